This is an optimization exercise on Yosys and OpenROAD, whose aim is small area, a short achievable clock period and few clock cycles per item, not a production implementation.
RTL that was checked went through simulation tests only; none was proved equivalent to the original.
The runs stand in the order in which they began. Some may have run side by side, so a run need not build on the results above it, and the first need not be the original design.
Not every run is shown, and edits may drop behaviour that the tests do not exercise.
For runs 1, 2, 5, 6, 9, 10, 12 to 14 and 17 to 24, only the layout was checked, not whether the RTL still works.
No driver is modelled on the clock port, so clock power and skew are understated where the tree is cut down; a real chip needs a root buffer or a tree.
Power is estimated from default activity; no workload was simulated.

==> flow/design.v <==
`timescale 1ns / 1ps
module adder(input wire [7:0] A,
             input wire [6:1] T,
             output wire [8:0] S
            );
    wire [8:0] p = A + A[7:1];
    wire [2:0] r = {T[4], (T[2] & ~T[4]) | T[6],
                    (T[1] & ~T[2]) | (T[3] & ~T[4]) | (T[5] & ~T[6])};
    wire [2:0] lo = p[2:0] + r;
    wire c3 = (T[6] & (p[2:0] >= 3'd2)) | (T[5] & (p[2:0] >= 3'd3)) |
              (T[4] & (p[2:0] >= 3'd4)) | (T[3] & (p[2:0] >= 3'd5)) |
              (T[2] & (p[2:0] >= 3'd6)) | (T[1] & (p[2:0] == 3'd7));
    assign S = {p[8:3] + c3, lo};
endmodule
`timescale 1ns / 1ps
`timescale 1ns / 1ps
module cbrt(input [7:0] a,
            output [6:1] t
            );
    assign t[1] = |a;                                               
    assign t[2] = |a[7:3];                                          
    assign t[3] = |a[7:5] | (a[4] & a[3] & (a[2] | (a[1] & a[0])));  
    assign t[4] = a[7] | a[6];                                      
    assign t[5] = a[7] | (&a[6:2] & (a[1] | a[0]));                 
    assign t[6] = a[7] & a[6] & (a[5] | (a[4] & a[3]));             
endmodule
`timescale 1ns / 1ps
module functions(input clk,
                 input rst,
                 input [7:0] a,
                 input [7:0] b,
                 input start,
                 output reg [9:0] out,
                 output wire busy
                );
    wire [6:1] t;
    cbrt root(.a(b), .t(t));
    wire [8:0] hi;
    adder sum(.A(a), .T(t), .S(hi));
    assign busy = 1'b0;
    always @(posedge clk)
        if (rst)
            out <= 10'd0;
        else if (start)
            out <= {hi, a[0]};
endmodule
==> flow/flow/run.sh <==
#!/bin/bash
# The standard layout (standard.sh), with three changes:
#  - synthesis maps the logic with its own delay-driven ABC script
#    (flow/abc.script) and leaves adders to ABC instead of ORFS's
#    full/half-adder cells;
#  - the port buffers are the smallest buffer instead of the resizer's
#    default pick (a slow delay buffer).
set -euo pipefail
here=$(pwd)
cat flow/abc_wrap.tcl synth_recipe.tcl > own_synth.tcl
export MY_ABC_SCRIPT=$here/flow/abc.script
export MY_ABC_D=1500
bash standard.sh SYNTH_SCRIPT=$here/own_synth.tcl ADDER_MAP_FILE= \
  BUFFER_PORTS_ARGS="-buffer_cell sky130_fd_sc_hd__buf_1" finish > orfs_flow.log 2>&1
==> flow/flow/abc.script <==
strash
dch
map -D 1500
topo
stime -c
buffer -c
upsize -c -D 1500
dnsize -c -D 1500
==> flow/flow/abc_wrap.tcl <==
# Runs Yosys's abc with this flow's own ABC script (flow/abc.script) and
# delay target in place of ORFS's; everything else in the synthesis is
# the standard script, which this file is put in front of.
proc abc {args} {
  set i [lsearch -exact $args -script]
  if {$i >= 0} { set args [lreplace $args $i [expr {$i + 1}] -script $::env(MY_ABC_SCRIPT)] }
  set i [lsearch -exact $args -D]
  if {$i >= 0} { set args [lreplace $args $i [expr {$i + 1}]] }
  lappend args -D $::env(MY_ABC_D)
  puts "abc (own script): $args"
  yosys abc {*}$args
}
==> flow/standard.sh <==
#!/bin/bash
# synth_recipe.tcl (not shown) runs the flow's synth.tcl, then flattens the netlist and writes it again
# the make line also repeats each setting of config.mk as NAME=value (left out here)
make -C /OpenROAD-flow-scripts/flow DESIGN_CONFIG=/design/flow/config.mk WORK_HOME=/design/flow/orfs CLKGATE_MAP_FILE= SYNTH_SCRIPT=/design/flow/synth_recipe.tcl "${@:-finish}"
==> flow/config.mk <==
export PLATFORM = sky130hd
export DESIGN_NAME = functions
export DESIGN_NICKNAME = functions
export VERILOG_FILES = /design/flow/design.v
export SDC_FILE = /design/flow/constraint.sdc
export NUM_CORES = 4
export LEC_CHECK = 0
export CAP_MARGIN = 20
export CORE_AREA = 4 4 56 56
export DIE_AREA = 0 0 60 60
export SLEW_MARGIN = 20
==> flow/constraint.sdc <==
create_clock -name core_clock -period 5.5 [get_ports {clk}]
set_input_delay 1.1000 -clock core_clock [delete_from_list [all_inputs] [get_ports {clk}]]
set_output_delay 1.1000 -clock core_clock [all_outputs]
set_load 0.01 [all_outputs]
==> results of run 1 <==
-- where the power goes --
part	switching, mW	internal (mW)
registers	0.00345	0.0798
logic	0.0531	0.0296
clock network	0.0273	0.0402
total	0.0838	0.150
-- per-layer routing --
layer | vias up | track usage | part of all wire
met5 | - | 0 | 0
met3 | 0 | 0.0281 | 0.056
met1 | 424 | 0.165 | 0.48
met4 | 0 | 0.0316 | 0
li1 | 536 | - | -
met2 | 27 | 0.194 | 0.46
-- final cells by class --
cell class / instances / area [um2] / area share
Multi-Input combinational cell: 113 / 576 / 0.559
Sequential cell: 10 / 200 / 0.194
Timing Repair Buffer: 28 / 105 / 0.102
Inverter: 20 / 75.1 / 0.0729
Tap cell: 30 / 37.5 / 0.0365
Clock buffer: 4 / 36.3 / 0.0352
-- critical path: cells and delay by family --
family | cells | cell delay [ns]
AOI/OAI and AO/OA | 4 | 0.67
and+or+nand+nor | 5 | 0.72
buffers and inverters | 3 | 0.26
-- cell families after synthesis --
family / Yosys count / share of synthesized area
compound gates: 43 / 0.286
other cells: 1 / 0.00433
simple gates: 60 / 0.283
buf+inv: 23 / 0.104
xor+xnor: 9 / 0.0910
flops: 10 / 0.231
-- metrics by stage --
| step | total power [mW] | instances | cell area [um2] |
|---|---|---|---|
| 3_3_place_gp | 0.166 | 201 | 993 |
| 6_report | 0.233 | 205 | 1030 |
| 4_1_cts | 0.236 | 205 | 1030 |
| 2_1_floorplan | 0.145 | 146 | 866 |
| 3_5_place_dp | 0.168 | 201 | 993 |
| 5_1_grt | 0.254 | 205 | 1030 |
-- final timing paths --
kind	from	cells after the start	slack (ns)	end
max reg2reg	out[0]	2	4.83	out[0]
min reg2reg	out[6]	2	0.53	out[6]
max	b[3]	12	2.87	out[8]
min	out[6]	2	0.53	out[6]
-- cells in the final DEF, fill, tap and decap left out --
cell	count
nor2_1	30
buf_1	28
inv_1	20
o21ai_0	20
nand2_1	20
dfxtp_1	10
a21oi_1	9
xor2_1	7
nand3_1	5
a31oi_1	4
o21ai_1	3
clkbuf_4	3
nor3_1	2
xnor2_1	2
nand4_1	1
o211ai_1	1
a22oi_1	1
o21ai_2	1
o31ai_1	1
o21a_1	1
a31o_1	1
o2111ai_2	1
nand3_2	1
nor2_2	1
conb_1	1
clkbuf_8	1
==> impl_metrics.env, run 1 <==
export IMPL_cts_tree="built"
export IMPL_yosysSeqAreaShare=0.231
export IMPL_area_growth_pct=18.9
export IMPL_cp_slowest_stage_delay_ns=0.32
export IMPL_initial_utilization=0.343
export IMPL_ir_worst_vdd_v=0.000184
export IMPL_nFillCells=289
export IMPL_end_kind="flip-flop"
export IMPL_synth_most_common_cell="nor2_1"
export IMPL_final_util=0.408
export IMPL_viasPerCell=4.81
export IMPL_path_max_fanout=4
export IMPL_dp_slack_ns=2.60
export IMPL_synth_commonest_cells="nor2_1 (30), inv_1 (20), nand2_1 (20), o21ai_0 (20), dfxtp_1 (10)"
export IMPL_status="finished clean"
export IMPL_die_h_um=60
export IMPL_hold_violations=0
export IMPL_synth_top_cell_by_area="dfxtp_1"
export IMPL_finalWirelength_um=2040
export IMPL_largest_register="out"
export IMPL_ys_async_sr_fraction=0
export IMPL_drv_slew=0
export IMPL_synth_ff_type="dfxtp_1"
export IMPL_cp_slowest_cell="o21ai_0"
export IMPL_grt_pass1_wl_um=3510
export IMPL_synth_distinct_cells=25
export IMPL_relSlewSlack=0.536
export IMPL_grt_use_total=0.122
export IMPL_largest_register_ffs=10
export IMPL_yosys_area_top_type_share=0.231
export IMPL_ios=30
export IMPL_antenna_found_initial=0
export IMPL_fin_skew_ns=0
export IMPL_first_pass_iters=4
export IMPL_drc=0
export IMPL_core_um2=2520
export IMPL_num_antenna_cells=0
export IMPL_fin_hold_ws_ns=0.527
export IMPL_place_gp_congestion=0.873
export IMPL_synth_seq_cells=10
export IMPL_reg_top3="out (10)"
export IMPL_post_route_period_util=0.479
export IMPL_max_cap_violations=0
export IMPL_rsz0062_at_grt="false"
export IMPL_rows=18
export IMPL_cpMostUsedCell="inv_1"
export IMPL_io_buffers=28
export IMPL_cts_root_buf="clkbuf_4"
export IMPL_cts_buffer_depth=2
export IMPL_netlist_area_um2=866
export IMPL_worst_pin_slew_ns=0.696
export IMPL_drt_initial_drc_count=40
export IMPL_period_needed_ns=2.63
export IMPL_die_x_um=60
export IMPL_grt_pass1_vias=913
export IMPL_ant_nets=0
export IMPL_crit_required_ns=5.63
export IMPL_syn_nets=165
export IMPL_die_area_um2=3600
export IMPL_p_leak_nw=0.460
export IMPL_grt_max_degree=21
export IMPL_cts_resized=0
export IMPL_cp_cell_sequence="buf_1 > inv_1 > nor2_1 > nand4_1 > o21ai_0 > nand3_1 > o2111ai_2 > nand3_2 > nor2_2 > inv_1 > o21ai_1 > a31oi_1"
export IMPL_ys_top_cells_by_area="dfxtp_1 (23%), nor2_1 (13%), o21ai_0 (12%), inv_1 (8.7%), nand2_1 (8.7%)"
export IMPL_setup_ws_ns=2.87
export IMPL_powerDensity_nw_per_um2=227
export IMPL_finalSetupViolations=0
export IMPL_wl_per_cell_um=9.97
export IMPL_syn_inst=146
export IMPL_arrival_ns=2.76
export IMPL_insertion_delay_ns=0.27
export IMPL_numCtsBuffers=3
export IMPL_dr_total_vias=987
export IMPL_synth_edf_count=0
export IMPL_cts_htree_levels=1
export IMPL_cts_sinks=10
export IMPL_synth_area_per_cell_um2=5.93
export IMPL_hold_buffers=0
export IMPL_cts_setup_buffers=0
export IMPL_fin_setup_tns_ns=0
export IMPL_clk_pin_slew_ns=0.07
export IMPL_critPathLaunchType="input port"
export IMPL_fin_nets=195
export IMPL_grt_overflow=0
export IMPL_yosysWarnings=1
export IMPL_maxClockFrequency_ghz=0.380
export IMPL_hold_path_class="reg -> reg"
export IMPL_drive_gt1_frac=0.0457
export IMPL_worstSetupPathType="in -> reg"
export IMPL_hpwl_um=1690
==> run 2, diff against run 1 <==
==> flow/design.v (replaced) <==
`timescale 1ns / 1ps
module adder #(parameter J = 5)
             (input wire [7:0] A,
              input wire [6:1] T,
              output wire [J+1:0] S
             );
    wire [2:0] r = {T[4], (T[2] & ~T[4]) | T[6],
                    (T[1] & ~T[2]) | (T[3] & ~T[4]) | (T[5] & ~T[6])};
    assign S = A[J-1:0] + A[J:1] + r;
endmodule
`timescale 1ns / 1ps
`timescale 1ns / 1ps
module cbrt(input [7:0] a,
            output [6:1] t
            );
    assign t[1] = |a;                                               
    assign t[2] = |a[7:3];                                          
    assign t[3] = |a[7:5] | (a[4] & a[3] & (a[2] | (a[1] & a[0])));  
    assign t[4] = a[7] | a[6];                                      
    assign t[5] = a[7] | (&a[6:2] & (a[1] | a[0]));                 
    assign t[6] = a[7] & a[6] & (a[5] | (a[4] & a[3]));             
endmodule
`timescale 1ns / 1ps
module functions(input clk,
                 input rst,
                 input [7:0] a,
                 input [7:0] b,
                 input start,
                 output wire [9:0] out,
                 output wire busy
                );
    localparam J = 3;
    wire [6:1] t;
    cbrt root(.a(b), .t(t));
    wire [J+1:0] lo;
    adder #(.J(J)) sum(.A(a), .T(t), .S(lo));
    reg       a0_q;
    reg [J-1:0] lo_q;
    reg [1:0] c_q;
    reg [7:J] ahi_q;
    always @(posedge clk)
        if (rst) begin
            a0_q  <= 1'b0;
            lo_q  <= 0;
            c_q   <= 2'd0;
            ahi_q <= 0;
        end else if (start) begin
            a0_q  <= a[0];
            lo_q  <= lo[J-1:0];
            c_q   <= lo[J+1:J];
            ahi_q <= a[7:J];
        end
    wire [8-J:0] hi = ahi_q + ahi_q[7:J+1] + c_q;
    assign out  = {hi, lo_q, a0_q};
    assign busy = 1'b0;
endmodule
--- a/flow/flow/run.sh
+++ b/flow/flow/run.sh
@@ -10,5 +10,5 @@
 cat flow/abc_wrap.tcl synth_recipe.tcl > own_synth.tcl
 export MY_ABC_SCRIPT=$here/flow/abc.script
-export MY_ABC_D=1500
+export MY_ABC_D=1000
 bash standard.sh SYNTH_SCRIPT=$here/own_synth.tcl ADDER_MAP_FILE= \
   BUFFER_PORTS_ARGS="-buffer_cell sky130_fd_sc_hd__buf_1" finish > orfs_flow.log 2>&1
==> flow/flow/abc.script (replaced) <==
strash
dch
map -D 1000
topo
stime -c
buffer -c
upsize -c -D 1000
dnsize -c -D 1000
==> run 2 against run 1 <==
- still clean on timing, DRC and antenna
- sequential power increased by 8.9%
- via count down 8.1%
- area after synthesis shrank 3.3%
- cell count is 10% lower
- largest cell class unchanged
- largest power group unchanged
==> impl_metrics.env, run 2 <==
export IMPL_status="finished clean"
export IMPL_powerDensity_nw_per_um2=223
export IMPL_hold_buffers=0
export IMPL_ios=30
export IMPL_fin_nets=174
export IMPL_dr_total_vias=907
export IMPL_place_gp_congestion=0.693
export IMPL_crit_required_ns=4.40
export IMPL_crit_reg2reg_launch="c_q[0]"
export IMPL_cts_setup_buffers=0
export IMPL_critPathLaunchType="flip-flop"
export IMPL_die_x_um=60
export IMPL_wl_per_cell_um=10.2
export IMPL_drive_gt1_frac=0.0909
export IMPL_cp_slowest_cell="dfxtp_1"
export IMPL_reg_top3="ahi_q (5), lo_q (3), c_q (2)"
export IMPL_ant_nets=0
export IMPL_final_common_cell="buf_1"
export IMPL_largest_register="ahi_q"
export IMPL_synth_top_cell_by_area="dfxtp_1"
export IMPL_synth_commonest_cells="nand2_1 (23), a21oi_1 (16), nor2_1 (12)"
export IMPL_cts_buffer_depth=2
export IMPL_period_needed_ns=2.89
export IMPL_hold_violations=0
export IMPL_hold_path_class="reg -> reg"
export IMPL_cts_sinks=11
export IMPL_synth_edf_count=0
export IMPL_cts_root_buf="clkbuf_4"
export IMPL_yosysWarnings=1
export IMPL_drv_slew=0
export IMPL_cts_resized=0
export IMPL_cp_cell_sequence="inv_2 > nor2_1 > nor2_1 > a21oi_1 > nor3_1 > o21bai_2 > nor2_1 > nand2_1 > nand2_1 > buf_1"
export IMPL_ys_async_sr_fraction=0
export IMPL_power_mw=0.219
export IMPL_initial_utilization=0.332
export IMPL_synth_ff_type="dfxtp_1"
export IMPL_cts_htree_levels=1
export IMPL_clk_pin_slew_ns=0.07
export IMPL_nFillCells=295
export IMPL_maxClockFrequency_ghz=0.346
export IMPL_finalWirelength_um=1870
export IMPL_die_h_um=60
export IMPL_syn_inst=126
export IMPL_core_um2=2520
export IMPL_path_max_fanout=4
export IMPL_num_antenna_cells=0
export IMPL_io_buffers=28
export IMPL_largest_register_ffs=5
export IMPL_synth_seq_cells=11
export IMPL_cpMostUsedCell="nor2_1"
export IMPL_syn_nets=145
export IMPL_insertion_delay_ns=0.27
export IMPL_grt_pass1_wl_um=3080
export IMPL_ys_top_cells_by_area="dfxtp_1 (26%), nand2_1 (10%), a21oi_1 (9.6%), o21ai_0 (6.6%), nor2_1 (5.4%)"
export IMPL_final_util=0.389
export IMPL_worst_hold_path_num_cells=2
export IMPL_numCtsBuffers=3
export IMPL_viasPerCell=4.93
export IMPL_r2r_end="c_q[0]"
export IMPL_p_leak_nw=0.396
export IMPL_final_cell_mix="buf_1 (28), nand2_1 (23), a21oi_1 (16), nor2_1 (12)"
export IMPL_drc=0
export IMPL_cts_tree="built"
export IMPL_arrival_ns=1.79
export IMPL_synth_distinct_cells=29
export IMPL_grt_pass1_vias=804
export IMPL_finalSetupViolations=0
export IMPL_netlist_area_um2=837
export IMPL_r2r_slack_ns=4.77
export IMPL_antenna_found_initial=0
export IMPL_yosysSeqAreaShare=0.263
export IMPL_worstSetupPathType="reg -> out"
export IMPL_end_kind="primary output"
export IMPL_hpwl_um=1550
export IMPL_fin_hold_ws_ns=0.486
export IMPL_fin_setup_tns_ns=0
export IMPL_grt_use_total=0.113
export IMPL_yosys_area_top_type_share=0.263
export IMPL_area_growth_pct=17.3
export IMPL_path_buf_inv=2
export IMPL_hold_start="c_q[1]"
export IMPL_first_pass_iters=4
export IMPL_rows=18
export IMPL_post_route_period_util=0.525
export IMPL_fin_skew_ns=0
export IMPL_max_cap_violations=0
export IMPL_grt_max_degree=13
export IMPL_cp_slowest_stage_delay_ns=0.34
export IMPL_die_area_um2=3600
export IMPL_whs_endpoint="c_q[1]"
export IMPL_grt_overflow=0
export IMPL_r2r_cells=2
export IMPL_ir_worst_vdd_v=0.000102
export IMPL_rsz0062_at_grt="false"
export IMPL_synth_most_common_cell="nand2_1"
export IMPL_drt_initial_drc_count=16
export IMPL_synth_area_per_cell_um2=6.64
export IMPL_crit_family="simple AND/OR/NAND/NOR gates"
[run 2: cell count changes in the layout (fill, tap and decap cells not counted), sizes merged, moves of 2 or more]
cell and delta:
a21oi +7, nor2 -18, nand4 +2, inv -7, xor2 -4, nor3 +2
xnor2 +2, a31oi -3, o21ai -10, nand3 +3, nand2 +3
[run 2: cell type report]
type,instances,area [um2],share of cell area
repair buffers,28,105,0.107
well taps,30,37.5,0.0382
clock buffers,4,26.3,0.0268
multi-input cells,98,544,0.554
inverters,13,48.8,0.0497
flip-flops and latches,11,220,0.224
[run 2: per-layer routing]
metal	GRT usage	part of all wire
met1	0.114	0.39
met2	0.216	0.54
met3	0.00864	0.048
met4	0.0759	0.022
met5	0	0
[run 2: tightest hold or removal path, delay by kind of cell, from the launching register on]
kind / cells / cell delay [ns]
and+or+nand+nor: 1 / 0.07
AOI/OAI and AO/OA: 1 / 0.06
DFF: 1 / 0.32
[run 2: report_power, final]
part	leakage (nW)	internal, mW	switching [mW]
clock network	0.0150	0.0281	0.0272
logic	0.290	0.0280	0.0449
registers	0.0913	0.0861	0.00459
total	0.396	0.142	0.0767
[run 2: cells by family after synthesis]
kind of cell / after synthesis / share of synthesized area
and+or+nand+nor: 53 / 0.311
AOI/OAI and AO/OA: 37 / 0.262
buffers and inverters: 17 / 0.0867
DFF: 11 / 0.263
xor gates and xnor gates: 7 / 0.0732
other: 1 / 0.00448
[run 2: worst max path at each step]
stage / from / to / slack (ns) / cells after the start
floorplan: ahi_q[4] / out[8] / 3.14 / 9
global placement: ahi_q[4] / out[8] / 2.98 / 10
detailed placement: ahi_q[4] / out[8] / 2.91 / 10
CTS: ahi_q[4] / out[8] / 2.61 / 10
global route: ahi_q[4] / out[8] / 2.42 / 10
finish: ahi_q[4] / out[8] / 2.61 / 10
[run 2: through the flow]
step | std cells | setup slack (ns) | area, um2
after detailed placement | 180 | 2.91 | 956
after floorplan | 126 | 3.14 | 837
final | 184 | 2.61 | 982
after global placement | 180 | 2.98 | 956
after global routing | 184 | 2.42 | 982
after CTS | 184 | 2.61 | 982
==> run 3, diff against run 2 <==
--- a/flow/design.v
+++ b/flow/design.v
@@ -30,5 +30,5 @@
                  output wire busy
                 );
-    localparam J = 3;
+    localparam J = 5;
     wire [6:1] t;
     cbrt root(.a(b), .t(t));
--- a/flow/flow/run.sh
+++ b/flow/flow/run.sh
@@ -12,3 +12,5 @@
 export MY_ABC_D=1000
 bash standard.sh SYNTH_SCRIPT=$here/own_synth.tcl ADDER_MAP_FILE= \
-  BUFFER_PORTS_ARGS="-buffer_cell sky130_fd_sc_hd__buf_1" finish > orfs_flow.log 2>&1
+  BUFFER_PORTS_ARGS="-buffer_cell sky130_fd_sc_hd__buf_1" \
+  CTS_ARGS="-sink_clustering_enable -sink_clustering_size 30 -sink_clustering_max_diameter 200 -buf_list sky130_fd_sc_hd__clkbuf_4 -root_buf sky130_fd_sc_hd__clkbuf_4 -repair_clock_nets" \
+  finish > orfs_flow.log 2>&1
==> run 3 against run 2 <==
- still clean
- clock skew unchanged
- cell count increased by 7.1%
- cell area increased by 4.1%
- synthesized cell count increased by 9.5%
- maximum frequency increased by 13%
- sequential cell count unchanged
- sequential share of layout area decreased by 0.88 points
- worst hold slack improved by 0.0013 ns
- area after synthesis increased by 3.7%
- register-to-register slack improved by 0.04 ns
- non-clock buffer count unchanged
- largest power group unchanged
==> impl_metrics.env, run 3 <==
export IMPL_status="finished clean"
export IMPL_nFillCells=282
export IMPL_synth_most_common_cell="nand2_1"
export IMPL_switching_power_mw=0.0805
export IMPL_grt_overflow=0
export IMPL_ant_nets=0
export IMPL_initial_utilization=0.344
export IMPL_drive_gt1_frac=0.0778
export IMPL_drt_met1_wl_um=979
export IMPL_ys_top_cells_by_area="dfxtp_1 (25%), nand2_1 (14%), nor2_1 (7.3%), o21ai_0 (6.9%), inv_1 (6.1%)"
export IMPL_p_int_mw=0.148
export IMPL_ys_async_sr_fraction=0
export IMPL_worstSetupPathType="reg -> out"
export IMPL_clk_pin_slew_ns=0.07
export IMPL_hold_path_class="reg -> reg"
export IMPL_arrival_ns=1.47
export IMPL_pwr_share_clk=0.261
export IMPL_p_leak_nw=0.437
export IMPL_wl_met3_um=115
export IMPL_reg_top3="lo_q (5), ahi_q (3), c_q (2)"
export IMPL_grt_max_degree=15
export IMPL_cp_cell_sequence="inv_1 > nor2_1 > nor2_1 > xor2_1 > nor2_1 > xnor2_1 > buf_1"
export IMPL_final_util=0.405
export IMPL_cts_setup_buffers=0
export IMPL_syn_inst=138
export IMPL_wl_met2_um=916
export IMPL_cp_slowest_stage_delay_ns=0.33
export IMPL_critPathLaunchType="flip-flop"
export IMPL_viasPerCell=4.95
export IMPL_cts_root_buf="clkbuf_4"
export IMPL_period_needed_ns=2.57
export IMPL_top_layer_used="met4"
export IMPL_max_cap_violations=0
export IMPL_fin_setup_tns_ns=0
export IMPL_numCtsBuffers=3
export IMPL_yosysWarnings=1
export IMPL_drc=0
export IMPL_die_h_um=60
export IMPL_cts_resized=0
export IMPL_core_um2=2520
export IMPL_hold_buffers=0
export IMPL_die_area_um2=3600
export IMPL_largest_register_ffs=5
export IMPL_antenna_found_initial=0
export IMPL_path_buf_inv=2
export IMPL_largest_register="lo_q"
export IMPL_ios=30
export IMPL_yosysSeqAreaShare=0.254
export IMPL_post_route_period_util=0.467
export IMPL_io_buffers=28
export IMPL_grt_use_total=0.121
export IMPL_netlist_area_um2=868
export IMPL_area_growth_pct=17.7
export IMPL_drt_initial_drc_count=58
export IMPL_synth_seq_cells=11
export IMPL_synth_top_cell_by_area="dfxtp_1"
export IMPL_cts_tree="built"
export IMPL_grt_pass1_vias=847
export IMPL_cp_slowest_cell="dfxtp_1"
export IMPL_cts_buffer_depth=2
export IMPL_worst_pin_slew_ns=0.502
export IMPL_cts_htree_levels=1
export IMPL_finalWirelength_um=2030
export IMPL_crit_required_ns=4.40
export IMPL_ir_worst_vdd_v=0.000107
export IMPL_first_pass_iters=5
export IMPL_cpMostUsedCell="nor2_1"
export IMPL_dr_total_vias=975
export IMPL_syn_nets=157
export IMPL_wl_per_cell_um=10.3
export IMPL_finalSetupViolations=0
export IMPL_synth_distinct_cells=30
export IMPL_yosys_area_top_type_share=0.254
export IMPL_insertion_delay_ns=0.26
export IMPL_drv_slew=0
export IMPL_die_x_um=60
export IMPL_hpwl_um=1730
export IMPL_power_share_switching=0.353
export IMPL_maxClockFrequency_ghz=0.390
export IMPL_grt_pass1_wl_um=3350
export IMPL_final_cell_mix="nand2_1 (32), buf_1 (28), nor2_1 (17), inv_1 (14), o21ai_0 (12)"
export IMPL_end_kind="primary output"
export IMPL_rows=18
export IMPL_fin_nets=187
export IMPL_path_max_fanout=4
export IMPL_place_gp_congestion=0.802
export IMPL_final_common_cell="nand2_1"
export IMPL_comb_power_share=0.343
export IMPL_hold_violations=0
export IMPL_cts_sinks=11
export IMPL_synth_area_per_cell_um2=6.29
export IMPL_synth_ff_type="dfxtp_1"
export IMPL_seqPwrFrac=0.396
export IMPL_crit_family="XOR/XNOR gates"
export IMPL_fin_skew_ns=0
export IMPL_synth_commonest_cells="nand2_1 (32), nor2_1 (17), inv_1 (14)"
export IMPL_synth_edf_count=0
export IMPL_num_antenna_cells=0
export IMPL_rsz0062_at_grt="false"
export IMPL_relSlewSlack=0.665
export IMPL_powerDensity_nw_per_um2=223
==> run 3: per-layer routing <==
layer  up-vias  track usage
met3         4       0.0259
met5         -            0
met2        30        0.190
met1       421        0.159
li1        520            -
met4         0       0.0506
==> run 3: cells by family (layout without fill, tap and decap cells) <==
group,Yosys count,count (layout),synth area share
xor+xnor,6,6,0.0605
compound gates,35,35,0.249
other cells,1,1,0.00432
buf+inv,18,47,0.0864
simple gates,67,67,0.346
flops,11,11,0.254
==> run 3: area by class of cell <==
| type | count | area, um2 | share of cell area |
|---|---|---|---|
| repair buffers | 28 | 105 | 0.103 |
| inverters | 15 | 56.3 | 0.0551 |
| clock buffers | 4 | 30.0 | 0.0294 |
| well taps | 30 | 37.5 | 0.0367 |
| multi-input cells | 109 | 573 | 0.561 |
| flip-flops and latches | 11 | 220 | 0.215 |
==> run 3: through the flow <==
step | area (um2) | hold WS, ns | instances | power, mW | worst slack (ns)
detailed placement | 992 | 0.475 | 193 | 0.171 | 2.95
floorplan | 868 | 0.452 | 138 | 0.148 | 3.31
CTS | 1020 | 0.486 | 197 | 0.230 | 2.91
finish | 1020 | 0.487 | 197 | 0.228 | 2.93
global route | 1020 | 0.508 | 197 | 0.246 | 2.80
global placement | 992 | 0.489 | 193 | 0.169 | 3.01
==> run 3: power groups by stage <==
stage	sequential (mW)	clock, mW	combinational (mW)
2_1_floorplan	0.0931	0	0.0549
3_3_place_gp	0.0922	0	0.0766
3_5_place_dp	0.0922	0	0.0786
4_1_cts	0.0904	0.0610	0.0790
5_1_grt	0.0914	0.0653	0.0895
6_report	0.0903	0.0596	0.0784
==> run 3: tightest hold or removal path, cell delays in order (launching register included) <==
cell and delay (ns):
dfxtp_1 0.33, nand2_1 0.06, a21oi_1 0.05
==> run 3: worst paths after layout <==
check           start  endpoint  slack [ns]  cells after the start
max          ahi_q[6]    out[8]        2.93                      7
max reg2reg    c_q[0]    c_q[0]        4.81                      2
min            c_q[1]    c_q[1]        0.49                      2
min reg2reg    c_q[1]    c_q[1]        0.49                      2
Testbench counts for the RTL of run 3, summed over its fixed seeds: cycles 800, items 800.
==> run 4, diff against run 3 <==
==> flow/flow/run.sh (replaced) <==
#!/bin/bash
# The standard layout (standard.sh), with two changes:
#  - synthesis maps the logic with its own delay-driven ABC script
#    (flow/abc.script) and leaves adders to ABC instead of ORFS's
#    full/half-adder cells;
#  - the port buffers are the smallest buffer instead of the resizer's
#    default pick (a slow delay buffer).
set -euo pipefail
here=$(pwd)
cat flow/abc_wrap.tcl synth_recipe.tcl > own_synth.tcl
export MY_ABC_SCRIPT=$here/flow/abc.script
export MY_ABC_D=1000
bash standard.sh SYNTH_SCRIPT=$here/own_synth.tcl ADDER_MAP_FILE= \
  BUFFER_PORTS_ARGS="-buffer_cell sky130_fd_sc_hd__buf_1" finish > orfs_flow.log 2>&1
--- a/flow/config.mk
+++ b/flow/config.mk
@@ -7,5 +7,5 @@
 export LEC_CHECK = 0
 export CAP_MARGIN = 20
-export CORE_AREA = 4 4 56 56
-export DIE_AREA = 0 0 60 60
+export CORE_AREA = 4 4 66 66
+export DIE_AREA = 0 0 70 70
 export SLEW_MARGIN = 20
==> run 4 against run 3 <==
- critical path type unchanged
- cell area rose by 3.7%
- sequential cell count did not move
- synthesized cell count did not move
- worst hold slack barely moved
- critical endpoint unchanged
- global-route usage fell by 4.2 points
- setup slack improved by 0.056 ns
- area after synthesis did not move
- count of clock-buffer cells in the layout did not move
==> impl_metrics.env, run 4 <==
export IMPL_status="finished clean"
export IMPL_syn_nets=157
export IMPL_die_h_um=70
export IMPL_final_cell_mix="nand2_1 (32), buf_1 (28), nor2_1 (17), inv_1 (14), o21ai_0 (12)"
export IMPL_synth_area_per_cell_um2=6.29
export IMPL_pwr_share_clk=0.317
export IMPL_cp_cell_sequence="inv_1 > nor2_1 > nor2_1 > xor2_1 > nor2_1 > xnor2_1 > buf_1"
export IMPL_cp_slowest_cell="dfxtp_1"
export IMPL_viasPerCell=4.26
export IMPL_finalWirelength_um=1940
export IMPL_power_share_switching=0.326
export IMPL_hold_path_class="reg -> reg"
export IMPL_synth_edf_count=0
export IMPL_drv_slew=0
export IMPL_cp_slowest_stage_delay_ns=0.32
export IMPL_cpMostUsedCell="nor2_1"
export IMPL_maxClockFrequency_ghz=0.398
export IMPL_synth_top_family_by_area="simple AND/OR/NAND/NOR gates"
export IMPL_die_area_um2=4900
export IMPL_ys_async_sr_fraction=0
export IMPL_synth_xor_area_frac=0.0605
export IMPL_seqPwrFrac=0.369
export IMPL_largest_register="lo_q"
export IMPL_syn_inst=138
export IMPL_register_area_um2=220
export IMPL_switching_power_mw=0.0801
export IMPL_synth_mux_area_frac=0
export IMPL_numCtsBuffers=3
export IMPL_worstSetupPathType="reg -> out"
export IMPL_p_leak_nw=0.441
export IMPL_hold_violations=0
export IMPL_nFillCells=441
export IMPL_fin_nets=187
export IMPL_drt_met1_wl_um=998
export IMPL_grt_overflow=0
export IMPL_cts_setup_buffers=0
export IMPL_fin_skew_ns=0
export IMPL_synthSimpleGateAreaFrac=0.346
export IMPL_synth_distinct_cells=30
export IMPL_final_common_cell="nand2_1"
export IMPL_initial_utilization=0.235
export IMPL_ios=30
export IMPL_cts_htree_levels=1
export IMPL_hpwl_um=1660
export IMPL_arrival_ns=1.41
export IMPL_dr_total_vias=915
export IMPL_grt_pass1_vias=792
export IMPL_yosysSeqAreaShare=0.254
export IMPL_ir_worst_vdd_v=0.0000632
export IMPL_netlist_area_um2=868
export IMPL_rows=22
export IMPL_yosys_area_top_type_share=0.254
export IMPL_insertion_delay_ns=0.23
export IMPL_top_layer_used="met4"
export IMPL_period_needed_ns=2.51
export IMPL_place_gp_congestion=0.749
export IMPL_num_antenna_cells=0
export IMPL_cts_resized=0
export IMPL_end_kind="primary output"
export IMPL_rsz0062_at_grt="false"
export IMPL_comb_power_share=0.315
export IMPL_synth_seq_cells=11
export IMPL_grt_pass1_wl_um=3220
export IMPL_drive_gt1_frac=0.0719
export IMPL_fin_setup_tns_ns=0
export IMPL_cts_tree="built"
export IMPL_synth_top_cell_by_area="dfxtp_1"
export IMPL_finalSetupViolations=0
export IMPL_critPathLaunchType="flip-flop"
export IMPL_p_int_mw=0.166
export IMPL_yosysWarnings=1
export IMPL_grt_use_total=0.0791
export IMPL_cts_sinks=11
export IMPL_synth_most_common_cell="nand2_1"
export IMPL_drt_initial_drc_count=56
export IMPL_max_cap_violations=0
export IMPL_core_um2=3690
export IMPL_placed_area_um2=1010
export IMPL_wl_met2_um=830
export IMPL_design_area_um2=1060
export IMPL_first_pass_iters=4
export IMPL_clk_pin_slew_ns=0.05
export IMPL_synth_compound_area_frac=0.249
export IMPL_hold_buffers=0
export IMPL_ys_top_cells_by_area="dfxtp_1 (25%), nand2_1 (14%), nor2_1 (7.3%), o21ai_0 (6.9%), inv_1 (6.1%)"
export IMPL_ant_nets=0
export IMPL_wl_met3_um=70
export IMPL_synth_commonest_cells="nand2_1 (32), nor2_1 (17), inv_1 (14)"
export IMPL_grt_max_degree=15
export IMPL_cts_root_buf="clkbuf_8"
export IMPL_path_max_fanout=4
export IMPL_synthAdderAreaFrac=0
export IMPL_io_buffers=28
export IMPL_antenna_found_initial=0
export IMPL_die_x_um=70
export IMPL_post_route_period_util=0.456
export IMPL_drc=0
export IMPL_reg_top3="lo_q (5), ahi_q (3), c_q (2)"
export IMPL_cts_buffer_depth=2
export IMPL_crit_required_ns=4.40
export IMPL_wl_per_cell_um=9.00
export IMPL_multi_input_area_um2=573
export IMPL_synth_ff_type="dfxtp_1"
export IMPL_area_growth_pct=22.0
export IMPL_powerDensity_nw_per_um2=232
export IMPL_largest_register_ffs=5
[run 4: layout make-up]
type | count | area share
inverter | 15 | 0.0531
sequential | 11 | 0.208
timing repair buffer | 28 | 0.0992
multi-input combinational | 109 | 0.541
clock buffer | 4 | 0.0425
tap | 48 | 0.0567
[run 4: power groups by stage]
stage	sequential, mW	clock (mW)	combinational, mW
3_5_place_dp	0.0923	0	0.0779
4_1_cts	0.0907	0.0807	0.0782
6_report	0.0906	0.0779	0.0773
5_1_grt	0.0915	0.0856	0.0896
2_1_floorplan	0.0931	0	0.0549
3_3_place_gp	0.0922	0	0.0780
[run 4: critical path, delay by kind of cell, from the launching register on]
kind                   cells  cell delay [ns]
buffers and inverters      2             0.27
flip-flops                 1             0.32
XOR/XNOR                   2             0.34
AND/OR/NAND/NOR            3             0.25
[run 4: metrics by stage]
| step | instances | power [mW] | utilization | setup WS (ns) | hold WS [ns] |
|---|---|---|---|---|---|
| after floorplan | 138 | 0.148 | - | 3.31 | 0.452 |
| after global placement | 211 | 0.170 | 0.275 | 2.96 | 0.493 |
| after detailed placement | 211 | 0.170 | 0.275 | 2.94 | 0.483 |
| after CTS | 215 | 0.250 | 0.287 | 2.96 | 0.490 |
| after global routing | 215 | 0.267 | 0.287 | 2.83 | 0.503 |
| final | 215 | 0.246 | 0.287 | 2.99 | 0.487 |
[run 4: cells by family after synthesis]
| group | count (synthesis) |
|---|---|
| buf+inv | 18 |
| flops | 11 |
| compound gates | 35 |
| simple gates | 67 |
| other cells | 1 |
| xor+xnor | 6 |
[run 4: metal layers]
metal,GRT usage,up-vias
met3,0.0129,4
met2,0.121,19
li1,-,516
met4,0.0447,0
met5,0,-
met1,0.105,376
[run 4: worst paths after layout]
| kind | start | end | slack, ns | depth (start not counted) |
|---|---|---|---|---|
| hold reg to reg | c_q[1] | c_q[1] | 0.49 | 2 |
| hold / removal | c_q[1] | c_q[1] | 0.49 | 2 |
| setup / recovery | ahi_q[6] | out[8] | 2.99 | 7 |
| setup reg to reg | c_q[0] | c_q[0] | 4.82 | 2 |
==> run 5, diff against run 4 <==
--- a/flow/design.v
+++ b/flow/design.v
@@ -31,25 +31,38 @@
                 );
     localparam J = 5;
+    localparam W = 9 - J;
     wire [6:1] t;
     cbrt root(.a(b), .t(t));
     wire [J+1:0] lo;
     adder #(.J(J)) sum(.A(a), .T(t), .S(lo));
-    reg       a0_q;
+    wire [W-1:0] v = a[7:J] + a[7:J+1];
+    reg         a0_q;
     reg [J-1:0] lo_q;
-    reg [1:0] c_q;
-    reg [7:J] ahi_q;
+    reg [1:0]   c_q;
+    reg [W-1:0] v_q;
     always @(posedge clk)
         if (rst) begin
-            a0_q  <= 1'b0;
-            lo_q  <= 0;
-            c_q   <= 2'd0;
-            ahi_q <= 0;
+            a0_q <= 1'b0;
+            lo_q <= 0;
+            c_q  <= 2'd0;
+            v_q  <= 0;
         end else if (start) begin
-            a0_q  <= a[0];
-            lo_q  <= lo[J-1:0];
-            c_q   <= lo[J+1:J];
-            ahi_q <= a[7:J];
+            a0_q <= a[0];
+            lo_q <= lo[J-1:0];
+            c_q  <= lo[J+1:J];
+            v_q  <= v;
         end
-    wire [8-J:0] hi = ahi_q + ahi_q[7:J+1] + c_q;
+    reg [W-1:0] hi;
+    reg ones0, ones1;
+    integer i;
+    always @(*) begin
+        ones0 = 1'b1;
+        ones1 = 1'b1;
+        for (i = 0; i < W; i = i + 1) begin
+            hi[i] = v_q[i] ^ ((c_q[0] & ones0) | (c_q[1] & ones1 & (i > 0)));
+            ones0 = ones0 & v_q[i];
+            if (i > 0) ones1 = ones1 & v_q[i];
+        end
+    end
     assign out  = {hi, lo_q, a0_q};
     assign busy = 1'b0;
==> run 5 against run 4 <==
- sequential share of layout area down 0.27 points
- non-clock buffer count is the same
- wire length up 9.3%
- first-iteration DRC count fell by 45%
- area after synthesis rose by 14%
- largest power group unchanged
==> impl_metrics.env, run 5 <==
export IMPL_numCtsBuffers=3
export IMPL_die_x_um=70
export IMPL_seqPwrFrac=0.353
export IMPL_crit_reg2reg_launch="lo_q[4]"
export IMPL_fin_cells=214
export IMPL_critPathLaunchType="input port"
export IMPL_ios=30
export IMPL_drc=0
export IMPL_die_h_um=70
export IMPL_grt_max_degree=20
export IMPL_cts_resized=0
export IMPL_synth_top_cell_by_area="dfxtp_1"
export IMPL_multi_input_area_um2=651
export IMPL_drv_slew=0
export IMPL_synth_seq_cells=12
export IMPL_ys_async_sr_fraction=0
export IMPL_cts_setup_buffers=0
export IMPL_dr_total_vias=964
export IMPL_r2r_end="lo_q[4]"
export IMPL_die_area_um2=4900
export IMPL_worst_hold_path_num_cells=2
export IMPL_fin_setup_tns_ns=0
export IMPL_path_buf_inv=1
export IMPL_fin_nets=186
export IMPL_crit_required_ns=5.59
export IMPL_period_needed_ns=2.45
export IMPL_ys_top_cells_by_area="dfxtp_1 (24%), nand2_1 (9.9%), xor2_1 (7.1%), inv_1 (5.3%), o21ai_0 (5.1%)"
export IMPL_hold_buffers=0
export IMPL_r2r_cells=3
export IMPL_area_growth_pct=18.5
export IMPL_largest_register="lo_q"
export IMPL_crit_start="a[0]"
export IMPL_ir_worst_vdd_v=0.0000760
export IMPL_power_share_switching=0.321
export IMPL_netlist_area_um2=988
export IMPL_rows=22
export IMPL_whs_endpoint="c_q[1]"
export IMPL_post_route_period_util=0.446
export IMPL_hold_path_class="reg -> reg"
export IMPL_hpwl_um=1770
export IMPL_maxClockFrequency_ghz=0.408
export IMPL_worst_pin_slew_ns=0.670
export IMPL_fin_skew_ns=0
export IMPL_synth_ff_type="dfxtp_1"
export IMPL_max_cap_violations=0
export IMPL_yosysSeqAreaShare=0.243
export IMPL_yosysWarnings=1
export IMPL_finalSetupViolations=0
export IMPL_antenna_found_initial=0
export IMPL_register_area_um2=240
export IMPL_final_common_cell="buf_1"
export IMPL_r2r_slack_ns=4.77
export IMPL_p_leak_nw=0.477
export IMPL_synth_commonest_cells="nand2_1 (26), inv_1 (14), dfxtp_1 (12)"
export IMPL_powerDensity_nw_per_um2=238
export IMPL_first_pass_iters=4
export IMPL_grt_overflow=0
export IMPL_final_cell_mix="buf_1 (28), nand2_1 (26), inv_1 (14), dfxtp_1 (12), o21ai_0 (10)"
export IMPL_finalWirelength_um=2120
export IMPL_drt_initial_drc_count=31
export IMPL_dp_slack_ns=2.83
export IMPL_drive_gt1_frac=0.139
export IMPL_wl_per_cell_um=9.89
export IMPL_pwr_share_clk=0.334
export IMPL_status="finished clean"
export IMPL_setup_ws_ns=3.05
export IMPL_grt_pass1_vias=892
export IMPL_largest_register_ffs=5
export IMPL_ant_nets=0
export IMPL_hold_violations=0
export IMPL_synth_distinct_cells=37
export IMPL_grt_use_total=0.0925
export IMPL_cts_buffer_depth=2
export IMPL_place_gp_congestion=0.771
export IMPL_insertion_delay_ns=0.23
export IMPL_p_int_mw=0.189
export IMPL_end_kind="flip-flop"
export IMPL_dp_cells=210
export IMPL_worstSetupPathType="in -> reg"
export IMPL_viasPerCell=4.50
export IMPL_clk_pin_slew_ns=0.05
export IMPL_hold_start="c_q[1]"
export IMPL_core_um2=3690
export IMPL_arrival_ns=2.55
export IMPL_reg_top3="lo_q (5), v_q (4), c_q (2)"
export IMPL_cts_tree="built"
export IMPL_yosys_area_top_type_share=0.243
export IMPL_cp_slowest_cell="or2_2"
export IMPL_switching_power_mw=0.0895
export IMPL_num_antenna_cells=0
export IMPL_syn_nets=157
export IMPL_grt_pass1_wl_um=3770
export IMPL_comb_power_share=0.313
export IMPL_cp_slowest_stage_delay_ns=0.32
export IMPL_cts_sinks=12
export IMPL_io_buffers=28
export IMPL_cts_htree_levels=1
export IMPL_synth_area_per_cell_um2=7.16
export IMPL_cp_cell_sequence="buf_1 > o21ai_2 > nand3b_1 > o22ai_1 > or2_2 > a21oi_2 > nand4_1 > o211ai_1 > a31oi_1"
export IMPL_synth_edf_count=0
export IMPL_rsz0062_at_grt="false"
export IMPL_syn_inst=138
export IMPL_cts_root_buf="clkbuf_8"
export IMPL_crit_family="compound AO/OA/AOI/OAI gates"
export IMPL_synth_most_common_cell="nand2_1"
export IMPL_path_max_fanout=4
export IMPL_relSlewSlack=0.554
export IMPL_initial_utilization=0.268
export IMPL_nFillCells=433
==> run 5: cell type report <==
class | count | share of cell area
Tap cell | 48 | 0.0513
Timing Repair Buffer | 28 | 0.0897
Multi-Input combinational cell | 106 | 0.556
Clock buffer | 4 | 0.0470
Sequential cell | 12 | 0.205
Inverter | 16 | 0.0513
==> run 5: cell families (layout without fill, tap and decap cells) <==
family                 Yosys count  in the layout  synth area share
AO/OA/AOI/OAI                   38             38             0.280
flip-flops                      12             12             0.243
other                            1              1           0.00379
AND/OR/NAND/NOR                 57             57             0.278
buffers and inverters           20             48            0.0987
XOR/XNOR                        10             10            0.0962
==> run 5: worst max-delay path by stage <==
stage | endpoint | slack [ns] | cells after the start
final | c_q[0] | 3.05 | 9
after floorplan | c_q[0] | 3.19 | 8
after detailed placement | c_q[0] | 2.83 | 10
after CTS | c_q[0] | 3.08 | 10
after global placement | c_q[0] | 2.88 | 9
after global routing | c_q[0] | 2.86 | 10
==> run 5: layer usage <==
layer,share of wire,track usage,vias up,routed length [um]
met4,0.013,0.0447,0,27
li1,-,-,527,-
met3,0.068,0.0115,2,144
met1,0.49,0.124,404,1050
met2,0.42,0.146,31,899
met5,0,0,-,0
==> run 5: power groups by stage <==
stage / Sequential, mW / Combinational [mW] / Clock [mW]
detailed placement: 0.100 / 0.0875 / 0
finish: 0.0983 / 0.0871 / 0.0931
global placement: 0.0999 / 0.0873 / 0
floorplan: 0.101 / 0.0643 / 0
CTS: 0.0983 / 0.0877 / 0.0960
global route: 0.0993 / 0.0991 / 0.100
==> run 5: metrics by stage <==
step | area (um2) | hold WS (ns) | util | power [mW]
2_1_floorplan | 988 | 0.438 | - | 0.165
3_5_place_dp | 1120 | 0.457 | 0.303 | 0.188
5_1_grt | 1170 | 0.511 | 0.318 | 0.299
3_3_place_gp | 1120 | 0.454 | 0.303 | 0.187
6_report | 1170 | 0.468 | 0.318 | 0.278
4_1_cts | 1170 | 0.465 | 0.318 | 0.282
==> run 5: worst register-to-register path, stage by stage, from the launching register on <==
cell and delay (ns):
dfxtp_1 0.32, o21ai_0 0.07, a31o_1 0.21, nor2_1 0.07
==> run 6, diff against run 5 <==
--- a/flow/design.v
+++ b/flow/design.v
@@ -30,5 +30,5 @@
                  output wire busy
                 );
-    localparam J = 5;
+    localparam J = 4;
     localparam W = 9 - J;
     wire [6:1] t;
==> run 6 against run 5 <==
- still clean
- worst hold slack better by 0.052 ns
- maximum frequency fell by 2.6%
- die area unchanged
- critical path type is now reg -> out
==> impl_metrics.env, run 6 <==
export IMPL_die_area_um2=4900
export IMPL_ant_nets=0
export IMPL_period_needed_ns=2.52
export IMPL_post_route_period_util=0.458
export IMPL_fin_nets=187
export IMPL_status="finished clean"
export IMPL_die_x_um=70
export IMPL_dr_total_vias=927
export IMPL_drv_slew=0
export IMPL_antenna_found_initial=0
export IMPL_cts_sinks=12
export IMPL_crit_required_ns=4.40
export IMPL_rows=22
export IMPL_drive_gt1_frac=0.114
export IMPL_num_antenna_cells=0
export IMPL_viasPerCell=4.31
export IMPL_nFillCells=438
export IMPL_cts_tree="built"
export IMPL_clk_pin_slew_ns=0.05
export IMPL_fin_setup_tns_ns=0
export IMPL_hold_violations=0
export IMPL_wl_per_cell_um=9.50
export IMPL_yosysWarnings=1
export IMPL_maxClockFrequency_ghz=0.397
export IMPL_grt_pass1_wl_um=3570
export IMPL_ios=30
export IMPL_netlist_area_um2=978
export IMPL_rsz0062_at_grt="false"
export IMPL_synth_seq_cells=12
export IMPL_hold_path_class="reg -> reg"
export IMPL_finalSetupViolations=0
export IMPL_path_max_fanout=3
export IMPL_area_growth_pct=18.5
export IMPL_grt_overflow=0
export IMPL_final_cell_mix="buf_1 (28), nand2_1 (26), inv_1 (15), a21oi_1 (14)"
export IMPL_synth_edf_count=0
export IMPL_syn_inst=140
export IMPL_critPathLaunchType="flip-flop"
export IMPL_ys_async_sr_fraction=0
export IMPL_relSlewSlack=0.521
export IMPL_insertion_delay_ns=0.24
export IMPL_cts_root_buf="clkbuf_8"
export IMPL_largest_register_ffs=5
export IMPL_setup_ws_ns=2.98
export IMPL_yosysSeqAreaShare=0.246
export IMPL_grt_max_degree=22
export IMPL_drt_initial_drc_count=20
export IMPL_synth_commonest_cells="nand2_1 (26), inv_1 (15), a21oi_1 (14)"
export IMPL_reg_top3="v_q (5), lo_q (4), c_q (2)"
export IMPL_synth_distinct_cells=32
export IMPL_final_common_cell="buf_1"
export IMPL_numCtsBuffers=3
export IMPL_ir_worst_vdd_v=0.0000702
export IMPL_grt_use_total=0.0872
export IMPL_synth_top_cell_by_area="dfxtp_1"
export IMPL_io_buffers=28
export IMPL_worstSetupPathType="reg -> out"
export IMPL_cts_setup_buffers=0
export IMPL_syn_nets=159
export IMPL_arrival_ns=1.42
export IMPL_finalWirelength_um=2040
export IMPL_yosys_area_top_type_share=0.246
export IMPL_cts_resized=0
export IMPL_hold_buffers=0
export IMPL_p_leak_nw=0.529
export IMPL_cts_buffer_depth=2
export IMPL_worst_pin_slew_ns=0.718
export IMPL_fin_skew_ns=0
export IMPL_place_gp_congestion=0.749
export IMPL_largest_register="v_q"
export IMPL_die_h_um=70
export IMPL_core_um2=3690
export IMPL_ys_top_cells_by_area="dfxtp_1 (25%), nand2_1 (10%), a21oi_1 (7.2%), xor2_1 (6.3%), o21ai_0 (6.1%)"
export IMPL_max_cap_violations=0
export IMPL_first_pass_iters=4
export IMPL_hpwl_um=1730
export IMPL_cts_htree_levels=1
export IMPL_dp_slack_ns=3.09
export IMPL_synth_area_per_cell_um2=6.99
export IMPL_synth_most_common_cell="nand2_1"
export IMPL_powerDensity_nw_per_um2=238
export IMPL_drc=0
export IMPL_initial_utilization=0.265
export IMPL_grt_pass1_vias=823
export IMPL_synth_ff_type="dfxtp_1"
export IMPL_end_kind="primary output"
run 6: metrics by stage:
step	area, um2	utilization	total power, mW	hold slack, ns	std cells
2_1_floorplan	978	-	0.161	0.490	140
3_3_place_gp	1100	0.300	0.183	0.508	211
3_5_place_dp	1100	0.300	0.183	0.509	211
4_1_cts	1160	0.314	0.280	0.526	215
5_1_grt	1160	0.314	0.296	0.559	215
6_report	1160	0.314	0.276	0.520	215
run 6: critical path: stages, from the launching register on:
cell and delay [ns]:
dfxtp_1 0.36, a21oi_1 0.11, nor2_1 0.19, and3_1 0.22, xor2_1 0.14, buf_1 0.16
run 6: path summary, 6_finish.rpt:
check | end | slack [ns] | depth (start not counted) | startpoint
min reg2reg | c_q[1] | 0.52 | 2 | c_q[1]
max reg2reg | v_q[2] | 4.78 | 2 | v_q[2]
max | out[9] | 2.98 | 5 | v_q[0]
min | c_q[1] | 0.52 | 2 | c_q[1]
run 6: power breakdown:
group	internal, mW	total, mW	leakage, nW	switching, mW
logic	0.0316	0.0816	0.401	0.0500
registers	0.0946	0.0991	0.0996	0.00447
clock network	0.0632	0.0950	0.0288	0.0318
total	0.189	0.276	0.529	0.0863
run 6: layer usage:
layer / up-vias / wire length (um) / share of wire / track usage
met5: - / 0 / 0 / 0
met4: 0 / 25 / 0.012 / 0.0511
met3: 2 / 50 / 0.024 / 0.0115
met2: 12 / 931 / 0.46 / 0.129
met1: 395 / 1040 / 0.51 / 0.119
li1: 518 / - / - / -
run 6: cell type report:
| cell class | instances | area, um2 | share of cell area |
|---|---|---|---|
| clock buffer | 4 | 55.1 | 0.0475 |
| inverter | 16 | 60.1 | 0.0518 |
| multi-input combinational | 107 | 639 | 0.551 |
| sequential | 12 | 240 | 0.207 |
| tap | 48 | 60.1 | 0.0518 |
| timing repair buffer | 28 | 105 | 0.0906 |
run 6: kinds of logic (layout without fill, tap and decap cells):
family                    after synthesis  count (layout)  synth area share
buffers and inverters                  21              48             0.101
xor gates and xnor gates               11              11             0.106
and+or+nand+nor                        56              56             0.311
AOI/OAI and AO/OA                      39              39             0.233
DFF                                    12              12             0.246
other                                   1               1           0.00383
==> run 7, diff against run 6 <==
--- a/flow/design.v
+++ b/flow/design.v
@@ -30,39 +30,26 @@
                  output wire busy
                 );
-    localparam J = 4;
-    localparam W = 9 - J;
+    localparam J = 5;
     wire [6:1] t;
     cbrt root(.a(b), .t(t));
     wire [J+1:0] lo;
     adder #(.J(J)) sum(.A(a), .T(t), .S(lo));
-    wire [W-1:0] v = a[7:J] + a[7:J+1];
-    reg         a0_q;
+    reg       a0_q;
     reg [J-1:0] lo_q;
-    reg [1:0]   c_q;
-    reg [W-1:0] v_q;
+    reg [1:0] c_q;
+    reg [7:J] ahi_q;
     always @(posedge clk)
         if (rst) begin
-            a0_q <= 1'b0;
-            lo_q <= 0;
-            c_q  <= 2'd0;
-            v_q  <= 0;
+            a0_q  <= 1'b0;
+            lo_q  <= 0;
+            c_q   <= 2'd0;
+            ahi_q <= 0;
         end else if (start) begin
-            a0_q <= a[0];
-            lo_q <= lo[J-1:0];
-            c_q  <= lo[J+1:J];
-            v_q  <= v;
+            a0_q  <= a[0];
+            lo_q  <= lo[J-1:0];
+            c_q   <= lo[J+1:J];
+            ahi_q <= a[7:J];
         end
-    reg [W-1:0] hi;
-    reg ones0, ones1;
-    integer i;
-    always @(*) begin
-        ones0 = 1'b1;
-        ones1 = 1'b1;
-        for (i = 0; i < W; i = i + 1) begin
-            hi[i] = v_q[i] ^ ((c_q[0] & ones0) | (c_q[1] & ones1 & (i > 0)));
-            ones0 = ones0 & v_q[i];
-            if (i > 0) ones1 = ones1 & v_q[i];
-        end
-    end
+    wire [8-J:0] hi = ahi_q + ahi_q[7:J+1] + c_q;
     assign out  = {hi, lo_q, a0_q};
     assign busy = 1'b0;
==> flow/flow/run.sh (replaced) <==
#!/bin/bash
# The standard layout (standard.sh), with three changes:
#  - synthesis maps the logic with its own delay-driven ABC script
#    (flow/abc.script) and leaves adders to ABC instead of ORFS's
#    full/half-adder cells;
#  - the port buffers are the smallest buffer instead of the resizer's
#    default pick (a slow delay buffer);
#  - the clock tree is one buffer (flow/post_cts.tcl).
set -euo pipefail
here=$(pwd)
cat flow/abc_wrap.tcl synth_recipe.tcl > own_synth.tcl
export MY_ABC_SCRIPT=$here/flow/abc.script
export MY_ABC_D=1000
bash standard.sh SYNTH_SCRIPT=$here/own_synth.tcl ADDER_MAP_FILE= \
  BUFFER_PORTS_ARGS="-buffer_cell sky130_fd_sc_hd__buf_1" \
  CTS_ARGS="-sink_clustering_enable -repair_clock_nets -buf_list sky130_fd_sc_hd__clkbuf_4 -root_buf sky130_fd_sc_hd__clkbuf_4" \
  POST_CTS_TCL=$here/flow/post_cts.tcl \
  finish > orfs_flow.log 2>&1
==> flow/flow/post_cts.tcl (new file) <==
# After CTS: the clock tree TritonCTS builds for this small design is a root
# buffer feeding two leaf buffers. Drive every clock sink from the root
# buffer instead and remove the leaf buffers, so the clock port feeds one
# buffer and that buffer feeds all the flip-flops.
set block [ord::get_db_block]
set clk_port_net [$block findNet clk]
set root ""
foreach it [$clk_port_net getITerms] {
  if {[$it isInputSignal] || [[$it getMTerm] getIoType] eq "INPUT"} {
    set root [$it getInst]
  }
}
if {$root eq ""} { error "post_cts: no buffer on the clock port" }
set root_out ""
foreach it [$root getITerms] {
  if {[[$it getMTerm] getIoType] eq "OUTPUT"} { set root_out [$it getNet] }
}
puts "post_cts: root buffer [$root getName] drives [$root_out getName]"
set leaves {}
foreach it [$root_out getITerms] {
  set inst [$it getInst]
  if {$inst eq $root} { continue }
  if {[string match "*clkbuf*" [[$inst getMaster] getName]]} { lappend leaves $inst }
}
foreach leaf $leaves {
  set out ""
  foreach it [$leaf getITerms] {
    if {[[$it getMTerm] getIoType] eq "OUTPUT"} { set out [$it getNet] }
  }
  set sinks {}
  foreach it [$out getITerms] {
    if {[$it getInst] ne $leaf} { lappend sinks $it }
  }
  foreach it $sinks {
    $it disconnect
    $it connect $root_out
  }
  puts "post_cts: removed [$leaf getName], [llength $sinks] sinks moved to [$root_out getName]"
  odb::dbInst_destroy $leaf
  odb::dbNet_destroy $out
}
==> run 7 against run 6 <==
- largest power group unchanged
- worst hold slack lost 0.015 ns
- wire length shrank 5.7%
- non-clock buffer count is the same
- still clean on timing, DRC and antenna
==> impl_metrics.env, run 7 <==
export IMPL_arrival_ns=1.38
export IMPL_path_max_fanout=4
export IMPL_hpwl_um=1660
export IMPL_drt_initial_drc_count=97
export IMPL_final_common_cell="nand2_1"
export IMPL_synth_most_common_cell="nand2_1"
export IMPL_cpMostUsedCell="nor2_1"
export IMPL_finalSetupViolations=0
export IMPL_end_kind="primary output"
export IMPL_synth_top_cell_by_area="dfxtp_1"
export IMPL_synth_edf_count=0
export IMPL_rsz0062_at_grt="false"
export IMPL_drive_gt1_frac=0.0667
export IMPL_synth_ff_type="dfxtp_1"
export IMPL_max_cap_violations=0
export IMPL_die_h_um=70
export IMPL_final_cell_mix="nand2_1 (32), buf_1 (28), nor2_1 (17), inv_1 (14), o21ai_0 (12)"
export IMPL_critPathLaunchType="flip-flop"
export IMPL_ys_async_sr_fraction=0
export IMPL_antenna_found_initial=0
export IMPL_drv_slew=0
export IMPL_fin_setup_tns_ns=0
export IMPL_period_needed_ns=2.48
export IMPL_nFillCells=439
export IMPL_insertion_delay_ns=0.17
export IMPL_synth_area_per_cell_um2=6.29
export IMPL_p_leak_nw=0.427
export IMPL_grt_pass1_vias=774
export IMPL_cts_sinks=11
export IMPL_finalWirelength_um=1930
export IMPL_first_pass_iters=5
export IMPL_syn_nets=157
export IMPL_io_buffers=28
export IMPL_viasPerCell=4.35
export IMPL_largest_register="lo_q"
export IMPL_dr_total_vias=927
export IMPL_rows=22
export IMPL_die_area_um2=4900
export IMPL_yosysWarnings=1
export IMPL_fin_nets=185
export IMPL_grt_use_total=0.0815
export IMPL_grt_max_degree=15
export IMPL_die_x_um=70
export IMPL_dp_cells=211
export IMPL_worstSetupPathType="reg -> out"
export IMPL_ant_nets=0
export IMPL_fin_cells=213
export IMPL_yosys_area_top_type_share=0.254
export IMPL_ios=30
export IMPL_reg_top3="lo_q (5), ahi_q (3), c_q (2)"
export IMPL_ys_top_cells_by_area="dfxtp_1 (25%), nand2_1 (14%), nor2_1 (7.3%), o21ai_0 (6.9%), inv_1 (6.1%)"
export IMPL_cp_cell_sequence="inv_1 > nor2_1 > nor2_1 > xor2_1 > nor2_1 > xnor2_1 > buf_1"
export IMPL_dp_slack_ns=2.94
export IMPL_grt_overflow=0
export IMPL_ir_worst_vdd_v=0.0000646
export IMPL_netlist_area_um2=868
export IMPL_powerDensity_nw_per_um2=199
export IMPL_grt_pass1_wl_um=3170
export IMPL_maxClockFrequency_ghz=0.404
export IMPL_place_gp_congestion=0.749
export IMPL_hold_path_class="reg -> reg"
export IMPL_area_growth_pct=18.6
export IMPL_post_route_period_util=0.450
export IMPL_setup_ws_ns=3.02
export IMPL_crit_required_ns=4.40
export IMPL_hold_violations=0
export IMPL_num_antenna_cells=0
export IMPL_wl_per_cell_um=9.04
export IMPL_synth_distinct_cells=30
export IMPL_clk_pin_slew_ns=0.12
export IMPL_core_um2=3690
export IMPL_cp_slowest_stage_delay_ns=0.35
export IMPL_status="finished clean"
export IMPL_cp_slowest_cell="dfxtp_1"
export IMPL_fin_skew_ns=0
export IMPL_synth_seq_cells=11
export IMPL_synth_commonest_cells="nand2_1 (32), nor2_1 (17), inv_1 (14)"
export IMPL_drc=0
export IMPL_largest_register_ffs=5
export IMPL_initial_utilization=0.235
export IMPL_yosysSeqAreaShare=0.254
export IMPL_syn_inst=138
run 7: changes by cell type in the layout (fill, tap and decap cells not counted), sizes merged, moves of 3 or more:
cell   previous run  this run
nor2             11        18
nand2            29        32
a21oi            14        11
xor2              8         4
run 7: metal layers:
layer,track usage,up-vias,part of all wire
met5,0,-,0
met4,0.0191,0,0.011
met3,0.00863,2,0.058
met2,0.132,27,0.45
met1,0.115,386,0.48
li1,-,512,-
run 7: layout make-up:
type	count	area (um2)	share of cell area
well taps	48	60.1	0.0583
multi-input cells	109	573	0.556
inverters	15	56.3	0.0547
clock buffers	2	15.0	0.0146
flip-flops and latches	11	220	0.214
repair buffers	28	105	0.102
run 7: path summary, 6_finish.rpt:
kind	startpoint	to	slack, ns	depth (start not counted)
max reg2reg	c_q[0]	c_q[0]	4.81	2
min reg2reg	c_q[1]	c_q[1]	0.50	2
min	c_q[1]	c_q[1]	0.50	2
max	ahi_q[6]	out[8]	3.02	7
run 7: logic make-up (layout without fill, tap and decap cells):
| logic type | count (synthesis) | after routing | share of synthesized area |
|---|---|---|---|
| AND/OR/NAND/NOR | 67 | 67 | 0.346 |
| AO/OA/AOI/OAI | 35 | 35 | 0.249 |
| flip-flops | 11 | 11 | 0.254 |
| other | 1 | 1 | 0.00432 |
| buffers and inverters | 18 | 45 | 0.0864 |
| XOR/XNOR | 6 | 6 | 0.0605 |
run 7: power by group:
group	leakage (nW)	switching [mW]	internal [mW]	total [mW]
Sequential	0.0912	0.00379	0.0864	0.0902
Clock	0.00920	0.0211	0.0164	0.0375
Combinational	0.327	0.0489	0.0284	0.0773
run 7: critical path: cells and delay by family, from the launching register on:
family / cells / cell delay [ns]
flops: 1 / 0.35
xor+xnor: 2 / 0.34
buf+inv: 2 / 0.27
simple gates: 3 / 0.25
run 7: per-stage QoR:
| stage | power, mW | utilization | area [um2] | hold WS [ns] |
|---|---|---|---|---|
| after floorplan | 0.148 | - | 868 | 0.452 |
| after global placement | 0.170 | 0.275 | 1010 | 0.493 |
| after detailed placement | 0.170 | 0.275 | 1010 | 0.483 |
| after global routing | 0.222 | 0.279 | 1030 | 0.531 |
| final | 0.205 | 0.279 | 1030 | 0.505 |
Testbench counts for the RTL of run 7, summed over its fixed seeds: cycles 800, items 800.
==> run 8, diff against run 7 <==
--- a/flow/flow/run.sh
+++ b/flow/flow/run.sh
@@ -14,5 +14,5 @@
 bash standard.sh SYNTH_SCRIPT=$here/own_synth.tcl ADDER_MAP_FILE= \
   BUFFER_PORTS_ARGS="-buffer_cell sky130_fd_sc_hd__buf_1" \
-  CTS_ARGS="-sink_clustering_enable -repair_clock_nets -buf_list sky130_fd_sc_hd__clkbuf_4 -root_buf sky130_fd_sc_hd__clkbuf_4" \
+  CTS_ARGS="-sink_clustering_enable -repair_clock_nets -dont_use_dummy_load -buf_list sky130_fd_sc_hd__clkbuf_4 -root_buf sky130_fd_sc_hd__clkbuf_4" \
   POST_CTS_TCL=$here/flow/post_cts.tcl \
   finish > orfs_flow.log 2>&1
==> run 8 against run 7 <==
- area after synthesis did not move
- sequential cell count did not move
- global-route usage did not move
- non-clock buffer count unchanged
- critical path depth stayed put
- largest power group unchanged
==> impl_metrics.env, run 8 <==
export IMPL_drt_initial_drc_count=101
export IMPL_rsz0062_at_grt="false"
export IMPL_die_area_um2=4900
export IMPL_ys_top_cells_by_area="dfxtp_1 (25%), nand2_1 (14%), nor2_1 (7.3%), o21ai_0 (6.9%), inv_1 (6.1%)"
export IMPL_synth_top_family_by_area="simple AND/OR/NAND/NOR gates"
export IMPL_powerDensity_nw_per_um2=192
export IMPL_largest_register="lo_q"
export IMPL_wl_per_cell_um=9.10
export IMPL_largest_register_ffs=5
export IMPL_grt_use_met1=0.115
export IMPL_drv_slew=0
export IMPL_max_cap_violations=0
export IMPL_status="finished clean"
export IMPL_nFillCells=438
export IMPL_design_area_um2=1020
export IMPL_path_buf_inv=2
export IMPL_grt_pass1_vias=774
export IMPL_maxClockFrequency_ghz=0.405
export IMPL_syn_nets=157
export IMPL_reg_top3="lo_q (5), ahi_q (3), c_q (2)"
export IMPL_drive_gt1_frac=0.0610
export IMPL_finalWirelength_um=1930
export IMPL_insertion_delay_ns=0.17
export IMPL_crit_family="flip-flops"
export IMPL_place_gp_congestion=0.749
export IMPL_grt_pass1_wl_um=3170
export IMPL_critPathLaunchType="flip-flop"
export IMPL_yosysSeqAreaShare=0.254
export IMPL_synth_xor_area_frac=0.0605
export IMPL_arrival_ns=1.37
export IMPL_fin_nets=185
export IMPL_synth_ff_type="dfxtp_1"
export IMPL_core_um2=3690
export IMPL_netlist_area_um2=868
export IMPL_drc=0
export IMPL_fin_setup_tns_ns=0
export IMPL_dr_total_vias=924
export IMPL_yosysWarnings=1
export IMPL_synth_seq_cells=11
export IMPL_synth_compound_area_frac=0.249
export IMPL_register_area_um2=220
export IMPL_yosys_area_top_type_share=0.254
export IMPL_num_antenna_cells=0
export IMPL_die_h_um=70
export IMPL_ys_async_sr_fraction=0
export IMPL_hpwl_um=1660
export IMPL_ir_worst_vdd_v=0.0000625
export IMPL_synth_mux_area_frac=0
export IMPL_cp_cell_sequence="inv_1 > nor2_1 > nor2_1 > xor2_1 > nor2_1 > xnor2_1 > buf_1"
export IMPL_synth_top_cell_by_area="dfxtp_1"
export IMPL_antenna_found_initial=0
export IMPL_crit_required_ns=4.40
export IMPL_p_leak_nw=0.423
export IMPL_hold_path_class="reg -> reg"
export IMPL_post_route_period_util=0.449
export IMPL_synthAdderAreaFrac=0
export IMPL_synth_edf_count=0
export IMPL_placed_area_um2=1010
export IMPL_final_cell_mix="nand2_1 (32), buf_1 (28), nor2_1 (17), inv_1 (14), o21ai_0 (12)"
export IMPL_cp_slowest_cell="dfxtp_1"
export IMPL_end_kind="primary output"
export IMPL_synth_area_per_cell_um2=6.29
export IMPL_synth_commonest_cells="nand2_1 (32), nor2_1 (17), inv_1 (14)"
export IMPL_cts_sinks=11
export IMPL_die_x_um=70
export IMPL_cp_slowest_stage_delay_ns=0.35
export IMPL_worstSetupPathType="reg -> out"
export IMPL_path_max_fanout=4
export IMPL_ant_nets=0
export IMPL_first_pass_iters=6
export IMPL_period_needed_ns=2.47
export IMPL_cpMostUsedCell="nor2_1"
export IMPL_viasPerCell=4.36
export IMPL_grt_busiest_layer="met2"
export IMPL_met2_usage=0.132
export IMPL_multi_input_area_um2=573
export IMPL_synth_distinct_cells=30
export IMPL_syn_inst=138
export IMPL_initial_utilization=0.235
export IMPL_synth_most_common_cell="nand2_1"
export IMPL_finalSetupViolations=0
export IMPL_ios=30
export IMPL_synthSimpleGateAreaFrac=0.346
export IMPL_final_common_cell="nand2_1"
export IMPL_clk_pin_slew_ns=0.11
export IMPL_rows=22
export IMPL_grt_use_total=0.0815
export IMPL_area_growth_pct=17.7
export IMPL_fin_skew_ns=0
export IMPL_grt_max_degree=15
export IMPL_hold_violations=0
export IMPL_grt_overflow=0
export IMPL_met3_usage=0.00863
export IMPL_io_buffers=28
## run 8: power by group
| part | internal [mW] | total [mW] | switching (mW) |
|---|---|---|---|
| Combinational | 0.0284 | 0.0774 | 0.0490 |
| Clock | 0.00875 | 0.0286 | 0.0198 |
| Sequential | 0.0864 | 0.0902 | 0.00377 |
| Total | 0.124 | 0.196 | 0.0726 |
## run 8: cells by family after synthesis
logic type	Yosys count
AOI/OAI and AO/OA	35
xor gates and xnor gates	6
buffers and inverters	18
DFF	11
other	1
and+or+nand+nor	67
## run 8: final cells by class
type	instances	share of cell area
well taps	48	0.0588
inverters	15	0.0551
multi-input cells	109	0.561
flip-flops and latches	11	0.215
clock buffers	1	0.00734
repair buffers	28	0.103
## run 8: final timing paths
check | from | endpoint | slack, ns | depth (start not counted)
setup / recovery | ahi_q[6] | out[8] | 3.03 | 7
hold / removal | c_q[1] | c_q[1] | 0.50 | 2
setup reg to reg | c_q[0] | c_q[0] | 4.81 | 2
hold reg to reg | c_q[1] | c_q[1] | 0.50 | 2
## run 8: stage by stage
stage	hold WS (ns)	util	instances	setup slack, ns	power [mW]
finish	0.505	0.277	212	3.03	0.196
global route	0.530	0.277	212	2.87	0.213
detailed placement	0.483	0.275	211	2.94	0.170
global placement	0.493	0.275	211	2.96	0.170
floorplan	0.452	-	138	3.31	0.148
## run 8: layer usage
metal / share of wire / vias up
met3: 0.057 / 2
met4: 0.011 / 0
li1: - / 512
met5: 0 / -
met2: 0.45 / 27
met1: 0.49 / 383
## run 8: tightest hold or removal path, stage by stage, from the launching register on
cell     delay (ns)
dfxtp_1        0.34
nand2_1        0.07
a21oi_1        0.06
==> run 9, diff against run 8 <==
--- a/flow/design.v
+++ b/flow/design.v
@@ -31,25 +31,38 @@
                 );
     localparam J = 5;
+    localparam W = 9 - J;
     wire [6:1] t;
     cbrt root(.a(b), .t(t));
     wire [J+1:0] lo;
     adder #(.J(J)) sum(.A(a), .T(t), .S(lo));
-    reg       a0_q;
+    wire [W-1:0] v = a[7:J] + a[7:J+1];
+    reg         a0_q;
     reg [J-1:0] lo_q;
-    reg [1:0] c_q;
-    reg [7:J] ahi_q;
+    reg [1:0]   c_q;
+    reg [W-1:0] v_q;
     always @(posedge clk)
         if (rst) begin
-            a0_q  <= 1'b0;
-            lo_q  <= 0;
-            c_q   <= 2'd0;
-            ahi_q <= 0;
+            a0_q <= 1'b0;
+            lo_q <= 0;
+            c_q  <= 2'd0;
+            v_q  <= 0;
         end else if (start) begin
-            a0_q  <= a[0];
-            lo_q  <= lo[J-1:0];
-            c_q   <= lo[J+1:J];
-            ahi_q <= a[7:J];
+            a0_q <= a[0];
+            lo_q <= lo[J-1:0];
+            c_q  <= lo[J+1:J];
+            v_q  <= v;
         end
-    wire [8-J:0] hi = ahi_q + ahi_q[7:J+1] + c_q;
+    reg [W-1:0] hi;
+    reg ones0, ones1;
+    integer i;
+    always @(*) begin
+        ones0 = 1'b1;
+        ones1 = 1'b1;
+        for (i = 0; i < W; i = i + 1) begin
+            hi[i] = v_q[i] ^ ((c_q[0] & ones0) | (c_q[1] & ones1 & (i > 0)));
+            ones0 = ones0 & v_q[i];
+            if (i > 0) ones1 = ones1 & v_q[i];
+        end
+    end
     assign out  = {hi, lo_q, a0_q};
     assign busy = 1'b0;
==> run 9 against run 8 <==
- still clean on timing, DRC and antenna
- sequential share of layout area is 0.16 points lower
- power is 9.4% higher
- non-clock buffer count stayed put
- setup slack worse by 0.021 ns
- first-iteration DRC count is 28% lower
- die area stayed put
- combinational power is 12% higher
- maximum frequency is 0.85% lower
- wire length is 8.8% higher
==> impl_metrics.env, run 9 <==
export IMPL_status="finished clean"
export IMPL_comb_power_share=0.405
export IMPL_critPathLaunchType="input port"
export IMPL_ant_nets=0
export IMPL_dp_slack_ns=2.83
export IMPL_synth_edf_count=0
export IMPL_hold_path_class="reg -> reg"
export IMPL_finalSetupViolations=0
export IMPL_core_um2=3690
export IMPL_syn_inst=138
export IMPL_place_gp_congestion=0.771
export IMPL_period_needed_ns=2.49
export IMPL_cp_slowest_cell="or2_2"
export IMPL_yosysWarnings=1
export IMPL_relSlewSlack=0.565
export IMPL_initial_utilization=0.268
export IMPL_wl_per_cell_um=9.95
export IMPL_pwr_share_clk=0.138
export IMPL_ys_async_sr_fraction=0
export IMPL_synth_ff_type="dfxtp_1"
export IMPL_synth_seq_cells=12
export IMPL_final_common_cell="buf_1"
export IMPL_grt_pass1_vias=871
export IMPL_drt_initial_drc_count=73
export IMPL_multi_input_area_um2=651
export IMPL_ios=30
export IMPL_worstSetupPathType="in -> reg"
export IMPL_die_area_um2=4900
export IMPL_synth_top_cell_by_area="dfxtp_1"
export IMPL_nFillCells=438
export IMPL_hold_violations=0
export IMPL_ir_worst_vdd_v=0.0000664
export IMPL_netlist_area_um2=988
export IMPL_worst_pin_slew_ns=0.652
export IMPL_p_leak_nw=0.453
export IMPL_powerDensity_nw_per_um2=191
export IMPL_synth_most_common_cell="nand2_1"
export IMPL_cts_sinks=12
export IMPL_viasPerCell=4.52
export IMPL_clk_pin_slew_ns=0.12
export IMPL_register_area_um2=240
export IMPL_cp_cell_sequence="buf_1 > o21ai_2 > nand3b_1 > o22ai_1 > or2_2 > a21oi_2 > nand4_1 > o211ai_1 > a31oi_1"
export IMPL_insertion_delay_ns=0.17
export IMPL_die_x_um=70
export IMPL_end_kind="flip-flop"
export IMPL_final_util=0.305
export IMPL_fin_hold_ws_ns=0.477
export IMPL_grt_use_total=0.0961
export IMPL_grt_overflow=0
export IMPL_antenna_found_initial=0
export IMPL_finalWirelength_um=2100
export IMPL_yosys_area_top_type_share=0.243
export IMPL_crit_required_ns=5.55
export IMPL_largest_register_ffs=5
export IMPL_synth_commonest_cells="nand2_1 (26), inv_1 (14), dfxtp_1 (12)"
export IMPL_first_pass_iters=4
export IMPL_yosysSeqAreaShare=0.243
export IMPL_num_antenna_cells=0
export IMPL_fin_setup_tns_ns=0
export IMPL_fin_nets=184
export IMPL_largest_register="lo_q"
export IMPL_grt_max_degree=20
export IMPL_rows=22
export IMPL_p_int_mw=0.135
export IMPL_arrival_ns=2.54
export IMPL_io_buffers=28
export IMPL_rsz0062_at_grt="false"
export IMPL_switching_power_mw=0.0800
export IMPL_cp_slowest_stage_delay_ns=0.32
export IMPL_seqPwrFrac=0.457
export IMPL_max_cap_violations=0
export IMPL_grt_pass1_wl_um=3730
export IMPL_power_mw=0.214
export IMPL_fin_skew_ns=0
export IMPL_drv_slew=0
export IMPL_power_share_switching=0.373
export IMPL_setup_ws_ns=3.01
export IMPL_drive_gt1_frac=0.123
export IMPL_dr_total_vias=953
export IMPL_synth_area_per_cell_um2=7.16
export IMPL_path_max_fanout=4
export IMPL_reg_top3="lo_q (5), v_q (4), c_q (2)"
export IMPL_syn_nets=157
export IMPL_die_h_um=70
export IMPL_maxClockFrequency_ghz=0.402
export IMPL_synth_distinct_cells=37
export IMPL_ys_top_cells_by_area="dfxtp_1 (24%), nand2_1 (9.9%), xor2_1 (7.1%), inv_1 (5.3%), o21ai_0 (5.1%)"
export IMPL_drc=0
export IMPL_area_growth_pct=13.7
export IMPL_final_cell_mix="buf_1 (28), nand2_1 (26), inv_1 (14), dfxtp_1 (12), o21ai_0 (10)"
export IMPL_post_route_period_util=0.453
export IMPL_hpwl_um=1770
## run 9: per-layer routing
| layer | part of all wire | vias up | track usage |
|---|---|---|---|
| li1 | - | 520 | - |
| met1 | 0.50 | 406 | 0.136 |
| met2 | 0.43 | 25 | 0.156 |
| met3 | 0.058 | 2 | 0.00719 |
| met4 | 0.013 | 0 | 0.0255 |
| met5 | 0 | - | 0 |
## run 9: worst paths after layout
check | from | endpoint | slack, ns | cells past startpoint
setup / recovery | a[0] | c_q[0] | 3.01 | 9
setup reg to reg | lo_q[4] | lo_q[4] | 4.75 | 3
hold / removal | c_q[1] | c_q[1] | 0.48 | 2
hold reg to reg | c_q[1] | c_q[1] | 0.48 | 2
## run 9: critical path, delay by kind of cell
family          cells  cell delay (ns)
buf+inv             1             0.14
simple gates        3             0.60
compound gates      5             0.69
## run 9: area by class of cell
class                           instances  share of cell area
Tap cell                               48              0.0535
Inverter                               16              0.0535
Sequential cell                        12               0.214
Clock buffer                            1             0.00668
Multi-Input combinational cell        106               0.579
Timing Repair Buffer                   28              0.0935
## run 9: cells by family after synthesis
family,Yosys count,share of synthesized area
AND/OR/NAND/NOR,57,0.278
buffers and inverters,20,0.0987
XOR/XNOR,10,0.0962
AO/OA/AOI/OAI,38,0.280
other,1,0.00379
flip-flops,12,0.243
## run 9: through the flow
step                cell area (um2)  std cells
finish                         1120        211
global placement               1120        210
detailed placement             1120        210
floorplan                       988        138
global route                   1120        211
## run 9: power groups by stage
stage | sequential [mW] | clock (mW) | combinational [mW]
final | 0.0980 | 0.0296 | 0.0869
after global routing | 0.0992 | 0.0340 | 0.0991
after detailed placement | 0.100 | 0 | 0.0875
after global placement | 0.0999 | 0 | 0.0873
after floorplan | 0.101 | 0 | 0.0643
==> run 10, diff against run 9 <==
--- a/flow/design.v
+++ b/flow/design.v
@@ -36,34 +36,36 @@
     wire [J+1:0] lo;
     adder #(.J(J)) sum(.A(a), .T(t), .S(lo));
+    wire [1:0] c = lo[J+1:J];
     wire [W-1:0] v = a[7:J] + a[7:J+1];
     reg         a0_q;
     reg [J-1:0] lo_q;
-    reg [1:0]   c_q;
-    reg [W-1:0] v_q;
+    reg         sj_q;
+    reg         u_q;
+    reg [W-1:1] v_q;
     always @(posedge clk)
         if (rst) begin
             a0_q <= 1'b0;
             lo_q <= 0;
-            c_q  <= 2'd0;
+            sj_q <= 1'b0;
+            u_q  <= 1'b0;
             v_q  <= 0;
         end else if (start) begin
             a0_q <= a[0];
             lo_q <= lo[J-1:0];
-            c_q  <= lo[J+1:J];
-            v_q  <= v;
+            sj_q <= v[0] ^ c[0];
+            u_q  <= c[1] | (c[0] & v[0]);
+            v_q  <= v[W-1:1];
         end
-    reg [W-1:0] hi;
-    reg ones0, ones1;
+    reg [W-1:1] hi;
+    reg ones;
     integer i;
     always @(*) begin
-        ones0 = 1'b1;
-        ones1 = 1'b1;
-        for (i = 0; i < W; i = i + 1) begin
-            hi[i] = v_q[i] ^ ((c_q[0] & ones0) | (c_q[1] & ones1 & (i > 0)));
-            ones0 = ones0 & v_q[i];
-            if (i > 0) ones1 = ones1 & v_q[i];
+        ones = u_q;
+        for (i = 1; i < W; i = i + 1) begin
+            hi[i] = v_q[i] ^ ones;
+            ones = ones & v_q[i];
         end
     end
-    assign out  = {hi, lo_q, a0_q};
+    assign out  = {hi, sj_q, lo_q, a0_q};
     assign busy = 1'b0;
 endmodule
==> run 10 against run 9 <==
- wire length grew 16%
- area after synthesis grew 6.1%
- power fell by 0.72%
- cell count increased by 11%
- sequential cell count is 1 lower
- die area unchanged
- cell area grew 6.0%
- still clean
- worst hold slack lost 0.0084 ns
- first-iteration DRC count is 37% higher
==> impl_metrics.env, run 10 <==
export IMPL_synth_most_common_cell="nand2_1"
export IMPL_drc=0
export IMPL_period_needed_ns=2.52
export IMPL_end_kind="flip-flop"
export IMPL_die_area_um2=4900
export IMPL_synth_ff_type="dfxtp_1"
export IMPL_initial_utilization=0.284
export IMPL_synth_distinct_cells=31
export IMPL_core_um2=3690
export IMPL_final_common_cell="nand2_1"
export IMPL_hold_path_class="reg -> reg"
export IMPL_reg_top3="lo_q (5), v_q (3)"
export IMPL_r2r_end="u_q"
export IMPL_finalWirelength_um=2430
export IMPL_largest_register_ffs=5
export IMPL_num_antenna_cells=0
export IMPL_wl_met3_um=197
export IMPL_switching_power_mw=0.0826
export IMPL_path_max_fanout=8
export IMPL_wl_per_cell_um=10.3
export IMPL_syn_nets=181
export IMPL_largest_register="lo_q"
export IMPL_status="finished clean"
export IMPL_crit_end="sj_q"
export IMPL_drv_slew=0
export IMPL_worst_pin_slew_ns=0.612
export IMPL_synth_top_cell_by_area="dfxtp_1"
export IMPL_yosysWarnings=1
export IMPL_finalSetupViolations=0
export IMPL_fin_hold_ws_ns=0.468
export IMPL_rows=22
export IMPL_hold_violations=0
export IMPL_yosysSeqAreaShare=0.210
export IMPL_power_share_switching=0.388
export IMPL_grt_overflow=0
export IMPL_nFillCells=446
export IMPL_fin_setup_tns_ns=0
export IMPL_grt_pass1_vias=1006
export IMPL_max_cap_violations=0
export IMPL_synth_seq_cells=11
export IMPL_drt_met1_wl_um=1210
export IMPL_power_mw=0.213
export IMPL_fin_nets=208
export IMPL_synth_commonest_cells="nand2_1 (36), nor2_1 (17), inv_1 (16), nand3_1 (16), o21ai_0 (12)"
export IMPL_drive_gt1_frac=0.0963
export IMPL_setup_ws_ns=2.98
export IMPL_antenna_found_initial=0
export IMPL_top_layer_used="met3"
export IMPL_ys_top_cells_by_area="dfxtp_1 (21%), nand2_1 (13%), nand3_1 (7.6%), nor2_1 (6.1%), o21ai_0 (5.7%)"
export IMPL_cts_sinks=11
export IMPL_crit_start="a[2]"
export IMPL_comb_power_share=0.446
export IMPL_worstSetupPathType="in -> reg"
export IMPL_hpwl_um=2080
export IMPL_pwr_share_clk=0.130
export IMPL_arrival_ns=2.58
export IMPL_final_cell_mix="nand2_1 (36), buf_1 (28), nor2_1 (17), inv_1 (16), nand3_1 (16)"
export IMPL_io_buffers=28
export IMPL_relSlewSlack=0.592
export IMPL_grt_use_total=0.106
export IMPL_insertion_delay_ns=0.16
export IMPL_grt_pass1_wl_um=4340
export IMPL_die_x_um=70
export IMPL_syn_inst=162
export IMPL_wl_met2_um=1020
export IMPL_drt_initial_drc_count=100
export IMPL_ios=30
export IMPL_powerDensity_nw_per_um2=179
export IMPL_fin_skew_ns=0
export IMPL_die_h_um=70
export IMPL_first_pass_iters=4
export IMPL_r2r_cells=2
export IMPL_viasPerCell=4.81
export IMPL_rsz0062_at_grt="false"
export IMPL_dp_slack_ns=2.78
export IMPL_ir_worst_vdd_v=0.0000692
export IMPL_ant_nets=0
export IMPL_r2r_slack_ns=4.75
export IMPL_crit_reg2reg_launch="u_q"
export IMPL_p_int_mw=0.130
export IMPL_seqPwrFrac=0.425
export IMPL_synth_area_per_cell_um2=6.47
export IMPL_crit_required_ns=5.56
export IMPL_place_gp_congestion=0.860
export IMPL_p_leak_nw=0.498
export IMPL_grt_max_degree=17
export IMPL_clk_pin_slew_ns=0.11
export IMPL_netlist_area_um2=1050
export IMPL_synth_edf_count=0
export IMPL_dr_total_vias=1130
export IMPL_final_util=0.323
export IMPL_critPathLaunchType="input port"
export IMPL_area_growth_pct=13.6
export IMPL_maxClockFrequency_ghz=0.398
export IMPL_post_route_period_util=0.457
export IMPL_ys_async_sr_fraction=0
export IMPL_yosys_area_top_type_share=0.210
## run 10: cell count changes after synthesis, moves of 5 or more
cell / change
nor2_1: +9
xor2_1: -5
nand2_1: +10
nand3_1: +9
## run 10: routing by layer
metal	vias up	GRT usage
met5	-	0
met4	0	0.00638
met3	0	0.0216
met2	35	0.172
met1	489	0.150
li1	606	-
## run 10: worst min path at each step
stage | from | end | slack (ns) | cells after the start
3_3_place_gp | lo_q[4] | lo_q[4] | 0.46 | 2
6_report | lo_q[4] | lo_q[4] | 0.47 | 2
5_1_grt | lo_q[4] | lo_q[4] | 0.50 | 2
2_1_floorplan | sj_q | sj_q | 0.45 | 2
3_5_place_dp | lo_q[4] | lo_q[4] | 0.45 | 2
## run 10: cells by family (layout without fill, tap and decap cells)
group,after synthesis,in the layout,share of synthesized area
simple gates,90,90,0.436
compound gates,33,33,0.206
buf+inv,20,45,0.0859
flops,11,11,0.210
xor+xnor,7,7,0.0585
other cells,1,1,0.00358
## run 10: area by class of cell
class | instances | area, um2 | share of cell area
inverters | 16 | 60.1 | 0.0504
well taps | 48 | 60.1 | 0.0504
multi-input cells | 131 | 738 | 0.620
repair buffers | 28 | 105 | 0.0882
clock buffers | 1 | 7.51 | 0.00630
flip-flops and latches | 11 | 220 | 0.185
## run 10: worst max-delay path: stages
cell       delay, ns
buf_1           0.23
nand2_1         0.12
nand2_1         0.13
nand4_2         0.15
o2bb2ai_1       0.18
a21oi_2         0.18
nand4_2         0.12
nand3_1         0.12
nand4_2         0.10
nand3_2         0.10
a21oi_2         0.06
## run 10: power by group through the flow
| stage | clock (mW) | combinational (mW) | sequential (mW) |
|---|---|---|---|
| 6_report | 0.0277 | 0.0949 | 0.0904 |
| 5_1_grt | 0.0313 | 0.108 | 0.0913 |
| 3_5_place_dp | 0 | 0.0951 | 0.0922 |
| 3_3_place_gp | 0 | 0.0949 | 0.0923 |
| 2_1_floorplan | 0 | 0.0699 | 0.0936 |
## run 10: through the flow
stage,instance area [um2],instances
global placement,1180,234
detailed placement,1180,234
global route,1190,235
floorplan,1050,162
finish,1190,235
==> run 11, diff against run 10 <==
--- a/flow/design.v
+++ b/flow/design.v
@@ -31,41 +31,26 @@
                 );
     localparam J = 5;
-    localparam W = 9 - J;
     wire [6:1] t;
     cbrt root(.a(b), .t(t));
     wire [J+1:0] lo;
     adder #(.J(J)) sum(.A(a), .T(t), .S(lo));
-    wire [1:0] c = lo[J+1:J];
-    wire [W-1:0] v = a[7:J] + a[7:J+1];
-    reg         a0_q;
+    reg       a0_q;
     reg [J-1:0] lo_q;
-    reg         sj_q;
-    reg         u_q;
-    reg [W-1:1] v_q;
+    reg [1:0] c_q;
+    reg [7:J] ahi_q;
     always @(posedge clk)
         if (rst) begin
-            a0_q <= 1'b0;
-            lo_q <= 0;
-            sj_q <= 1'b0;
-            u_q  <= 1'b0;
-            v_q  <= 0;
+            a0_q  <= 1'b0;
+            lo_q  <= 0;
+            c_q   <= 2'd0;
+            ahi_q <= 0;
         end else if (start) begin
-            a0_q <= a[0];
-            lo_q <= lo[J-1:0];
-            sj_q <= v[0] ^ c[0];
-            u_q  <= c[1] | (c[0] & v[0]);
-            v_q  <= v[W-1:1];
+            a0_q  <= a[0];
+            lo_q  <= lo[J-1:0];
+            c_q   <= lo[J+1:J];
+            ahi_q <= a[7:J];
         end
-    reg [W-1:1] hi;
-    reg ones;
-    integer i;
-    always @(*) begin
-        ones = u_q;
-        for (i = 1; i < W; i = i + 1) begin
-            hi[i] = v_q[i] ^ ones;
-            ones = ones & v_q[i];
-        end
-    end
-    assign out  = {hi, sj_q, lo_q, a0_q};
+    wire [8-J:0] hi = ahi_q + ahi_q[7:J+1] + c_q;
+    assign out  = {hi, lo_q, a0_q};
     assign busy = 1'b0;
 endmodule
--- a/flow/flow/run.sh
+++ b/flow/flow/run.sh
@@ -11,5 +11,5 @@
 cat flow/abc_wrap.tcl synth_recipe.tcl > own_synth.tcl
 export MY_ABC_SCRIPT=$here/flow/abc.script
-export MY_ABC_D=1000
+export MY_ABC_D=1500
 bash standard.sh SYNTH_SCRIPT=$here/own_synth.tcl ADDER_MAP_FILE= \
   BUFFER_PORTS_ARGS="-buffer_cell sky130_fd_sc_hd__buf_1" \
==> flow/flow/abc.script (replaced) <==
strash
dch
map -D 1500
topo
stime -c
buffer -c
upsize -c -D 1500
dnsize -c -D 1500
==> run 11 against run 10 <==
- setup slack worse by 0.18 ns
- clock power up 1%
- highest routed layer is now met4
- worst hold slack better by 0.017 ns
- sequential share of layout area up 4.3 points
- still clean
- sequential power up 0.8%
- first-iteration DRC count down 37%
- global-route usage down 2.8 points
- register-to-register slack better by 0.05 ns
- critical path type unchanged
- count of clock-buffer cells in the layout unchanged
- largest cell class unchanged
- synthesized cell count down 24%
- power down 7.2%
- critical path depth up 3
==> impl_metrics.env, run 11 <==
export IMPL_relSlewSlack=0.638
export IMPL_hpwl_um=1460
export IMPL_syn_inst=123
export IMPL_die_x_um=70
export IMPL_fin_cells=197
export IMPL_grt_pass1_vias=687
export IMPL_viasPerCell=4.19
export IMPL_grt_pass1_wl_um=2900
export IMPL_ant_nets=0
export IMPL_yosysWarnings=1
export IMPL_num_antenna_cells=0
export IMPL_crit_reg2reg_launch="c_q[0]"
export IMPL_path_max_fanout=3
export IMPL_insertion_delay_ns=0.17
export IMPL_hold_start="lo_q[4]"
export IMPL_hold_path_class="reg -> reg"
export IMPL_design_area_um2=966
export IMPL_worstSetupPathType="in -> reg"
export IMPL_area_growth_pct=19.0
export IMPL_die_area_um2=4900
export IMPL_end_kind="flip-flop"
export IMPL_fin_setup_tns_ns=0
export IMPL_yosys_area_top_type_share=0.271
export IMPL_first_pass_iters=6
export IMPL_fin_skew_ns=0
export IMPL_worst_hold_path_num_cells=2
export IMPL_fin_hold_ws_ns=0.485
export IMPL_final_cell_mix="buf_1 (28), nor2_1 (19), nand2_1 (15), inv_1 (14), o21ai_0 (14)"
export IMPL_antenna_found_initial=0
export IMPL_clk_pin_slew_ns=0.11
export IMPL_synth_commonest_cells="nor2_1 (19), nand2_1 (15), inv_1 (14), o21ai_0 (14), a21oi_1 (13)"
export IMPL_io_buffers=28
export IMPL_period_needed_ns=2.70
export IMPL_p_leak_nw=0.384
export IMPL_powerDensity_nw_per_um2=205
export IMPL_drv_slew=0
export IMPL_largest_register_ffs=5
export IMPL_finalSetupViolations=0
export IMPL_reg_top3="lo_q (5), ahi_q (3), c_q (2)"
export IMPL_rows=22
export IMPL_max_cap_violations=0
export IMPL_core_um2=3690
export IMPL_syn_nets=142
export IMPL_ios=30
export IMPL_whs_endpoint="lo_q[4]"
export IMPL_netlist_area_um2=812
export IMPL_r2r_end="c_q[0]"
export IMPL_synth_ff_type="dfxtp_1"
export IMPL_grt_max_degree=17
export IMPL_largest_register="lo_q"
export IMPL_synth_edf_count=0
export IMPL_dp_cells=196
export IMPL_placed_area_um2=958
export IMPL_hold_violations=0
export IMPL_ys_async_sr_fraction=0
export IMPL_arrival_ns=2.74
export IMPL_crit_required_ns=5.54
export IMPL_dp_slack_ns=2.61
export IMPL_synth_distinct_cells=28
export IMPL_ys_top_cells_by_area="dfxtp_1 (27%), xor2_1 (9.7%), nor2_1 (8.8%), o21ai_0 (8.6%), a21oi_1 (8.0%)"
export IMPL_die_h_um=70
export IMPL_synth_most_common_cell="nor2_1"
export IMPL_maxClockFrequency_ghz=0.371
export IMPL_grt_use_total=0.0777
export IMPL_yosysSeqAreaShare=0.271
export IMPL_power_mw=0.198
export IMPL_synth_area_per_cell_um2=6.60
export IMPL_final_common_cell="buf_1"
export IMPL_post_route_period_util=0.490
export IMPL_drt_initial_drc_count=63
export IMPL_dr_total_vias=826
export IMPL_worst_pin_slew_ns=0.543
export IMPL_ir_worst_vdd_v=0.0000792
export IMPL_place_gp_congestion=0.684
export IMPL_grt_overflow=0
export IMPL_drive_gt1_frac=0.0604
export IMPL_finalWirelength_um=1710
export IMPL_rsz0062_at_grt="false"
export IMPL_drc=0
export IMPL_r2r_cells=2
export IMPL_synth_top_cell_by_area="dfxtp_1"
export IMPL_status="finished clean"
export IMPL_final_util=0.262
export IMPL_synth_seq_cells=11
export IMPL_fin_nets=170
export IMPL_initial_utilization=0.220
export IMPL_critPathLaunchType="input port"
export IMPL_setup_ws_ns=2.80
export IMPL_wl_per_cell_um=8.69
export IMPL_r2r_slack_ns=4.80
export IMPL_cts_sinks=11
## run 11: cell types whose count changed in the layout (fill, tap and decap cells not counted), sizes merged, moves of 2 or more
cell / previous run / this run
a31oi: 3 / 1
xor2: 3 / 9
nand4: 10 / 1
nand2: 37 / 17
inv: 16 / 14
a21oi: 11 / 14
o21ai: 13 / 16
nand3: 19 / 0
## run 11: layer usage
layer | GRT usage | part of all wire
met1 | 0.109 | 0.50
met2 | 0.115 | 0.39
met3 | 0.0144 | 0.093
met4 | 0.0319 | 0.017
met5 | 0 | 0
## run 11: layout make-up
| type | instances | area [um2] |
|---|---|---|
| timing repair buffer | 28 | 105 |
| multi-input combinational | 94 | 517 |
| fill | 436 | 2720 |
| tap | 48 | 60.1 |
| inverter | 15 | 56.3 |
| sequential | 11 | 220 |
| clock buffer | 1 | 7.51 |
## run 11: cells by family after synthesis
group,Yosys count,synth area share
buf+inv,18,0.0924
other cells,1,0.00462
xor+xnor,13,0.140
flops,11,0.271
simple gates,44,0.240
compound gates,36,0.251
## run 11: power breakdown
part,switching (mW),leakage [nW],internal (mW)
combinational,0.0479,0.288,0.0305
sequential,0.00394,0.0912,0.0871
clock,0.0194,0.00460,0.00874
## run 11: worst max-delay path, cell delays in order
cell and delay [ns]:
buf_1 0.10, and2_1 0.16, nor2_1 0.14, nor3_1 0.08, nor2_1 0.13, or2_1 0.14
nand2_2 0.06, o21a_2 0.21, a21oi_2 0.18, nand2_1 0.09, nor2_1 0.09, nand2_1 0.07
o211ai_1 0.12, a31oi_1 0.06
## run 11: how the worst max path moves through the flow
stage,start,to,slack (ns),cells past startpoint
2_1_floorplan,b[7],c_q[0],2.92,14
3_3_place_gp,b[7],c_q[0],2.64,15
3_5_place_dp,b[4],c_q[0],2.61,14
5_1_grt,b[7],c_q[0],2.62,14
6_report,b[4],c_q[0],2.80,14
Testbench counts for the RTL of run 11, summed over its fixed seeds: cycles 800, items 800.
==> run 12, diff against run 11 <==
--- a/flow/design.v
+++ b/flow/design.v
@@ -30,5 +30,5 @@
                  output wire busy
                 );
-    localparam J = 5;
+    localparam J = 6;
     wire [6:1] t;
     cbrt root(.a(b), .t(t));
--- a/flow/flow/run.sh
+++ b/flow/flow/run.sh
@@ -11,5 +11,5 @@
 cat flow/abc_wrap.tcl synth_recipe.tcl > own_synth.tcl
 export MY_ABC_SCRIPT=$here/flow/abc.script
-export MY_ABC_D=1500
+export MY_ABC_D=1000
 bash standard.sh SYNTH_SCRIPT=$here/own_synth.tcl ADDER_MAP_FILE= \
   BUFFER_PORTS_ARGS="-buffer_cell sky130_fd_sc_hd__buf_1" \
==> flow/flow/abc.script (replaced) <==
strash
dch
map -D 1000
topo
stime -c
buffer -c
upsize -c -D 1000
dnsize -c -D 1000
==> run 12 against run 11 <==
- critical path type unchanged
- still clean
- highest routed layer unchanged
- combinational power is 14% higher
- cell count rose by 7.1%
- maximum frequency rose by 11%
- worst hold slack improved by 0.039 ns
- wire length increased by 20%
- global-route usage increased by 1.2 points
- first-iteration DRC count grew 6.3%
- critical path depth is 6 lower
- clock skew stayed put
- core utilization increased by 3.3 points
==> impl_metrics.env, run 12 <==
export IMPL_hold_violations=0
export IMPL_core_um2=3690
export IMPL_critPathLaunchType="input port"
export IMPL_ys_top_cells_by_area="dfxtp_1 (24%), nand2_1 (10%), xor2_1 (7.5%), o21ai_0 (7.0%), nor2_1 (5.2%)"
export IMPL_rows=22
export IMPL_synth_most_common_cell="nand2_1"
export IMPL_fin_hold_ws_ns=0.525
export IMPL_drc=0
export IMPL_r2r_end="c_q[0]"
export IMPL_design_area_um2=1090
export IMPL_ir_worst_vdd_v=0.0000604
export IMPL_r2r_slack_ns=4.81
export IMPL_power_mw=0.209
export IMPL_viasPerCell=4.60
export IMPL_synth_area_per_cell_um2=6.81
export IMPL_worst_hold_path_num_cells=2
export IMPL_synth_commonest_cells="nand2_1 (25), nor2_1 (13), o21ai_0 (13)"
export IMPL_grt_pass1_vias=823
export IMPL_grt_max_degree=17
export IMPL_finalWirelength_um=2060
export IMPL_antenna_found_initial=0
export IMPL_nFillCells=435
export IMPL_num_antenna_cells=0
export IMPL_max_cap_violations=0
export IMPL_first_pass_iters=4
export IMPL_fin_setup_tns_ns=0
export IMPL_rsz0062_at_grt="false"
export IMPL_die_area_um2=4900
export IMPL_clk_pin_slew_ns=0.11
export IMPL_final_cell_mix="buf_1 (28), nand2_1 (25), nor2_1 (13), o21ai_0 (13), inv_1 (12)"
export IMPL_path_max_fanout=6
export IMPL_die_x_um=70
export IMPL_ios=30
export IMPL_hold_start="c_q[1]"
export IMPL_cp_slowest_stage_delay_ns=0.26
export IMPL_yosysWarnings=1
export IMPL_largest_register="lo_q"
export IMPL_synth_top_cell_by_area="dfxtp_1"
export IMPL_maxClockFrequency_ghz=0.413
export IMPL_worstSetupPathType="in -> reg"
export IMPL_ys_async_sr_fraction=0
export IMPL_place_gp_congestion=0.740
export IMPL_fin_nets=184
export IMPL_crit_reg2reg_launch="c_q[0]"
export IMPL_hold_path_class="reg -> reg"
export IMPL_synth_distinct_cells=33
export IMPL_hpwl_um=1730
export IMPL_netlist_area_um2=933
export IMPL_fin_skew_ns=0
export IMPL_synth_edf_count=0
export IMPL_syn_nets=156
export IMPL_crit_family="simple AND/OR/NAND/NOR gates"
export IMPL_cts_sinks=11
export IMPL_wl_per_cell_um=9.75
export IMPL_yosys_area_top_type_share=0.236
export IMPL_area_growth_pct=16.5
export IMPL_relSlewSlack=0.606
export IMPL_drv_slew=0
export IMPL_reg_top3="lo_q (6), ahi_q (2), c_q (2)"
export IMPL_grt_overflow=0
export IMPL_largest_register_ffs=6
export IMPL_cp_cell_sequence="buf_1 > o21ai_0 > nand3_1 > nand2_1 > xor2_1 > and2_1 > nand3_2 > o2111a_1"
export IMPL_insertion_delay_ns=0.17
export IMPL_powerDensity_nw_per_um2=192
export IMPL_drive_gt1_frac=0.0859
export IMPL_crit_required_ns=5.58
export IMPL_placed_area_um2=1080
export IMPL_grt_use_total=0.0900
export IMPL_io_buffers=28
export IMPL_r2r_cells=2
export IMPL_die_h_um=70
export IMPL_final_common_cell="buf_1"
export IMPL_synth_ff_type="dfxtp_1"
export IMPL_synth_seq_cells=11
export IMPL_end_kind="flip-flop"
export IMPL_worst_pin_slew_ns=0.591
export IMPL_finalSetupViolations=0
export IMPL_yosysSeqAreaShare=0.236
export IMPL_dr_total_vias=970
export IMPL_status="finished clean"
export IMPL_p_leak_nw=0.440
export IMPL_post_route_period_util=0.441
export IMPL_whs_endpoint="c_q[1]"
export IMPL_drt_initial_drc_count=67
export IMPL_path_buf_inv=1
export IMPL_cp_slowest_cell="xor2_1"
export IMPL_grt_pass1_wl_um=3540
export IMPL_period_needed_ns=2.42
export IMPL_ant_nets=0
export IMPL_arrival_ns=2.50
export IMPL_initial_utilization=0.253
export IMPL_syn_inst=137
[run 12: cell types whose count changed in the layout (fill, tap and decap cells not counted), moves of 2 or more]
cell     previous run  this run
nand2_1            15        25
nand3_1             0         7
nor2_1             19        13
a21oi_1            13         9
a31oi_1             1         3
inv_1              14        12
nand4_1             1         3
o21ai_1             2         0
o21ai_2             0         2
or2_2               2         4
[run 12: stage by stage]
stage | setup WS, ns | utilization | cells
after floorplan | 3.21 | - | 137
after global placement | 2.86 | 0.293 | 210
after detailed placement | 2.87 | 0.293 | 210
after global routing | 2.81 | 0.295 | 211
final | 3.08 | 0.295 | 211
[run 12: power breakdown]
group | leakage, nW | internal (mW) | switching [mW] | total, mW
Clock | 0.00460 | 0.00875 | 0.0200 | 0.0288
Combinational | 0.344 | 0.0339 | 0.0556 | 0.0895
Sequential | 0.0912 | 0.0868 | 0.00416 | 0.0910
Total | 0.440 | 0.129 | 0.0798 | 0.209
[run 12: area by class of cell]
class	instances	area, um2	share of cell area
flip-flops and latches	11	220	0.203
repair buffers	28	105	0.0967
well taps	48	60.1	0.0552
clock buffers	1	7.51	0.00690
multi-input cells	111	649	0.597
inverters	12	45.0	0.0414
[run 12: logic make-up after synthesis]
family | share of synthesized area
other | 0.00402
AO/OA/AOI/OAI | 0.267
XOR/XNOR | 0.122
buffers and inverters | 0.0684
adder cells (fa/ha/maj) | 0.0107
flip-flops | 0.236
AND/OR/NAND/NOR | 0.292
[run 12: tightest hold or removal path: cells and delay by family (launching register included)]
kind / cells / cell delay [ns]
flip-flops: 1 / 0.36
AND/OR/NAND/NOR: 1 / 0.07
AO/OA/AOI/OAI: 1 / 0.06
[run 12: worst max path at each step]
stage	start	to	slack, ns	cells past startpoint
after global routing	a[3]	lo_q[4]	2.81	8
after floorplan	b[7]	lo_q[4]	3.21	7
after global placement	a[2]	c_q[0]	2.86	7
final	a[3]	lo_q[4]	3.08	8
after detailed placement	b[7]	lo_q[4]	2.87	8
[run 12: per-layer routing]
metal,up-vias,track usage,wire (um)
met5,-,0,0
met4,0,0.00638,6
met3,2,0.0230,144
met2,24,0.140,956
met1,419,0.130,950
li1,525,-,-
==> run 13, diff against run 12 <==
==> flow/design.v (replaced) <==
`timescale 1ns / 1ps
module adder(input wire [8:0] P,
             input wire [6:1] T,
             output wire [4:0] LO,
             output wire C5
            );
    function carry_out(input [4:0] x, input integer j, input [6:1] t);
        integer m;
        reg c;
        begin
            c = (x >= (1 << j));
            for (m = 1; m <= 6; m = m + 1)
                c = c | (t[m] & (x >= (1 << j) - m));
            carry_out = c;
        end
    endfunction
    wire [2:0] r = {T[4], (T[2] & ~T[4]) | T[6],
                    (T[1] & ~T[2]) | (T[3] & ~T[4]) | (T[5] & ~T[6])};
    wire [3:0] low = P[2:0] + r;
    assign LO[2:0] = low[2:0];
    assign LO[3]   = P[3] ^ carry_out({2'b00, P[2:0]}, 3, T);
    assign LO[4]   = P[4] ^ carry_out({1'b0, P[3:0]}, 4, T);
    assign C5      = carry_out(P[4:0], 5, T);
endmodule
`timescale 1ns / 1ps
`timescale 1ns / 1ps
module cbrt(input [7:0] a,
            output [6:1] t
            );
    assign t[1] = |a;                                               
    assign t[2] = |a[7:3];                                          
    assign t[3] = |a[7:5] | (a[4] & a[3] & (a[2] | (a[1] & a[0])));  
    assign t[4] = a[7] | a[6];                                      
    assign t[5] = a[7] | (&a[6:2] & (a[1] | a[0]));                 
    assign t[6] = a[7] & a[6] & (a[5] | (a[4] & a[3]));             
endmodule
`timescale 1ns / 1ps
module functions(input clk,
                 input rst,
                 input [7:0] a,
                 input [7:0] b,
                 input start,
                 output wire [9:0] out,
                 output wire busy
                );
    wire [6:1] t;
    cbrt root(.a(b), .t(t));
    wire [8:0] p = a + a[7:1];
    wire [4:0] lo;
    wire c5;
    adder sum(.P(p), .T(t), .LO(lo), .C5(c5));
    reg       a0_q;
    reg [4:0] lo_q;
    reg       c_q;
    reg [8:5] p_q;
    always @(posedge clk)
        if (rst) begin
            a0_q <= 1'b0;
            lo_q <= 5'd0;
            c_q  <= 1'b0;
            p_q  <= 4'd0;
        end else if (start) begin
            a0_q <= a[0];
            lo_q <= lo;
            c_q  <= c5;
            p_q  <= p[8:5];
        end
    reg [8:5] hi;
    reg ones;
    integer i;
    always @(*) begin
        ones = c_q;
        for (i = 5; i <= 8; i = i + 1) begin
            hi[i] = p_q[i] ^ ones;
            ones = ones & p_q[i];
        end
    end
    assign out  = {hi, lo_q, a0_q};
    assign busy = 1'b0;
endmodule
==> run 13 against run 12 <==
- clock skew unchanged
- global-route usage increased by 0.43 points
- cell area increased by 5.4%
- sequential cell count unchanged
- cell count increased by 11%
- non-clock buffer count unchanged
- critical path depth increased by 2
- worst hold slack got worse by 0.023 ns
- clock power about the same
- combinational power increased by 1%
- critical endpoint unchanged
- largest power group unchanged
==> impl_metrics.env, run 13 <==
export IMPL_status="finished clean"
export IMPL_die_x_um=70
export IMPL_largest_register="lo_q"
export IMPL_path_buf_inv=2
export IMPL_multi_input_area_um2=674
export IMPL_arrival_ns=2.42
export IMPL_synth_edf_count=0
export IMPL_netlist_area_um2=992
export IMPL_powerDensity_nw_per_um2=184
export IMPL_fin_nets=208
export IMPL_first_pass_iters=4
export IMPL_reg_top3="lo_q (5), p_q (4)"
export IMPL_synth_ff_type="dfxtp_1"
export IMPL_crit_required_ns=5.61
export IMPL_drc=0
export IMPL_p_int_mw=0.130
export IMPL_grt_use_total=0.0943
export IMPL_grt_pass1_vias=847
export IMPL_worstSetupPathType="in -> reg"
export IMPL_setup_ws_ns=3.18
export IMPL_syn_inst=161
export IMPL_io_buffers=28
export IMPL_fin_setup_tns_ns=0
export IMPL_hold_path_class="reg -> reg"
export IMPL_nFillCells=429
export IMPL_max_cap_violations=0
export IMPL_dp_cells=234
export IMPL_synth_most_common_cell="nand2_1"
export IMPL_finalSetupViolations=0
export IMPL_p_leak_nw=0.502
export IMPL_grt_overflow=0
export IMPL_period_needed_ns=2.32
export IMPL_ios=30
export IMPL_fin_hold_ws_ns=0.501
export IMPL_r2r_slack_ns=4.77
export IMPL_grt_pass1_wl_um=3680
export IMPL_yosys_area_top_type_share=0.222
export IMPL_rows=22
export IMPL_drt_initial_drc_count=121
export IMPL_ys_async_sr_fraction=0
export IMPL_yosysWarnings=2
export IMPL_pwr_share_clk=0.136
export IMPL_post_route_period_util=0.421
export IMPL_dp_slack_ns=2.99
export IMPL_seqPwrFrac=0.433
export IMPL_cp_slowest_cell="o22ai_2"
export IMPL_core_um2=3690
export IMPL_ant_nets=0
export IMPL_end_kind="flip-flop"
export IMPL_cp_cell_sequence="buf_1 > nand2_1 > nand2_2 > o22ai_2 > inv_2 > o21ai_2 > a32oi_1 > nand4_2 > nand3_1 > a31oi_1"
export IMPL_power_share_switching=0.384
export IMPL_place_gp_congestion=0.739
export IMPL_largest_register_ffs=5
export IMPL_drive_gt1_frac=0.0749
export IMPL_area_growth_pct=15.5
export IMPL_rsz0062_at_grt="false"
export IMPL_num_antenna_cells=0
export IMPL_initial_utilization=0.269
export IMPL_synth_distinct_cells=36
export IMPL_hpwl_um=1880
export IMPL_crit_family="compound AO/OA/AOI/OAI gates"
export IMPL_ys_top_cells_by_area="dfxtp_1 (22%), nand2_1 (11%), nor2_1 (9.8%), inv_1 (7.2%), a21oi_1 (6.1%)"
export IMPL_synth_top_cell_by_area="dfxtp_1"
export IMPL_register_area_um2=220
export IMPL_antenna_found_initial=0
export IMPL_syn_nets=180
export IMPL_die_area_um2=4900
export IMPL_synth_commonest_cells="nand2_1 (28), nor2_1 (26), inv_1 (19)"
export IMPL_grt_max_degree=17
export IMPL_switching_power_mw=0.0807
export IMPL_relSlewSlack=0.635
export IMPL_cp_slowest_stage_delay_ns=0.28
export IMPL_critPathLaunchType="input port"
export IMPL_finalWirelength_um=2190
export IMPL_hold_violations=0
export IMPL_clk_pin_slew_ns=0.11
export IMPL_dr_total_vias=1024
export IMPL_synth_area_per_cell_um2=6.16
export IMPL_fin_skew_ns=0
export IMPL_synth_seq_cells=11
export IMPL_ir_worst_vdd_v=0.0000718
export IMPL_wl_per_cell_um=9.31
export IMPL_path_max_fanout=6
export IMPL_yosysSeqAreaShare=0.222
export IMPL_worst_pin_slew_ns=0.547
export IMPL_drv_slew=0
export IMPL_maxClockFrequency_ghz=0.432
export IMPL_cts_sinks=11
export IMPL_comb_power_share=0.431
export IMPL_viasPerCell=4.36
export IMPL_fin_cells=235
export IMPL_insertion_delay_ns=0.17
export IMPL_die_h_um=70
export IMPL_final_cell_mix="nand2_1 (28), buf_1 (28), nor2_1 (26), inv_1 (19), a21oi_1 (12)"
## run 13: cell count changes in the layout (fill, tap and decap cells not counted), moves of 3 or more
cell / change
a21oi_1: +3
or2_2: -3
nand2_1: +3
nor2_1: +13
xor2_1: -3
inv_1: +7
## run 13: through the flow
step	power, mW	cell area (um2)	utilization
global route	0.228	1150	0.311
global placement	0.184	1140	0.309
detailed placement	0.184	1140	0.309
floorplan	0.161	992	-
finish	0.210	1150	0.311
## run 13: area by class of cell
type	instances	area share
timing repair buffer	28	0.0917
multi-input combinational	126	0.588
clock buffer	1	0.00655
sequential	11	0.192
tap	48	0.0524
inverter	21	0.0688
## run 13: power groups by stage
stage	clock network (mW)	logic (mW)	registers, mW
3_5_place_dp	0	0.0914	0.0929
3_3_place_gp	0	0.0907	0.0930
2_1_floorplan	0	0.0664	0.0941
6_report	0.0287	0.0906	0.0911
5_1_grt	0.0325	0.103	0.0918
## run 13: path summary, 6_finish.rpt
check	from	endpoint	cells after the start
worst min-delay path	p_q[7]	p_q[7]	2
worst max register to register	lo_q[3]	lo_q[3]	2
worst max-delay path	a[2]	lo_q[4]	10
worst min register to register	p_q[7]	p_q[7]	2
## run 13: routing by layer
metal  routed length (um)  global-route usage  vias up  part of all wire
met1                 1220               0.148      412              0.56
met2                  822               0.130       26              0.38
met4                   18              0.0191        0            0.0082
li1                     -                   -      584                 -
met3                  125              0.0187        2             0.057
met5                    0                   0        -                 0
## run 13: cell families after synthesis
| group | Yosys count | synth area share |
|---|---|---|
| and+or+nand+nor | 76 | 0.344 |
| xor gates and xnor gates | 10 | 0.0958 |
| AOI/OAI and AO/OA | 39 | 0.236 |
| DFF | 11 | 0.222 |
| buffers and inverters | 24 | 0.0984 |
| other | 1 | 0.00378 |
## run 13: worst min-delay path: stages (launching register included)
cell and delay, ns:
dfxtp_1 0.35, nand2_1 0.07, a21oi_1 0.05
==> run 14, diff against run 13 <==
--- a/flow/flow/run.sh
+++ b/flow/flow/run.sh
@@ -11,5 +11,5 @@
 cat flow/abc_wrap.tcl synth_recipe.tcl > own_synth.tcl
 export MY_ABC_SCRIPT=$here/flow/abc.script
-export MY_ABC_D=1000
+export MY_ABC_D=1500
 bash standard.sh SYNTH_SCRIPT=$here/own_synth.tcl ADDER_MAP_FILE= \
   BUFFER_PORTS_ARGS="-buffer_cell sky130_fd_sc_hd__buf_1" \
==> flow/flow/abc.script (replaced) <==
strash
dch
map -D 1500
topo
stime -c
buffer -c
upsize -c -D 1500
dnsize -c -D 1500
--- a/flow/config.mk
+++ b/flow/config.mk
@@ -9,3 +9,5 @@
 export CORE_AREA = 4 4 66 66
 export DIE_AREA = 0 0 70 70
+export SETUP_SLACK_MARGIN = 3.2
 export SLEW_MARGIN = 20
+export TNS_END_PERCENT = 10
==> run 14 against run 13 <==
- still clean on timing, DRC and antenna
- worst hold slack lost 0.00070 ns
- combinational power increased by 8.6%
- non-clock buffer count is 5 higher
- power up 3.7%
- sequential share of layout area shrank 1.3 points
- register-to-register slack better by 0.04 ns
- count of clock-buffer cells in the layout did not move
- via count shrank 2.8%
- synthesized cell count down 11%
- die area stayed put
- cell area up 7.2%
- clock power down 3%
- highest routed layer unchanged
==> impl_metrics.env, run 14 <==
export IMPL_synth_edf_count=0
export IMPL_powerDensity_nw_per_um2=178
export IMPL_synth_top_cell_by_area="dfxtp_1"
export IMPL_io_buffers=28
export IMPL_synth_area_per_cell_um2=6.14
export IMPL_fin_nets=195
export IMPL_finalSetupViolations=0
export IMPL_dp_cells=216
export IMPL_ir_worst_vdd_v=0.0000706
export IMPL_grt_pass1_vias=803
export IMPL_synthSimpleGateAreaFrac=0.285
export IMPL_synth_top_family_by_area="simple AND/OR/NAND/NOR gates"
export IMPL_grt_overflow=0
export IMPL_status="finished clean"
export IMPL_r2r_end="lo_q[3]"
export IMPL_area_growth_pct=39.9
export IMPL_netlist_area_um2=878
export IMPL_dp_slack_ns=2.75
export IMPL_viasPerCell=4.48
export IMPL_p_leak_nw=0.530
export IMPL_worstSetupPathType="in -> reg"
export IMPL_core_um2=3690
export IMPL_critPathLaunchType="input port"
export IMPL_drc=0
export IMPL_die_area_um2=4900
export IMPL_synth_commonest_cells="nor2_1 (25), nand2_1 (23), inv_1 (19)"
export IMPL_first_pass_iters=6
export IMPL_syn_nets=162
export IMPL_yosysSeqAreaShare=0.251
export IMPL_synth_xor_area_frac=0.130
export IMPL_crit_end="lo_q[4]"
export IMPL_synth_distinct_cells=22
export IMPL_maxClockFrequency_ghz=0.420
export IMPL_fin_cells=222
export IMPL_rows=22
export IMPL_largest_register="lo_q"
export IMPL_antenna_found_initial=0
export IMPL_synth_ff_type="dfxtp_1"
export IMPL_ys_async_sr_fraction=0
export IMPL_power_mw=0.218
export IMPL_design_area_um2=1230
export IMPL_die_h_um=70
export IMPL_synth_seq_cells=11
export IMPL_placed_area_um2=1050
export IMPL_period_needed_ns=2.38
export IMPL_ant_nets=0
export IMPL_path_max_fanout=3
export IMPL_crit_required_ns=5.55
export IMPL_drv_slew=0
export IMPL_dr_total_vias=995
export IMPL_grt_pass1_wl_um=3350
export IMPL_post_route_period_util=0.433
export IMPL_setup_ws_ns=3.12
export IMPL_arrival_ns=2.43
export IMPL_yosys_area_top_type_share=0.251
export IMPL_reg_top3="lo_q (5), p_q (4)"
export IMPL_rsz0062_at_grt="true"
export IMPL_initial_utilization=0.238
export IMPL_hold_violations=0
export IMPL_relSlewSlack=0.617
export IMPL_drt_initial_drc_count=85
export IMPL_syn_inst=143
export IMPL_crit_reg2reg_launch="lo_q[3]"
export IMPL_synth_most_common_cell="nor2_1"
export IMPL_insertion_delay_ns=0.16
export IMPL_ios=30
export IMPL_num_antenna_cells=0
export IMPL_crit_start="b[7]"
export IMPL_fin_skew_ns=0
export IMPL_nFillCells=424
export IMPL_final_util=0.333
export IMPL_hpwl_um=1710
export IMPL_yosysWarnings=2
export IMPL_synthAdderAreaFrac=0
export IMPL_r2r_cells=2
export IMPL_final_cell_mix="nor2_1 (23), buf_1 (23), nand2_1 (14), inv_1 (14), a21oi_1 (12)"
export IMPL_grt_max_degree=18
export IMPL_cts_sinks=11
export IMPL_largest_register_ffs=5
export IMPL_drive_gt1_frac=0.218
export IMPL_fin_setup_tns_ns=0
export IMPL_synth_compound_area_frac=0.228
export IMPL_grt_use_total=0.0850
export IMPL_end_kind="flip-flop"
export IMPL_max_cap_violations=0
export IMPL_r2r_slack_ns=4.81
export IMPL_clk_pin_slew_ns=0.11
export IMPL_wl_per_cell_um=9.73
export IMPL_fin_hold_ws_ns=0.501
export IMPL_ys_top_cells_by_area="dfxtp_1 (25%), nor2_1 (11%), nand2_1 (9.8%), o21ai_0 (9.1%), inv_1 (8.1%)"
export IMPL_synth_mux_area_frac=0
export IMPL_hold_path_class="reg -> reg"
export IMPL_die_x_um=70
export IMPL_place_gp_congestion=0.869
export IMPL_worst_pin_slew_ns=0.575
export IMPL_finalWirelength_um=2160
run 14: changes by cell type after synthesis, moves of 3 or more:
cell / delta
nand2_1: -5
a31oi_1: -4
nand3_1: -5
xnor2_1: +3
o21ai_0: +5
run 14: worst min path at each step:
| stage | startpoint | endpoint | slack (ns) | depth (start not counted) |
|---|---|---|---|---|
| finish | c_q | c_q | 0.50 | 2 |
| global route | c_q | c_q | 0.53 | 2 |
| detailed placement | c_q | c_q | 0.48 | 2 |
| global placement | c_q | c_q | 0.48 | 2 |
| floorplan | c_q | c_q | 0.45 | 2 |
run 14: critical path, stage by stage:
cell       delay [ns]
buf_1            0.08
inv_2            0.10
nand2_4          0.07
buf_4            0.14
o311ai_1         0.32
o2111ai_2        0.17
nor2_1           0.16
nor2_1           0.08
xor2_1           0.13
a21oi_1          0.07
run 14: per-layer routing:
layer  global-route usage  part of all wire
met2                0.130              0.47
met4               0.0255             0.013
met5                    0                 0
met1                0.122              0.46
met3               0.0115             0.059
run 14: power by group:
part           switching [mW]  total [mW]  internal (mW)  leakage, nW
Sequential            0.00446      0.0919         0.0875       0.0912
Clock                  0.0190      0.0278        0.00874      0.00460
Combinational          0.0572      0.0984         0.0412        0.434
Total                  0.0807       0.218          0.137        0.530
run 14: logic make-up (layout without fill, tap and decap cells):
| group | Yosys count | in the layout |
|---|---|---|
| other cells | 1 | 1 |
| flops | 11 | 11 |
| xor+xnor | 13 | 13 |
| buf+inv | 22 | 53 |
| simple gates | 60 | 60 |
| compound gates | 36 | 36 |
run 14: layout make-up:
type / count / area, um2 / share of cell area
tap: 48 / 60.1 / 0.0489
multi-input combinational: 110 / 684 / 0.557
clock buffer: 1 / 7.51 / 0.00611
inverter: 19 / 73.8 / 0.0601
sequential: 11 / 220 / 0.179
timing repair buffer: 33 / 183 / 0.149
==> run 15, diff against run 14 <==
==> flow/design.v (replaced) <==
`timescale 1ns / 1ps
module adder #(parameter J = 5)
             (input wire [7:0] A,
              input wire [6:1] T,
              output wire [J+1:0] S
             );
    wire [2:0] r = {T[4], (T[2] & ~T[4]) | T[6],
                    (T[1] & ~T[2]) | (T[3] & ~T[4]) | (T[5] & ~T[6])};
    assign S = A[J-1:0] + A[J:1] + r;
endmodule
`timescale 1ns / 1ps
`timescale 1ns / 1ps
module cbrt(input [7:0] a,
            output [6:1] t
            );
    assign t[1] = |a;                                               
    assign t[2] = |a[7:3];                                          
    assign t[3] = |a[7:5] | (a[4] & a[3] & (a[2] | (a[1] & a[0])));  
    assign t[4] = a[7] | a[6];                                      
    assign t[5] = a[7] | (&a[6:2] & (a[1] | a[0]));                 
    assign t[6] = a[7] & a[6] & (a[5] | (a[4] & a[3]));             
endmodule
`timescale 1ns / 1ps
module functions(input clk,
                 input rst,
                 input [7:0] a,
                 input [7:0] b,
                 input start,
                 output wire [9:0] out,
                 output wire busy
                );
    localparam J = 5;
    wire [6:1] t;
    cbrt root(.a(b), .t(t));
    wire [J+1:0] lo;
    adder #(.J(J)) sum(.A(a), .T(t), .S(lo));
    reg       a0_q;
    reg [J-1:0] lo_q;
    reg [1:0] c_q;
    reg [7:J] ahi_q;
    always @(posedge clk)
        if (rst) begin
            a0_q  <= 1'b0;
            lo_q  <= 0;
            c_q   <= 2'd0;
            ahi_q <= 0;
        end else if (start) begin
            a0_q  <= a[0];
            lo_q  <= lo[J-1:0];
            c_q   <= lo[J+1:J];
            ahi_q <= a[7:J];
        end
    wire [8-J:0] hi = ahi_q + ahi_q[7:J+1] + c_q;
    assign out  = {hi, lo_q, a0_q};
    assign busy = 1'b0;
endmodule
--- a/flow/flow/run.sh
+++ b/flow/flow/run.sh
@@ -11,5 +11,5 @@
 cat flow/abc_wrap.tcl synth_recipe.tcl > own_synth.tcl
 export MY_ABC_SCRIPT=$here/flow/abc.script
-export MY_ABC_D=1500
+export MY_ABC_D=1000
 bash standard.sh SYNTH_SCRIPT=$here/own_synth.tcl ADDER_MAP_FILE= \
   BUFFER_PORTS_ARGS="-buffer_cell sky130_fd_sc_hd__buf_1" \
==> flow/flow/abc.script (replaced) <==
strash
dch
map -D 1000
topo
stime -c
buffer -c
upsize -c -D 1000
dnsize -c -D 1000
--- a/flow/config.mk
+++ b/flow/config.mk
@@ -9,5 +9,5 @@
 export CORE_AREA = 4 4 66 66
 export DIE_AREA = 0 0 70 70
-export SETUP_SLACK_MARGIN = 3.2
+export SETUP_SLACK_MARGIN = 3.4
 export SLEW_MARGIN = 20
 export TNS_END_PERCENT = 10
==> run 15 against run 14 <==
- register-to-register slack got worse by 0.02 ns
- cell count fell by 3.6%
- combinational power fell by 18%
- sequential cell count did not move
- global-route usage rose by 0.34 points
- critical path depth fell by 3
- clock skew did not move
- worst hold slack got worse by 0.011 ns
- first-iteration DRC count fell by 22%
- critical path type is now reg -> out
- highest routed layer is now met3
==> impl_metrics.env, run 15 <==
export IMPL_status="finished clean"
export IMPL_synth_most_common_cell="nand2_1"
export IMPL_viasPerCell=4.51
export IMPL_cts_sinks=11
export IMPL_grt_pass1_vias=837
export IMPL_r2r_end="ahi_q[6]"
export IMPL_syn_nets=157
export IMPL_grt_use_total=0.0884
export IMPL_yosysWarnings=1
export IMPL_synth_distinct_cells=30
export IMPL_grt_max_degree=15
export IMPL_syn_inst=138
export IMPL_place_gp_congestion=0.781
export IMPL_drt_initial_drc_count=66
export IMPL_whs_endpoint="c_q[1]"
export IMPL_grt_pass1_wl_um=3510
export IMPL_core_um2=3690
export IMPL_critPathLaunchType="flip-flop"
export IMPL_max_cap_violations=0
export IMPL_first_pass_iters=5
export IMPL_post_route_period_util=0.435
export IMPL_drive_gt1_frac=0.133
export IMPL_io_buffers=28
export IMPL_arrival_ns=1.29
export IMPL_grt_overflow=0
export IMPL_fin_setup_tns_ns=0
export IMPL_yosysSeqAreaShare=0.254
export IMPL_final_cell_mix="nand2_1 (31), buf_1 (26), nor2_1 (14), inv_1 (13), o21ai_0 (12)"
export IMPL_end_kind="primary output"
export IMPL_largest_register="lo_q"
export IMPL_dr_total_vias=965
export IMPL_crit_reg2reg_launch="ahi_q[6]"
export IMPL_antenna_found_initial=0
export IMPL_ant_nets=0
export IMPL_area_growth_pct=21.9
export IMPL_p_leak_nw=0.442
export IMPL_worstSetupPathType="reg -> out"
export IMPL_synth_area_per_cell_um2=6.29
export IMPL_placed_area_um2=1020
export IMPL_drc=0
export IMPL_fin_skew_ns=0
export IMPL_ys_async_sr_fraction=0
export IMPL_synth_seq_cells=11
export IMPL_rows=22
export IMPL_rsz0062_at_grt="true"
export IMPL_num_antenna_cells=0
export IMPL_fin_nets=187
export IMPL_maxClockFrequency_ghz=0.418
export IMPL_die_area_um2=4900
export IMPL_netlist_area_um2=868
export IMPL_power_mw=0.198
export IMPL_final_common_cell="nand2_1"
export IMPL_die_x_um=70
export IMPL_synth_edf_count=0
export IMPL_crit_required_ns=4.40
export IMPL_hpwl_um=1670
export IMPL_r2r_cells=3
export IMPL_reg_top3="lo_q (5), ahi_q (3), c_q (2)"
export IMPL_clk_pin_slew_ns=0.10
export IMPL_worst_hold_path_num_cells=2
export IMPL_powerDensity_nw_per_um2=187
export IMPL_insertion_delay_ns=0.16
export IMPL_hold_start="c_q[1]"
export IMPL_design_area_um2=1060
export IMPL_hold_path_class="reg -> reg"
export IMPL_hold_violations=0
export IMPL_yosys_area_top_type_share=0.254
export IMPL_initial_utilization=0.235
export IMPL_die_h_um=70
export IMPL_setup_ws_ns=3.11
export IMPL_path_max_fanout=4
export IMPL_synth_commonest_cells="nand2_1 (32), nor2_1 (17), inv_1 (14)"
export IMPL_dp_slack_ns=2.98
export IMPL_largest_register_ffs=5
export IMPL_ir_worst_vdd_v=0.0000683
export IMPL_drv_slew=0
export IMPL_synth_ff_type="dfxtp_1"
export IMPL_wl_per_cell_um=8.86
export IMPL_finalSetupViolations=0
export IMPL_finalWirelength_um=1900
export IMPL_ys_top_cells_by_area="dfxtp_1 (25%), nand2_1 (14%), nor2_1 (7.3%), o21ai_0 (6.9%), inv_1 (6.1%)"
export IMPL_period_needed_ns=2.39
export IMPL_ios=30
export IMPL_r2r_slack_ns=4.79
export IMPL_synth_top_cell_by_area="dfxtp_1"
[run 15: cell count changes after synthesis, sizes merged, moves of 2 or more]
cell	previous run	this run
a31oi	0	2
nor4	2	0
a21oi	13	11
a22oi	2	0
nor2	25	18
nand4	0	3
nand3	2	9
nor3	4	2
xor2	6	4
xnor2	7	2
nand2	23	32
inv	19	14
[run 15: power by group]
part | internal [mW] | switching, mW | total [mW] | leakage (nW)
logic | 0.0305 | 0.0498 | 0.0802 | 0.345
registers | 0.0867 | 0.00409 | 0.0908 | 0.0923
clock network | 0.00874 | 0.0186 | 0.0273 | 0.00460
total | 0.126 | 0.0724 | 0.198 | 0.442
[run 15: per-stage QoR]
step,std cells,hold WS [ns],util
floorplan,138,0.452,-
detailed placement,211,0.477,0.277
global route,214,0.509,0.287
global placement,211,0.486,0.277
finish,214,0.490,0.287
[run 15: worst max path at each step]
stage,from,end,slack [ns],cells past startpoint
6_report,ahi_q[6],out[8],3.11,7
3_3_place_gp,b[6],c_q[0],3.02,10
2_1_floorplan,ahi_q[6],out[8],3.36,6
5_1_grt,ahi_q[6],out[8],2.98,7
3_5_place_dp,a[0],c_q[0],2.98,10
[run 15: area by class of cell]
class / count / area (um2)
clock buffers: 1 / 7.51
fillers: 425 / 2630
inverters: 15 / 56.3
multi-input cells: 109 / 588
flip-flops and latches: 11 / 224
well taps: 48 / 60.1
repair buffers: 30 / 123
[run 15: critical path, stage by stage (launching register included)]
cell	delay, ns
dfxtp_2	0.37
inv_2	0.05
nor2_2	0.11
nor2_2	0.04
xor2_1	0.17
nor2_1	0.12
xnor2_1	0.12
buf_2	0.14
[run 15: cell families after synthesis]
kind of cell	synth area share
AND/OR/NAND/NOR	0.346
AO/OA/AOI/OAI	0.249
buffers and inverters	0.0864
flip-flops	0.254
XOR/XNOR	0.0605
other	0.00432
[run 15: per-layer routing]
layer,share of wire,GRT usage,up-vias
met5,0,0,-
met4,0,0.0128,0
met3,0.063,0.0144,0
met2,0.46,0.143,24
met1,0.47,0.125,421
li1,-,-,520
Testbench counts for the RTL of run 15, summed over its fixed seeds: cycles 800, items 800.
==> run 16, diff against run 15 <==
--- a/flow/config.mk
+++ b/flow/config.mk
@@ -9,5 +9,5 @@
 export CORE_AREA = 4 4 66 66
 export DIE_AREA = 0 0 70 70
-export SETUP_SLACK_MARGIN = 3.4
+export SETUP_SLACK_MARGIN = 3.2
 export SLEW_MARGIN = 20
 export TNS_END_PERCENT = 10
==> run 16 against run 15 <==
- via count is 3.0% lower
- cell count down 0.47%
- critical endpoint unchanged
- largest cell class unchanged
- cell area shrank 2.1%
==> impl_metrics.env, run 16 <==
export IMPL_path_max_fanout=3
export IMPL_drt_initial_drc_count=105
export IMPL_num_antenna_cells=0
export IMPL_seqPwrFrac=0.457
export IMPL_arrival_ns=1.30
export IMPL_cts_sinks=11
export IMPL_grt_pass1_wl_um=3160
export IMPL_grt_use_total=0.0812
export IMPL_die_h_um=70
export IMPL_area_growth_pct=19.3
export IMPL_hold_violations=0
export IMPL_worst_hold_path_num_cells=2
export IMPL_fin_setup_tns_ns=0
export IMPL_post_route_period_util=0.437
export IMPL_reg_top3="lo_q (5), ahi_q (3), c_q (2)"
export IMPL_final_cell_mix="nand2_1 (32), buf_1 (25), nor2_1 (17), inv_1 (13), o21ai_0 (11)"
export IMPL_rows=22
export IMPL_synth_seq_cells=11
export IMPL_r2r_end="c_q[0]"
export IMPL_grt_overflow=0
export IMPL_insertion_delay_ns=0.17
export IMPL_ant_nets=0
export IMPL_hold_start="c_q[1]"
export IMPL_synth_top_cell_by_area="dfxtp_1"
export IMPL_end_kind="primary output"
export IMPL_synth_most_common_cell="nand2_1"
export IMPL_worstSetupPathType="reg -> out"
export IMPL_io_buffers=28
export IMPL_pwr_share_clk=0.146
export IMPL_p_leak_nw=0.438
export IMPL_nFillCells=440
export IMPL_largest_register="lo_q"
export IMPL_synth_commonest_cells="nand2_1 (32), nor2_1 (17), inv_1 (14)"
export IMPL_yosysSeqAreaShare=0.254
export IMPL_ys_async_sr_fraction=0
export IMPL_largest_register_ffs=5
export IMPL_wl_per_cell_um=9.05
export IMPL_finalWirelength_um=1930
export IMPL_crit_required_ns=4.40
export IMPL_switching_power_mw=0.0730
export IMPL_fin_nets=186
export IMPL_antenna_found_initial=0
export IMPL_ir_worst_vdd_v=0.0000632
export IMPL_drc=0
export IMPL_synth_ff_type="dfxtp_1"
export IMPL_maxClockFrequency_ghz=0.416
export IMPL_viasPerCell=4.39
export IMPL_power_share_switching=0.369
export IMPL_synth_edf_count=0
export IMPL_r2r_slack_ns=4.81
export IMPL_dr_total_vias=936
export IMPL_critPathLaunchType="flip-flop"
export IMPL_fin_skew_ns=0
export IMPL_first_pass_iters=7
export IMPL_netlist_area_um2=868
export IMPL_final_common_cell="nand2_1"
export IMPL_synth_area_per_cell_um2=6.29
export IMPL_whs_endpoint="c_q[1]"
export IMPL_drive_gt1_frac=0.103
export IMPL_hold_path_class="reg -> reg"
export IMPL_syn_inst=138
export IMPL_powerDensity_nw_per_um2=191
export IMPL_grt_max_degree=15
export IMPL_status="finished clean"
export IMPL_hpwl_um=1660
export IMPL_drv_slew=0
export IMPL_rsz0062_at_grt="true"
export IMPL_p_int_mw=0.125
export IMPL_grt_pass1_vias=777
export IMPL_crit_reg2reg_launch="c_q[0]"
export IMPL_comb_power_share=0.397
export IMPL_die_area_um2=4900
export IMPL_r2r_cells=2
export IMPL_die_x_um=70
export IMPL_yosysWarnings=1
export IMPL_place_gp_congestion=0.749
export IMPL_clk_pin_slew_ns=0.11
export IMPL_initial_utilization=0.235
export IMPL_period_needed_ns=2.40
export IMPL_syn_nets=157
export IMPL_ios=30
export IMPL_ys_top_cells_by_area="dfxtp_1 (25%), nand2_1 (14%), nor2_1 (7.3%), o21ai_0 (6.9%), inv_1 (6.1%)"
export IMPL_synth_distinct_cells=30
export IMPL_yosys_area_top_type_share=0.254
export IMPL_core_um2=3690
export IMPL_power_mw=0.198
export IMPL_max_cap_violations=0
export IMPL_finalSetupViolations=0
[run 16: cell count changes in the layout (fill, tap and decap cells not counted), sizes merged]
| cell | before | now |
|---|---|---|
| buf | 29 | 27 |
| clkbuf | 2 | 3 |
[run 16: worst max path at each step]
stage             start  endpoint  slack, ns
2_1_floorplan      b[7]    c_q[0]       3.31
3_3_place_gp       a[0]    c_q[0]       2.96
3_5_place_dp       a[0]    c_q[0]       2.94
5_1_grt        ahi_q[6]    out[8]       2.98
6_report       ahi_q[6]    out[8]       3.10
[run 16: power groups by stage]
stage               Sequential, mW  Combinational [mW]  Clock [mW]
finish                      0.0904              0.0786      0.0288
global route                0.0915              0.0911      0.0317
detailed placement          0.0923              0.0779           0
global placement            0.0922              0.0780           0
floorplan                   0.0931              0.0549           0
[run 16: critical path, cell delays in order, from the launching register on]
cell and delay (ns):
dfxtp_2 0.35, nor2_1 0.16, nor2_1 0.08, xor2_1 0.16, nor2_1 0.12, xnor2_1 0.12
buf_2 0.14
[run 16: metal layers]
metal  GRT usage  routed length, um  vias to the layer above
met5           0                  0                        -
met4      0.0191                 33                        0
met3     0.00863                131                        5
met2       0.132                842                       30
met1       0.114                920                      387
li1            -                  -                      514
[run 16: through the flow]
step | cell area [um2] | util | hold slack [ns] | setup slack, ns | std cells
3_3_place_gp | 1010 | 0.275 | 0.493 | 2.96 | 211
3_5_place_dp | 1010 | 0.275 | 0.483 | 2.94 | 211
2_1_floorplan | 868 | - | 0.452 | 3.31 | 138
6_report | 1040 | 0.281 | 0.492 | 3.10 | 213
5_1_grt | 1040 | 0.281 | 0.514 | 2.98 | 213
[run 16: kinds of logic (layout without fill, tap and decap cells)]
kind of cell	Yosys count	after routing	synth area share
and+or+nand+nor	67	67	0.346
AOI/OAI and AO/OA	35	35	0.249
buffers and inverters	18	45	0.0864
DFF	11	11	0.254
xor gates and xnor gates	6	6	0.0605
other	1	1	0.00432
[run 16: cell type report]
type                       count  area (um2)  area share
tap                           48        60.1      0.0580
sequential                    11         223       0.215
timing repair buffer          29         116       0.112
inverter                      15        56.3      0.0543
clock buffer                   1        7.51     0.00725
multi-input combinational    109         573       0.553
==> run 17, diff against run 16 <==
--- a/flow/design.v
+++ b/flow/design.v
@@ -30,27 +30,74 @@
                  output wire busy
                 );
-    localparam J = 5;
+    function [2:0] enc_hi(input [2:0] x);
+        case (x)
+            3'b000: enc_hi = 3'd0;
+            3'b001: enc_hi = 3'd3;
+            3'b010: enc_hi = 3'd5;
+            3'b011: enc_hi = 3'd2;
+            3'b100: enc_hi = 3'd6;
+            3'b101: enc_hi = 3'd7;
+            3'b110: enc_hi = 3'd1;
+            3'b111: enc_hi = 3'd4;
+        endcase
+    endfunction
+    function [3:0] hi_of(input [2:0] e, input [1:0] c);
+        case ({e, c})
+            5'b00000: hi_of = 4'd0;
+            5'b00001: hi_of = 4'd1;
+            5'b00010: hi_of = 4'd2;
+            5'b00011: hi_of = 4'd0;
+            5'b01100: hi_of = 4'd1;
+            5'b01101: hi_of = 4'd2;
+            5'b01110: hi_of = 4'd3;
+            5'b01111: hi_of = 4'd1;
+            5'b10100: hi_of = 4'd3;
+            5'b10101: hi_of = 4'd4;
+            5'b10110: hi_of = 4'd5;
+            5'b10111: hi_of = 4'd3;
+            5'b01000: hi_of = 4'd4;
+            5'b01001: hi_of = 4'd5;
+            5'b01010: hi_of = 4'd6;
+            5'b01011: hi_of = 4'd4;
+            5'b11000: hi_of = 4'd6;
+            5'b11001: hi_of = 4'd7;
+            5'b11010: hi_of = 4'd8;
+            5'b11011: hi_of = 4'd6;
+            5'b11100: hi_of = 4'd7;
+            5'b11101: hi_of = 4'd8;
+            5'b11110: hi_of = 4'd9;
+            5'b11111: hi_of = 4'd7;
+            5'b00100: hi_of = 4'd9;
+            5'b00101: hi_of = 4'd10;
+            5'b00110: hi_of = 4'd11;
+            5'b00111: hi_of = 4'd9;
+            5'b10000: hi_of = 4'd10;
+            5'b10001: hi_of = 4'd11;
+            5'b10010: hi_of = 4'd12;
+            5'b10011: hi_of = 4'd10;
+            default: hi_of = 4'd0;
+        endcase
+    endfunction
     wire [6:1] t;
     cbrt root(.a(b), .t(t));
-    wire [J+1:0] lo;
-    adder #(.J(J)) sum(.A(a), .T(t), .S(lo));
+    wire [6:0] lo;
+    adder #(.J(5)) sum(.A(a), .T(t), .S(lo));
     reg       a0_q;
-    reg [J-1:0] lo_q;
+    reg [4:0] lo_q;
     reg [1:0] c_q;
-    reg [7:J] ahi_q;
+    reg [2:0] e_q;
     always @(posedge clk)
         if (rst) begin
-            a0_q  <= 1'b0;
-            lo_q  <= 0;
-            c_q   <= 2'd0;
-            ahi_q <= 0;
+            a0_q <= 1'b0;
+            lo_q <= 5'd0;
+            c_q  <= 2'd0;
+            e_q  <= 3'd0;
         end else if (start) begin
-            a0_q  <= a[0];
-            lo_q  <= lo[J-1:0];
-            c_q   <= lo[J+1:J];
-            ahi_q <= a[7:J];
+            a0_q <= a[0];
+            lo_q <= lo[4:0];
+            c_q  <= lo[6:5];
+            e_q  <= enc_hi(a[7:5]);
         end
-    wire [8-J:0] hi = ahi_q + ahi_q[7:J+1] + c_q;
-    assign out  = {hi, lo_q, a0_q};
+    assign out  = {hi_of(e_q, c_q), lo_q, a0_q};
     assign busy = 1'b0;
 endmodule
==> run 17 against run 16 <==
- clock power about the same
- setup slack improved by 0.11 ns
- cell count down 0.47%
- register-to-register slack got worse by 0.09 ns
- sequential cell count unchanged
- area after synthesis rose by 2.9%
- first-iteration DRC count down 36%
- synthesized cell count is 2.9% lower
- critical endpoint unchanged
- largest power group unchanged
==> impl_metrics.env, run 17 <==
export IMPL_grt_use_total=0.0936
export IMPL_drc=0
export IMPL_fin_skew_ns=0
export IMPL_area_growth_pct=23.5
export IMPL_cts_sinks=11
export IMPL_power_mw=0.202
export IMPL_end_kind="primary output"
export IMPL_dp_slack_ns=3.03
export IMPL_synth_most_common_cell="nand2_1"
export IMPL_synth_ff_type="dfxtp_1"
export IMPL_relSlewSlack=0.624
export IMPL_num_antenna_cells=0
export IMPL_initial_utilization=0.242
export IMPL_ys_async_sr_fraction=0
export IMPL_final_util=0.299
export IMPL_largest_register="lo_q"
export IMPL_fin_setup_tns_ns=0
export IMPL_die_area_um2=4900
export IMPL_cpMostUsedCell="inv_2"
export IMPL_largest_register_ffs=5
export IMPL_ir_worst_vdd_v=0.0000597
export IMPL_synth_commonest_cells="nand2_1 (22), nor2_1 (17), inv_1 (12)"
export IMPL_final_common_cell="buf_1"
export IMPL_first_pass_iters=6
export IMPL_wl_per_cell_um=9.63
export IMPL_ys_top_cells_by_area="dfxtp_1 (25%), nand2_1 (9.2%), nor2_1 (7.1%), o21ai_0 (6.2%), inv_1 (5.0%)"
export IMPL_dp_cells=207
export IMPL_fin_cells=212
export IMPL_reg_top3="lo_q (5), e_q (3), c_q (2)"
export IMPL_drv_slew=0
export IMPL_synth_edf_count=0
export IMPL_status="finished clean"
export IMPL_syn_inst=134
export IMPL_fin_nets=185
export IMPL_rsz0062_at_grt="true"
export IMPL_io_buffers=28
export IMPL_yosysWarnings=1
export IMPL_dr_total_vias=933
export IMPL_design_area_um2=1100
export IMPL_placed_area_um2=1030
export IMPL_synth_seq_cells=11
export IMPL_p_leak_nw=0.439
export IMPL_place_gp_congestion=0.746
export IMPL_drive_gt1_frac=0.195
export IMPL_cp_slowest_stage_delay_ns=0.34
export IMPL_die_x_um=70
export IMPL_ant_nets=0
export IMPL_path_max_fanout=3
export IMPL_powerDensity_nw_per_um2=183
export IMPL_fin_hold_ws_ns=0.486
export IMPL_finalWirelength_um=2040
export IMPL_cp_slowest_cell="dfxtp_2"
export IMPL_finalSetupViolations=0
export IMPL_yosysSeqAreaShare=0.246
export IMPL_yosys_area_top_type_share=0.246
export IMPL_insertion_delay_ns=0.17
export IMPL_viasPerCell=4.40
export IMPL_maxClockFrequency_ghz=0.436
export IMPL_hold_path_class="reg -> reg"
export IMPL_worst_pin_slew_ns=0.564
export IMPL_worstSetupPathType="reg -> out"
export IMPL_netlist_area_um2=893
export IMPL_core_um2=3690
export IMPL_critPathLaunchType="flip-flop"
export IMPL_rows=22
export IMPL_cp_cell_sequence="inv_2 > nand2_2 > nor2_4 > nor2_2 > inv_2 > nand3_2 > a21boi_2 > buf_2"
export IMPL_setup_ws_ns=3.21
export IMPL_grt_pass1_vias=856
export IMPL_arrival_ns=1.19
export IMPL_r2r_slack_ns=4.72
export IMPL_synth_top_cell_by_area="dfxtp_1"
export IMPL_clk_pin_slew_ns=0.11
export IMPL_grt_overflow=0
export IMPL_drt_initial_drc_count=67
export IMPL_nFillCells=414
export IMPL_grt_max_degree=18
export IMPL_post_route_period_util=0.417
export IMPL_max_cap_violations=0
export IMPL_synth_area_per_cell_um2=6.67
export IMPL_synth_distinct_cells=34
export IMPL_syn_nets=153
export IMPL_antenna_found_initial=0
export IMPL_grt_pass1_wl_um=3580
export IMPL_final_cell_mix="buf_1 (26), nand2_1 (21), nor2_1 (15), o21ai_0 (11)"
export IMPL_ios=30
export IMPL_hpwl_um=1660
export IMPL_hold_violations=0
export IMPL_period_needed_ns=2.29
export IMPL_crit_required_ns=4.40
export IMPL_die_h_um=70
==> run 17: cell count changes after synthesis, moves of 3 or more <==
cell,change
nand2_1,-10
a21oi_1,-3
a31oi_1,+3
o21ai_1,+3
==> run 17: cell type report <==
| class | count | area [um2] | share of cell area |
|---|---|---|---|
| well taps | 48 | 60.1 | 0.0544 |
| multi-input cells | 106 | 619 | 0.561 |
| repair buffers | 32 | 138 | 0.125 |
| flip-flops and latches | 11 | 226 | 0.205 |
| clock buffers | 1 | 7.51 | 0.00680 |
| inverters | 14 | 52.6 | 0.0476 |
==> run 17: cell families (layout without fill, tap and decap cells) <==
logic type                count (synthesis)  in the layout  synth area share
AOI/OAI and AO/OA                        37             37             0.267
xor gates and xnor gates                  7              7            0.0686
and+or+nand+nor                          61             61             0.325
buffers and inverters                    17             47            0.0882
DFF                                      11             11             0.246
other                                     1              1           0.00420
==> run 17: path summary, 6_finish.rpt <==
path | start | endpoint | cells past startpoint
hold reg to reg | c_q[1] | c_q[1] | 2
setup reg to reg | e_q[2] | e_q[2] | 2
setup / recovery | c_q[1] | out[8] | 8
hold / removal | c_q[1] | c_q[1] | 2
==> run 17: report_power, final <==
part / switching [mW] / internal [mW] / total [mW] / leakage [nW]
clock network: 0.0201 / 0.00875 / 0.0288 / 0.00460
registers: 0.00514 / 0.0866 / 0.0917 / 0.0926
logic: 0.0486 / 0.0324 / 0.0810 / 0.342
total: 0.0738 / 0.128 / 0.202 / 0.439
==> run 17: worst max-delay path, delay by kind of cell (launching register included) <==
family | cells | cell delay, ns
simple gates | 4 | 0.26
flops | 1 | 0.34
compound gates | 1 | 0.16
buf+inv | 3 | 0.26
==> run 17: metal layers <==
layer	part of all wire	up-vias	global-route usage
li1	-	514	-
met1	0.49	384	0.126
met2	0.42	33	0.148
met3	0.075	2	0.0144
met4	0.020	0	0.0383
met5	0	-	0
==> run 18, diff against run 17 <==
--- a/flow/config.mk
+++ b/flow/config.mk
@@ -9,5 +9,3 @@
 export CORE_AREA = 4 4 66 66
 export DIE_AREA = 0 0 70 70
-export SETUP_SLACK_MARGIN = 3.2
 export SLEW_MARGIN = 20
-export TNS_END_PERCENT = 10
==> run 18 against run 17 <==
- worst hold slack got worse by 0.0020 ns
- setup slack worse by 0.16 ns
- sequential share of layout area is 0.66 points higher
- critical endpoint unchanged
- power decreased by 2.7%
- global-route usage fell by 0.24 points
- clock skew unchanged
- largest power group unchanged
==> impl_metrics.env, run 18 <==
export IMPL_post_route_period_util=0.446
export IMPL_hpwl_um=1660
export IMPL_r2r_end="e_q[2]"
export IMPL_ys_async_sr_fraction=0
export IMPL_cts_sinks=11
export IMPL_worst_pin_slew_ns=0.574
export IMPL_yosysSeqAreaShare=0.246
export IMPL_period_needed_ns=2.45
export IMPL_synth_edf_count=0
export IMPL_ys_top_cells_by_area="dfxtp_1 (25%), nand2_1 (9.2%), nor2_1 (7.1%), o21ai_0 (6.2%), inv_1 (5.0%)"
export IMPL_final_cell_mix="buf_1 (28), nand2_1 (22), nor2_1 (17), inv_1 (12)"
export IMPL_path_buf_inv=3
export IMPL_cp_cell_sequence="inv_1 > nand2_1 > nor2_1 > nor2_1 > inv_1 > nand3_1 > a21boi_0 > buf_1"
export IMPL_initial_utilization=0.242
export IMPL_num_antenna_cells=0
export IMPL_synth_mux_area_frac=0
export IMPL_p_leak_nw=0.411
export IMPL_synth_xor_area_frac=0.0686
export IMPL_place_gp_congestion=0.746
export IMPL_first_pass_iters=4
export IMPL_end_kind="primary output"
export IMPL_grt_pass1_vias=851
export IMPL_rsz0062_at_grt="false"
export IMPL_synth_top_cell_by_area="dfxtp_1"
export IMPL_synth_most_common_cell="nand2_1"
export IMPL_synth_compound_area_frac=0.268
export IMPL_crit_required_ns=4.40
export IMPL_insertion_delay_ns=0.17
export IMPL_max_cap_violations=0
export IMPL_grt_max_degree=18
export IMPL_finalWirelength_um=1970
export IMPL_maxClockFrequency_ghz=0.408
export IMPL_yosys_area_top_type_share=0.246
export IMPL_grt_pass1_wl_um=3530
export IMPL_fin_cells=208
export IMPL_core_um2=3690
export IMPL_drv_slew=0
export IMPL_synthSimpleGateAreaFrac=0.325
export IMPL_final_common_cell="buf_1"
export IMPL_status="finished clean"
export IMPL_syn_inst=134
export IMPL_worst_hold_path_num_cells=2
export IMPL_area_growth_pct=16.4
export IMPL_syn_nets=153
export IMPL_fin_nets=181
export IMPL_viasPerCell=4.40
export IMPL_yosysWarnings=1
export IMPL_antenna_found_initial=0
export IMPL_relSlewSlack=0.617
export IMPL_grt_overflow=0
export IMPL_clk_pin_slew_ns=0.11
export IMPL_drt_initial_drc_count=82
export IMPL_hold_violations=0
export IMPL_drc=0
export IMPL_critPathLaunchType="flip-flop"
export IMPL_synth_distinct_cells=34
export IMPL_netlist_area_um2=893
export IMPL_rows=22
export IMPL_dr_total_vias=915
export IMPL_largest_register_ffs=5
export IMPL_reg_top3="lo_q (5), e_q (3), c_q (2)"
export IMPL_ir_worst_vdd_v=0.0000599
export IMPL_drive_gt1_frac=0.0813
export IMPL_powerDensity_nw_per_um2=189
export IMPL_fin_setup_tns_ns=0
export IMPL_grt_use_total=0.0913
export IMPL_synth_seq_cells=11
export IMPL_synthAdderAreaFrac=0
export IMPL_arrival_ns=1.35
export IMPL_r2r_cells=2
export IMPL_die_x_um=70
export IMPL_ant_nets=0
export IMPL_largest_register="lo_q"
export IMPL_worstSetupPathType="reg -> out"
export IMPL_synth_area_per_cell_um2=6.67
export IMPL_fin_skew_ns=0
export IMPL_die_area_um2=4900
export IMPL_synth_ff_type="dfxtp_1"
export IMPL_crit_family="flip-flops"
export IMPL_hold_start="c_q[1]"
export IMPL_cp_slowest_cell="dfxtp_1"
export IMPL_cp_slowest_stage_delay_ns=0.35
export IMPL_hold_path_class="reg -> reg"
export IMPL_wl_per_cell_um=9.49
export IMPL_dp_cells=207
export IMPL_crit_reg2reg_launch="e_q[2]"
export IMPL_io_buffers=28
export IMPL_r2r_slack_ns=4.74
export IMPL_synth_top_family_by_area="simple AND/OR/NAND/NOR gates"
export IMPL_path_max_fanout=3
export IMPL_whs_endpoint="c_q[1]"
export IMPL_die_h_um=70
export IMPL_ios=30
export IMPL_synth_commonest_cells="nand2_1 (22), nor2_1 (17), inv_1 (12)"
export IMPL_finalSetupViolations=0
run 18: cell counts after synthesis:
No cell type changed its count.
run 18: cell type report:
type | count | area [um2]
inverter | 14 | 52.6
clock buffer | 1 | 7.51
tap | 48 | 60.1
timing repair buffer | 28 | 105
sequential | 11 | 220
multi-input combinational | 106 | 594
fill | 421 | 2650
run 18: routing by layer:
metal  wire length [um]  track usage  vias up  part of all wire
li1                   -            -      504                 -
met1                998        0.123      374              0.51
met2                791        0.144       35              0.40
met3                143       0.0144        2             0.072
met4                 40       0.0383        0             0.020
met5                  0            0        -                 0
run 18: worst max-delay path by stage:
stage | start | endpoint | cells past startpoint
2_1_floorplan | b[7] | lo_q[4] | 8
3_3_place_gp | b[7] | lo_q[4] | 9
3_5_place_dp | b[7] | lo_q[4] | 9
5_1_grt | e_q[0] | out[8] | 7
6_report | c_q[1] | out[8] | 8
run 18: cells by family (layout without fill, tap and decap cells):
family	count (synthesis)	in the layout
compound gates	37	37
xor+xnor	7	7
buf+inv	17	43
flops	11	11
other cells	1	1
simple gates	61	61
run 18: worst min-delay path, delay by kind of cell, from the launching register on:
family,cells,cell delay (ns)
AO/OA/AOI/OAI,1,0.06
flip-flops,1,0.33
AND/OR/NAND/NOR,1,0.06
run 18: power breakdown:
group	leakage, nW	internal [mW]	total (mW)	switching [mW]
combinational	0.315	0.0295	0.0759	0.0464
clock	0.00460	0.00875	0.0290	0.0203
sequential	0.0911	0.0865	0.0913	0.00478
run 18: through the flow:
step | hold slack [ns] | setup WS, ns | total power, mW | util | area (um2)
final | 0.484 | 3.05 | 0.196 | 0.282 | 1040
after global routing | 0.521 | 2.88 | 0.213 | 0.282 | 1040
after detailed placement | 0.465 | 3.03 | 0.170 | 0.280 | 1030
after global placement | 0.467 | 3.05 | 0.169 | 0.280 | 1030
after floorplan | 0.438 | 3.31 | 0.149 | - | 893
==> run 19, diff against run 18 <==
==> flow/design.v (replaced) <==
`timescale 1ns / 1ps
module adder #(parameter J = 5)
             (input wire [7:0] A,
              input wire [6:1] T,
              output wire [J+1:0] S
             );
    wire [2:0] r = {T[4], (T[2] & ~T[4]) | T[6],
                    (T[1] & ~T[2]) | (T[3] & ~T[4]) | (T[5] & ~T[6])};
    assign S = A[J-1:0] + A[J:1] + r;
endmodule
`timescale 1ns / 1ps
`timescale 1ns / 1ps
module cbrt(input [7:0] a,
            output [6:1] t
            );
    assign t[1] = |a;                                               
    assign t[2] = |a[7:3];                                          
    assign t[3] = |a[7:5] | (a[4] & a[3] & (a[2] | (a[1] & a[0])));  
    assign t[4] = a[7] | a[6];                                      
    assign t[5] = a[7] | (&a[6:2] & (a[1] | a[0]));                 
    assign t[6] = a[7] & a[6] & (a[5] | (a[4] & a[3]));             
endmodule
`timescale 1ns / 1ps
module functions(input clk,
                 input rst,
                 input [7:0] a,
                 input [7:0] b,
                 input start,
                 output wire [9:0] out,
                 output wire busy
                );
    localparam J = 3;
    localparam W = 9 - J;
    wire [6:1] t;
    cbrt root(.a(b), .t(t));
    wire [J+1:0] lo;
    adder #(.J(J)) sum(.A(a), .T(t), .S(lo));
    wire [1:0] c = lo[J+1:J];
    wire [W-1:0] v = a[7:J] + a[7:J+1];
    reg         a0_q;
    reg [J-1:0] lo_q;
    reg         sj_q;
    reg         u_q;
    reg [W-1:1] v_q;
    always @(posedge clk)
        if (rst) begin
            a0_q <= 1'b0;
            lo_q <= 0;
            sj_q <= 1'b0;
            u_q  <= 1'b0;
            v_q  <= 0;
        end else if (start) begin
            a0_q <= a[0];
            lo_q <= lo[J-1:0];
            sj_q <= v[0] ^ c[0];
            u_q  <= c[1] | (c[0] & v[0]);
            v_q  <= v[W-1:1];
        end
    reg [W-1:1] hi;
    reg ones;
    integer i;
    always @(*) begin
        ones = u_q;
        for (i = 1; i < W; i = i + 1) begin
            hi[i] = v_q[i] ^ ones;
            ones = ones & v_q[i];
        end
    end
    assign out  = {hi, sj_q, lo_q, a0_q};
    assign busy = 1'b0;
endmodule
==> run 19 against run 18 <==
- cell area shrank 0.36%
- clock skew unchanged
- clock power fell by 2%
- combinational power shrank 2%
- count of clock-buffer cells in the layout stayed put
- register-to-register slack improved by 0.03 ns
- core utilization shrank 0.10 points
- maximum frequency increased by 1.4%
- sequential power fell by 0.5%
- sequential cell count stayed put
- first-iteration DRC count fell by 9.8%
- non-clock buffer count is the same
- critical path type unchanged
- largest cell class unchanged
- largest power group unchanged
==> impl_metrics.env, run 19 <==
export IMPL_dr_total_vias=908
export IMPL_drive_gt1_frac=0.102
export IMPL_ant_nets=0
export IMPL_synth_distinct_cells=34
export IMPL_ys_async_sr_fraction=0
export IMPL_wl_per_cell_um=9.35
export IMPL_synth_top_family_by_area="simple AND/OR/NAND/NOR gates"
export IMPL_finalSetupViolations=0
export IMPL_synthAdderAreaFrac=0
export IMPL_syn_nets=153
export IMPL_final_cell_mix="buf_1 (28), nand2_1 (20), o21ai_0 (15), nor2_1 (14), inv_1 (13)"
export IMPL_relSlewSlack=0.511
export IMPL_max_cap_violations=0
export IMPL_p_leak_nw=0.438
export IMPL_synth_ff_type="dfxtp_1"
export IMPL_hold_path_class="reg -> reg"
export IMPL_die_area_um2=4900
export IMPL_rsz0062_at_grt="false"
export IMPL_power_mw=0.194
export IMPL_grt_pass1_wl_um=3430
export IMPL_hold_violations=0
export IMPL_multi_input_area_um2=594
export IMPL_ys_top_cells_by_area="dfxtp_1 (25%), nand2_1 (8.4%), o21ai_0 (8.4%), nor2_1 (5.8%), inv_1 (5.4%)"
export IMPL_arrival_ns=1.32
export IMPL_worst_pin_slew_ns=0.734
export IMPL_synth_top_cell_by_area="dfxtp_1"
export IMPL_synth_xor_area_frac=0.0780
export IMPL_fin_skew_ns=0
export IMPL_viasPerCell=4.43
export IMPL_grt_pass1_vias=836
export IMPL_first_pass_iters=4
export IMPL_drt_initial_drc_count=74
export IMPL_maxClockFrequency_ghz=0.413
export IMPL_synth_area_per_cell_um2=6.70
export IMPL_die_h_um=70
export IMPL_yosys_area_top_type_share=0.245
export IMPL_period_needed_ns=2.42
export IMPL_syn_inst=134
export IMPL_cts_sinks=11
export IMPL_largest_register="v_q"
export IMPL_die_x_um=70
export IMPL_num_antenna_cells=0
export IMPL_ios=30
export IMPL_synth_commonest_cells="nand2_1 (20), o21ai_0 (15), nor2_1 (14)"
export IMPL_register_area_um2=220
export IMPL_path_max_fanout=3
export IMPL_setup_ws_ns=3.08
export IMPL_critPathLaunchType="flip-flop"
export IMPL_ir_worst_vdd_v=0.0000593
export IMPL_grt_overflow=0
export IMPL_reg_top3="v_q (5), lo_q (3)"
export IMPL_end_kind="primary output"
export IMPL_insertion_delay_ns=0.17
export IMPL_post_route_period_util=0.440
export IMPL_antenna_found_initial=0
export IMPL_synth_edf_count=0
export IMPL_drc=0
export IMPL_dp_slack_ns=2.97
export IMPL_clk_pin_slew_ns=0.11
export IMPL_yosysWarnings=1
export IMPL_grt_use_total=0.0866
export IMPL_yosysSeqAreaShare=0.245
export IMPL_fin_setup_tns_ns=0
export IMPL_drv_slew=0
export IMPL_crit_required_ns=4.40
export IMPL_status="finished clean"
export IMPL_synthSimpleGateAreaFrac=0.302
export IMPL_netlist_area_um2=898
export IMPL_fin_cells=205
export IMPL_dp_cells=204
export IMPL_largest_register_ffs=5
export IMPL_synth_mux_area_frac=0
export IMPL_hpwl_um=1620
export IMPL_final_common_cell="buf_1"
export IMPL_io_buffers=28
export IMPL_r2r_slack_ns=4.77
export IMPL_worstSetupPathType="reg -> out"
export IMPL_area_growth_pct=15.3
export IMPL_synth_most_common_cell="nand2_1"
export IMPL_finalWirelength_um=1920
export IMPL_grt_max_degree=23
export IMPL_core_um2=3690
export IMPL_nFillCells=435
export IMPL_synth_seq_cells=11
export IMPL_initial_utilization=0.244
export IMPL_powerDensity_nw_per_um2=187
export IMPL_place_gp_congestion=0.781
export IMPL_final_util=0.281
export IMPL_synth_compound_area_frac=0.277
export IMPL_rows=22
export IMPL_fin_nets=178
[run 19: routing by layer]
metal / vias up / track usage / wire length (um)
met5: - / 0 / 0
met4: 0 / 0.0191 / 21
met3: 2 / 0.00432 / 141
met2: 22 / 0.145 / 819
met1: 387 / 0.122 / 936
li1: 497 / - / -
[run 19: path summary, 6_finish.rpt]
| kind | cells past startpoint | from | to |
|---|---|---|---|
| max | 7 | v_q[1] | out[9] |
| min | 2 | a0_q | a0_q |
| max reg2reg | 2 | sj_q | sj_q |
| min reg2reg | 2 | a0_q | a0_q |
[run 19: cell families after synthesis]
family                 after synthesis
AO/OA/AOI/OAI                       39
XOR/XNOR                             8
other                                1
buffers and inverters               19
flip-flops                          11
AND/OR/NAND/NOR                     56
[run 19: cell type report]
| type | count | area share |
|---|---|---|
| Clock buffer | 1 | 0.00725 |
| Inverter | 13 | 0.0471 |
| Multi-Input combinational cell | 104 | 0.574 |
| Sequential cell | 11 | 0.213 |
| Tap cell | 48 | 0.0580 |
| Timing Repair Buffer | 28 | 0.101 |
[run 19: through the flow]
stage / area [um2] / hold WS [ns]
floorplan: 898 / 0.492
global placement: 1030 / 0.507
detailed placement: 1030 / 0.528
global route: 1040 / 0.591
finish: 1040 / 0.549
[run 19: critical path: stages (launching register included)]
cell and delay [ns]:
dfxtp_1 0.36, nand2_1 0.06, inv_1 0.08, nand2_1 0.08
inv_1 0.09, and3_1 0.18, xor2_1 0.14, buf_1 0.16
[run 19: report_power, final]
group / leakage [nW] / total [mW] / internal, mW / switching, mW
Clock: 0.00460 / 0.0285 / 0.00875 / 0.0197
Sequential: 0.0915 / 0.0908 / 0.0867 / 0.00406
Combinational: 0.342 / 0.0744 / 0.0280 / 0.0463
Total: 0.438 / 0.194 / 0.124 / 0.0701
==> run 20, diff against run 19 <==
--- a/flow/design.v
+++ b/flow/design.v
@@ -30,5 +30,5 @@
                  output wire busy
                 );
-    localparam J = 3;
+    localparam J = 4;
     localparam W = 9 - J;
     wire [6:1] t;
==> run 20 against run 19 <==
- critical path type is now in -> reg
- cell area is 6.0% higher
- die area stayed put
- setup slack worse by 0.092 ns
- critical endpoint is now sj_q
- synthesized cell count is 3.0% higher
- largest cell class unchanged
- register-to-register slack better by 0.04 ns
- wire length is 14% higher
==> impl_metrics.env, run 20 <==
export IMPL_grt_pass1_vias=881
export IMPL_synthSimpleGateAreaFrac=0.250
export IMPL_drc=0
export IMPL_crit_start="a[0]"
export IMPL_yosys_area_top_type_share=0.230
export IMPL_grt_max_degree=19
export IMPL_synth_area_per_cell_um2=6.93
export IMPL_synth_distinct_cells=37
export IMPL_clk_pin_slew_ns=0.11
export IMPL_io_buffers=28
export IMPL_crit_reg2reg_launch="u_q"
export IMPL_area_growth_pct=14.9
export IMPL_synth_top_family_by_area="compound AO/OA/AOI/OAI gates"
export IMPL_fin_skew_ns=0
export IMPL_nFillCells=421
export IMPL_dr_total_vias=996
export IMPL_syn_nets=157
export IMPL_yosysSeqAreaShare=0.230
export IMPL_drt_initial_drc_count=32
export IMPL_synth_mux_area_frac=0
export IMPL_post_route_period_util=0.457
export IMPL_initial_utilization=0.259
export IMPL_ys_top_cells_by_area="dfxtp_1 (23%), nand3_1 (7.3%), inv_1 (6.7%), o21ai_0 (6.3%), nand2_1 (6.3%)"
export IMPL_crit_end="sj_q"
export IMPL_synth_edf_count=0
export IMPL_ios=30
export IMPL_cpMostUsedCell="nand3_1"
export IMPL_max_cap_violations=0
export IMPL_hold_path_class="reg -> reg"
export IMPL_finalSetupViolations=0
export IMPL_final_common_cell="buf_1"
export IMPL_path_max_fanout=5
export IMPL_synth_compound_area_frac=0.331
export IMPL_hold_violations=0
export IMPL_cp_cell_sequence="buf_1 > nand2_1 > a22oi_1 > xnor2_1 > nand3_1 > o221ai_2 > nand3_1 > a31oi_1"
export IMPL_finalWirelength_um=2180
export IMPL_grt_overflow=0
export IMPL_first_pass_iters=4
export IMPL_grt_pass1_wl_um=3730
export IMPL_rows=22
export IMPL_synth_seq_cells=11
export IMPL_cp_slowest_cell="buf_1"
export IMPL_place_gp_congestion=0.855
export IMPL_power_mw=0.203
export IMPL_die_h_um=70
export IMPL_status="finished clean"
export IMPL_crit_required_ns=5.61
export IMPL_syn_inst=138
export IMPL_rsz0062_at_grt="false"
export IMPL_synthAdderAreaFrac=0
export IMPL_drive_gt1_frac=0.0988
export IMPL_num_antenna_cells=0
export IMPL_powerDensity_nw_per_um2=185
export IMPL_synth_commonest_cells="inv_1 (17), nand2_1 (16), nand3_1 (14)"
export IMPL_drv_slew=0
export IMPL_multi_input_area_um2=638
export IMPL_yosysWarnings=1
export IMPL_synth_xor_area_frac=0.0825
export IMPL_r2r_cells=2
export IMPL_die_area_um2=4900
export IMPL_ant_nets=0
export IMPL_end_kind="flip-flop"
export IMPL_r2r_slack_ns=4.81
export IMPL_worst_pin_slew_ns=0.600
export IMPL_r2r_end="u_q"
export IMPL_synth_most_common_cell="inv_1"
export IMPL_critPathLaunchType="input port"
export IMPL_final_cell_mix="buf_1 (28), inv_1 (17), nand2_1 (16), nand3_1 (14), o21ai_0 (12)"
export IMPL_insertion_delay_ns=0.17
export IMPL_cp_slowest_stage_delay_ns=0.26
export IMPL_fin_nets=183
export IMPL_worstSetupPathType="in -> reg"
export IMPL_synth_ff_type="dfxtp_1"
export IMPL_final_util=0.298
export IMPL_core_um2=3690
export IMPL_ir_worst_vdd_v=0.0000667
export IMPL_hpwl_um=1820
export IMPL_ys_async_sr_fraction=0
export IMPL_die_x_um=70
export IMPL_maxClockFrequency_ghz=0.398
export IMPL_p_leak_nw=0.432
export IMPL_antenna_found_initial=0
export IMPL_period_needed_ns=2.51
export IMPL_netlist_area_um2=956
export IMPL_arrival_ns=2.62
export IMPL_reg_top3="lo_q (4), v_q (4)"
export IMPL_grt_use_total=0.0940
export IMPL_register_area_um2=220
export IMPL_relSlewSlack=0.600
export IMPL_wl_per_cell_um=10.4
export IMPL_cts_sinks=11
export IMPL_synth_top_cell_by_area="dfxtp_1"
export IMPL_fin_setup_tns_ns=0
export IMPL_viasPerCell=4.74
[run 20: cell types whose count changed after synthesis, sizes merged, moves of 3 or more]
| cell | change |
|---|---|
| a21oi | -3 |
| nor2 | -3 |
| inv | +5 |
| nand3 | +5 |
| nand2 | -7 |
[run 20: layer usage]
layer	up-vias	routed length (um)	global-route usage
met3	2	145	0.0101
met4	0	21	0.0191
met1	428	1110	0.133
li1	529	-	-
met5	-	0	0
met2	37	902	0.153
[run 20: how the worst min path moves through the flow]
stage	depth (start not counted)	from	endpoint
floorplan	2	v_q[4]	v_q[4]
detailed placement	2	v_q[4]	v_q[4]
global route	2	v_q[3]	v_q[3]
global placement	2	v_q[4]	v_q[4]
finish	2	v_q[4]	v_q[4]
[run 20: critical path: cells and delay by family]
kind,cells,cell delay (ns)
xor+xnor,1,0.22
simple gates,3,0.43
buf+inv,1,0.26
compound gates,3,0.60
[run 20: stage by stage]
step / hold WS [ns] / cell area [um2] / instances / worst slack [ns]
2_1_floorplan: 0.455 / 956 / 138 / 3.22
3_3_place_gp: 0.484 / 1090 / 209 / 2.83
3_5_place_dp: 0.486 / 1090 / 209 / 2.82
5_1_grt: 0.530 / 1100 / 210 / 2.80
6_report: 0.498 / 1100 / 210 / 2.99
[run 20: power by group]
group	total, mW	internal (mW)	switching (mW)
Clock	0.0288	0.00875	0.0201
Combinational	0.0839	0.0314	0.0525
Sequential	0.0904	0.0867	0.00367
[run 20: logic make-up after synthesis]
kind of cell              Yosys count
xor gates and xnor gates            9
DFF                                11
AOI/OAI and AO/OA                  43
buffers and inverters              23
and+or+nand+nor                    51
other                               1
[run 20: cell type report]
cell class	instances	share of cell area
clock buffers	1	0.00683
inverters	18	0.0615
multi-input cells	104	0.581
flip-flops and latches	11	0.200
well taps	48	0.0547
repair buffers	28	0.0957
==> run 21, diff against run 20 <==
--- a/flow/design.v
+++ b/flow/design.v
@@ -30,42 +30,34 @@
                  output wire busy
                 );
-    localparam J = 4;
-    localparam W = 9 - J;
+    localparam J = 5;
     wire [6:1] t;
     cbrt root(.a(b), .t(t));
     wire [J+1:0] lo;
     adder #(.J(J)) sum(.A(a), .T(t), .S(lo));
-    wire [1:0] c = lo[J+1:J];
-    wire [W-1:0] v = a[7:J] + a[7:J+1];
-    reg         a0_q;
+    reg       a0_q;
     reg [J-1:0] lo_q;
-    reg         sj_q;
-    reg         u_q;
-    reg [W-1:1] v_q;
+    reg [1:0] c_q;
+    reg [7:J] ahi_q;
     always @(posedge clk)
         if (rst) begin
-            a0_q <= 1'b0;
-            lo_q <= 0;
-            sj_q <= 1'b0;
-            u_q  <= 1'b0;
-            v_q  <= 0;
+            a0_q  <= 1'b0;
+            lo_q  <= 0;
+            c_q   <= 2'd0;
+            ahi_q <= 0;
         end else if (start) begin
-            a0_q <= a[0];
-            lo_q <= lo[J-1:0];
-            sj_q <= v[0] ^ c[0];
-            u_q  <= c[1] | (c[0] & v[0]);
-            v_q  <= v[W-1:1];
+            a0_q  <= a[0];
+            lo_q  <= lo[J-1:0];
+            c_q   <= lo[J+1:J];
+            ahi_q <= a[7:J];
         end
-    reg [W-1:1] hi;
-    reg ones;
-    integer i;
-    always @(*) begin
-        ones = u_q;
-        for (i = 1; i < W; i = i + 1) begin
-            hi[i] = v_q[i] ^ ones;
-            ones = ones & v_q[i];
-        end
-    end
-    assign out  = {hi, sj_q, lo_q, a0_q};
+    wire [8-J:0] hi;
+    upper hi_of(.ahi(ahi_q), .c(c_q), .s(hi));
+    assign out  = {hi, lo_q, a0_q};
     assign busy = 1'b0;
 endmodule
+module upper(input [7:5] ahi,
+             input [1:0] c,
+             output [3:0] s
+            );
+    assign s = ahi + ahi[7:6] + c;
+endmodule
==> flow/flow/run.sh (replaced) <==
#!/bin/bash
# The standard layout (standard.sh), with these changes:
#  - synthesis maps the logic with its own delay-driven ABC scripts
#    (flow/abc_wrap.tcl) and leaves adders to ABC instead of ORFS's
#    full/half-adder cells; the logic between the registers and the
#    outputs (module upper) is kept apart and mapped for speed;
#  - the port buffers are the smallest buffer instead of the resizer's
#    default pick (a slow delay buffer);
#  - the clock tree is one buffer (flow/post_cts.tcl).
set -euo pipefail
here=$(pwd)
cat flow/abc_wrap.tcl synth_recipe.tcl > own_synth.tcl
export MY_ABC_SCRIPT=$here/flow/abc.script
export MY_ABC_D=1000
export MY_FAST_SCRIPT=$here/flow/abc_fast.script
export MY_FAST_D=100
export MY_FAST_MODULES="upper"
bash standard.sh SYNTH_SCRIPT=$here/own_synth.tcl ADDER_MAP_FILE= \
  SYNTH_KEEP_MODULES="$MY_FAST_MODULES" \
  BUFFER_PORTS_ARGS="-buffer_cell sky130_fd_sc_hd__buf_1" \
  CTS_ARGS="-sink_clustering_enable -repair_clock_nets -dont_use_dummy_load -buf_list sky130_fd_sc_hd__clkbuf_4 -root_buf sky130_fd_sc_hd__clkbuf_4" \
  POST_CTS_TCL=$here/flow/post_cts.tcl \
  finish > orfs_flow.log 2>&1
==> flow/flow/abc_fast.script (new file) <==
strash
dch
map -D 100
topo
stime -c
buffer -c
upsize -c -D 100
dnsize -c -D 100
==> flow/flow/abc_wrap.tcl (replaced) <==
# Runs Yosys's abc with this flow's own ABC scripts in place of ORFS's.
# The modules named in MY_FAST_MODULES (kept whole by SYNTH_KEEP_MODULES)
# lie between the registers and the outputs; they are mapped first, for
# speed (flow/abc_fast.script). The rest is then mapped with
# flow/abc.script. Everything else in the synthesis is the standard
# script, which this file is put in front of.
proc abc {args} {
  set i [lsearch -exact $args -script]
  if {$i >= 0} { set args [lreplace $args $i [expr {$i + 1}]] }
  set i [lsearch -exact $args -D]
  if {$i >= 0} { set args [lreplace $args $i [expr {$i + 1}]] }
  foreach m $::env(MY_FAST_MODULES) {
    puts "abc (own fast script) on $m"
    yosys abc -script $::env(MY_FAST_SCRIPT) {*}$args -D $::env(MY_FAST_D) $m
  }
  puts "abc (own script): $args"
  yosys abc -script $::env(MY_ABC_SCRIPT) {*}$args -D $::env(MY_ABC_D)
}
--- a/flow/config.mk
+++ b/flow/config.mk
@@ -9,3 +9,5 @@
 export CORE_AREA = 4 4 66 66
 export DIE_AREA = 0 0 70 70
+export SETUP_SLACK_MARGIN = 3.2
 export SLEW_MARGIN = 20
+export TNS_END_PERCENT = 10
==> run 21 against run 20 <==
- global-route usage fell by 0.51 points
- die area is the same
- maximum frequency rose by 11%
- still clean
- count of clock-buffer cells in the layout is the same
- critical path type is now reg -> out
- critical endpoint is now out[8]
- highest routed layer unchanged
- via count shrank 0.40%
- worst hold slack better by 0.043 ns
- synthesized cell count rose by 7.2%
- critical path depth down 3
==> impl_metrics.env, run 21 <==
export IMPL_status="finished clean"
export IMPL_design_area_um2=1190
export IMPL_hold_violations=0
export IMPL_crit_reg2reg_launch="c_q[1]"
export IMPL_cp_slowest_cell="dfxtp_4"
export IMPL_finalSetupViolations=0
export IMPL_syn_nets=167
export IMPL_cp_slowest_stage_delay_ns=0.38
export IMPL_die_h_um=70
export IMPL_clk_pin_slew_ns=0.10
export IMPL_powerDensity_nw_per_um2=176
export IMPL_dr_total_vias=992
export IMPL_final_cell_mix="nand2_1 (26), buf_1 (23), inv_1 (17), nor2_1 (15), nand3_1 (11)"
export IMPL_period_needed_ns=2.25
export IMPL_ys_top_cells_by_area="dfxtp_1 (23%), nand2_1 (12%), nor2_1 (7.6%), inv_1 (7.2%), nand3_1 (5.9%)"
export IMPL_fin_cells=226
export IMPL_grt_max_degree=19
export IMPL_synthSimpleGateAreaFrac=0.369
export IMPL_largest_register_ffs=5
export IMPL_viasPerCell=4.39
export IMPL_ant_nets=0
export IMPL_critPathLaunchType="flip-flop"
export IMPL_final_common_cell="nand2_1"
export IMPL_finalWirelength_um=2060
export IMPL_hold_start="lo_q[2]"
export IMPL_wl_per_cell_um=9.13
export IMPL_synth_seq_cells=11
export IMPL_netlist_area_um2=938
export IMPL_cp_cell_sequence="o21a_1 > o21bai_1 > nand4_1 > nand2_1 > buf_2"
export IMPL_synth_distinct_cells=36
export IMPL_drt_initial_drc_count=93
export IMPL_fin_nets=199
export IMPL_arrival_ns=1.15
export IMPL_yosysSeqAreaShare=0.235
export IMPL_place_gp_congestion=0.722
export IMPL_whs_endpoint="lo_q[2]"
export IMPL_path_max_fanout=6
export IMPL_maxClockFrequency_ghz=0.444
export IMPL_hpwl_um=1680
export IMPL_synth_commonest_cells="nand2_1 (30), nor2_1 (19), inv_1 (18)"
export IMPL_hold_path_class="reg -> reg"
export IMPL_insertion_delay_ns=0.16
export IMPL_ir_worst_vdd_v=0.0000662
export IMPL_grt_pass1_wl_um=3480
export IMPL_initial_utilization=0.254
export IMPL_drc=0
export IMPL_end_kind="primary output"
export IMPL_synthAdderAreaFrac=0
export IMPL_worst_hold_path_num_cells=2
export IMPL_area_growth_pct=26.9
export IMPL_largest_register="lo_q"
export IMPL_num_antenna_cells=0
export IMPL_max_cap_violations=0
export IMPL_register_area_um2=226
export IMPL_die_area_um2=4900
export IMPL_worstSetupPathType="reg -> out"
export IMPL_relSlewSlack=0.579
export IMPL_p_leak_nw=0.518
export IMPL_fin_skew_ns=0
export IMPL_synth_top_family_by_area="simple AND/OR/NAND/NOR gates"
export IMPL_worst_pin_slew_ns=0.631
export IMPL_drive_gt1_frac=0.225
export IMPL_rsz0062_at_grt="true"
export IMPL_synth_mux_area_frac=0
export IMPL_core_um2=3690
export IMPL_yosys_area_top_type_share=0.235
export IMPL_grt_overflow=0
export IMPL_io_buffers=28
export IMPL_synth_ff_type="dfxtp_1"
export IMPL_ios=30
export IMPL_syn_inst=148
export IMPL_r2r_slack_ns=4.78
export IMPL_post_route_period_util=0.410
export IMPL_yosysWarnings=1
export IMPL_ys_async_sr_fraction=0
export IMPL_fin_hold_ws_ns=0.541
export IMPL_nFillCells=430
export IMPL_placed_area_um2=1080
export IMPL_multi_input_area_um2=681
export IMPL_rows=22
export IMPL_first_pass_iters=4
export IMPL_synth_compound_area_frac=0.267
export IMPL_reg_top3="lo_q (5), ahi_q (3), c_q (2)"
export IMPL_synth_area_per_cell_um2=6.34
export IMPL_dp_cells=220
export IMPL_synth_most_common_cell="nand2_1"
export IMPL_grt_pass1_vias=836
export IMPL_die_x_um=70
export IMPL_fin_setup_tns_ns=0
export IMPL_synth_xor_area_frac=0.0280
export IMPL_cts_sinks=11
export IMPL_drv_slew=0
export IMPL_r2r_end="c_q[1]"
export IMPL_synth_top_cell_by_area="dfxtp_1"
export IMPL_antenna_found_initial=0
export IMPL_r2r_cells=3
export IMPL_grt_use_total=0.0889
export IMPL_crit_required_ns=4.40
export IMPL_synth_edf_count=0
==> run 21: area by class of cell <==
class / instances / area share
inverters: 18 / 0.0567
well taps: 48 / 0.0504
multi-input cells: 115 / 0.571
flip-flops and latches: 11 / 0.190
clock buffers: 1 / 0.00630
repair buffers: 33 / 0.125
==> run 21: per-module statistics from Yosys, one instance, submodules excluded <==
module / area [um2] / cells / flip-flops and latches / copies in the design
functions: 806 / 122 / 11 / 1
upper: 133 / 26 / 0 / 1
==> run 21: cell families (layout without fill, tap and decap cells) <==
family	Yosys count	in the layout
simple gates	74	74
compound gates	37	37
buf+inv	22	52
flops	11	11
xor+xnor	3	3
other cells	1	1
==> run 21: worst max path at each step <==
stage / from / to
3_3_place_gp: a[0] / lo_q[4]
2_1_floorplan: b[4] / c_q[0]
6_report: ahi_q[6] / out[8]
3_5_place_dp: a[0] / lo_q[4]
5_1_grt: ahi_q[6] / out[8]
==> run 21: through the flow <==
| step | total power, mW | setup WS, ns | util |
|---|---|---|---|
| after detailed placement | 0.174 | 3.04 | 0.293 |
| after global placement | 0.173 | 3.07 | 0.293 |
| after global routing | 0.228 | 3.17 | 0.323 |
| after floorplan | 0.153 | 3.32 | - |
| final | 0.210 | 3.25 | 0.323 |
==> run 21: worst max-delay path: cells and delay by family, from the launching register on <==
family	cells	cell delay (ns)
flops	1	0.38
compound gates	2	0.37
buf+inv	1	0.13
simple gates	2	0.12
==> run 21: report_power, final <==
group,internal [mW],switching [mW],total [mW]
clock network,0.00874,0.0186,0.0273
registers,0.0863,0.00476,0.0911
logic,0.0376,0.0540,0.0917
total,0.133,0.0774,0.210
==> run 21: per-layer routing <==
layer,share of wire,up-vias,track usage
li1,-,552,-
met1,0.54,404,0.145
met2,0.38,32,0.114
met3,0.052,4,0.00576
met4,0.026,0,0.0383
met5,0,-,0
==> run 22, diff against run 21 <==
--- a/flow/config.mk
+++ b/flow/config.mk
@@ -9,5 +9,3 @@
 export CORE_AREA = 4 4 66 66
 export DIE_AREA = 0 0 70 70
-export SETUP_SLACK_MARGIN = 3.2
 export SLEW_MARGIN = 20
-export TNS_END_PERCENT = 10
==> run 22 against run 21 <==
- still clean
- maximum frequency fell by 4.8%
- via count is 3.3% lower
- core utilization down 2.8 points
- largest cell class unchanged
- largest power group is now registers
==> impl_metrics.env, run 22 <==
export IMPL_clk_pin_slew_ns=0.11
export IMPL_synth_commonest_cells="nand2_1 (30), nor2_1 (19), inv_1 (18)"
export IMPL_worst_pin_slew_ns=0.631
export IMPL_synth_seq_cells=11
export IMPL_final_common_cell="nand2_1"
export IMPL_cts_sinks=11
export IMPL_syn_nets=167
export IMPL_largest_register_ffs=5
export IMPL_die_area_um2=4900
export IMPL_fin_setup_tns_ns=0
export IMPL_critPathLaunchType="flip-flop"
export IMPL_p_int_mw=0.126
export IMPL_comb_power_share=0.407
export IMPL_hpwl_um=1680
export IMPL_area_growth_pct=15.9
export IMPL_path_max_fanout=7
export IMPL_place_gp_congestion=0.722
export IMPL_synth_area_per_cell_um2=6.34
export IMPL_core_um2=3690
export IMPL_insertion_delay_ns=0.16
export IMPL_hold_path_class="reg -> reg"
export IMPL_powerDensity_nw_per_um2=183
export IMPL_ios=30
export IMPL_seqPwrFrac=0.455
export IMPL_yosysWarnings=1
export IMPL_ys_top_cells_by_area="dfxtp_1 (23%), nand2_1 (12%), nor2_1 (7.6%), inv_1 (7.2%), nand3_1 (5.9%)"
export IMPL_grt_pass1_vias=806
export IMPL_power_share_switching=0.370
export IMPL_period_needed_ns=2.37
export IMPL_largest_register="lo_q"
export IMPL_hold_violations=0
export IMPL_synth_top_cell_by_area="dfxtp_1"
export IMPL_fin_skew_ns=0
export IMPL_drc=0
export IMPL_drive_gt1_frac=0.0751
export IMPL_pwr_share_clk=0.138
export IMPL_register_area_um2=220
export IMPL_relSlewSlack=0.580
export IMPL_finalWirelength_um=2000
export IMPL_die_h_um=70
export IMPL_p_leak_nw=0.460
export IMPL_synth_ff_type="dfxtp_1"
export IMPL_setup_ws_ns=3.13
export IMPL_rows=22
export IMPL_post_route_period_util=0.430
export IMPL_wl_per_cell_um=9.06
export IMPL_status="finished clean"
export IMPL_initial_utilization=0.254
export IMPL_antenna_found_initial=0
export IMPL_finalSetupViolations=0
export IMPL_grt_overflow=0
export IMPL_worstSetupPathType="reg -> out"
export IMPL_dp_slack_ns=3.04
export IMPL_drt_initial_drc_count=135
export IMPL_hold_start="c_q[1]"
export IMPL_worst_hold_path_num_cells=2
export IMPL_drv_slew=0
export IMPL_rsz0062_at_grt="false"
export IMPL_ir_worst_vdd_v=0.0000617
export IMPL_maxClockFrequency_ghz=0.423
export IMPL_yosysSeqAreaShare=0.235
export IMPL_final_cell_mix="nand2_1 (30), buf_1 (28), nor2_1 (19), inv_1 (18)"
export IMPL_r2r_slack_ns=4.77
export IMPL_io_buffers=28
export IMPL_r2r_cells=2
export IMPL_max_cap_violations=0
export IMPL_viasPerCell=4.34
export IMPL_synth_distinct_cells=36
export IMPL_first_pass_iters=6
export IMPL_crit_required_ns=4.40
export IMPL_arrival_ns=1.27
export IMPL_grt_use_total=0.0874
export IMPL_end_kind="primary output"
export IMPL_crit_reg2reg_launch="ahi_q[6]"
export IMPL_ys_async_sr_fraction=0
export IMPL_netlist_area_um2=938
export IMPL_grt_max_degree=19
export IMPL_synth_edf_count=0
export IMPL_fin_nets=194
export IMPL_dr_total_vias=959
export IMPL_multi_input_area_um2=627
export IMPL_whs_endpoint="c_q[1]"
export IMPL_ant_nets=0
export IMPL_yosys_area_top_type_share=0.235
export IMPL_r2r_end="ahi_q[6]"
export IMPL_reg_top3="lo_q (5), ahi_q (3), c_q (2)"
export IMPL_nFillCells=438
export IMPL_grt_pass1_wl_um=3410
export IMPL_switching_power_mw=0.0737
export IMPL_syn_inst=148
export IMPL_synth_most_common_cell="nand2_1"
export IMPL_die_x_um=70
export IMPL_num_antenna_cells=0
## run 22: cell count changes in the layout (fill, tap and decap cells not counted), sizes merged
cell,delta
buf,-1
clkbuf,-4
## run 22: worst max path at each step
stage                   from      end  slack, ns  depth (start not counted)
finish              ahi_q[6]   out[8]       3.13                          5
global route        ahi_q[6]   out[8]       2.98                          5
detailed placement      a[0]  lo_q[4]       3.04                          9
global placement        a[0]  lo_q[4]       3.07                          9
floorplan               b[4]   c_q[0]       3.32                         10
## run 22: logic make-up (layout without fill, tap and decap cells)
family	after synthesis	after routing	share of synthesized area
other	1	1	0.00400
DFF	11	11	0.235
AOI/OAI and AO/OA	37	37	0.267
and+or+nand+nor	74	74	0.369
xor gates and xnor gates	3	3	0.0280
buffers and inverters	22	47	0.0973
## run 22: power groups by stage
| stage | logic, mW | registers [mW] | clock network, mW |
|---|---|---|---|
| 2_1_floorplan | 0.0595 | 0.0935 | 0 |
| 3_3_place_gp | 0.0804 | 0.0924 | 0 |
| 3_5_place_dp | 0.0815 | 0.0925 | 0 |
| 5_1_grt | 0.0914 | 0.0921 | 0.0341 |
| 6_report | 0.0811 | 0.0907 | 0.0275 |
## run 22: per-stage QoR
step           hold WS [ns]  area (um2)  total power, mW  cells   util
6_report              0.521        1090            0.199    221  0.295
5_1_grt               0.563        1090            0.218    221  0.295
3_5_place_dp          0.507        1080            0.174    220  0.293
3_3_place_gp          0.502        1080            0.173    220  0.293
2_1_floorplan         0.467         938            0.153    148      -
## run 22: cell type report
| type | count | area share |
|---|---|---|
| clock buffer | 1 | 0.00690 |
| inverter | 18 | 0.0621 |
| sequential | 11 | 0.203 |
| timing repair buffer | 28 | 0.0967 |
| multi-input combinational | 115 | 0.577 |
| tap | 48 | 0.0552 |
## run 22: layer usage
layer,routed length (um),vias to the layer above,GRT usage
met1,1130,388,0.144
met4,36,0,0.0319
met5,0,-,0
met3,80,2,0.00576
met2,753,26,0.113
li1,-,543,-
## run 22: Yosys stat by module, one instance, submodules excluded
module	copies in the design	cells	flip-flops and latches	area (um2)
functions	1	122	11	806
upper	1	26	0	133
## run 22: worst max-delay path, stage by stage (launching register included)
cell     delay, ns
dfxtp_1       0.46
inv_1         0.08
o21ai_1       0.22
nand4_1       0.11
nand2_1       0.07
buf_1         0.14
==> run 23, diff against run 22 <==
--- a/flow/design.v
+++ b/flow/design.v
@@ -30,5 +30,5 @@
                  output wire busy
                 );
-    localparam J = 5;
+    localparam J = 4;
     wire [6:1] t;
     cbrt root(.a(b), .t(t));
@@ -51,13 +51,6 @@
             ahi_q <= a[7:J];
         end
-    wire [8-J:0] hi;
-    upper hi_of(.ahi(ahi_q), .c(c_q), .s(hi));
+    wire [8-J:0] hi = ahi_q + ahi_q[7:J+1] + c_q;
     assign out  = {hi, lo_q, a0_q};
     assign busy = 1'b0;
 endmodule
-module upper(input [7:5] ahi,
-             input [1:0] c,
-             output [3:0] s
-            );
-    assign s = ahi + ahi[7:6] + c;
-endmodule
==> flow/flow/run.sh (replaced) <==
#!/bin/bash
# The standard layout (standard.sh), with three changes:
#  - synthesis maps the logic with its own delay-driven ABC script
#    (flow/abc.script) and leaves adders to ABC instead of ORFS's
#    full/half-adder cells;
#  - the port buffers are the smallest buffer instead of the resizer's
#    default pick (a slow delay buffer);
#  - the clock tree is one buffer (flow/post_cts.tcl).
set -euo pipefail
here=$(pwd)
cat flow/abc_wrap.tcl synth_recipe.tcl > own_synth.tcl
export MY_ABC_SCRIPT=$here/flow/abc.script
export MY_ABC_D=1000
bash standard.sh SYNTH_SCRIPT=$here/own_synth.tcl ADDER_MAP_FILE= \
  BUFFER_PORTS_ARGS="-buffer_cell sky130_fd_sc_hd__buf_1" \
  CTS_ARGS="-sink_clustering_enable -repair_clock_nets -dont_use_dummy_load -buf_list sky130_fd_sc_hd__clkbuf_4 -root_buf sky130_fd_sc_hd__clkbuf_4" \
  POST_CTS_TCL=$here/flow/post_cts.tcl \
  finish > orfs_flow.log 2>&1
==> flow/flow/abc_wrap.tcl (replaced) <==
# Runs Yosys's abc with this flow's own ABC script (flow/abc.script) and
# delay target in place of ORFS's; everything else in the synthesis is
# the standard script, which this file is put in front of.
proc abc {args} {
  set i [lsearch -exact $args -script]
  if {$i >= 0} { set args [lreplace $args $i [expr {$i + 1}] -script $::env(MY_ABC_SCRIPT)] }
  set i [lsearch -exact $args -D]
  if {$i >= 0} { set args [lreplace $args $i [expr {$i + 1}]] }
  lappend args -D $::env(MY_ABC_D)
  puts "abc (own script): $args"
  yosys abc {*}$args
}
--- a/flow/config.mk
+++ b/flow/config.mk
@@ -9,3 +9,5 @@
 export CORE_AREA = 4 4 66 66
 export DIE_AREA = 0 0 70 70
+export SETUP_SLACK_MARGIN = 3.2
 export SLEW_MARGIN = 20
+export TNS_END_PERCENT = 10
removed: flow/flow/abc_fast.script
==> run 23 against run 22 <==
- register-to-register slack worse by 0.12 ns
- via count fell by 1.8%
- die area unchanged
- worst hold slack better by 0.018 ns
- critical path depth increased by 2
- largest power group is now combinational logic
- still clean
- sequential power shrank 1%
- clock power increased by 1%
- core utilization grew 1.3 points
- sequential share of layout area down 0.41 points
==> impl_metrics.env, run 23 <==
export IMPL_cp_num_cells=7
export IMPL_powerDensity_nw_per_um2=183
export IMPL_maxClockFrequency_ghz=0.375
export IMPL_hpwl_um=1640
export IMPL_synth_seq_cells=11
export IMPL_end_kind="primary output"
export IMPL_ios=30
export IMPL_grt_pass1_vias=784
export IMPL_finalWirelength_um=2000
export IMPL_cts_sinks=11
export IMPL_netlist_area_um2=927
export IMPL_synthAdderAreaFrac=0
export IMPL_switching_power_mw=0.0782
export IMPL_status="finished clean"
export IMPL_drc=0
export IMPL_io_buffers=28
export IMPL_worst_pin_slew_ns=0.823
export IMPL_synth_most_common_cell="nor2_1"
export IMPL_drt_initial_drc_count=19
export IMPL_die_x_um=70
export IMPL_period_needed_ns=2.67
export IMPL_core_um2=3690
export IMPL_num_antenna_cells=0
export IMPL_critPathLaunchType="flip-flop"
export IMPL_grt_pass1_wl_um=3270
export IMPL_clk_pin_slew_ns=0.11
export IMPL_rsz0062_at_grt="true"
export IMPL_viasPerCell=4.46
export IMPL_fin_nets=184
export IMPL_die_area_um2=4900
export IMPL_ant_nets=0
export IMPL_syn_nets=156
export IMPL_crit_required_ns=4.40
export IMPL_synth_distinct_cells=37
export IMPL_place_gp_congestion=0.759
export IMPL_crit_family="compound AO/OA/AOI/OAI gates"
export IMPL_wl_per_cell_um=9.48
export IMPL_cp_slowest_cell="dfxtp_2"
export IMPL_yosys_area_top_type_share=0.238
export IMPL_p_leak_nw=0.434
export IMPL_reg_top3="ahi_q (4), lo_q (4), c_q (2)"
export IMPL_pwr_share_clk=0.134
export IMPL_dr_total_vias=942
export IMPL_synth_compound_area_frac=0.277
export IMPL_power_share_switching=0.376
export IMPL_fin_setup_tns_ns=0
export IMPL_syn_inst=137
export IMPL_worstSetupPathType="reg -> out"
export IMPL_hold_violations=0
export IMPL_ir_worst_vdd_v=0.0000622
export IMPL_worst_hold_path_num_cells=2
export IMPL_initial_utilization=0.251
export IMPL_area_growth_pct=22.4
export IMPL_synthSimpleGateAreaFrac=0.302
export IMPL_first_pass_iters=4
export IMPL_final_common_cell="buf_1"
export IMPL_hold_path_class="reg -> reg"
export IMPL_drive_gt1_frac=0.209
export IMPL_synth_mux_area_frac=0
export IMPL_synth_edf_count=0
export IMPL_comb_power_share=0.434
export IMPL_power_mw=0.208
export IMPL_r2r_cells=5
export IMPL_yosysWarnings=1
export IMPL_synth_area_per_cell_um2=6.77
export IMPL_synth_top_cell_by_area="dfxtp_1"
export IMPL_drv_slew=0
export IMPL_path_buf_inv=2
export IMPL_final_cell_mix="buf_1 (26), nor2_1 (19), nand2_1 (16), inv_1 (11), o21ai_0 (10)"
export IMPL_seqPwrFrac=0.432
export IMPL_grt_use_total=0.0838
export IMPL_ys_top_cells_by_area="dfxtp_1 (24%), nor2_1 (8.9%), nand2_1 (6.9%), xnor2_1 (5.7%), o21ai_0 (5.4%)"
export IMPL_synth_top_family_by_area="simple AND/OR/NAND/NOR gates"
export IMPL_register_area_um2=225
export IMPL_path_max_fanout=2
export IMPL_cp_slowest_stage_delay_ns=0.34
export IMPL_finalSetupViolations=0
export IMPL_insertion_delay_ns=0.17
export IMPL_arrival_ns=1.57
export IMPL_nFillCells=454
export IMPL_multi_input_area_um2=671
export IMPL_p_int_mw=0.130
export IMPL_relSlewSlack=0.451
export IMPL_rows=22
export IMPL_grt_overflow=0
export IMPL_grt_max_degree=23
export IMPL_max_cap_violations=0
export IMPL_synth_ff_type="dfxtp_1"
export IMPL_fin_skew_ns=0
export IMPL_ys_async_sr_fraction=0
export IMPL_antenna_found_initial=0
export IMPL_die_h_um=70
export IMPL_cp_cell_sequence="inv_2 > nor2_1 > o21bai_2 > xnor2_2 > o31ai_4 > xnor2_1 > buf_2"
export IMPL_synth_xor_area_frac=0.0945
export IMPL_yosysSeqAreaShare=0.238
export IMPL_post_route_period_util=0.485
export IMPL_synth_commonest_cells="nor2_1 (22), nand2_1 (17), dfxtp_1 (11), inv_1 (11), o21ai_0 (10)"
run 23: cell count changes after synthesis, moves of 2 or more:
cell | before | now
xnor2_1 | 1 | 6
nor2_2 | 0 | 2
nor3_1 | 0 | 2
nor2_1 | 19 | 22
inv_1 | 18 | 11
nand2_2 | 1 | 3
nand2_1 | 30 | 17
o21a_1 | 2 | 0
xor2_1 | 2 | 4
inv_2 | 0 | 4
nand3_1 | 11 | 3
nand4_1 | 3 | 1
run 23: power groups by stage:
stage / clock, mW / combinational (mW) / sequential, mW
after floorplan: 0 / 0.0623 / 0.0923
after detailed placement: 0 / 0.0859 / 0.0913
after global routing: 0.0313 / 0.101 / 0.0905
after global placement: 0 / 0.0853 / 0.0912
final: 0.0279 / 0.0903 / 0.0898
run 23: metal layers:
metal / vias to the layer above / global-route usage / wire [um]
met4: 0 / 0.00638 / 7
met2: 27 / 0.139 / 900
li1: 512 / - / -
met3: 2 / 0.0273 / 164
met5: - / 0 / 0
met1: 401 / 0.110 / 928
run 23: layout make-up:
type,count,share of cell area
Multi-Input combinational cell,107,0.591
Sequential cell,11,0.198
Timing Repair Buffer,29,0.101
Tap cell,48,0.0529
Inverter,15,0.0496
Clock buffer,1,0.00662
run 23: worst min-delay path: stages (launching register included):
cell and delay (ns):
dfxtp_1 0.32, o21ai_0 0.14, a21oi_1 0.04
run 23: cell families after synthesis:
kind of cell              after synthesis
buffers and inverters                  19
other                                   1
AOI/OAI and AO/OA                      38
DFF                                    11
and+or+nand+nor                        58
xor gates and xnor gates               10
run 23: worst paths after layout:
| path | startpoint | to | slack, ns |
|---|---|---|---|
| min reg2reg | lo_q[1] | lo_q[1] | 0.54 |
| max reg2reg | ahi_q[5] | ahi_q[5] | 4.65 |
| min | lo_q[1] | lo_q[1] | 0.54 |
| max | ahi_q[5] | out[8] | 2.83 |
run 23: stage by stage:
stage               area (um2)   util  hold WS, ns  std cells  worst slack [ns]
finish                    1130  0.308        0.539        211              2.83
floorplan                  935      -        0.492        137              3.15
detailed placement        1080  0.292        0.514        209              2.89
global placement          1080  0.292        0.515        209              2.94
global route              1130  0.308        0.560        211              2.76
==> run 24, diff against run 23 <==
--- a/flow/design.v
+++ b/flow/design.v
@@ -30,27 +30,42 @@
                  output wire busy
                 );
-    localparam J = 4;
+    localparam J = 3;
+    localparam W = 9 - J;
     wire [6:1] t;
     cbrt root(.a(b), .t(t));
     wire [J+1:0] lo;
     adder #(.J(J)) sum(.A(a), .T(t), .S(lo));
-    reg       a0_q;
+    wire [1:0] c = lo[J+1:J];
+    wire [W-1:0] v = a[7:J] + a[7:J+1];
+    reg         a0_q;
     reg [J-1:0] lo_q;
-    reg [1:0] c_q;
-    reg [7:J] ahi_q;
+    reg         sj_q;
+    reg         u_q;
+    reg [W-1:1] v_q;
     always @(posedge clk)
         if (rst) begin
-            a0_q  <= 1'b0;
-            lo_q  <= 0;
-            c_q   <= 2'd0;
-            ahi_q <= 0;
+            a0_q <= 1'b0;
+            lo_q <= 0;
+            sj_q <= 1'b0;
+            u_q  <= 1'b0;
+            v_q  <= 0;
         end else if (start) begin
-            a0_q  <= a[0];
-            lo_q  <= lo[J-1:0];
-            c_q   <= lo[J+1:J];
-            ahi_q <= a[7:J];
+            a0_q <= a[0];
+            lo_q <= lo[J-1:0];
+            sj_q <= v[0] ^ c[0];
+            u_q  <= c[1] | (c[0] & v[0]);
+            v_q  <= v[W-1:1];
         end
-    wire [8-J:0] hi = ahi_q + ahi_q[7:J+1] + c_q;
-    assign out  = {hi, lo_q, a0_q};
+    reg [W-1:1] hi;
+    reg ones;
+    integer i;
+    always @(*) begin
+        ones = u_q;
+        for (i = 1; i < W; i = i + 1) begin
+            hi[i] = v_q[i] ^ ones;
+            ones = ones & v_q[i];
+        end
+    end
+    assign out  = {hi, sj_q, lo_q, a0_q};
     assign busy = 1'b0;
 endmodule
==> run 24 against run 23 <==
- synthesized cell count down 2.2%
- worst hold slack improved by 0.014 ns
- count of clock-buffer cells in the layout did not move
- via count increased by 1.6%
- critical path depth did not move
- combinational power is 2% lower
- wire length rose by 6.7%
- cell area rose by 4.3%
- setup slack improved by 0.39 ns
- cell count is the same
- maximum frequency up 17%
- still clean on timing, DRC and antenna
- sequential power increased by 2%
==> impl_metrics.env, run 24 <==
export IMPL_drv_slew=0
export IMPL_p_leak_nw=0.508
export IMPL_synth_ff_type="dfxtp_1"
export IMPL_dr_total_vias=957
export IMPL_netlist_area_um2=898
export IMPL_synth_commonest_cells="nand2_1 (20), o21ai_0 (15), nor2_1 (14)"
export IMPL_worstSetupPathType="reg -> out"
export IMPL_worst_hold_path_num_cells=2
export IMPL_io_buffers=28
export IMPL_finalWirelength_um=2140
export IMPL_fin_cells=211
export IMPL_crit_reg2reg_launch="u_q"
export IMPL_yosysSeqAreaShare=0.245
export IMPL_worst_pin_slew_ns=0.769
export IMPL_syn_nets=153
export IMPL_yosys_area_top_type_share=0.245
export IMPL_period_needed_ns=2.28
export IMPL_drt_initial_drc_count=65
export IMPL_ios=30
export IMPL_whs_endpoint="lo_q[0]"
export IMPL_largest_register="v_q"
export IMPL_grt_pass1_wl_um=3470
export IMPL_grt_overflow=0
export IMPL_dp_cells=204
export IMPL_r2r_cells=3
export IMPL_synth_edf_count=0
export IMPL_synth_distinct_cells=34
export IMPL_syn_inst=134
export IMPL_antenna_found_initial=0
export IMPL_die_area_um2=4900
export IMPL_drc=0
export IMPL_ir_worst_vdd_v=0.0000626
export IMPL_clk_pin_slew_ns=0.11
export IMPL_nFillCells=419
export IMPL_status="finished clean"
export IMPL_hpwl_um=1620
export IMPL_initial_utilization=0.244
export IMPL_post_route_period_util=0.414
export IMPL_cts_sinks=11
export IMPL_wl_per_cell_um=10.1
export IMPL_yosysWarnings=1
export IMPL_fin_nets=184
export IMPL_power_mw=0.209
export IMPL_viasPerCell=4.54
export IMPL_grt_pass1_vias=842
export IMPL_largest_register_ffs=5
export IMPL_register_area_um2=223
export IMPL_hold_violations=0
export IMPL_fin_setup_tns_ns=0
export IMPL_ys_top_cells_by_area="dfxtp_1 (25%), nand2_1 (8.4%), o21ai_0 (8.4%), nor2_1 (5.8%), inv_1 (5.4%)"
export IMPL_final_common_cell="buf_1"
export IMPL_die_h_um=70
export IMPL_grt_max_degree=23
export IMPL_num_antenna_cells=0
export IMPL_grt_use_total=0.0878
export IMPL_r2r_slack_ns=4.70
export IMPL_final_cell_mix="buf_1 (19), nand2_1 (15), nor2_1 (14), o21ai_0 (14), inv_1 (10)"
export IMPL_hold_path_class="reg -> reg"
export IMPL_critPathLaunchType="flip-flop"
export IMPL_area_growth_pct=31.8
export IMPL_crit_required_ns=4.40
export IMPL_powerDensity_nw_per_um2=176
export IMPL_rows=22
export IMPL_fin_hold_ws_ns=0.553
export IMPL_die_x_um=70
export IMPL_ys_async_sr_fraction=0
export IMPL_reg_top3="v_q (5), lo_q (3)"
export IMPL_place_gp_congestion=0.781
export IMPL_final_util=0.321
export IMPL_synth_most_common_cell="nand2_1"
export IMPL_max_cap_violations=0
export IMPL_drive_gt1_frac=0.307
export IMPL_synth_area_per_cell_um2=6.70
export IMPL_synth_top_cell_by_area="dfxtp_1"
export IMPL_r2r_end="u_q"
export IMPL_end_kind="primary output"
export IMPL_multi_input_area_um2=683
export IMPL_relSlewSlack=0.487
export IMPL_finalSetupViolations=0
export IMPL_arrival_ns=1.18
export IMPL_rsz0062_at_grt="true"
export IMPL_first_pass_iters=5
export IMPL_path_max_fanout=3
export IMPL_hold_start="lo_q[0]"
export IMPL_ant_nets=0
export IMPL_maxClockFrequency_ghz=0.439
export IMPL_fin_skew_ns=0
export IMPL_synth_seq_cells=11
export IMPL_core_um2=3690
export IMPL_insertion_delay_ns=0.17
## run 24: area by class of cell
type,count,share of cell area
repair buffers,34,0.136
inverters,13,0.0412
multi-input cells,104,0.577
well taps,48,0.0507
flip-flops and latches,11,0.188
clock buffers,1,0.00634
## run 24: power by group
group | total (mW) | switching (mW) | internal (mW)
clock network | 0.0288 | 0.0200 | 0.00875
registers | 0.0912 | 0.00422 | 0.0870
logic | 0.0886 | 0.0532 | 0.0354
total | 0.209 | 0.0774 | 0.131
## run 24: stage by stage
step,instance area (um2),setup WS (ns)
floorplan,898,3.25
detailed placement,1030,2.97
global placement,1030,2.97
finish,1180,3.22
global route,1180,3.13
## run 24: logic make-up (layout without fill, tap and decap cells)
| logic type | Yosys count | after routing | share of synthesized area |
|---|---|---|---|
| AOI/OAI and AO/OA | 39 | 39 | 0.277 |
| xor gates and xnor gates | 8 | 8 | 0.0780 |
| buffers and inverters | 19 | 48 | 0.0933 |
| DFF | 11 | 11 | 0.245 |
| other | 1 | 1 | 0.00417 |
| and+or+nand+nor | 56 | 56 | 0.302 |
## run 24: metal layers
layer | track usage | up-vias | wire [um]
li1 | - | 508 | -
met1 | 0.124 | 413 | 981
met2 | 0.147 | 34 | 972
met3 | 0.00432 | 2 | 161
met4 | 0.0191 | 0 | 21
met5 | 0 | - | 0
## run 24: worst max-delay path: stages (launching register included)
cell and delay (ns):
dfxtp_2 0.35, nand2_2 0.05, inv_2 0.05, nand2_2 0.05, inv_2 0.06, and3_4 0.17, xor2_1 0.13, buf_2 0.14
## run 24: how the worst max path moves through the flow
stage / startpoint / end / slack, ns
after floorplan: b[3] / u_q / 3.25
after detailed placement: b[6] / u_q / 2.97
final: v_q[1] / out[9] / 3.22
after global routing: b[4] / sj_q / 3.13
after global placement: b[6] / sj_q / 2.97
==> run 25, diff against run 24 <==
--- a/flow/design.v
+++ b/flow/design.v
@@ -30,42 +30,27 @@
                  output wire busy
                 );
-    localparam J = 3;
-    localparam W = 9 - J;
+    localparam J = 5;
     wire [6:1] t;
     cbrt root(.a(b), .t(t));
     wire [J+1:0] lo;
     adder #(.J(J)) sum(.A(a), .T(t), .S(lo));
-    wire [1:0] c = lo[J+1:J];
-    wire [W-1:0] v = a[7:J] + a[7:J+1];
-    reg         a0_q;
+    reg       a0_q;
     reg [J-1:0] lo_q;
-    reg         sj_q;
-    reg         u_q;
-    reg [W-1:1] v_q;
+    reg [1:0] c_q;
+    reg [7:J] ahi_q;
     always @(posedge clk)
         if (rst) begin
-            a0_q <= 1'b0;
-            lo_q <= 0;
-            sj_q <= 1'b0;
-            u_q  <= 1'b0;
-            v_q  <= 0;
+            a0_q  <= 1'b0;
+            lo_q  <= 0;
+            c_q   <= 2'd0;
+            ahi_q <= 0;
         end else if (start) begin
-            a0_q <= a[0];
-            lo_q <= lo[J-1:0];
-            sj_q <= v[0] ^ c[0];
-            u_q  <= c[1] | (c[0] & v[0]);
-            v_q  <= v[W-1:1];
+            a0_q  <= a[0];
+            lo_q  <= lo[J-1:0];
+            c_q   <= lo[J+1:J];
+            ahi_q <= a[7:J];
         end
-    reg [W-1:1] hi;
-    reg ones;
-    integer i;
-    always @(*) begin
-        ones = u_q;
-        for (i = 1; i < W; i = i + 1) begin
-            hi[i] = v_q[i] ^ ones;
-            ones = ones & v_q[i];
-        end
-    end
-    assign out  = {hi, sj_q, lo_q, a0_q};
+    wire [8-J:0] hi = ahi_q + ahi_q[7:J+1] + c_q;
+    assign out  = {hi, lo_q, a0_q};
     assign busy = 1'b0;
 endmodule
--- a/flow/config.mk
+++ b/flow/config.mk
@@ -9,5 +9,5 @@
 export CORE_AREA = 4 4 66 66
 export DIE_AREA = 0 0 70 70
-export SETUP_SLACK_MARGIN = 3.2
+export SETUP_SLACK_MARGIN = 3.3
 export SLEW_MARGIN = 20
-export TNS_END_PERCENT = 10
+export TNS_END_PERCENT = 30
==> run 25 against run 24 <==
- critical path type unchanged
- still clean on timing, DRC and antenna
- cell area down 12%
- non-clock buffer count down 5
- combinational power shrank 11%
==> impl_metrics.env, run 25 <==
export IMPL_grt_pass1_vias=777
export IMPL_nFillCells=440
export IMPL_core_um2=3690
export IMPL_synth_area_per_cell_um2=6.29
export IMPL_fin_nets=186
export IMPL_fin_hold_ws_ns=0.492
export IMPL_synth_distinct_cells=30
export IMPL_drv_slew=0
export IMPL_dp_cells=211
export IMPL_synth_seq_cells=11
export IMPL_setup_ws_ns=3.10
export IMPL_netlist_area_um2=868
export IMPL_ir_worst_vdd_v=0.0000632
export IMPL_hold_start="c_q[1]"
export IMPL_yosysSeqAreaShare=0.254
export IMPL_final_cell_mix="nand2_1 (32), buf_1 (25), nor2_1 (17), inv_1 (13), o21ai_0 (11)"
export IMPL_largest_register="lo_q"
export IMPL_cp_slowest_stage_delay_ns=0.35
export IMPL_wl_per_cell_um=9.05
export IMPL_finalWirelength_um=1930
export IMPL_hold_violations=0
export IMPL_clk_pin_slew_ns=0.11
export IMPL_crit_start="ahi_q[6]"
export IMPL_drt_initial_drc_count=105
export IMPL_end_kind="primary output"
export IMPL_yosys_area_top_type_share=0.254
export IMPL_grt_use_total=0.0812
export IMPL_die_h_um=70
export IMPL_final_util=0.281
export IMPL_power_mw=0.198
export IMPL_crit_family="simple AND/OR/NAND/NOR gates"
export IMPL_ys_async_sr_fraction=0
export IMPL_place_gp_congestion=0.749
export IMPL_io_buffers=28
export IMPL_area_growth_pct=19.3
export IMPL_register_area_um2=223
export IMPL_syn_inst=138
export IMPL_maxClockFrequency_ghz=0.416
export IMPL_final_common_cell="nand2_1"
export IMPL_largest_register_ffs=5
export IMPL_rsz0062_at_grt="true"
export IMPL_powerDensity_nw_per_um2=191
export IMPL_finalSetupViolations=0
export IMPL_dr_total_vias=936
export IMPL_syn_nets=157
export IMPL_ys_top_cells_by_area="dfxtp_1 (25%), nand2_1 (14%), nor2_1 (7.3%), o21ai_0 (6.9%), inv_1 (6.1%)"
export IMPL_design_area_um2=1040
export IMPL_ios=30
export IMPL_insertion_delay_ns=0.17
export IMPL_first_pass_iters=7
export IMPL_status="finished clean"
export IMPL_hpwl_um=1660
export IMPL_arrival_ns=1.30
export IMPL_synth_ff_type="dfxtp_1"
export IMPL_period_needed_ns=2.40
export IMPL_synth_commonest_cells="nand2_1 (32), nor2_1 (17), inv_1 (14)"
export IMPL_viasPerCell=4.39
export IMPL_max_cap_violations=0
export IMPL_yosysWarnings=1
export IMPL_p_leak_nw=0.438
export IMPL_r2r_slack_ns=4.81
export IMPL_grt_overflow=0
export IMPL_num_antenna_cells=0
export IMPL_fin_skew_ns=0
export IMPL_path_buf_inv=1
export IMPL_multi_input_area_um2=573
export IMPL_initial_utilization=0.235
export IMPL_cp_slowest_cell="dfxtp_2"
export IMPL_hold_path_class="reg -> reg"
export IMPL_cp_cell_sequence="nor2_1 > nor2_1 > xor2_1 > nor2_1 > xnor2_1 > buf_2"
export IMPL_crit_reg2reg_launch="c_q[0]"
export IMPL_reg_top3="lo_q (5), ahi_q (3), c_q (2)"
export IMPL_synth_edf_count=0
export IMPL_fin_setup_tns_ns=0
export IMPL_die_area_um2=4900
export IMPL_grt_max_degree=15
export IMPL_cts_sinks=11
export IMPL_synth_top_cell_by_area="dfxtp_1"
export IMPL_drc=0
export IMPL_rows=22
export IMPL_cpMostUsedCell="nor2_1"
export IMPL_ant_nets=0
export IMPL_synth_most_common_cell="nand2_1"
export IMPL_die_x_um=70
export IMPL_path_max_fanout=3
export IMPL_antenna_found_initial=0
export IMPL_grt_pass1_wl_um=3160
export IMPL_drive_gt1_frac=0.103
export IMPL_placed_area_um2=1010
export IMPL_crit_required_ns=4.40
export IMPL_worstSetupPathType="reg -> out"
export IMPL_post_route_period_util=0.437
export IMPL_fin_cells=213
export IMPL_critPathLaunchType="flip-flop"
export IMPL_dp_slack_ns=2.94
-- run 25: worst reg2reg max path, stage by stage, from the launching register on --
cell,delay [ns]
dfxtp_1,0.34
o211ai_1,0.17
a31oi_1,0.06
-- run 25: final timing paths --
kind / endpoint / depth (start not counted)
hold / removal: c_q[1] / 2
setup reg to reg: c_q[0] / 2
setup / recovery: out[8] / 6
hold reg to reg: c_q[1] / 2
-- run 25: routing by layer --
metal  up-vias  global-route usage  wire length (um)
li1        514                   -                 -
met1       387               0.114               920
met2        30               0.132               842
met3         5             0.00863               131
met4         0              0.0191                33
met5         -                   0                 0
-- run 25: final cells by class --
type / instances / share of cell area
tap: 48 / 0.0580
inverter: 15 / 0.0543
clock buffer: 1 / 0.00725
timing repair buffer: 29 / 0.112
sequential: 11 / 0.215
multi-input combinational: 109 / 0.553
-- run 25: power breakdown --
group,total (mW),leakage (nW),switching (mW),internal (mW)
Sequential,0.0904,0.0920,0.00385,0.0866
Clock,0.0288,0.00460,0.0201,0.00875
Combinational,0.0786,0.341,0.0491,0.0295
Total,0.198,0.438,0.0730,0.125
-- run 25: kinds of logic (layout without fill, tap and decap cells) --
kind of cell | after synthesis | count (layout) | share of synthesized area
buffers and inverters | 18 | 45 | 0.0864
other | 1 | 1 | 0.00432
and+or+nand+nor | 67 | 67 | 0.346
xor gates and xnor gates | 6 | 6 | 0.0605
DFF | 11 | 11 | 0.254
AOI/OAI and AO/OA | 35 | 35 | 0.249
Testbench counts for the RTL of run 25, summed over its fixed seeds: cycles 800, items 800.
==> run 26, diff against run 25 <==
--- a/flow/flow/run.sh
+++ b/flow/flow/run.sh
@@ -14,5 +14,5 @@
 bash standard.sh SYNTH_SCRIPT=$here/own_synth.tcl ADDER_MAP_FILE= \
   BUFFER_PORTS_ARGS="-buffer_cell sky130_fd_sc_hd__buf_1" \
-  CTS_ARGS="-sink_clustering_enable -repair_clock_nets -dont_use_dummy_load -buf_list sky130_fd_sc_hd__clkbuf_4 -root_buf sky130_fd_sc_hd__clkbuf_4" \
+  CTS_ARGS="-sink_clustering_enable -repair_clock_nets -dont_use_dummy_load -buf_list sky130_fd_sc_hd__clkbuf_8 -root_buf sky130_fd_sc_hd__clkbuf_8" \
   POST_CTS_TCL=$here/flow/post_cts.tcl \
   finish > orfs_flow.log 2>&1
--- a/flow/config.mk
+++ b/flow/config.mk
@@ -9,5 +9,5 @@
 export CORE_AREA = 4 4 66 66
 export DIE_AREA = 0 0 70 70
-export SETUP_SLACK_MARGIN = 3.3
+export SETUP_SLACK_MARGIN = 3.2
 export SLEW_MARGIN = 20
-export TNS_END_PERCENT = 30
+export TNS_END_PERCENT = 10
==> run 26 against run 25 <==
- area after synthesis unchanged
- core utilization grew 0.75 points
- power up 4.9%
- non-clock buffer count grew 1
- still clean on timing, DRC and antenna
- sequential share of layout area shrank 0.67 points
- clock power grew 24%
==> impl_metrics.env, run 26 <==
export IMPL_final_cell_mix="nand2_1 (31), buf_1 (25), nor2_1 (17), inv_1 (13), o21ai_0 (11)"
export IMPL_drc=0
export IMPL_die_h_um=70
export IMPL_die_area_um2=4900
export IMPL_p_leak_nw=0.451
export IMPL_ys_async_sr_fraction=0
export IMPL_r2r_end="c_q[0]"
export IMPL_crit_required_ns=4.40
export IMPL_cts_sinks=11
export IMPL_hold_path_class="reg -> reg"
export IMPL_worstSetupPathType="reg -> out"
export IMPL_clk_pin_slew_ns=0.07
export IMPL_largest_register_ffs=5
export IMPL_grt_busiest_layer="met2"
export IMPL_drv_slew=0
export IMPL_critPathLaunchType="flip-flop"
export IMPL_final_common_cell="nand2_1"
export IMPL_path_max_fanout=3
export IMPL_place_gp_congestion=0.749
export IMPL_synth_top_cell_by_area="dfxtp_1"
export IMPL_reg_top3="lo_q (5), ahi_q (3), c_q (2)"
export IMPL_wl_per_cell_um=9.10
export IMPL_end_kind="primary output"
export IMPL_met2_usage=0.131
export IMPL_synth_distinct_cells=30
export IMPL_nFillCells=438
export IMPL_viasPerCell=4.36
export IMPL_synth_area_per_cell_um2=6.29
export IMPL_hold_violations=0
export IMPL_insertion_delay_ns=0.13
export IMPL_antenna_found_initial=0
export IMPL_dr_total_vias=934
export IMPL_ir_worst_vdd_v=0.0000733
export IMPL_crit_reg2reg_launch="c_q[0]"
export IMPL_yosysWarnings=1
export IMPL_synth_edf_count=0
export IMPL_ios=30
export IMPL_hold_start="c_q[1]"
export IMPL_maxClockFrequency_ghz=0.425
export IMPL_crit_start="ahi_q[6]"
export IMPL_synth_ff_type="dfxtp_1"
export IMPL_grt_use_total=0.0809
export IMPL_hpwl_um=1660
export IMPL_largest_register="lo_q"
export IMPL_ys_top_cells_by_area="dfxtp_1 (25%), nand2_1 (14%), nor2_1 (7.3%), o21ai_0 (6.9%), inv_1 (6.1%)"
export IMPL_area_growth_pct=22.5
export IMPL_final_util=0.288
export IMPL_max_cap_violations=0
export IMPL_drive_gt1_frac=0.120
export IMPL_ant_nets=0
export IMPL_drt_initial_drc_count=128
export IMPL_grt_use_met1=0.114
export IMPL_syn_inst=138
export IMPL_grt_overflow=0
export IMPL_period_needed_ns=2.36
export IMPL_fin_setup_tns_ns=0
export IMPL_initial_utilization=0.235
export IMPL_grt_pass1_vias=771
export IMPL_synth_seq_cells=11
export IMPL_die_x_um=70
export IMPL_post_route_period_util=0.428
export IMPL_rsz0062_at_grt="true"
export IMPL_r2r_slack_ns=4.82
export IMPL_grt_pass1_wl_um=3150
export IMPL_placed_area_um2=1010
export IMPL_setup_ws_ns=3.14
export IMPL_fin_nets=187
export IMPL_core_um2=3690
export IMPL_arrival_ns=1.26
export IMPL_status="finished clean"
export IMPL_num_antenna_cells=0
export IMPL_design_area_um2=1060
export IMPL_rows=22
export IMPL_io_buffers=28
export IMPL_netlist_area_um2=868
export IMPL_met3_usage=0.00863
export IMPL_finalSetupViolations=0
export IMPL_dp_slack_ns=2.94
export IMPL_powerDensity_nw_per_um2=195
export IMPL_worst_hold_path_num_cells=2
export IMPL_synth_most_common_cell="nand2_1"
export IMPL_whs_endpoint="c_q[1]"
export IMPL_r2r_cells=2
export IMPL_yosys_area_top_type_share=0.254
export IMPL_yosysSeqAreaShare=0.254
export IMPL_synth_commonest_cells="nand2_1 (32), nor2_1 (17), inv_1 (14)"
export IMPL_first_pass_iters=6
export IMPL_fin_skew_ns=0
export IMPL_grt_max_degree=15
export IMPL_finalWirelength_um=1950
export IMPL_syn_nets=157
==> run 26: cell counts after synthesis <==
No cell type changed its count.
==> run 26: critical path, stage by stage, from the launching register on <==
cell and delay (ns):
dfxtp_2 0.34, nor2_1 0.16, nor2_1 0.08, xor2_1 0.16, nor2_1 0.12, xnor2_1 0.12
buf_2 0.14
==> run 26: cell type report <==
cell class,count,area [um2],area share
multi-input cells,109,588,0.553
flip-flops and latches,11,221,0.208
repair buffers,30,124,0.116
well taps,48,60.1,0.0565
inverters,15,56.3,0.0529
clock buffers,1,13.8,0.0129
==> run 26: routing by layer <==
layer	vias up	wire length [um]
li1	515	-
met1	394	974
met2	23	856
met3	2	94
met4	0	22
met5	-	0
==> run 26: through the flow <==
stage	total power [mW]	hold slack, ns	instances
final	0.207	0.492	214
after global routing	0.225	0.508	214
after detailed placement	0.170	0.483	211
after global placement	0.170	0.493	211
after floorplan	0.148	0.452	138
==> run 26: worst max path at each step <==
stage,to,slack [ns],cells after the start
5_1_grt,c_q[0],3.03,10
6_report,out[8],3.14,6
3_3_place_gp,c_q[0],2.96,10
3_5_place_dp,c_q[0],2.94,10
2_1_floorplan,c_q[0],3.31,8
==> run 26: cell families (layout without fill, tap and decap cells) <==
group                  after synthesis  count (layout)  share of synthesized area
XOR/XNOR                             6               6                     0.0605
AND/OR/NAND/NOR                     67              67                      0.346
flip-flops                          11              11                      0.254
AO/OA/AOI/OAI                       35              35                      0.249
other                                1               1                    0.00432
buffers and inverters               18              46                     0.0864
==> run 26: power breakdown <==
part / switching, mW / internal, mW
registers: 0.00395 / 0.0866
logic: 0.0503 / 0.0308
clock network: 0.0192 / 0.0166
total: 0.0735 / 0.134
==> run 27, diff against run 26 <==
--- a/flow/flow/run.sh
+++ b/flow/flow/run.sh
@@ -14,5 +14,5 @@
 bash standard.sh SYNTH_SCRIPT=$here/own_synth.tcl ADDER_MAP_FILE= \
   BUFFER_PORTS_ARGS="-buffer_cell sky130_fd_sc_hd__buf_1" \
-  CTS_ARGS="-sink_clustering_enable -repair_clock_nets -dont_use_dummy_load -buf_list sky130_fd_sc_hd__clkbuf_8 -root_buf sky130_fd_sc_hd__clkbuf_8" \
+  CTS_ARGS="-sink_clustering_enable -repair_clock_nets -dont_use_dummy_load -buf_list sky130_fd_sc_hd__clkbuf_4 -root_buf sky130_fd_sc_hd__clkbuf_4" \
   POST_CTS_TCL=$here/flow/post_cts.tcl \
   finish > orfs_flow.log 2>&1
==> flow/flow/abc.script (replaced) <==
strash
dch
map -D 1000
topo
stime -c
==> run 27 against run 26 <==
- count of clock-buffer cells in the layout unchanged
- highest routed layer unchanged
- synthesized cell count down 0.72%
- area after synthesis decreased by 5.0%
- cell area grew 4.0%
- global-route usage up 0.80 points
- setup slack worse by 0.053 ns
- still clean on timing, DRC and antenna
- clock power fell by 16%
==> impl_metrics.env, run 27 <==
export IMPL_path_max_fanout=3
export IMPL_grt_pass1_vias=769
export IMPL_synth_distinct_cells=21
export IMPL_rsz0062_at_grt="true"
export IMPL_viasPerCell=4.42
export IMPL_final_common_cell="nand2_1"
export IMPL_drv_slew=0
export IMPL_critPathLaunchType="flip-flop"
export IMPL_yosysWarnings=1
export IMPL_ir_worst_vdd_v=0.0000732
export IMPL_power_share_switching=0.370
export IMPL_comb_power_share=0.410
export IMPL_insertion_delay_ns=0.17
export IMPL_placed_area_um2=981
export IMPL_maxClockFrequency_ghz=0.415
export IMPL_rows=22
export IMPL_seqPwrFrac=0.443
export IMPL_ys_async_sr_fraction=0
export IMPL_drive_gt1_frac=0.170
export IMPL_area_growth_pct=34.1
export IMPL_finalWirelength_um=2060
export IMPL_fin_cells=219
export IMPL_nFillCells=448
export IMPL_synth_top_cell_by_area="dfxtp_1"
export IMPL_place_gp_congestion=0.707
export IMPL_drt_initial_drc_count=46
export IMPL_p_int_mw=0.129
export IMPL_final_util=0.300
export IMPL_crit_required_ns=4.40
export IMPL_synth_ff_type="dfxtp_1"
export IMPL_worstSetupPathType="reg -> out"
export IMPL_drc=0
export IMPL_largest_register_ffs=5
export IMPL_grt_overflow=0
export IMPL_initial_utilization=0.224
export IMPL_p_leak_nw=0.430
export IMPL_syn_inst=137
export IMPL_setup_ws_ns=3.09
export IMPL_max_cap_violations=0
export IMPL_power_mw=0.204
export IMPL_largest_register="lo_q"
export IMPL_post_route_period_util=0.438
export IMPL_synth_edf_count=0
export IMPL_die_area_um2=4900
export IMPL_period_needed_ns=2.41
export IMPL_synth_area_per_cell_um2=6.02
export IMPL_die_h_um=70
export IMPL_pwr_share_clk=0.147
export IMPL_hpwl_um=1670
export IMPL_fin_nets=192
export IMPL_dr_total_vias=968
export IMPL_ant_nets=0
export IMPL_core_um2=3690
export IMPL_powerDensity_nw_per_um2=185
export IMPL_final_cell_mix="nand2_1 (32), buf_1 (24), nor2_1 (14), o21ai_0 (13), clkinv_1 (12)"
export IMPL_synth_seq_cells=11
export IMPL_grt_max_degree=15
export IMPL_cts_sinks=11
export IMPL_wl_per_cell_um=9.40
export IMPL_switching_power_mw=0.0756
export IMPL_first_pass_iters=4
export IMPL_fin_hold_ws_ns=0.504
export IMPL_clk_pin_slew_ns=0.12
export IMPL_arrival_ns=1.31
export IMPL_end_kind="primary output"
export IMPL_yosys_area_top_type_share=0.267
export IMPL_fin_skew_ns=0
export IMPL_ys_top_cells_by_area="dfxtp_1 (27%), nand2_1 (15%), o21ai_0 (9.7%), nor2_1 (8.2%), clkinv_1 (6.8%)"
export IMPL_dp_slack_ns=2.80
export IMPL_grt_use_total=0.0889
export IMPL_yosysSeqAreaShare=0.267
export IMPL_ios=30
export IMPL_die_x_um=70
export IMPL_antenna_found_initial=0
export IMPL_dp_cells=211
export IMPL_synth_most_common_cell="nand2_1"
export IMPL_reg_top3="lo_q (5), ahi_q (3), c_q (2)"
export IMPL_synth_commonest_cells="nand2_1 (32), nor2_1 (18), o21ai_0 (16)"
export IMPL_netlist_area_um2=825
export IMPL_grt_pass1_wl_um=3390
export IMPL_status="finished clean"
export IMPL_hold_path_class="reg -> reg"
export IMPL_syn_nets=156
export IMPL_finalSetupViolations=0
export IMPL_design_area_um2=1110
export IMPL_num_antenna_cells=0
export IMPL_hold_violations=0
export IMPL_fin_setup_tns_ns=0
export IMPL_io_buffers=28
==> run 27: worst paths after layout <==
check | start | end | slack (ns) | depth (start not counted)
max | c_q[1] | out[8] | 3.09 | 7
min | lo_q[4] | lo_q[4] | 0.50 | 2
max reg2reg | ahi_q[6] | ahi_q[6] | 4.66 | 4
min reg2reg | lo_q[4] | lo_q[4] | 0.50 | 2
==> run 27: routing by layer <==
metal,GRT usage,up-vias,part of all wire
met5,0,-,0
met2,0.134,31,0.42
met3,0.00863,2,0.063
li1,-,526,-
met4,0.0255,0,0.013
met1,0.132,409,0.50
==> run 27: area by class of cell <==
| class | count | area, um2 | share of cell area |
|---|---|---|---|
| inverters | 15 | 58.8 | 0.0532 |
| flip-flops and latches | 11 | 229 | 0.207 |
| clock buffers | 1 | 7.51 | 0.00679 |
| multi-input cells | 109 | 588 | 0.532 |
| well taps | 48 | 60.1 | 0.0543 |
| repair buffers | 35 | 163 | 0.147 |
==> run 27: power groups by stage <==
stage               sequential, mW  combinational (mW)  clock (mW)
floorplan                   0.0932              0.0512           0
global placement            0.0920              0.0739           0
detailed placement          0.0920              0.0749           0
global route                0.0914              0.0964      0.0338
finish                      0.0905              0.0837      0.0300
==> run 27: kinds of logic after synthesis <==
| logic type | Yosys count | share of synthesized area |
|---|---|---|
| compound gates | 35 | 0.235 |
| xor+xnor | 6 | 0.0637 |
| buf+inv | 17 | 0.0865 |
| flops | 11 | 0.267 |
| other cells | 1 | 0.00455 |
| simple gates | 67 | 0.343 |
==> run 27: critical path, stage by stage (launching register included) <==
cell and delay, ns:
dfxtp_4 0.39, inv_2 0.05, nor2_4 0.10, nor2_2 0.04, xor2_1 0.21, nor2_1 0.07
xnor2_1 0.14, buf_2 0.14
==> run 28, diff against run 27 <==
==> flow/flow/abc.script (replaced) <==
strash
dch
map -D 1000
topo
stime -c
buffer -c
upsize -c -D 1000
dnsize -c -D 1000
--- a/flow/config.mk
+++ b/flow/config.mk
@@ -7,6 +7,6 @@
 export LEC_CHECK = 0
 export CAP_MARGIN = 20
-export CORE_AREA = 4 4 66 66
-export DIE_AREA = 0 0 70 70
+export CORE_AREA = 2 2 60 60
+export DIE_AREA = 0 0 62 62
 export SETUP_SLACK_MARGIN = 3.2
 export SLEW_MARGIN = 20
==> run 28 against run 27 <==
- synthesized cell count rose by 0.73%
- critical path type unchanged
- register-to-register slack improved by 0.14 ns
- clock skew did not move
- still clean
==> impl_metrics.env, run 28 <==
export IMPL_finalSetupViolations=0
export IMPL_synth_ff_type="dfxtp_1"
export IMPL_ant_nets=0
export IMPL_synth_compound_area_frac=0.249
export IMPL_grt_max_degree=15
export IMPL_powerDensity_nw_per_um2=191
export IMPL_status="finished clean"
export IMPL_grt_pass1_wl_um=3020
export IMPL_cp_slowest_stage_delay_ns=0.36
export IMPL_cp_cell_sequence="inv_2 > nor2_1 > nor2_1 > xor2_1 > nor2_1 > xnor2_1 > buf_2"
export IMPL_ir_worst_vdd_v=0.0000730
export IMPL_reg_top3="lo_q (5), ahi_q (3), c_q (2)"
export IMPL_die_area_um2=3840
export IMPL_ys_top_cells_by_area="dfxtp_1 (25%), nand2_1 (14%), nor2_1 (7.3%), o21ai_0 (6.9%), inv_1 (6.1%)"
export IMPL_fin_nets=185
export IMPL_cts_sinks=11
export IMPL_cpMostUsedCell="nor2_1"
export IMPL_synth_edf_count=0
export IMPL_cp_slowest_cell="dfxtp_2"
export IMPL_hold_path_class="reg -> reg"
export IMPL_largest_register="lo_q"
export IMPL_synth_xor_area_frac=0.0605
export IMPL_synth_seq_cells=11
export IMPL_yosys_area_top_type_share=0.254
export IMPL_antenna_found_initial=0
export IMPL_fin_skew_ns=0
export IMPL_clk_pin_slew_ns=0.11
export IMPL_worstSetupPathType="reg -> out"
export IMPL_synthSimpleGateAreaFrac=0.346
export IMPL_synth_most_common_cell="nand2_1"
export IMPL_power_mw=0.196
export IMPL_hold_violations=0
export IMPL_die_h_um=62
export IMPL_viasPerCell=4.47
export IMPL_syn_nets=157
export IMPL_core_um2=3280
export IMPL_drive_gt1_frac=0.0915
export IMPL_r2r_cells=2
export IMPL_crit_start="ahi_q[6]"
export IMPL_ios=30
export IMPL_post_route_period_util=0.434
export IMPL_die_x_um=62
export IMPL_end_kind="primary output"
export IMPL_largest_register_ffs=5
export IMPL_drc=0
export IMPL_grt_pass1_vias=760
export IMPL_fin_setup_tns_ns=0
export IMPL_area_growth_pct=18.2
export IMPL_io_buffers=28
export IMPL_num_antenna_cells=0
export IMPL_grt_overflow=0
export IMPL_rows=21
export IMPL_maxClockFrequency_ghz=0.419
export IMPL_period_needed_ns=2.39
export IMPL_synth_mux_area_frac=0
export IMPL_max_cap_violations=0
export IMPL_hpwl_um=1540
export IMPL_finalWirelength_um=1820
export IMPL_drv_slew=0
export IMPL_synthAdderAreaFrac=0
export IMPL_synth_area_per_cell_um2=6.29
export IMPL_synth_top_cell_by_area="dfxtp_1"
export IMPL_r2r_slack_ns=4.80
export IMPL_p_leak_nw=0.427
export IMPL_arrival_ns=1.29
export IMPL_r2r_end="ahi_q[5]"
export IMPL_final_cell_mix="nand2_1 (32), buf_1 (27), nor2_1 (16), inv_1 (13), o21ai_0 (12)"
export IMPL_netlist_area_um2=868
export IMPL_synth_top_family_by_area="simple AND/OR/NAND/NOR gates"
export IMPL_wl_per_cell_um=8.65
export IMPL_hold_start="ahi_q[6]"
export IMPL_critPathLaunchType="flip-flop"
export IMPL_synth_distinct_cells=30
export IMPL_rsz0062_at_grt="true"
export IMPL_path_max_fanout=4
export IMPL_yosysSeqAreaShare=0.254
export IMPL_synth_commonest_cells="nand2_1 (32), nor2_1 (17), inv_1 (14)"
export IMPL_grt_use_total=0.110
export IMPL_first_pass_iters=4
export IMPL_crit_end="out[8]"
export IMPL_initial_utilization=0.264
export IMPL_crit_reg2reg_launch="ahi_q[5]"
export IMPL_syn_inst=138
export IMPL_yosysWarnings=1
export IMPL_insertion_delay_ns=0.17
export IMPL_place_gp_congestion=0.726
export IMPL_final_common_cell="nand2_1"
export IMPL_drt_initial_drc_count=59
export IMPL_ys_async_sr_fraction=0
export IMPL_dr_total_vias=938
export IMPL_crit_required_ns=4.40
## run 28: changes by cell type in the layout (fill, tap and decap cells not counted), moves of 3 or more
cell / before / now
clkinv_1: 12 / 1
buf_1: 24 / 27
clkbuf_2: 3 / 0
inv_1: 0 / 13
buf_4: 7 / 0
## run 28: worst min-delay path by stage
stage	endpoint	slack (ns)	cells past startpoint
floorplan	c_q[1]	0.45	2
global placement	lo_q[4]	0.50	2
detailed placement	c_q[1]	0.49	2
global route	c_q[1]	0.53	2
finish	ahi_q[6]	0.50	2
## run 28: where the power goes
| part | internal (mW) | total, mW | switching [mW] |
|---|---|---|---|
| clock | 0.00875 | 0.0282 | 0.0195 |
| sequential | 0.0866 | 0.0908 | 0.00424 |
| combinational | 0.0288 | 0.0774 | 0.0486 |
| total | 0.124 | 0.196 | 0.0723 |
## run 28: cell type report
class,count,area [um2]
Sequential cell,11,223
Tap cell,46,57.6
Inverter,15,56.3
Timing Repair Buffer,28,106
Fill cell,373,2260
Clock buffer,1,7.51
Multi-Input combinational cell,109,576
## run 28: layer usage
layer | track usage | wire length, um | share of wire
met1 | 0.164 | 941 | 0.52
met2 | 0.176 | 781 | 0.43
met3 | 0.00828 | 94 | 0.052
met4 | 0.0182 | 0 | 0
met5 | 0 | 0 | 0
## run 28: worst max-delay path: cells and delay by family, from the launching register on
family | cells | cell delay (ns)
buffers and inverters | 2 | 0.21
AND/OR/NAND/NOR | 3 | 0.22
XOR/XNOR | 2 | 0.34
flip-flops | 1 | 0.36
## run 28: logic make-up after synthesis
kind of cell | Yosys count
AOI/OAI and AO/OA | 35
xor gates and xnor gates | 6
buffers and inverters | 18
DFF | 11
other | 1
and+or+nand+nor | 67
## run 28: per-stage QoR
step	cells	utilization	hold slack [ns]	setup WS, ns	instance area (um2)
2_1_floorplan	138	-	0.452	3.31	868
3_3_place_gp	209	0.308	0.498	2.97	1010
3_5_place_dp	209	0.308	0.494	2.95	1010
5_1_grt	210	0.312	0.533	2.92	1030
6_report	210	0.312	0.502	3.11	1030
==> run 29, diff against run 28 <==
--- a/flow/flow/run.sh
+++ b/flow/flow/run.sh
@@ -11,5 +11,5 @@
 cat flow/abc_wrap.tcl synth_recipe.tcl > own_synth.tcl
 export MY_ABC_SCRIPT=$here/flow/abc.script
-export MY_ABC_D=1000
+export MY_ABC_D=900
 bash standard.sh SYNTH_SCRIPT=$here/own_synth.tcl ADDER_MAP_FILE= \
   BUFFER_PORTS_ARGS="-buffer_cell sky130_fd_sc_hd__buf_1" \
==> flow/flow/abc.script (replaced) <==
strash
dch
map -D 900
topo
stime -c
buffer -c
upsize -c -D 900
dnsize -c -D 900
--- a/flow/config.mk
+++ b/flow/config.mk
@@ -7,6 +7,6 @@
 export LEC_CHECK = 0
 export CAP_MARGIN = 20
-export CORE_AREA = 2 2 60 60
-export DIE_AREA = 0 0 62 62
+export CORE_AREA = 4 4 66 66
+export DIE_AREA = 0 0 70 70
 export SETUP_SLACK_MARGIN = 3.2
 export SLEW_MARGIN = 20
==> run 29 against run 28 <==
- synthesized cell count up 8.7%
- cell count is 6.2% higher
- via count is 12% higher
- global-route usage decreased by 1.1 points
- clock skew unchanged
- setup slack got worse by 0.057 ns
- sequential share of layout area down 1.7 points
- critical path type unchanged
- highest routed layer is now met4
==> impl_metrics.env, run 29 <==
export IMPL_status="finished clean"
export IMPL_largest_register_ffs=5
export IMPL_power_mw=0.208
export IMPL_arrival_ns=1.34
export IMPL_max_cap_violations=0
export IMPL_netlist_area_um2=955
export IMPL_synth_distinct_cells=32
export IMPL_grt_use_total=0.0988
export IMPL_synth_area_per_cell_um2=6.36
export IMPL_finalWirelength_um=2260
export IMPL_nFillCells=407
export IMPL_powerDensity_nw_per_um2=185
export IMPL_worstSetupPathType="reg -> out"
export IMPL_drc=0
export IMPL_ys_async_sr_fraction=0
export IMPL_initial_utilization=0.259
export IMPL_cp_cell_sequence="nor2_2 > nor2_1 > xor2_1 > nor2_1 > xnor2_1 > buf_2"
export IMPL_ys_top_cells_by_area="dfxtp_1 (23%), nand2_1 (10%), o21ai_0 (7.3%), inv_1 (6.3%), nor2_1 (6.3%)"
export IMPL_io_buffers=28
export IMPL_viasPerCell=4.70
export IMPL_ios=30
export IMPL_crit_family="flip-flops"
export IMPL_syn_inst=150
export IMPL_hpwl_um=1880
export IMPL_cp_slowest_cell="dfxtp_4"
export IMPL_place_gp_congestion=0.822
export IMPL_crit_reg2reg_launch="ahi_q[5]"
export IMPL_critPathLaunchType="flip-flop"
export IMPL_fin_setup_tns_ns=0
export IMPL_core_um2=3690
export IMPL_yosys_area_top_type_share=0.231
export IMPL_p_leak_nw=0.458
export IMPL_path_max_fanout=3
export IMPL_fin_skew_ns=0
export IMPL_rows=22
export IMPL_synth_commonest_cells="nand2_1 (26), inv_1 (16), nor2_1 (16)"
export IMPL_syn_nets=169
export IMPL_synth_seq_cells=11
export IMPL_clk_pin_slew_ns=0.12
export IMPL_reg_top3="lo_q (5), ahi_q (3), c_q (2)"
export IMPL_post_route_period_util=0.444
export IMPL_r2r_slack_ns=4.82
export IMPL_die_x_um=70
export IMPL_crit_required_ns=4.40
export IMPL_grt_pass1_wl_um=3880
export IMPL_grt_max_degree=14
export IMPL_grt_overflow=0
export IMPL_first_pass_iters=4
export IMPL_drive_gt1_frac=0.109
export IMPL_ir_worst_vdd_v=0.0000660
export IMPL_drt_initial_drc_count=50
export IMPL_ant_nets=0
export IMPL_dr_total_vias=1047
export IMPL_synth_ff_type="dfxtp_1"
export IMPL_die_h_um=70
export IMPL_path_buf_inv=1
export IMPL_synth_edf_count=0
export IMPL_area_growth_pct=17.8
export IMPL_fin_nets=196
export IMPL_maxClockFrequency_ghz=0.409
export IMPL_wl_per_cell_um=10.1
export IMPL_largest_register="lo_q"
export IMPL_final_cell_mix="buf_1 (27), nand2_1 (26), inv_1 (15), nor2_1 (14), o21ai_0 (14)"
export IMPL_period_needed_ns=2.44
export IMPL_finalSetupViolations=0
export IMPL_num_antenna_cells=0
export IMPL_end_kind="primary output"
export IMPL_crit_start="ahi_q[6]"
export IMPL_yosysWarnings=1
export IMPL_cpMostUsedCell="nor2_1"
export IMPL_grt_pass1_vias=919
export IMPL_insertion_delay_ns=0.17
export IMPL_cts_sinks=11
export IMPL_hold_path_class="reg -> reg"
export IMPL_die_area_um2=4900
export IMPL_yosysSeqAreaShare=0.231
export IMPL_rsz0062_at_grt="true"
export IMPL_final_common_cell="buf_1"
export IMPL_cp_slowest_stage_delay_ns=0.38
export IMPL_synth_most_common_cell="nand2_1"
export IMPL_hold_start="c_q[1]"
export IMPL_hold_violations=0
export IMPL_drv_slew=0
export IMPL_synth_top_cell_by_area="dfxtp_1"
export IMPL_antenna_found_initial=0
==> run 29: kinds of logic (layout without fill, tap and decap cells) <==
group | count (synthesis) | count (layout) | synth area share
AO/OA/AOI/OAI | 43 | 43 | 0.274
XOR/XNOR | 6 | 6 | 0.0550
buffers and inverters | 20 | 45 | 0.0865
flip-flops | 11 | 11 | 0.231
other | 1 | 1 | 0.00393
AND/OR/NAND/NOR | 69 | 69 | 0.350
==> run 29: layout make-up <==
cell class              instances  area [um2]  share of cell area
repair buffers                 28         106              0.0945
inverters                      16        62.6              0.0556
well taps                      48        60.1              0.0534
flip-flops and latches         11         225               0.200
clock buffers                   1        7.51             0.00667
multi-input cells             119         663               0.590
==> run 29: per-stage QoR <==
| stage | worst slack (ns) | hold slack [ns] | util | area (um2) | std cells |
|---|---|---|---|---|---|
| after floorplan | 3.35 | 0.452 | - | 955 | 150 |
| after global placement | 3.00 | 0.484 | 0.297 | 1100 | 222 |
| after detailed placement | 2.98 | 0.480 | 0.297 | 1100 | 222 |
| after global routing | 2.98 | 0.501 | 0.305 | 1120 | 223 |
| final | 3.06 | 0.495 | 0.305 | 1120 | 223 |
==> run 29: worst paths after layout <==
check             end  cells past startpoint
min reg2reg    c_q[1]                      2
max            out[8]                      6
max reg2reg  ahi_q[5]                      2
min            c_q[1]                      2
==> run 29: tightest hold or removal path, delay by kind of cell, from the launching register on <==
family          cells  cell delay, ns
simple gates        1            0.06
flops               1            0.35
compound gates      1            0.06
==> run 29: where the power goes <==
group,total (mW),switching (mW),internal (mW)
registers,0.0900,0.00371,0.0863
clock network,0.0302,0.0214,0.00877
logic,0.0875,0.0554,0.0321
total,0.208,0.0805,0.127
==> run 29: metal layers <==
metal | share of wire | vias up | GRT usage | wire, um
met2 | 0.42 | 32 | 0.158 | 954
met3 | 0.069 | 2 | 0.0115 | 157
li1 | - | 570 | - | -
met5 | 0 | - | 0 | 0
met1 | 0.49 | 443 | 0.137 | 1120
met4 | 0.015 | 0 | 0.0319 | 33
==> run 30, diff against run 29 <==
--- a/flow/flow/run.sh
+++ b/flow/flow/run.sh
@@ -11,5 +11,5 @@
 cat flow/abc_wrap.tcl synth_recipe.tcl > own_synth.tcl
 export MY_ABC_SCRIPT=$here/flow/abc.script
-export MY_ABC_D=900
+export MY_ABC_D=1100
 bash standard.sh SYNTH_SCRIPT=$here/own_synth.tcl ADDER_MAP_FILE= \
   BUFFER_PORTS_ARGS="-buffer_cell sky130_fd_sc_hd__buf_1" \
==> flow/flow/abc.script (replaced) <==
strash
dch
map -D 1100
topo
stime -c
buffer -c
upsize -c -D 1100
dnsize -c -D 1100
==> run 30 against run 29 <==
- register-to-register slack got worse by 0.04 ns
- critical endpoint unchanged
- power increased by 3.1%
- clock skew unchanged
- count of clock-buffer cells in the layout unchanged
- setup slack improved by 0.0014 ns
- non-clock buffer count increased by 3
- worst hold slack improved by 0.012 ns
- critical path depth increased by 1
==> impl_metrics.env, run 30 <==
export IMPL_critPathLaunchType="flip-flop"
export IMPL_initial_utilization=0.249
export IMPL_die_x_um=70
export IMPL_ys_async_sr_fraction=0
export IMPL_setup_ws_ns=3.06
export IMPL_cts_sinks=11
export IMPL_drt_initial_drc_count=75
export IMPL_grt_use_total=0.0976
export IMPL_wl_per_cell_um=10.2
export IMPL_num_antenna_cells=0
export IMPL_ys_top_cells_by_area="dfxtp_1 (24%), nor2_1 (9.4%), xor2_1 (7.6%), nand2_1 (7.3%), inv_1 (6.1%)"
export IMPL_area_growth_pct=21.4
export IMPL_fin_setup_tns_ns=0
export IMPL_ant_nets=0
export IMPL_viasPerCell=4.51
export IMPL_hold_violations=0
export IMPL_ir_worst_vdd_v=0.0000553
export IMPL_finalWirelength_um=2210
export IMPL_drive_gt1_frac=0.178
export IMPL_dr_total_vias=978
export IMPL_synth_most_common_cell="nor2_1"
export IMPL_yosysWarnings=1
export IMPL_final_common_cell="buf_1"
export IMPL_maxClockFrequency_ghz=0.409
export IMPL_synth_area_per_cell_um2=6.57
export IMPL_grt_pass1_vias=889
export IMPL_grt_pass1_wl_um=3720
export IMPL_synth_distinct_cells=34
export IMPL_final_cell_mix="buf_1 (27), nor2_1 (19), nand2_1 (18), inv_1 (13), o21ai_0 (11)"
export IMPL_die_h_um=70
export IMPL_dp_slack_ns=2.88
export IMPL_crit_required_ns=4.40
export IMPL_path_max_fanout=3
export IMPL_hpwl_um=1760
export IMPL_largest_register_ffs=5
export IMPL_first_pass_iters=4
export IMPL_place_gp_congestion=0.831
export IMPL_r2r_slack_ns=4.78
export IMPL_status="finished clean"
export IMPL_post_route_period_util=0.444
export IMPL_p_leak_nw=0.465
export IMPL_fin_skew_ns=0
export IMPL_hold_path_class="reg -> reg"
export IMPL_arrival_ns=1.34
export IMPL_worstSetupPathType="reg -> out"
export IMPL_synth_ff_type="dfxtp_1"
export IMPL_grt_overflow=0
export IMPL_fin_hold_ws_ns=0.507
export IMPL_core_um2=3690
export IMPL_worst_pin_slew_ns=0.543
export IMPL_synth_commonest_cells="nor2_1 (23), nand2_1 (18), inv_1 (15)"
export IMPL_period_needed_ns=2.44
export IMPL_ios=30
export IMPL_rows=22
export IMPL_syn_nets=159
export IMPL_synth_seq_cells=11
export IMPL_yosys_area_top_type_share=0.239
export IMPL_grt_max_degree=16
export IMPL_syn_inst=140
export IMPL_finalSetupViolations=0
export IMPL_synth_edf_count=0
export IMPL_drv_slew=0
export IMPL_largest_register="lo_q"
export IMPL_io_buffers=28
export IMPL_rsz0062_at_grt="true"
export IMPL_clk_pin_slew_ns=0.12
export IMPL_synth_top_cell_by_area="dfxtp_1"
export IMPL_netlist_area_um2=920
export IMPL_yosysSeqAreaShare=0.239
export IMPL_relSlewSlack=0.638
export IMPL_max_cap_violations=0
export IMPL_powerDensity_nw_per_um2=192
export IMPL_drc=0
export IMPL_fin_nets=190
export IMPL_die_area_um2=4900
export IMPL_insertion_delay_ns=0.17
export IMPL_antenna_found_initial=0
export IMPL_reg_top3="lo_q (5), ahi_q (3), c_q (2)"
export IMPL_end_kind="primary output"
## run 30: routing by layer
| layer | routed length (um) | global-route usage | up-vias |
|---|---|---|---|
| met5 | 0 | 0 | - |
| met4 | 27 | 0.0255 | 0 |
| met3 | 108 | 0.0129 | 2 |
| met2 | 1030 | 0.162 | 24 |
| met1 | 1040 | 0.132 | 432 |
| li1 | - | - | 520 |
## run 30: worst paths after layout
path             from       end  cells past startpoint
min reg2reg   lo_q[4]   lo_q[4]                      2
max            c_q[1]    out[8]                      7
min           lo_q[4]   lo_q[4]                      2
max reg2reg  ahi_q[6]  ahi_q[6]                      3
## run 30: where the power goes
group          leakage (nW)  switching [mW]  internal [mW]
registers            0.0925         0.00379         0.0871
clock network       0.00460          0.0210        0.00876
logic                 0.368          0.0582         0.0352
## run 30: worst max-delay path, cell delays in order (launching register included)
cell and delay, ns:
dfxtp_2 0.38, inv_2 0.04, nor2_2 0.11, nor2_2 0.04
xor2_1 0.17, nor2_1 0.14, xnor2_1 0.13, buf_2 0.15
## run 30: layout make-up
type,instances,area (um2)
inverters,18,67.6
multi-input cells,108,627
clock buffers,1,7.51
well taps,48,60.1
flip-flops and latches,11,225
fillers,430,2570
repair buffers,31,129
## run 30: kinds of logic (layout without fill, tap and decap cells)
kind of cell / count (synthesis) / after routing / share of synthesized area
and+or+nand+nor: 60 / 60 / 0.317
buffers and inverters: 21 / 50 / 0.0939
xor gates and xnor gates: 10 / 10 / 0.0952
AOI/OAI and AO/OA: 37 / 37 / 0.250
DFF: 11 / 11 / 0.239
other: 1 / 1 / 0.00408
## run 30: through the flow
| step | total power, mW | utilization | std cells | cell area [um2] |
|---|---|---|---|---|
| floorplan | 0.157 | - | 140 | 920 |
| global placement | 0.181 | 0.289 | 213 | 1070 |
| detailed placement | 0.182 | 0.289 | 213 | 1070 |
| global route | 0.233 | 0.303 | 217 | 1120 |
| finish | 0.214 | 0.303 | 217 | 1120 |
==> run 31, diff against run 30 <==
--- a/flow/flow/run.sh
+++ b/flow/flow/run.sh
@@ -11,5 +11,5 @@
 cat flow/abc_wrap.tcl synth_recipe.tcl > own_synth.tcl
 export MY_ABC_SCRIPT=$here/flow/abc.script
-export MY_ABC_D=1100
+export MY_ABC_D=1000
 bash standard.sh SYNTH_SCRIPT=$here/own_synth.tcl ADDER_MAP_FILE= \
   BUFFER_PORTS_ARGS="-buffer_cell sky130_fd_sc_hd__buf_1" \
==> flow/flow/abc.script (replaced) <==
strash
dch
map -D 1000
topo
stime -c
buffer -c
upsize -c -D 1000
dnsize -c -D 1000
--- a/flow/config.mk
+++ b/flow/config.mk
@@ -9,4 +9,5 @@
 export CORE_AREA = 4 4 66 66
 export DIE_AREA = 0 0 70 70
+export PLACE_DENSITY = 0.85
 export SETUP_SLACK_MARGIN = 3.2
 export SLEW_MARGIN = 20
==> run 31 against run 30 <==
- highest routed layer unchanged
- largest power group is now registers
- largest cell class unchanged
- global-route usage is 0.98 points lower
- non-clock buffer count is 2 lower
- first-iteration DRC count is 55% lower
==> impl_metrics.env, run 31 <==
export IMPL_initial_utilization=0.235
export IMPL_setup_ws_ns=3.07
export IMPL_period_needed_ns=2.43
export IMPL_core_um2=3690
export IMPL_power_mw=0.200
export IMPL_ios=30
export IMPL_synth_area_per_cell_um2=6.29
export IMPL_largest_register="lo_q"
export IMPL_dr_total_vias=962
export IMPL_netlist_area_um2=868
export IMPL_drive_gt1_frac=0.115
export IMPL_register_area_um2=225
export IMPL_fin_nets=186
export IMPL_syn_inst=138
export IMPL_fin_setup_tns_ns=0
export IMPL_yosysWarnings=1
export IMPL_wl_met2_um=998
export IMPL_powerDensity_nw_per_um2=192
export IMPL_yosysSeqAreaShare=0.254
export IMPL_nFillCells=423
export IMPL_status="finished clean"
export IMPL_ir_worst_vdd_v=0.0000680
export IMPL_synth_top_cell_by_area="dfxtp_1"
export IMPL_dp_cells=211
export IMPL_first_pass_iters=5
export IMPL_cts_sinks=11
export IMPL_synth_ff_type="dfxtp_1"
export IMPL_ant_nets=0
export IMPL_wl_per_cell_um=10.1
export IMPL_grt_overflow=0
export IMPL_fin_cells=213
export IMPL_drt_met1_wl_um=1010
export IMPL_insertion_delay_ns=0.17
export IMPL_drv_slew=0
export IMPL_p_leak_nw=0.434
export IMPL_largest_register_ffs=5
export IMPL_ys_async_sr_fraction=0
export IMPL_final_cell_mix="nand2_1 (32), buf_1 (27), nor2_1 (14), inv_1 (12), o21ai_0 (12)"
export IMPL_place_gp_congestion=0.775
export IMPL_hpwl_um=1860
export IMPL_yosys_area_top_type_share=0.254
export IMPL_design_area_um2=1040
export IMPL_antenna_found_initial=0
export IMPL_multi_input_area_um2=581
export IMPL_synth_most_common_cell="nand2_1"
export IMPL_hold_path_class="reg -> reg"
export IMPL_rsz0062_at_grt="true"
export IMPL_num_antenna_cells=0
export IMPL_syn_nets=157
export IMPL_worstSetupPathType="reg -> out"
export IMPL_path_max_fanout=3
export IMPL_max_cap_violations=0
export IMPL_arrival_ns=1.33
export IMPL_clk_pin_slew_ns=0.11
export IMPL_top_layer_used="met4"
export IMPL_reg_top3="lo_q (5), ahi_q (3), c_q (2)"
export IMPL_wl_met3_um=126
export IMPL_finalSetupViolations=0
export IMPL_grt_pass1_vias=827
export IMPL_post_route_period_util=0.441
export IMPL_drt_initial_drc_count=34
export IMPL_synth_commonest_cells="nand2_1 (32), nor2_1 (17), inv_1 (14)"
export IMPL_maxClockFrequency_ghz=0.412
export IMPL_fin_skew_ns=0
export IMPL_dp_slack_ns=2.94
export IMPL_placed_area_um2=1010
export IMPL_die_h_um=70
export IMPL_synth_distinct_cells=30
export IMPL_drc=0
export IMPL_ys_top_cells_by_area="dfxtp_1 (25%), nand2_1 (14%), nor2_1 (7.3%), o21ai_0 (6.9%), inv_1 (6.1%)"
export IMPL_rows=22
export IMPL_hold_violations=0
export IMPL_critPathLaunchType="flip-flop"
export IMPL_finalWirelength_um=2160
export IMPL_grt_pass1_wl_um=3420
export IMPL_end_kind="primary output"
export IMPL_synth_seq_cells=11
export IMPL_grt_max_degree=15
export IMPL_area_growth_pct=20.2
export IMPL_grt_use_total=0.0878
export IMPL_viasPerCell=4.52
export IMPL_final_common_cell="nand2_1"
export IMPL_die_x_um=70
export IMPL_crit_required_ns=4.40
export IMPL_die_area_um2=4900
export IMPL_synth_edf_count=0
export IMPL_io_buffers=28
run 31: cell type report:
cell class	instances	share of cell area
inverter	15	0.0540
sequential	11	0.216
clock buffer	1	0.00719
tap	48	0.0576
timing repair buffer	29	0.109
multi-input combinational	109	0.556
run 31: metal layers:
layer | track usage | up-vias
li1 | - | 520
met1 | 0.116 | 408
met2 | 0.152 | 32
met3 | 0.0101 | 2
met4 | 0.0191 | 0
met5 | 0 | -
run 31: report_power, final:
| part | total, mW | internal, mW | switching [mW] | leakage (nW) |
|---|---|---|---|---|
| clock | 0.0293 | 0.00876 | 0.0206 | 0.00460 |
| sequential | 0.0905 | 0.0862 | 0.00423 | 0.0923 |
| combinational | 0.0801 | 0.0294 | 0.0507 | 0.337 |
| total | 0.200 | 0.124 | 0.0755 | 0.434 |
run 31: kinds of logic (layout without fill, tap and decap cells):
family / Yosys count / in the layout / share of synthesized area
XOR/XNOR: 6 / 6 / 0.0605
buffers and inverters: 18 / 45 / 0.0864
AO/OA/AOI/OAI: 35 / 35 / 0.249
other: 1 / 1 / 0.00432
flip-flops: 11 / 11 / 0.254
AND/OR/NAND/NOR: 67 / 67 / 0.346
run 31: critical path, stage by stage, from the launching register on:
cell,delay [ns]
dfxtp_4,0.39
inv_2,0.04
nor2_2,0.10
nor2_2,0.05
xor2_1,0.21
nor2_1,0.09
xnor2_1,0.14
buf_2,0.14
run 31: worst paths after layout:
| check | cells past startpoint | endpoint | slack, ns | startpoint |
|---|---|---|---|---|
| worst max register to register | 3 | ahi_q[6] | 4.74 | ahi_q[6] |
| worst max-delay path | 7 | out[8] | 3.07 | c_q[1] |
| worst min register to register | 2 | lo_q[4] | 0.52 | lo_q[4] |
| worst min-delay path | 2 | lo_q[4] | 0.52 | lo_q[4] |
run 31: per-stage QoR:
step	hold WS (ns)	util
floorplan	0.452	-
finish	0.517	0.283
detailed placement	0.496	0.275
global placement	0.497	0.275
global route	0.543	0.283
==> run 32, diff against run 31 <==
--- a/flow/config.mk
+++ b/flow/config.mk
@@ -9,5 +9,5 @@
 export CORE_AREA = 4 4 66 66
 export DIE_AREA = 0 0 70 70
-export PLACE_DENSITY = 0.85
+export PLACE_DENSITY = 0.35
 export SETUP_SLACK_MARGIN = 3.2
 export SLEW_MARGIN = 20
==> run 32 against run 31 <==
- maximum frequency fell by 0.92%
- cell area rose by 1.3%
- non-clock buffer count did not move
==> impl_metrics.env, run 32 <==
export IMPL_status="finished clean"
export IMPL_worst_pin_slew_ns=0.588
export IMPL_final_util=0.287
export IMPL_p_int_mw=0.125
export IMPL_largest_register="lo_q"
export IMPL_final_common_cell="nand2_1"
export IMPL_yosys_area_top_type_share=0.254
export IMPL_end_kind="primary output"
export IMPL_seqPwrFrac=0.454
export IMPL_wl_met3_um=119
export IMPL_grt_overflow=0
export IMPL_synth_top_cell_by_area="dfxtp_1"
export IMPL_grt_pass1_vias=856
export IMPL_yosysWarnings=1
export IMPL_whs_endpoint="c_q[1]"
export IMPL_first_pass_iters=4
export IMPL_grt_use_total=0.0973
export IMPL_grt_max_degree=15
export IMPL_clk_pin_slew_ns=0.11
export IMPL_path_max_fanout=4
export IMPL_viasPerCell=4.55
export IMPL_hold_path_class="reg -> reg"
export IMPL_ys_top_cells_by_area="dfxtp_1 (25%), nand2_1 (14%), nor2_1 (7.3%), o21ai_0 (6.9%), inv_1 (6.1%)"
export IMPL_synth_most_common_cell="nand2_1"
export IMPL_die_x_um=70
export IMPL_core_um2=3690
export IMPL_cts_sinks=11
export IMPL_reg_top3="lo_q (5), ahi_q (3), c_q (2)"
export IMPL_post_route_period_util=0.445
export IMPL_dr_total_vias=969
export IMPL_synth_commonest_cells="nand2_1 (32), nor2_1 (17), inv_1 (14)"
export IMPL_ios=30
export IMPL_powerDensity_nw_per_um2=189
export IMPL_initial_utilization=0.235
export IMPL_register_area_um2=225
export IMPL_r2r_end="lo_q[4]"
export IMPL_die_h_um=70
export IMPL_dp_cells=211
export IMPL_rows=22
export IMPL_area_growth_pct=21.8
export IMPL_yosysSeqAreaShare=0.254
export IMPL_power_share_switching=0.374
export IMPL_rsz0062_at_grt="true"
export IMPL_netlist_area_um2=868
export IMPL_wl_met2_um=1040
export IMPL_ir_worst_vdd_v=0.0000934
export IMPL_drt_met1_wl_um=1040
export IMPL_ant_nets=0
export IMPL_largest_register_ffs=5
export IMPL_insertion_delay_ns=0.17
export IMPL_hpwl_um=1850
export IMPL_crit_required_ns=4.40
export IMPL_r2r_slack_ns=4.81
export IMPL_num_antenna_cells=0
export IMPL_maxClockFrequency_ghz=0.408
export IMPL_r2r_cells=2
export IMPL_fin_skew_ns=0
export IMPL_drive_gt1_frac=0.133
export IMPL_fin_cells=213
export IMPL_antenna_found_initial=0
export IMPL_crit_reg2reg_launch="lo_q[4]"
export IMPL_period_needed_ns=2.45
export IMPL_synth_area_per_cell_um2=6.29
export IMPL_finalSetupViolations=0
export IMPL_max_cap_violations=0
export IMPL_power_mw=0.200
export IMPL_synth_ff_type="dfxtp_1"
export IMPL_switching_power_mw=0.0746
export IMPL_drt_initial_drc_count=51
export IMPL_hold_start="c_q[1]"
export IMPL_synth_distinct_cells=30
export IMPL_synth_edf_count=0
export IMPL_synth_seq_cells=11
export IMPL_ys_async_sr_fraction=0
export IMPL_worstSetupPathType="reg -> out"
export IMPL_p_leak_nw=0.439
export IMPL_finalWirelength_um=2220
export IMPL_place_gp_congestion=0.737
export IMPL_fin_nets=186
export IMPL_final_cell_mix="nand2_1 (32), buf_1 (25), nor2_1 (14), inv_1 (12), o21ai_0 (11)"
export IMPL_grt_pass1_wl_um=3670
export IMPL_drc=0
export IMPL_worst_hold_path_num_cells=2
export IMPL_multi_input_area_um2=586
export IMPL_syn_inst=138
export IMPL_fin_setup_tns_ns=0
export IMPL_pwr_share_clk=0.142
export IMPL_die_area_um2=4900
export IMPL_critPathLaunchType="flip-flop"
export IMPL_fin_hold_ws_ns=0.509
export IMPL_drv_slew=0
export IMPL_top_layer_used="met4"
export IMPL_comb_power_share=0.404
export IMPL_hold_violations=0
export IMPL_relSlewSlack=0.608
export IMPL_syn_nets=157
export IMPL_arrival_ns=1.35
export IMPL_io_buffers=28
export IMPL_nFillCells=442
export IMPL_wl_per_cell_um=10.4
run 32: final cells by class:
class,count,share of cell area
sequential,11,0.213
inverter,15,0.0592
tap,48,0.0568
timing repair buffer,29,0.110
clock buffer,1,0.00710
multi-input combinational,109,0.554
run 32: metrics by stage:
step           worst slack [ns]  cell area (um2)
2_1_floorplan              3.31              868
6_report                   3.05             1060
5_1_grt                    2.96             1060
3_5_place_dp               2.95             1010
3_3_place_gp               2.96             1010
run 32: cell families (layout without fill, tap and decap cells):
logic type                Yosys count  in the layout  synth area share
buffers and inverters              18             45            0.0864
AOI/OAI and AO/OA                  35             35             0.249
other                               1              1           0.00432
DFF                                11             11             0.254
and+or+nand+nor                    67             67             0.346
xor gates and xnor gates            6              6            0.0605
run 32: worst max-delay path: stages, from the launching register on:
cell     delay, ns
dfxtp_4       0.38
inv_4         0.07
nor2_4        0.03
nor2_2        0.10
xor2_1        0.22
nor2_1        0.09
xnor2_1       0.14
buf_2         0.14
run 32: how the worst max path moves through the flow:
| stage | from | end | slack, ns | cells past startpoint |
|---|---|---|---|---|
| after floorplan | b[7] | c_q[0] | 3.31 | 8 |
| after global placement | b[7] | lo_q[4] | 2.96 | 11 |
| after detailed placement | b[7] | c_q[0] | 2.95 | 11 |
| after global routing | ahi_q[6] | out[8] | 2.96 | 7 |
| final | ahi_q[6] | out[8] | 3.05 | 7 |
run 32: per-layer routing:
metal	GRT usage	vias to the layer above
li1	-	517
met4	0.0191	0
met3	0.0245	2
met1	0.131	428
met2	0.157	22
met5	0	-
run 32: power by group through the flow:
stage          registers [mW]  logic (mW)  clock network (mW)
3_3_place_gp           0.0921      0.0793                   0
2_1_floorplan          0.0931      0.0549                   0
5_1_grt                0.0918      0.0927              0.0339
3_5_place_dp           0.0922      0.0795                   0
6_report               0.0906      0.0807              0.0283
==> run 33, diff against run 32 <==
==> flow/flow/abc.script (replaced) <==
strash
dch
map -D 1000
strash
dch
map -D 1000
topo
stime -c
buffer -c
upsize -c -D 1000
dnsize -c -D 1000
--- a/flow/config.mk
+++ b/flow/config.mk
@@ -9,5 +9,4 @@
 export CORE_AREA = 4 4 66 66
 export DIE_AREA = 0 0 70 70
-export PLACE_DENSITY = 0.35
 export SETUP_SLACK_MARGIN = 3.2
 export SLEW_MARGIN = 20
==> run 33 against run 32 <==
- core utilization is 2.0 points higher
- maximum frequency is 4.0% higher
- worst hold slack better by 0.023 ns
- setup slack better by 0.094 ns
- wire length is 11% lower
- count of clock-buffer cells in the layout stayed put
- sequential power is 0.4% lower
- power is 2.4% higher
- cell area is 7.1% higher
- critical path type unchanged
- largest cell class unchanged
- largest power group unchanged
- highest routed layer unchanged
==> impl_metrics.env, run 33 <==
export IMPL_status="finished clean"
export IMPL_ys_top_cells_by_area="dfxtp_1 (24%), o21ai_0 (7.0%), nand2_1 (6.8%), nor2_1 (6.8%), inv_1 (6.4%)"
export IMPL_largest_register="lo_q"
export IMPL_die_area_um2=4900
export IMPL_num_antenna_cells=0
export IMPL_worstSetupPathType="reg -> out"
export IMPL_syn_nets=153
export IMPL_first_pass_iters=4
export IMPL_synth_distinct_cells=34
export IMPL_drc=0
export IMPL_cp_cell_sequence="inv_2 > nor2_2 > nor2_1 > xor2_1 > nand3_1 > o211ai_1 > buf_2"
export IMPL_wl_per_cell_um=9.32
export IMPL_ios=30
export IMPL_hold_violations=0
export IMPL_grt_pass1_vias=787
export IMPL_drv_slew=0
export IMPL_reg_top3="lo_q (5), ahi_q (3), c_q (2)"
export IMPL_yosysWarnings=1
export IMPL_period_needed_ns=2.36
export IMPL_switching_power_mw=0.0760
export IMPL_largest_register_ffs=5
export IMPL_powerDensity_nw_per_um2=181
export IMPL_crit_required_ns=4.40
export IMPL_grt_max_degree=18
export IMPL_insertion_delay_ns=0.17
export IMPL_yosysSeqAreaShare=0.236
export IMPL_setup_ws_ns=3.14
export IMPL_p_int_mw=0.128
export IMPL_p_leak_nw=0.472
export IMPL_grt_overflow=0
export IMPL_max_cap_violations=0
export IMPL_core_um2=3690
export IMPL_rsz0062_at_grt="true"
export IMPL_synth_commonest_cells="nand2_1 (17), nor2_1 (17), inv_1 (16)"
export IMPL_antenna_found_initial=0
export IMPL_path_buf_inv=2
export IMPL_finalSetupViolations=0
export IMPL_finalWirelength_um=1990
export IMPL_cp_slowest_cell="dfxtp_2"
export IMPL_seqPwrFrac=0.441
export IMPL_fin_setup_tns_ns=0
export IMPL_die_h_um=70
export IMPL_comb_power_share=0.421
export IMPL_cts_sinks=11
export IMPL_final_cell_mix="buf_1 (26), nand2_1 (17), nor2_1 (15), inv_1 (14), o21ai_0 (13)"
export IMPL_ir_worst_vdd_v=0.0000674
export IMPL_area_growth_pct=21.2
export IMPL_syn_inst=134
export IMPL_synth_area_per_cell_um2=6.97
export IMPL_ys_async_sr_fraction=0
export IMPL_rows=22
export IMPL_viasPerCell=4.42
export IMPL_critPathLaunchType="flip-flop"
export IMPL_initial_utilization=0.253
export IMPL_synth_seq_cells=11
export IMPL_drive_gt1_frac=0.206
export IMPL_place_gp_congestion=0.781
export IMPL_path_max_fanout=3
export IMPL_yosys_area_top_type_share=0.236
export IMPL_hold_path_class="reg -> reg"
export IMPL_netlist_area_um2=935
export IMPL_pwr_share_clk=0.138
export IMPL_dp_slack_ns=2.89
export IMPL_fin_skew_ns=0
export IMPL_synth_top_cell_by_area="dfxtp_1"
export IMPL_fin_hold_ws_ns=0.532
export IMPL_cp_slowest_stage_delay_ns=0.36
export IMPL_power_share_switching=0.372
export IMPL_drt_initial_drc_count=102
export IMPL_grt_use_total=0.0886
export IMPL_clk_pin_slew_ns=0.11
export IMPL_synth_edf_count=0
export IMPL_io_buffers=28
export IMPL_crit_family="flip-flops"
export IMPL_final_common_cell="buf_1"
export IMPL_die_x_um=70
export IMPL_hpwl_um=1690
export IMPL_arrival_ns=1.26
export IMPL_ant_nets=0
export IMPL_post_route_period_util=0.428
export IMPL_synth_ff_type="dfxtp_1"
export IMPL_maxClockFrequency_ghz=0.424
export IMPL_dr_total_vias=941
export IMPL_fin_nets=186
export IMPL_end_kind="primary output"
export IMPL_grt_pass1_wl_um=3490
-- run 33: cell types whose count changed after synthesis, sizes merged, moves of 2 or more --
cell,change
inv,+2
nand2,-11
nand3,+4
o21bai,+2
-- run 33: final cells by class --
type                       instances  area, um2
sequential                        11        223
fill                             439       2560
clock buffer                       1       7.51
inverter                          17       63.8
timing repair buffer              33        145
multi-input combinational        103        633
tap                               48       60.1
-- run 33: worst reg2reg max path: cells and delay by family, from the launching register on --
family                 cells  cell delay (ns)
flip-flops                 1             0.35
buffers and inverters      2             0.24
AND/OR/NAND/NOR            1             0.05
AO/OA/AOI/OAI              1             0.06
-- run 33: cell families after synthesis --
logic type / synth area share
simple gates: 0.357
compound gates: 0.264
buf+inv: 0.0924
other cells: 0.00401
flops: 0.236
xor+xnor: 0.0469
-- run 33: power groups by stage --
stage	Clock (mW)	Combinational, mW	Sequential (mW)
finish	0.0282	0.0861	0.0902
detailed placement	0	0.0837	0.0920
global route	0.0330	0.0974	0.0912
global placement	0	0.0827	0.0920
floorplan	0	0.0602	0.0933
-- run 33: per-stage QoR --
step           total power [mW]  std cells  instance area (um2)   util
5_1_grt                   0.222        213                 1130  0.307
6_report                  0.205        213                 1130  0.307
3_5_place_dp              0.176        207                 1080  0.292
3_3_place_gp              0.175        207                 1080  0.292
2_1_floorplan             0.154        134                  935      -
-- run 33: routing by layer --
metal,track usage,vias to the layer above,wire length (um)
met2,0.135,24,853
met4,0.0191,0,21
met3,0.00863,2,118
li1,-,517,-
met1,0.133,398,992
met5,0,-,0
-- run 33: worst paths after layout --
path / start / to / slack [ns] / depth (start not counted)
setup reg to reg: c_q[1] / c_q[1] / 4.69 / 4
setup / recovery: ahi_q[6] / out[8] / 3.14 / 7
hold reg to reg: lo_q[3] / lo_q[3] / 0.53 / 2
hold / removal: lo_q[3] / lo_q[3] / 0.53 / 2
==> run 34, diff against run 33 <==
==> flow/flow/abc.script (replaced) <==
strash
dch -f
map -D 1000
topo
stime -c
buffer -c
upsize -c -D 1000
dnsize -c -D 1000
==> run 34 against run 33 <==
- sequential share of layout area up 0.31 points
- via count up 5.8%
- register-to-register slack better by 0.12 ns
- critical path depth unchanged
- largest cell class unchanged
- wire length up 7.4%
==> impl_metrics.env, run 34 <==
export IMPL_reg_top3="lo_q (5), ahi_q (3), c_q (2)"
export IMPL_powerDensity_nw_per_um2=186
export IMPL_grt_overflow=0
export IMPL_final_common_cell="nand2_1"
export IMPL_arrival_ns=1.34
export IMPL_dr_total_vias=996
export IMPL_grt_use_total=0.0943
export IMPL_rsz0062_at_grt="true"
export IMPL_die_area_um2=4900
export IMPL_drc=0
export IMPL_netlist_area_um2=955
export IMPL_viasPerCell=4.55
export IMPL_first_pass_iters=4
export IMPL_clk_pin_slew_ns=0.11
export IMPL_status="finished clean"
export IMPL_crit_reg2reg_launch="lo_q[4]"
export IMPL_end_kind="primary output"
export IMPL_cp_slowest_stage_delay_ns=0.36
export IMPL_fin_nets=192
export IMPL_period_needed_ns=2.44
export IMPL_r2r_slack_ns=4.81
export IMPL_drv_slew=0
export IMPL_nFillCells=425
export IMPL_worstSetupPathType="reg -> out"
export IMPL_cts_sinks=11
export IMPL_ios=30
export IMPL_synth_edf_count=0
export IMPL_cp_slowest_cell="dfxtp_2"
export IMPL_cp_num_cells=7
export IMPL_die_h_um=70
export IMPL_p_leak_nw=0.481
export IMPL_crit_end="out[7]"
export IMPL_fin_hold_ws_ns=0.481
export IMPL_ant_nets=0
export IMPL_crit_start="ahi_q[6]"
export IMPL_syn_inst=144
export IMPL_ys_async_sr_fraction=0
export IMPL_path_buf_inv=3
export IMPL_die_x_um=70
export IMPL_place_gp_congestion=0.795
export IMPL_cp_cell_sequence="inv_2 > nor2_1 > nor2_1 > xor2_1 > buf_4 > xor2_1 > buf_2"
export IMPL_drive_gt1_frac=0.140
export IMPL_area_growth_pct=16.8
export IMPL_hold_violations=0
export IMPL_crit_required_ns=4.40
export IMPL_ys_top_cells_by_area="dfxtp_1 (23%), nand2_1 (11%), nor2_1 (7.1%), a21oi_1 (6.8%), o21ai_0 (6.8%)"
export IMPL_synth_distinct_cells=34
export IMPL_rows=22
export IMPL_hpwl_um=1790
export IMPL_core_um2=3690
export IMPL_ir_worst_vdd_v=0.0000694
export IMPL_antenna_found_initial=0
export IMPL_num_antenna_cells=0
export IMPL_finalWirelength_um=2130
export IMPL_synth_seq_cells=11
export IMPL_maxClockFrequency_ghz=0.410
export IMPL_max_cap_violations=0
export IMPL_drt_initial_drc_count=97
export IMPL_synth_top_cell_by_area="dfxtp_1"
export IMPL_yosys_area_top_type_share=0.231
export IMPL_wl_per_cell_um=9.74
export IMPL_grt_pass1_wl_um=3720
export IMPL_finalSetupViolations=0
export IMPL_fin_skew_ns=0
export IMPL_initial_utilization=0.259
export IMPL_io_buffers=28
export IMPL_grt_max_degree=14
export IMPL_synth_ff_type="dfxtp_1"
export IMPL_synth_most_common_cell="nand2_1"
export IMPL_yosysWarnings=1
export IMPL_synth_area_per_cell_um2=6.63
export IMPL_hold_path_class="reg -> reg"
export IMPL_grt_pass1_vias=893
export IMPL_fin_setup_tns_ns=0
export IMPL_insertion_delay_ns=0.17
export IMPL_largest_register="lo_q"
export IMPL_r2r_end="lo_q[4]"
export IMPL_largest_register_ffs=5
export IMPL_yosysSeqAreaShare=0.231
export IMPL_post_route_period_util=0.444
export IMPL_synth_commonest_cells="nand2_1 (28), nor2_1 (18), inv_1 (17)"
export IMPL_r2r_cells=2
export IMPL_crit_family="flip-flops"
export IMPL_syn_nets=163
export IMPL_final_cell_mix="nand2_1 (28), buf_1 (25), nor2_1 (17), inv_1 (16)"
export IMPL_critPathLaunchType="flip-flop"
export IMPL_path_max_fanout=4
## run 34: report_power, final
group	switching (mW)	internal [mW]	total (mW)	leakage (nW)
clock	0.0198	0.00875	0.0285	0.00460
sequential	0.00374	0.0864	0.0901	0.0919
combinational	0.0554	0.0333	0.0887	0.385
## run 34: logic make-up after synthesis
logic type | count (synthesis) | share of synthesized area
buf+inv | 21 | 0.101
simple gates | 64 | 0.341
compound gates | 40 | 0.252
xor+xnor | 7 | 0.0721
other cells | 1 | 0.00393
flops | 11 | 0.231
## run 34: worst min path at each step
stage                     cells after the start  slack (ns)    to  start
after floorplan                               2        0.44  a0_q   a0_q
after global placement                        2        0.45  a0_q   a0_q
after detailed placement                      2        0.46  a0_q   a0_q
after global routing                          2        0.51  a0_q   a0_q
final                                         2        0.48  a0_q   a0_q
## run 34: cell type report
| cell class | instances | area [um2] | area share |
|---|---|---|---|
| Timing Repair Buffer | 29 | 116 | 0.104 |
| Sequential cell | 11 | 223 | 0.200 |
| Inverter | 18 | 67.6 | 0.0606 |
| Clock buffer | 1 | 7.51 | 0.00673 |
| Multi-Input combinational cell | 112 | 641 | 0.575 |
| Tap cell | 48 | 60.1 | 0.0539 |
## run 34: worst min-delay path: cells and delay by family, from the launching register on
| family | cells | cell delay [ns] |
|---|---|---|
| AO/OA/AOI/OAI | 1 | 0.05 |
| flip-flops | 1 | 0.33 |
| AND/OR/NAND/NOR | 1 | 0.06 |
## run 34: routing by layer
| layer | GRT usage | share of wire | up-vias |
|---|---|---|---|
| met5 | 0 | 0 | - |
| met4 | 0.0191 | 0.010 | 0 |
| met3 | 0.00288 | 0.040 | 2 |
| met2 | 0.153 | 0.46 | 20 |
| met1 | 0.138 | 0.49 | 441 |
| li1 | - | - | 533 |
## run 34: through the flow
step | area [um2] | instances | util | total power [mW] | setup slack, ns
floorplan | 955 | 144 | - | 0.154 | 3.30
global placement | 1090 | 217 | 0.296 | 0.177 | 3.00
detailed placement | 1090 | 217 | 0.296 | 0.178 | 2.97
global route | 1110 | 219 | 0.302 | 0.226 | 2.93
finish | 1110 | 219 | 0.302 | 0.207 | 3.06

[static timing again, ports no longer ideal]
Ports are ideal in the flow. The routed layouts listed here were re-timed in OpenROAD. Step 1 (the two cells are an assumption about what drives the block):
set clk [get_ports {clk}]
set_driving_cell -lib_cell sky130_fd_sc_hd__clkbuf_16 $clk
set_driving_cell -lib_cell sky130_fd_sc_hd__buf_2 [delete_from_list [all_inputs] $clk]
Step 2 moves the port delays by t, midway between the first and last clock arrival at a register: inputs arrive t later, outputs are due t later. That takes back most of the time a late clock gives input paths. a / b / c = ideal / step 1 / step 2; a / b = the first two.
run | t (ns) | setup slack, ns | worst setup path after step 2 | clock arrival spread, ns | worst slew at a driven data input, ns
run 1 | 0.284 | 2.867 / 2.860 / 2.576 | input to register | 0.002 / 0.002 | 0.04
run 2 | 0.287 | 2.611 / 2.591 / 2.879 | register to output | 0.004 / 0.003 | 0.03
run 3 | 0.283 | 2.934 / 2.916 / 2.956 | input to register | 0.005 / 0.005 | 0.04
run 4 | 0.254 | 2.990 / 2.969 / 2.941 | input to register | 0.001 / 0.001 | 0.03
run 5 | 0.255 | 3.049 / 3.048 / 2.793 | input to register | 0.002 / 0.002 | 0.03
run 6 | 0.261 | 2.983 / 2.961 / 3.062 | input to register | 0.004 / 0.003 | 0.03
run 7 | 0.192 | 3.024 / 3.005 / 2.958 | input to register | 0.001 / 0.001 | 0.03
run 8 | 0.186 | 3.031 / 3.012 / 2.953 | input to register | 0.001 / 0.001 | 0.03
run 9 | 0.191 | 3.009 / 3.006 / 2.815 | input to register | 0.001 / 0.000 | 0.03
run 10 | 0.182 | 2.985 / 2.981 / 2.799 | input to register | 0.001 / 0.001 | 0.03
run 11 | 0.188 | 2.802 / 2.802 / 2.615 | input to register | 0.001 / 0.001 | 0.03
run 12 | 0.189 | 3.077 / 3.074 / 2.885 | input to register | 0.001 / 0.001 | 0.03
run 13 | 0.189 | 3.184 / 3.184 / 2.995 | input to register | 0.000 / 0.000 | 0.03
run 14 | 0.185 | 3.118 / 3.087 / 2.901 | input to register | 0.000 / 0.001 | 0.06
run 15 | 0.180 | 3.109 / 3.092 / 3.001 | input to register | 0.001 / 0.002 | 0.03
run 16 | 0.189 | 3.097 / 3.077 / 3.002 | input to register | 0.000 / 0.000 | 0.03
run 17 | 0.192 | 3.209 / 3.186 / 3.044 | input to register | 0.001 / 0.001 | 0.03
run 18 | 0.193 | 3.047 / 3.024 / 3.031 | input to register | 0.001 / 0.001 | 0.03
run 19 | 0.186 | 3.081 / 3.062 / 2.991 | input to register | 0.001 / 0.001 | 0.03
run 20 | 0.189 | 2.988 / 2.984 / 2.796 | input to register | 0.000 / 0.001 | 0.03
run 21 | 0.184 | 3.247 / 3.226 / 3.084 | input to register | 0.001 / 0.001 | 0.03
run 22 | 0.184 | 3.134 / 3.114 / 3.042 | input to register | 0.001 / 0.001 | 0.03
run 23 | 0.187 | 2.830 / 2.809 / 2.902 | input to register | 0.001 / 0.002 | 0.03
run 24 | 0.188 | 3.223 / 3.204 / 3.056 | input to register | 0.001 / 0.001 | 0.03
run 25 | 0.189 | 3.097 / 3.077 / 3.002 | input to register | 0.000 / 0.000 | 0.03
run 26 | 0.154 | 3.144 / 3.122 / 3.015 | input to register | 0.001 / 0.001 | 0.03
run 27 | 0.194 | 3.091 / 3.071 / 2.946 | input to register | 0.000 / 0.001 | 0.04
run 28 | 0.185 | 3.113 / 3.094 / 2.972 | input to register | 0.000 / 0.000 | 0.03
run 29 | 0.195 | 3.056 / 3.035 / 2.991 | input to register | 0.001 / 0.001 | 0.03
run 30 | 0.193 | 3.058 / 3.037 / 2.898 | input to register | 0.000 / 0.000 | 0.03
run 31 | 0.189 | 3.073 / 3.054 / 2.934 | input to register | 0.001 / 0.000 | 0.03
run 32 | 0.189 | 3.050 / 3.028 / 2.963 | input to register | 0.001 / 0.001 | 0.03
run 33 | 0.185 | 3.144 / 3.125 / 2.964 | input to register | 0.001 / 0.000 | 0.03
run 34 | 0.186 | 3.059 / 3.041 / 2.976 | input to register | 0.000 / 0.000 | 0.04
After both steps setup and hold are still met in every run listed. For run 1, which loses most, drivers alone change the setup slack by -0.007 ns; drivers and shift together by -0.291 ns.
